Context: an optimization exercise on an open-source flow, tuned for small area, a short achievable clock period and few clock cycles per item. The choices shown serve that exercise and are no tape-out recipe.
The RTL was checked by simulation tests, not by an equivalence proof against the original design.
Order is by start time. A run may have started before the one above it ended, and the first run may already hold edits.
Some runs may be left out. An edit can pass the tests and still lose a function that they never use.
Power and IR drop assume default switching activity.

==> design/flow/design.v <==
`default_nettype none
module pe
  ( input  var logic        i_clk
  , input  var logic        i_arst
  , input  var logic        i_doProcess
  , input  var logic [7:0]  i_a
  , input  var logic [7:0]  i_b
  , output var logic [7:0]  o_a
  , output var logic [7:0]  o_b
  , output var logic [31:0] o_y
  );
  logic [7:0]  a_q, b_q;
  logic [31:0] y_q;
  always_ff @(posedge i_clk, posedge i_arst)
    if (i_arst) begin
      a_q <= '0;
      b_q <= '0;
    end else if (i_doProcess) begin
      a_q <= i_a;
      b_q <= i_b;
    end
  always_ff @(posedge i_clk, posedge i_arst)
    if (i_arst)
      y_q <= '0;
    else if (i_doProcess)
      y_q <= y_q + (32'(i_a) * 32'(i_b));
    else
      y_q <= '0;
  always_comb begin
    o_a = a_q;
    o_b = b_q;
    o_y = y_q;
  end
endmodule
`resetall
`default_nettype none
module systolicArray
  #(parameter int unsigned N = 4)
  ( input  var logic                         i_clk
  , input  var logic                         i_arst
  , input  var logic                         i_doProcess
  , input  var logic [N-1:0][(2*N)-2:0][7:0] i_row
  , input  var logic [N-1:0][(2*N)-2:0][7:0] i_col
  , output var logic [N-1:0][N-1:0][31:0]    o_c
  );
  /*verilator lint_off UNUSED*/
  logic [N-1:0][N:0][7:0] rowInterConnect;
  logic [N:0][N-1:0][7:0] colInterConnect;
  /*verilator lint_on UNUSED*/
  for (genvar i = 0; i < N; i++) begin: PerDummyRowColInterconnect
    always_comb
      rowInterConnect[i][0] = i_row[i][0];
    always_comb
      colInterConnect[0][i] = i_col[i][0];
  end: PerDummyRowColInterconnect
  for (genvar i = 0; i < N; i++) begin: PerRow
    for (genvar j = 0; j < N; j++) begin: PerCol
      pe u_pe
      ( .i_clk
      , .i_arst
      , .i_doProcess
      , .i_a (rowInterConnect[i][j])
      , .i_b (colInterConnect[i][j])
      , .o_a (rowInterConnect[i][j+1])
      , .o_b (colInterConnect[i+1][j])
      , .o_y (o_c[i][j])
      );
    end: PerCol
  end: PerRow
endmodule
`resetall
`default_nettype none
module topSystolicArray
  #(parameter int unsigned N = 4)                              
  ( input  var logic                      i_clk
  , input  var logic                      i_arst
  , input  var logic [N-1:0][N-1:0][7:0]  i_a
  , input  var logic [N-1:0][N-1:0][7:0]  i_b
  , input  var logic                      i_validInput
  , output var logic [N-1:0][N-1:0][31:0] o_c
  , output var logic                      o_validResult
  );
    localparam bit N_VALID =
      &{ N > 2
      ,  N < 257
      };
  if (!N_VALID) begin: ParamCheck
    $error("Matrix dimension size 'N' is invalid.");
  end: ParamCheck
  localparam int unsigned MULT_CYCLES = 3*N-2;
  localparam int unsigned MULT_CYCLES_W = $clog2(MULT_CYCLES+1);
  logic [MULT_CYCLES_W-1:0] counter_d, counter_q;
  always_ff @(posedge i_clk, posedge i_arst)
    if (i_arst)
      counter_q <= 0;
    else
      counter_q <= counter_d;
  always_comb
    if (doProcess_d == '1)
      counter_d = counter_q + 1'b1;
    else
      counter_d = '0;
  logic validResult_q;
  always_ff @(posedge i_clk, posedge i_arst)
    if (i_arst)
      validResult_q <= '0;
    else if (counter_q == MULT_CYCLES_W'(MULT_CYCLES))
      validResult_q <= '1;
    else
      validResult_q <= '0;
  always_comb
    o_validResult = validResult_q;
  logic doProcess_d, doProcess_q;
  always_ff @(posedge i_clk, posedge i_arst)
    if (i_arst)
      doProcess_q <= '0;
    else
      doProcess_q <= doProcess_d;
  always_comb
    if (i_validInput)
      doProcess_d = '1;
    else if (counter_q == MULT_CYCLES_W'(MULT_CYCLES+1))
      doProcess_d = '0;
    else
      doProcess_d = doProcess_q;
  localparam int unsigned PAD = 8*(N-1);
  localparam bit [PAD-1:0] APPEND_ZERO = PAD'(0);
  logic [N-1:0][(2*N)-2:0][7:0] row_d, row_q;
  logic [N-1:0][(2*N)-2:0][7:0] col_d, col_q;
  logic [N-1:0][N-1:0][7:0] invertedRowElements;
  logic [N-1:0][N-1:0][7:0] invertedColElements;
  for (genvar i = 0; i < N; i++) begin: perRowCol
    always_ff @(posedge i_clk, posedge i_arst)
      if (i_arst)
        row_q[i] <= '0;
      else
        row_q[i] <= row_d[i];
    always_comb
      if (i_validInput)
        row_d[i] = {APPEND_ZERO, invertedRowElements[i]} << i*8;
      else if (counter_q != '0)
        row_d[i] = row_q[i] >> 8;
      else
        row_d[i] = row_q[i];
    for (genvar j = 0; j < N; j++) begin: perRowElement
      always_comb
        invertedRowElements[i][j] = i_a[i][N-j-1];
    end: perRowElement
    always_ff @(posedge i_clk, posedge i_arst)
      if (i_arst)
        col_q[i] <= '0;
      else
        col_q[i] <= col_d[i];
    always_comb
      if (i_validInput)
        col_d[i] = {APPEND_ZERO, invertedColElements[i]} << i*8;
      else if (counter_q != '0)
        col_d[i] = col_q[i] >> 8;
      else
        col_d[i] = col_q[i];
    for (genvar j = 0; j < N; j++) begin: perColElement
      always_comb
        invertedColElements[i][j] = i_b[N-j-1][i];
    end: perColElement
  end: perRowCol
  systolicArray
  #(.N (N))
  u_systolicArray
  ( .i_clk
  , .i_arst
  , .i_doProcess (doProcess_q)
  , .i_row (row_q)
  , .i_col (col_q)
  , .o_c
  );
endmodule
`resetall
==> design/flow/run.sh <==
#!/bin/bash
# synth_recipe.tcl (not shown) runs the flow's synth.tcl, then flattens the netlist and writes it again
# the make line also repeats each setting of config.mk as NAME=value (left out here)
make -C /OpenROAD-flow-scripts/flow DESIGN_CONFIG=/design/flow/config.mk WORK_HOME=/design/flow/orfs CLKGATE_MAP_FILE= SYNTH_SCRIPT=/design/flow/synth_recipe.tcl finish
==> design/flow/config.mk <==
export PLATFORM = sky130hd
export DESIGN_NAME = topSystolicArray
export DESIGN_NICKNAME = topSystolicArray
export VERILOG_FILES = /design/flow/design.v
export SDC_FILE = /design/flow/constraint.sdc
export NUM_CORES = 4
export LEC_CHECK = 0
export CAP_MARGIN = 20
export CORE_MARGIN = 2
export CORE_UTILIZATION = 40
export SLEW_MARGIN = 20
==> design/flow/constraint.sdc <==
create_clock -name core_clock -period 7.0 [get_ports {i_clk}]
set_input_delay 1.4000 -clock core_clock [delete_from_list [all_inputs] [get_ports {i_clk}]]
set_output_delay 1.4000 -clock core_clock [all_outputs]
set_load 0.01 [all_outputs]
==> results of run 1 <==
[power by group]
part	switching (W)	internal (W)
Combinational	0.00886	0.00703
Sequential	0.00194	0.00758
Clock	0.00303	0.00437
[worst max-delay path: cells and delay by family, from the launching register on]
kind                       cells  cell delay [ns]
adders and majority gates      6             2.57
xor gates and xnor gates       2             0.28
and+or+nand+nor                9             1.98
DFF                            1             0.58
buffers and inverters          3             0.31
AOI/OAI and AO/OA              3             0.65
[layout make-up]
type,count,area share [%]
Multi-Input combinational cell,6998,54.43
Sequential cell,1062,25.71
Clock buffer,187,3.751
Tap cell,2854,3.454
Antenna cell,5,0.01210
Inverter,993,3.616
Clock inverter,54,0.8000
Timing Repair Buffer,856,8.220
[state kept, by name, indices dropped and copies added (netlist names)]
| name | count |
|---|---|
| u_systolicArray.PerRow.PerCol.u_pe.y_q | 512 |
| u_systolicArray.PerRow.PerCol.u_pe.a_q | 96 |
| doProcess_q | 1 |
| validResult_q | 1 |
| u_systolicArray.PerRow.PerCol.u_pe.b_q | 96 |
| counter_q | 4 |
| col_q | 176 |
| row_q | 176 |
[layout by cell type, fill, tap and decap left out, drive strengths merged, types with 40 or more instances in the layout]
cell and instances:
nand3 109, a21o 155, nor2b 70, or3 61, o21bai 40, a21oi 466, nor2 578, nor3 159
clkdlybuf4s50 770, clkbuf 187, nand4 66, nand2b 58, mux2 192, xor2 205, xnor2 316, dfrtp 1062
o21ai 486, mux2i 209, buf 86, a211oi 46, fa 592, and3 60, o21a 66, nand2 924
and2 916, inv 999, ha 867
[path summary, 6_finish.rpt]
kind / start / end / slack, ns / cells after the start
worst min-delay path: row_q[189] / row_q[181] / 0.52 / 2
worst max-delay path: u_systolicArray.PerRow[0].PerCol[3].u_pe.b_q[2] / u_systolicArray.PerRow[1].PerCol[3].u_pe.y_q[19] / 0.45 / 23
worst min register to register: row_q[189] / row_q[181] / 0.52 / 2
max in group asynchronous: i_arst / u_systolicArray.PerRow[0].PerCol[2].u_pe.b_q[2] / 4.41 / 4
worst max register to register: u_systolicArray.PerRow[0].PerCol[3].u_pe.b_q[2] / u_systolicArray.PerRow[1].PerCol[3].u_pe.y_q[19] / 0.45 / 23
min in group asynchronous: i_arst / u_systolicArray.PerRow[0].PerCol[0].u_pe.y_q[4] / 0.98 / 2
[repair_timing]
action                                  in CTS  in global routing
gates resized for setup                      0                  5
endpoints found under the setup margin       0                 13
hold buffers                                 0                  0
[metrics by stage]
stage          setup slack [ns]  instances  total power (W)
4_1_cts                  0.3135      13000          0.03317
2_1_floorplan            -9.045       9306          0.01984
3_3_place_gp             0.3671      12760          0.02524
3_5_place_dp             0.3232      12760          0.02552
6_report                 0.4451      13010          0.03281
5_1_grt                 0.06926      13010          0.03539
[layer usage]
layer	wire, um	global-route usage (%)
met5	69	0
met4	7075	6.358
met3	12170	3.846
met2	119800	37.79
met1	109300	29.10
[cell families after synthesis]
kind of cell               count (synthesis)  synth area share (%)
AOI/OAI and AO/OA                       1505                 10.51
DFF                                     1062                 30.36
buffers and inverters                   1246                 5.370
muxes                                    401                 4.860
xor gates and xnor gates                 521                 5.213
adders and majority gates               1459                 25.93
and+or+nand+nor                         3112                 17.76
==> out/metrics.csv, run 1 <==
stage,metric,value,unit
die,rows,171,
drt,via_count,68090,
finish,num-fill-cells,20530,
placed_design,io_buffer_count,771,
timing,hold_slack,0.5150,ns
drt,antenna_left,0,
critical_path,end_kind,register,
yosys,synth.yosys.seq_area_share,30.36,%
yosys,yosys_most_used_dff,dfrtp_1,
clock_network,clkLatencyLatePin,0.82,ns
yosys,ys_warn_count,3,
timing,timing.final.crit_period,6.555,ns
critical_path,slowest_delay,0.58,ns
yosys,ys_types,96,
yosys,yosys.cell_count.top_type,dfrtp_1,
drt,routed_via_density,5.234,
clock_network,clkTransAtPathRegs,0.06,ns
critical_path,cpMostUsedCell,fa_1,
clock_network,clockBufferDepth,3,
finish,drive_above_1_share,5.350,%
critical_path,critPathMaxFanout,10,
clock_network,numClockSinks,1062,
placed_design,postPlaceCellArea,98650,sq um
critical_path,cp_cell_sequence,"and2_1, fa_1, fa_1, inv_1, fa_1, fa_1, inv_1, ha_1, nor2b_1, o21a_1, nor4_1, nor2_1, xnor2_1, ha_1, a21o_1, or3_1, nor4_1, nor3_1, o31ai_1, buf_4, nor2_1, xnor2_1, nor2_1",
global_routing,grt_antenna_before_repair,17,
die,die_x,471.8,um
clock_network,cts_tree,built,
hold_path,hp-class,register to register,
timing,worst_slew_pin_slew,1.105,ns
finish,regArea,26580,sq um
critical_path,crit_required,7.63,ns
power,p_leak,51.18,nW
timing,rsz0062_at_grt,false,
die,core,217400,sq um
clock_network,cts_root_buffer,clkbuf_16,
finish,nets,11770,
drt,drt_pass1_iterations,6,
timing,hold_viol,0,
timing,fmax,0.1526,GHz
power,p_per_area,317.4,nW/um^2
drt,wl_per_cell,19.10,um
finish,multiInputGateArea,56280,sq um
yosys,synth_top_area_share,30.36,%
power,ir_worst_vdd,0.0003843,V
placed_design,hpwl,191600,um
yosys,ys_top_cells_by_area,"dfrtp_1, fa_1, ha_1",
run_status,outcome,"complete, no violations",
global_routing,grt_max_degree,235,
finish,fin_area,103400,sq um
critical_path,crit_type,register to register,
yosys,synth_cells,9306,
yosys,yosysTopAreaCell,dfrtp_1,
global_routing,overflow,0,
die,fp.dieH,471.8,um
placed_design,globalplace.congestion,0.9038,
die,die_area,222600,sq um
yosys,async_flop_share,100.0,%
critical_path,arrival,7.19,ns
global_routing,grt_first_pass_wirelength,396500,um
die,initial_core_util,40.27,%
critical_path,critPathSlowestCell,dfrtp_1,
finish,finish.utilization,47.56,%
timing,slew_headroom,26.33,%
critical_path,startpoint_type,register,
yosys,synthTopCellsByCount,"dfrtp_1, inv_1, nand2_1",
clock_network,cts_made_buffers,138,
timing,setup_viol,0,
timing,skew,0.03742,ns
drt,wirelength,248400,um
drt,drt-initial-drc-count,3853,
clock_network,cts_max_level,4,
die,ios,772,
flow_run,cap_violations,0,
timing,finalSetupTns,0,ns
yosys,synth-seq-cells,1062,
yosys,netlist_area,87530,sq um
finish,syn_to_final_growth,18.11,%
timing,slew_violations,0,
global_routing,grt.total_usage,22.27,%
global_routing,grt_pass1_vias,70090,
drt,drc,0,
yosys,avgSynthCellArea,9.406,sq um
yosys,synth-edff-count,0,
timing,fin_crit_sh,93.64,%
clock_network,post_cts_buffers,0,
Testbench counts, summed over its fixed seeds: cycles 6,136, items 512.
==> run 2, diff against run 1 <==
==> design/flow/design.v (replaced) <==
`default_nettype none
module dotAcc
  ( input  var logic [7:0]  a0
  , input  var logic [7:0]  b0
  , input  var logic [7:0]  a1
  , input  var logic [7:0]  b1
  , input  var logic [17:0] acc
  , output var logic [17:0] s
  );
  logic pp1;
  logic pp2;
  logic pp3;
  logic pp4;
  logic pp5;
  logic pp6;
  logic pp7;
  logic pp8;
  logic pp9;
  logic pp10;
  logic pp11;
  logic pp12;
  logic pp13;
  logic pp14;
  logic pp15;
  logic pp16;
  logic pp17;
  logic pp18;
  logic pp19;
  logic pp20;
  logic pp21;
  logic pp22;
  logic pp23;
  logic pp24;
  logic pp25;
  logic pp26;
  logic pp27;
  logic pp28;
  logic pp29;
  logic pp30;
  logic pp31;
  logic pp32;
  logic pp33;
  logic pp34;
  logic pp35;
  logic pp36;
  logic pp37;
  logic pp38;
  logic pp39;
  logic pp40;
  logic pp41;
  logic pp42;
  logic pp43;
  logic pp44;
  logic pp45;
  logic pp46;
  logic pp47;
  logic pp48;
  logic pp49;
  logic pp50;
  logic pp51;
  logic pp52;
  logic pp53;
  logic pp54;
  logic pp55;
  logic pp56;
  logic pp57;
  logic pp58;
  logic pp59;
  logic pp60;
  logic pp61;
  logic pp62;
  logic pp63;
  logic pp64;
  logic pp65;
  logic pp66;
  logic pp67;
  logic pp68;
  logic pp69;
  logic pp70;
  logic pp71;
  logic pp72;
  logic pp73;
  logic pp74;
  logic pp75;
  logic pp76;
  logic pp77;
  logic pp78;
  logic pp79;
  logic pp80;
  logic pp81;
  logic pp82;
  logic pp83;
  logic pp84;
  logic pp85;
  logic pp86;
  logic pp87;
  logic pp88;
  logic pp89;
  logic pp90;
  logic pp91;
  logic pp92;
  logic pp93;
  logic pp94;
  logic pp95;
  logic pp96;
  logic pp97;
  logic pp98;
  logic pp99;
  logic pp100;
  logic pp101;
  logic pp102;
  logic pp103;
  logic pp104;
  logic pp105;
  logic pp106;
  logic pp107;
  logic pp108;
  logic pp109;
  logic pp110;
  logic pp111;
  logic pp112;
  logic pp113;
  logic pp114;
  logic pp115;
  logic pp116;
  logic pp117;
  logic pp118;
  logic pp119;
  logic pp120;
  logic pp121;
  logic pp122;
  logic pp123;
  logic pp124;
  logic pp125;
  logic pp126;
  logic pp127;
  logic pp128;
  logic s129;
  logic c130;
  logic s131;
  logic c132;
  logic s133;
  logic c134;
  logic s135;
  logic c136;
  logic s137;
  logic c138;
  logic s139;
  logic c140;
  logic s141;
  logic c142;
  logic s143;
  logic c144;
  logic s145;
  logic c146;
  logic s147;
  logic c148;
  logic s149;
  logic c150;
  logic s151;
  logic c152;
  logic s153;
  logic c154;
  logic s155;
  logic c156;
  logic s157;
  logic c158;
  logic s159;
  logic c160;
  logic s161;
  logic c162;
  logic s163;
  logic c164;
  logic s165;
  logic c166;
  logic s167;
  logic c168;
  logic s169;
  logic c170;
  logic s171;
  logic c172;
  logic s173;
  logic c174;
  logic s175;
  logic c176;
  logic s177;
  logic c178;
  logic s179;
  logic c180;
  logic s181;
  logic c182;
  logic s183;
  logic c184;
  logic s185;
  logic c186;
  logic s187;
  logic c188;
  logic s189;
  logic c190;
  logic s191;
  logic c192;
  logic s193;
  logic c194;
  logic s195;
  logic c196;
  logic s197;
  logic c198;
  logic s199;
  logic c200;
  logic s201;
  logic c202;
  logic s203;
  logic c204;
  logic s205;
  logic c206;
  logic s207;
  logic c208;
  logic s209;
  logic c210;
  logic s211;
  logic c212;
  logic s213;
  logic c214;
  logic s215;
  logic c216;
  logic s217;
  logic c218;
  logic s219;
  logic c220;
  logic s221;
  logic c222;
  logic s223;
  logic c224;
  logic s225;
  logic c226;
  logic s227;
  logic c228;
  logic s229;
  logic c230;
  logic s231;
  logic c232;
  logic s233;
  logic c234;
  logic s235;
  logic c236;
  logic s237;
  logic c238;
  logic s239;
  logic c240;
  logic s241;
  logic c242;
  logic s243;
  logic c244;
  logic s245;
  logic c246;
  logic s247;
  logic c248;
  logic s249;
  logic c250;
  logic s251;
  logic c252;
  logic s253;
  logic c254;
  logic s255;
  logic c256;
  logic s257;
  logic c258;
  logic s259;
  logic c260;
  logic s261;
  logic c262;
  logic s263;
  logic c264;
  logic s265;
  logic c266;
  logic s267;
  logic c268;
  logic s269;
  logic c270;
  logic s271;
  logic c272;
  logic s273;
  logic c274;
  logic s275;
  logic c276;
  logic s277;
  logic c278;
  logic s279;
  logic c280;
  logic s281;
  logic c282;
  logic s283;
  logic c284;
  logic s285;
  logic c286;
  logic s287;
  logic c288;
  logic s289;
  logic c290;
  logic s291;
  logic c292;
  logic s293;
  logic c294;
  logic s295;
  logic c296;
  logic s297;
  logic c298;
  logic s299;
  logic c300;
  logic s301;
  logic c302;
  logic s303;
  logic c304;
  logic s305;
  logic c306;
  logic s307;
  logic c308;
  logic s309;
  logic c310;
  logic s311;
  logic c312;
  logic s313;
  logic c314;
  logic s315;
  logic c316;
  logic s317;
  logic c318;
  logic s319;
  logic c320;
  logic s321;
  logic c322;
  logic s323;
  logic c324;
  logic s325;
  logic c326;
  logic s327;
  logic c328;
  logic s329;
  logic c330;
  logic s331;
  logic c332;
  logic s333;
  logic c334;
  logic s335;
  logic c336;
  logic s337;
  logic c338;
  logic s339;
  logic c340;
  logic s341;
  logic c342;
  logic s343;
  logic c344;
  logic s345;
  logic c346;
  logic s347;
  logic c348;
  logic s349;
  logic c350;
  logic s351;
  logic c352;
  logic s353;
  logic c354;
  logic s355;
  logic c356;
  logic s357;
  logic c358;
  logic s359;
  logic c360;
  logic s361;
  logic c362;
  logic s363;
  logic c364;
  logic s365;
  logic c366;
  logic s367;
  logic c368;
  logic s369;
  logic c370;
  logic s371;
  logic c372;
  assign pp1 = a0[0] & b0[0];
  assign pp2 = a0[0] & b0[1];
  assign pp3 = a0[0] & b0[2];
  assign pp4 = a0[0] & b0[3];
  assign pp5 = a0[0] & b0[4];
  assign pp6 = a0[0] & b0[5];
  assign pp7 = a0[0] & b0[6];
  assign pp8 = a0[0] & b0[7];
  assign pp9 = a0[1] & b0[0];
  assign pp10 = a0[1] & b0[1];
  assign pp11 = a0[1] & b0[2];
  assign pp12 = a0[1] & b0[3];
  assign pp13 = a0[1] & b0[4];
  assign pp14 = a0[1] & b0[5];
  assign pp15 = a0[1] & b0[6];
  assign pp16 = a0[1] & b0[7];
  assign pp17 = a0[2] & b0[0];
  assign pp18 = a0[2] & b0[1];
  assign pp19 = a0[2] & b0[2];
  assign pp20 = a0[2] & b0[3];
  assign pp21 = a0[2] & b0[4];
  assign pp22 = a0[2] & b0[5];
  assign pp23 = a0[2] & b0[6];
  assign pp24 = a0[2] & b0[7];
  assign pp25 = a0[3] & b0[0];
  assign pp26 = a0[3] & b0[1];
  assign pp27 = a0[3] & b0[2];
  assign pp28 = a0[3] & b0[3];
  assign pp29 = a0[3] & b0[4];
  assign pp30 = a0[3] & b0[5];
  assign pp31 = a0[3] & b0[6];
  assign pp32 = a0[3] & b0[7];
  assign pp33 = a0[4] & b0[0];
  assign pp34 = a0[4] & b0[1];
  assign pp35 = a0[4] & b0[2];
  assign pp36 = a0[4] & b0[3];
  assign pp37 = a0[4] & b0[4];
  assign pp38 = a0[4] & b0[5];
  assign pp39 = a0[4] & b0[6];
  assign pp40 = a0[4] & b0[7];
  assign pp41 = a0[5] & b0[0];
  assign pp42 = a0[5] & b0[1];
  assign pp43 = a0[5] & b0[2];
  assign pp44 = a0[5] & b0[3];
  assign pp45 = a0[5] & b0[4];
  assign pp46 = a0[5] & b0[5];
  assign pp47 = a0[5] & b0[6];
  assign pp48 = a0[5] & b0[7];
  assign pp49 = a0[6] & b0[0];
  assign pp50 = a0[6] & b0[1];
  assign pp51 = a0[6] & b0[2];
  assign pp52 = a0[6] & b0[3];
  assign pp53 = a0[6] & b0[4];
  assign pp54 = a0[6] & b0[5];
  assign pp55 = a0[6] & b0[6];
  assign pp56 = a0[6] & b0[7];
  assign pp57 = a0[7] & b0[0];
  assign pp58 = a0[7] & b0[1];
  assign pp59 = a0[7] & b0[2];
  assign pp60 = a0[7] & b0[3];
  assign pp61 = a0[7] & b0[4];
  assign pp62 = a0[7] & b0[5];
  assign pp63 = a0[7] & b0[6];
  assign pp64 = a0[7] & b0[7];
  assign pp65 = a1[0] & b1[0];
  assign pp66 = a1[0] & b1[1];
  assign pp67 = a1[0] & b1[2];
  assign pp68 = a1[0] & b1[3];
  assign pp69 = a1[0] & b1[4];
  assign pp70 = a1[0] & b1[5];
  assign pp71 = a1[0] & b1[6];
  assign pp72 = a1[0] & b1[7];
  assign pp73 = a1[1] & b1[0];
  assign pp74 = a1[1] & b1[1];
  assign pp75 = a1[1] & b1[2];
  assign pp76 = a1[1] & b1[3];
  assign pp77 = a1[1] & b1[4];
  assign pp78 = a1[1] & b1[5];
  assign pp79 = a1[1] & b1[6];
  assign pp80 = a1[1] & b1[7];
  assign pp81 = a1[2] & b1[0];
  assign pp82 = a1[2] & b1[1];
  assign pp83 = a1[2] & b1[2];
  assign pp84 = a1[2] & b1[3];
  assign pp85 = a1[2] & b1[4];
  assign pp86 = a1[2] & b1[5];
  assign pp87 = a1[2] & b1[6];
  assign pp88 = a1[2] & b1[7];
  assign pp89 = a1[3] & b1[0];
  assign pp90 = a1[3] & b1[1];
  assign pp91 = a1[3] & b1[2];
  assign pp92 = a1[3] & b1[3];
  assign pp93 = a1[3] & b1[4];
  assign pp94 = a1[3] & b1[5];
  assign pp95 = a1[3] & b1[6];
  assign pp96 = a1[3] & b1[7];
  assign pp97 = a1[4] & b1[0];
  assign pp98 = a1[4] & b1[1];
  assign pp99 = a1[4] & b1[2];
  assign pp100 = a1[4] & b1[3];
  assign pp101 = a1[4] & b1[4];
  assign pp102 = a1[4] & b1[5];
  assign pp103 = a1[4] & b1[6];
  assign pp104 = a1[4] & b1[7];
  assign pp105 = a1[5] & b1[0];
  assign pp106 = a1[5] & b1[1];
  assign pp107 = a1[5] & b1[2];
  assign pp108 = a1[5] & b1[3];
  assign pp109 = a1[5] & b1[4];
  assign pp110 = a1[5] & b1[5];
  assign pp111 = a1[5] & b1[6];
  assign pp112 = a1[5] & b1[7];
  assign pp113 = a1[6] & b1[0];
  assign pp114 = a1[6] & b1[1];
  assign pp115 = a1[6] & b1[2];
  assign pp116 = a1[6] & b1[3];
  assign pp117 = a1[6] & b1[4];
  assign pp118 = a1[6] & b1[5];
  assign pp119 = a1[6] & b1[6];
  assign pp120 = a1[6] & b1[7];
  assign pp121 = a1[7] & b1[0];
  assign pp122 = a1[7] & b1[1];
  assign pp123 = a1[7] & b1[2];
  assign pp124 = a1[7] & b1[3];
  assign pp125 = a1[7] & b1[4];
  assign pp126 = a1[7] & b1[5];
  assign pp127 = a1[7] & b1[6];
  assign pp128 = a1[7] & b1[7];
  assign s129 = acc[6] ^ pp7 ^ pp14;
  assign c130 = (acc[6] & pp7) | (acc[6] & pp14) | (pp7 & pp14);
  assign s131 = acc[7] ^ pp8 ^ pp15;
  assign c132 = (acc[7] & pp8) | (acc[7] & pp15) | (pp8 & pp15);
  assign s133 = pp22 ^ pp29 ^ pp36;
  assign c134 = (pp22 & pp29) | (pp22 & pp36) | (pp29 & pp36);
  assign s135 = pp43 ^ pp50;
  assign c136 = pp43 & pp50;
  assign s137 = acc[8] ^ pp16 ^ pp23;
  assign c138 = (acc[8] & pp16) | (acc[8] & pp23) | (pp16 & pp23);
  assign s139 = pp30 ^ pp37 ^ pp44;
  assign c140 = (pp30 & pp37) | (pp30 & pp44) | (pp37 & pp44);
  assign s141 = pp51 ^ pp58;
  assign c142 = pp51 & pp58;
  assign s143 = acc[9] ^ pp24 ^ pp31;
  assign c144 = (acc[9] & pp24) | (acc[9] & pp31) | (pp24 & pp31);
  assign s145 = pp38 ^ pp45;
  assign c146 = pp38 & pp45;
  assign s147 = acc[4] ^ pp5 ^ pp12;
  assign c148 = (acc[4] & pp5) | (acc[4] & pp12) | (pp5 & pp12);
  assign s149 = acc[5] ^ pp6 ^ pp13;
  assign c150 = (acc[5] & pp6) | (acc[5] & pp13) | (pp6 & pp13);
  assign s151 = pp20 ^ pp27 ^ pp34;
  assign c152 = (pp20 & pp27) | (pp20 & pp34) | (pp27 & pp34);
  assign s153 = pp41 ^ pp70;
  assign c154 = pp41 & pp70;
  assign s155 = pp21 ^ pp28 ^ pp35;
  assign c156 = (pp21 & pp28) | (pp21 & pp35) | (pp28 & pp35);
  assign s157 = pp42 ^ pp49 ^ pp71;
  assign c158 = (pp42 & pp49) | (pp42 & pp71) | (pp49 & pp71);
  assign s159 = pp78 ^ pp85 ^ pp92;
  assign c160 = (pp78 & pp85) | (pp78 & pp92) | (pp85 & pp92);
  assign s161 = pp99 ^ pp106;
  assign c162 = pp99 & pp106;
  assign s163 = pp57 ^ pp72 ^ pp79;
  assign c164 = (pp57 & pp72) | (pp57 & pp79) | (pp72 & pp79);
  assign s165 = pp86 ^ pp93 ^ pp100;
  assign c166 = (pp86 & pp93) | (pp86 & pp100) | (pp93 & pp100);
  assign s167 = pp107 ^ pp114 ^ pp121;
  assign c168 = (pp107 & pp114) | (pp107 & pp121) | (pp114 & pp121);
  assign s169 = s131 ^ s133 ^ s135;
  assign c170 = (s131 & s133) | (s131 & s135) | (s133 & s135);
  assign s171 = pp80 ^ pp87 ^ pp94;
  assign c172 = (pp80 & pp87) | (pp80 & pp94) | (pp87 & pp94);
  assign s173 = pp101 ^ pp108 ^ pp115;
  assign c174 = (pp101 & pp108) | (pp101 & pp115) | (pp108 & pp115);
  assign s175 = pp122 ^ s137 ^ s139;
  assign c176 = (pp122 & s137) | (pp122 & s139) | (s137 & s139);
  assign s177 = s141 ^ c132 ^ c134;
  assign c178 = (s141 & c132) | (s141 & c134) | (c132 & c134);
  assign s179 = pp52 ^ pp59 ^ pp88;
  assign c180 = (pp52 & pp59) | (pp52 & pp88) | (pp59 & pp88);
  assign s181 = pp95 ^ pp102 ^ pp109;
  assign c182 = (pp95 & pp102) | (pp95 & pp109) | (pp102 & pp109);
  assign s183 = pp116 ^ pp123 ^ s143;
  assign c184 = (pp116 & pp123) | (pp116 & s143) | (pp123 & s143);
  assign s185 = s145 ^ c138 ^ c140;
  assign c186 = (s145 & c138) | (s145 & c140) | (c138 & c140);
  assign s187 = acc[10] ^ pp32 ^ pp39;
  assign c188 = (acc[10] & pp32) | (acc[10] & pp39) | (pp32 & pp39);
  assign s189 = pp46 ^ pp53 ^ pp60;
  assign c190 = (pp46 & pp53) | (pp46 & pp60) | (pp53 & pp60);
  assign s191 = pp96 ^ pp103 ^ pp110;
  assign c192 = (pp96 & pp103) | (pp96 & pp110) | (pp103 & pp110);
  assign s193 = pp117 ^ pp124 ^ c144;
  assign c194 = (pp117 & pp124) | (pp117 & c144) | (pp124 & c144);
  assign s195 = acc[11] ^ pp40 ^ pp47;
  assign c196 = (acc[11] & pp40) | (acc[11] & pp47) | (pp40 & pp47);
  assign s197 = pp54 ^ pp61 ^ pp104;
  assign c198 = (pp54 & pp61) | (pp54 & pp104) | (pp61 & pp104);
  assign s199 = acc[2] ^ pp3;
  assign c200 = acc[2] & pp3;
  assign s201 = acc[3] ^ pp4 ^ pp11;
  assign c202 = (acc[3] & pp4) | (acc[3] & pp11) | (pp4 & pp11);
  assign s203 = pp18 ^ pp25 ^ pp68;
  assign c204 = (pp18 & pp25) | (pp18 & pp68) | (pp25 & pp68);
  assign s205 = pp19 ^ pp26 ^ pp33;
  assign c206 = (pp19 & pp26) | (pp19 & pp33) | (pp26 & pp33);
  assign s207 = pp69 ^ pp76 ^ pp83;
  assign c208 = (pp69 & pp76) | (pp69 & pp83) | (pp76 & pp83);
  assign s209 = pp90 ^ pp97;
  assign c210 = pp90 & pp97;
  assign s211 = pp77 ^ pp84 ^ pp91;
  assign c212 = (pp77 & pp84) | (pp77 & pp91) | (pp84 & pp91);
  assign s213 = pp98 ^ pp105 ^ s149;
  assign c214 = (pp98 & pp105) | (pp98 & s149) | (pp105 & s149);
  assign s215 = s151 ^ s153 ^ c148;
  assign c216 = (s151 & s153) | (s151 & c148) | (s153 & c148);
  assign s217 = pp113 ^ s129 ^ s155;
  assign c218 = (pp113 & s129) | (pp113 & s155) | (s129 & s155);
  assign s219 = s157 ^ s159 ^ s161;
  assign c220 = (s157 & s159) | (s157 & s161) | (s159 & s161);
  assign s221 = c150 ^ c152 ^ c154;
  assign c222 = (c150 & c152) | (c150 & c154) | (c152 & c154);
  assign s223 = c130 ^ s163 ^ s165;
  assign c224 = (c130 & s163) | (c130 & s165) | (s163 & s165);
  assign s225 = s167 ^ s169 ^ c156;
  assign c226 = (s167 & s169) | (s167 & c156) | (s169 & c156);
  assign s227 = c158 ^ c160 ^ c162;
  assign c228 = (c158 & c160) | (c158 & c162) | (c160 & c162);
  assign s229 = c136 ^ s171 ^ s173;
  assign c230 = (c136 & s171) | (c136 & s173) | (s171 & s173);
  assign s231 = s175 ^ s177 ^ c164;
  assign c232 = (s175 & s177) | (s175 & c164) | (s177 & c164);
  assign s233 = c166 ^ c168 ^ c170;
  assign c234 = (c166 & c168) | (c166 & c170) | (c168 & c170);
  assign s235 = c142 ^ s179 ^ s181;
  assign c236 = (c142 & s179) | (c142 & s181) | (s179 & s181);
  assign s237 = s183 ^ s185 ^ c172;
  assign c238 = (s183 & s185) | (s183 & c172) | (s185 & c172);
  assign s239 = c174 ^ c176 ^ c178;
  assign c240 = (c174 & c176) | (c174 & c178) | (c176 & c178);
  assign s241 = c146 ^ s187 ^ s189;
  assign c242 = (c146 & s187) | (c146 & s189) | (s187 & s189);
  assign s243 = s191 ^ s193 ^ c180;
  assign c244 = (s191 & s193) | (s191 & c180) | (s193 & c180);
  assign s245 = c182 ^ c184 ^ c186;
  assign c246 = (c182 & c184) | (c182 & c186) | (c184 & c186);
  assign s247 = pp111 ^ pp118 ^ pp125;
  assign c248 = (pp111 & pp118) | (pp111 & pp125) | (pp118 & pp125);
  assign s249 = s195 ^ s197 ^ c188;
  assign c250 = (s195 & s197) | (s195 & c188) | (s197 & c188);
  assign s251 = c190 ^ c192 ^ c194;
  assign c252 = (c190 & c192) | (c190 & c194) | (c192 & c194);
  assign s253 = acc[12] ^ pp48 ^ pp55;
  assign c254 = (acc[12] & pp48) | (acc[12] & pp55) | (pp48 & pp55);
  assign s255 = pp62 ^ pp112 ^ pp119;
  assign c256 = (pp62 & pp112) | (pp62 & pp119) | (pp112 & pp119);
  assign s257 = pp126 ^ c196 ^ c198;
  assign c258 = (pp126 & c196) | (pp126 & c198) | (c196 & c198);
  assign s259 = acc[13] ^ pp56 ^ pp63;
  assign c260 = (acc[13] & pp56) | (acc[13] & pp63) | (pp56 & pp63);
  assign s261 = acc[1] ^ pp2;
  assign c262 = acc[1] & pp2;
  assign s263 = pp10 ^ pp17 ^ pp67;
  assign c264 = (pp10 & pp17) | (pp10 & pp67) | (pp17 & pp67);
  assign s265 = pp74 ^ pp81;
  assign c266 = pp74 & pp81;
  assign s267 = pp75 ^ pp82 ^ pp89;
  assign c268 = (pp75 & pp82) | (pp75 & pp89) | (pp82 & pp89);
  assign s269 = s201 ^ s203 ^ c200;
  assign c270 = (s201 & s203) | (s201 & c200) | (s203 & c200);
  assign s271 = s147 ^ s205 ^ s207;
  assign c272 = (s147 & s205) | (s147 & s207) | (s205 & s207);
  assign s273 = s209 ^ c202 ^ c204;
  assign c274 = (s209 & c202) | (s209 & c204) | (c202 & c204);
  assign s275 = s211 ^ s213 ^ s215;
  assign c276 = (s211 & s213) | (s211 & s215) | (s213 & s215);
  assign s277 = c206 ^ c208 ^ c210;
  assign c278 = (c206 & c208) | (c206 & c210) | (c208 & c210);
  assign s279 = s217 ^ s219 ^ s221;
  assign c280 = (s217 & s219) | (s217 & s221) | (s219 & s221);
  assign s281 = c212 ^ c214 ^ c216;
  assign c282 = (c212 & c214) | (c212 & c216) | (c214 & c216);
  assign s283 = s223 ^ s225 ^ s227;
  assign c284 = (s223 & s225) | (s223 & s227) | (s225 & s227);
  assign s285 = c218 ^ c220 ^ c222;
  assign c286 = (c218 & c220) | (c218 & c222) | (c220 & c222);
  assign s287 = s229 ^ s231 ^ s233;
  assign c288 = (s229 & s231) | (s229 & s233) | (s231 & s233);
  assign s289 = c224 ^ c226 ^ c228;
  assign c290 = (c224 & c226) | (c224 & c228) | (c226 & c228);
  assign s291 = s235 ^ s237 ^ s239;
  assign c292 = (s235 & s237) | (s235 & s239) | (s237 & s239);
  assign s293 = c230 ^ c232 ^ c234;
  assign c294 = (c230 & c232) | (c230 & c234) | (c232 & c234);
  assign s295 = s241 ^ s243 ^ s245;
  assign c296 = (s241 & s243) | (s241 & s245) | (s243 & s245);
  assign s297 = c236 ^ c238 ^ c240;
  assign c298 = (c236 & c238) | (c236 & c240) | (c238 & c240);
  assign s299 = s247 ^ s249 ^ s251;
  assign c300 = (s247 & s249) | (s247 & s251) | (s249 & s251);
  assign s301 = c242 ^ c244 ^ c246;
  assign c302 = (c242 & c244) | (c242 & c246) | (c244 & c246);
  assign s303 = s253 ^ s255 ^ s257;
  assign c304 = (s253 & s255) | (s253 & s257) | (s255 & s257);
  assign s305 = c248 ^ c250 ^ c252;
  assign c306 = (c248 & c250) | (c248 & c252) | (c250 & c252);
  assign s307 = pp120 ^ pp127 ^ s259;
  assign c308 = (pp120 & pp127) | (pp120 & s259) | (pp127 & s259);
  assign s309 = c254 ^ c256 ^ c258;
  assign c310 = (c254 & c256) | (c254 & c258) | (c256 & c258);
  assign s311 = acc[14] ^ pp64 ^ pp128;
  assign c312 = (acc[14] & pp64) | (acc[14] & pp128) | (pp64 & pp128);
  assign s313 = pp9 ^ pp66;
  assign c314 = pp9 & pp66;
  assign s315 = s199 ^ s263 ^ s265;
  assign c316 = (s199 & s263) | (s199 & s265) | (s263 & s265);
  assign s317 = s267 ^ s269 ^ c264;
  assign c318 = (s267 & s269) | (s267 & c264) | (s269 & c264);
  assign s319 = s271 ^ s273 ^ c268;
  assign c320 = (s271 & s273) | (s271 & c268) | (s273 & c268);
  assign s321 = s275 ^ s277 ^ c272;
  assign c322 = (s275 & s277) | (s275 & c272) | (s277 & c272);
  assign s323 = s279 ^ s281 ^ c276;
  assign c324 = (s279 & s281) | (s279 & c276) | (s281 & c276);
  assign s325 = s283 ^ s285 ^ c280;
  assign c326 = (s283 & s285) | (s283 & c280) | (s285 & c280);
  assign s327 = s287 ^ s289 ^ c284;
  assign c328 = (s287 & s289) | (s287 & c284) | (s289 & c284);
  assign s329 = s291 ^ s293 ^ c288;
  assign c330 = (s291 & s293) | (s291 & c288) | (s293 & c288);
  assign s331 = s295 ^ s297 ^ c292;
  assign c332 = (s295 & s297) | (s295 & c292) | (s297 & c292);
  assign s333 = s299 ^ s301 ^ c296;
  assign c334 = (s299 & s301) | (s299 & c296) | (s301 & c296);
  assign s335 = s303 ^ s305 ^ c300;
  assign c336 = (s303 & s305) | (s303 & c300) | (s305 & c300);
  assign s337 = s307 ^ s309 ^ c304;
  assign c338 = (s307 & s309) | (s307 & c304) | (s309 & c304);
  assign s339 = c260 ^ s311 ^ c308;
  assign c340 = (c260 & s311) | (c260 & c308) | (s311 & c308);
  assign s341 = acc[0] ^ pp1;
  assign c342 = acc[0] & pp1;
  assign s343 = pp73 ^ s261 ^ s313;
  assign c344 = (pp73 & s261) | (pp73 & s313) | (s261 & s313);
  assign s345 = c262 ^ s315 ^ c314;
  assign c346 = (c262 & s315) | (c262 & c314) | (s315 & c314);
  assign s347 = c266 ^ s317 ^ c316;
  assign c348 = (c266 & s317) | (c266 & c316) | (s317 & c316);
  assign s349 = c270 ^ s319 ^ c318;
  assign c350 = (c270 & s319) | (c270 & c318) | (s319 & c318);
  assign s351 = c274 ^ s321 ^ c320;
  assign c352 = (c274 & s321) | (c274 & c320) | (s321 & c320);
  assign s353 = c278 ^ s323 ^ c322;
  assign c354 = (c278 & s323) | (c278 & c322) | (s323 & c322);
  assign s355 = c282 ^ s325 ^ c324;
  assign c356 = (c282 & s325) | (c282 & c324) | (s325 & c324);
  assign s357 = c286 ^ s327 ^ c326;
  assign c358 = (c286 & s327) | (c286 & c326) | (s327 & c326);
  assign s359 = c290 ^ s329 ^ c328;
  assign c360 = (c290 & s329) | (c290 & c328) | (s329 & c328);
  assign s361 = c294 ^ s331 ^ c330;
  assign c362 = (c294 & s331) | (c294 & c330) | (s331 & c330);
  assign s363 = c298 ^ s333 ^ c332;
  assign c364 = (c298 & s333) | (c298 & c332) | (s333 & c332);
  assign s365 = c302 ^ s335 ^ c334;
  assign c366 = (c302 & s335) | (c302 & c334) | (s335 & c334);
  assign s367 = c306 ^ s337 ^ c336;
  assign c368 = (c306 & s337) | (c306 & c336) | (s337 & c336);
  assign s369 = c310 ^ s339 ^ c338;
  assign c370 = (c310 & s339) | (c310 & c338) | (s339 & c338);
  assign s371 = acc[15] ^ c312 ^ c340;
  assign c372 = (acc[15] & c312) | (acc[15] & c340) | (c312 & c340);
  logic [17:0] ra, rb;
  assign ra = {acc[17], acc[16], s371, s369, s367, s365, s363, s361, s359, s357, s355, s353, s351, s349, s347, s345, s343, pp65};
  assign rb = {1'b0, c372, c370, c368, c366, c364, c362, c360, c358, c356, c354, c352, c350, c348, c346, c344, c342, s341};
  assign s = ra + rb;
endmodule
`resetall
`default_nettype none
module systolicArray
  ( input  var logic [3:0][1:0][7:0]  i_a
  , input  var logic [1:0][3:0][7:0]  i_b
  , input  var logic [3:0][3:0][17:0] i_acc
  , output var logic [3:0][3:0][17:0] o_c
  );
  for (genvar i = 0; i < 4; i++) begin: PerRow
    for (genvar j = 0; j < 4; j++) begin: PerCol
      dotAcc u_dotAcc
      ( .a0  (i_a[i][0])
      , .b0  (i_b[0][j])
      , .a1  (i_a[i][1])
      , .b1  (i_b[1][j])
      , .acc (i_acc[i][j])
      , .s   (o_c[i][j])
      );
    end: PerCol
  end: PerRow
endmodule
`resetall
`default_nettype none
module topSystolicArray
  ( input  var logic                  i_clk
  , input  var logic                  i_arst
  , input  var logic [3:0][3:0][7:0]  i_a
  , input  var logic [3:0][3:0][7:0]  i_b
  , input  var logic                  i_validInput
  , output var logic [3:0][3:0][31:0] o_c
  , output var logic                  o_validResult
  );
  logic validResult_q;
  always_ff @(posedge i_clk, posedge i_arst)
    if (i_arst)
      validResult_q <= 1'b0;
    else
      validResult_q <= i_validInput;
  always_comb
    o_validResult = validResult_q;
  logic [3:0][1:0][7:0] aHi_q;
  logic [1:0][3:0][7:0] bHi_q;
  for (genvar i = 0; i < 4; i++) begin: perHalf
    always_ff @(posedge i_clk) begin
      aHi_q[i] <= {i_a[i][3], i_a[i][2]};
      bHi_q[i/2][(i%2)*2 +: 2] <= {i_b[2 + i/2][(i%2)*2 + 1], i_b[2 + i/2][(i%2)*2]};
    end
  end: perHalf
  logic [3:0][1:0][7:0] xa;
  logic [1:0][3:0][7:0] xb;
  for (genvar i = 0; i < 4; i++) begin: perOperand
    for (genvar m = 0; m < 2; m++) begin: perK
      always_comb begin
        xa[i][m] = validResult_q ? aHi_q[i][m] : i_a[i][m];
        xb[m][i] = validResult_q ? bHi_q[m][i] : i_b[m][i];
      end
    end: perK
  end: perOperand
  logic [3:0][3:0][17:0] acc, sum, partial_q;
  for (genvar i = 0; i < 4; i++) begin: perRow
    for (genvar j = 0; j < 4; j++) begin: perCol
      always_comb
        acc[i][j] = validResult_q ? partial_q[i][j] : 18'd0;
      always_ff @(posedge i_clk)
        partial_q[i][j] <= sum[i][j];
      always_comb
        o_c[i][j] = {14'd0, sum[i][j]};
    end: perCol
  end: perRow
  systolicArray u_systolicArray
  ( .i_a   (xa)
  , .i_b   (xb)
  , .i_acc (acc)
  , .o_c   (sum)
  );
endmodule
`resetall
==> run 2 against run 1 <==
  * Sequential cell count down 645
  * Critical path type is now register to output pin
  * Cell count up 8.6%
  * Now fails the layout checks on setup timing
  * First-iteration DRC count up 43%
  * Area after synthesis down 8.8%
  * Worst hold slack worse by 0.029 ns
==> out/metrics.csv, run 2 <==
stage,metric,value,unit
global_routing,grt_pass1_vias,76750,
finish,finish.utilization,59.06,%
critical_path,r2r.worst_path.cells,23,
clock_network,cts_tree,built,
timing,worst_slew_pin_slew,0.7233,ns
finish,top_register,partial_q,
timing,slew_violations,0,
drt,drc,0,
clock_network,numClockSinks,417,
yosys,netlist_area,79830,sq um
yosys,synthTopCellsByCount,"fa_1, inv_1, nor2_1",
yosys,ys_types,76,
global_routing,grt.total_usage,37.70,%
timing,setup_slack,-1.760,ns
yosys,yosys_most_used_dff,dfxtp_1,
die,core,197800,sq um
critical_path,critPathMaxFanout,8,
critical_path,crit_type,register to output pin,
yosys,async_flop_share,0.2398,%
drt,antenna_left,0,
clock_network,clockBufferDepth,3,
run_status,violations,setup timing,
timing,setup_viol,255,
die,fp.dieH,450.7,um
run_status,outcome,failed layout checks,
critical_path,end_kind,output pin,
yosys,avgSynthCellArea,8.977,sq um
placed_design,io_buffer_count,547,
timing,fin_crit_sh,125.1,%
finish,syn_to_final_growth,46.35,%
yosys,synth-edff-count,0,
yosys,ys_warn_count,1,
clock_network,cts_made_buffers,60,
drt,via_count,72240,
yosys,synth-seq-cells,417,
yosys,synth_cells,8893,
yosys,synth.yosys.seq_area_share,10.46,%
die,die_area,203200,sq um
timing,skew,0.04199,ns
hold_path,whs_path_depth,2,
critical_path,crit_required,5.60,ns
die,ios,772,
finish,largest_reg_flops,288,
global_routing,grt_first_pass_wirelength,544400,um
drt,drt_pass1_iterations,6,
timing,rsz0062_at_grt,true,
clock_network,clkLatencyLatePin,0.77,ns
die,rows,163,
hold_path,hold_end,partial_q[35],
hold_path,hold_path_startpoint,partial_q[35],
drt,wirelength,387700,um
yosys,synth_top_area_share,44.94,%
drt,wl_per_cell,27.45,um
flow_run,cap_violations,0,
clock_network,cts_max_level,2,
placed_design,globalplace.congestion,1.022,
timing,fmax,0.1142,GHz
timing,hold_viol,0,
finish,reg_top3,"partial_q (288), aHi_q (64), bHi_q (64)",
yosys,yosys.cell_count.top_type,fa_1,
finish,layout_common_cells,"buf_4, fa_1, inv_1",
yosys,yosysTopAreaCell,fa_1,
critical_path,r2r-start,validResult_q,
global_routing,grt_max_degree,28,
finish,drive_above_1_share,31.22,%
die,die_x,450.7,um
finish,nets,13910,
drt,drt-initial-drc-count,5514,
critical_path,r2r_slack,0.40,ns
clock_network,clkTransAtPathRegs,0.06,ns
clock_network,cts_root_buffer,clkbuf_16,
timing,timing.final.crit_period,8.760,ns
global_routing,overflow,0,
yosys,ys_top_cells_by_area,"fa_1, dfxtp_1, inv_1",
critical_path,startpoint_type,register,
clock_network,ctsHoldBuffers,0,
finish,final_common_cell,buf_4,
die,initial_core_util,40.35,%
drt,routed_via_density,5.115,
critical_path,reg2reg_to,partial_q[233],
hold_path,hp-class,register to register,
critical_path,arrival,7.36,ns
placed_design,hpwl,325800,um
finish,num-fill-cells,17460,
global_routing,grt_antenna_before_repair,21,
timing,slew_headroom,50.54,%
-- run 2: cell types whose count changed in the layout (fill, tap and decap cells not counted), moves of 647 or more --
cell,previous run,this run
and2_1,915,181
fa_1,592,1709
dfrtp_1,1058,0
nor2_1,578,1371
inv_1,991,1638
buf_4,74,1774
-- run 2: area by class of cell --
type                       count  area [sq um]  area share (%)
inverter                    1710          6421           5.496
tap                         2640          3303           2.827
antenna                       17         42.54         0.03641
clock inverter                36         374.1          0.3202
multi-input combinational   6374         68750           58.84
clock buffer                  77          1687           1.444
timing repair buffer        2852         27900           23.88
sequential                   417          8357           7.153
-- run 2: worst max-delay path by stage --
stage / from / endpoint / depth (start not counted)
final: validResult_q / o_c[367] / 24
after global routing: validResult_q / o_c[401] / 23
after CTS: validResult_q / o_c[335] / 24
after detailed placement: i_a[34] / o_c[142] / 22
after global placement: i_a[34] / o_c[176] / 23
after floorplan: i_a[2] / o_c[112] / 21
-- run 2: per-stage QoR --
| stage | area, sq um | cells | setup TNS (ns) | hold WS, ns | setup slack (ns) |
|---|---|---|---|---|---|
| after floorplan | 84440 | 9116 | -62.84 | 0.5129 | -0.8472 |
| after global placement | 108500 | 13690 | -435.49 | 0.4767 | -2.393 |
| after detailed placement | 108500 | 13690 | -440.40 | 0.4796 | -2.396 |
| after CTS | 113300 | 13950 | -341.46 | 0.4860 | -1.779 |
| after global routing | 116800 | 14120 | -355.26 | 0.5116 | -1.915 |
| final | 116800 | 14120 | -314.30 | 0.4863 | -1.760 |
-- run 2: critical path, stage by stage, from the launching register on --
cell      delay (ns)
dfrtp_4         0.49
buf_12          0.16
buf_16          0.19
buf_16          0.18
buf_12          0.13
mux2i_4         0.21
buf_8           0.20
nor2_4          0.04
fa_1            0.53
fa_1            0.45
fa_1            0.48
fa_1            0.49
inv_1           0.05
fa_1            0.47
inv_1           0.05
fa_1            0.54
ha_4            0.22
a21o_1          0.19
or3_4           0.39
a21oi_4         0.21
o31ai_4         0.14
buf_4           0.17
o311ai_4        0.29
buf_12          0.17
buf_6           0.10
-- run 2: kinds of logic after synthesis --
group	share of synthesized area [%]
buffers and inverters	12.01
adders and majority gates	51.96
and+or+nand+nor	14.44
muxes	3.379
DFF	10.46
xor gates and xnor gates	2.457
other	0.004697
AOI/OAI and AO/OA	5.286
-- run 2: metal layers --
metal | share of wire [%] | track usage [%] | routed length [um]
met1 | 40 | 49.85 | 155800
met2 | 46 | 59.55 | 176600
met3 | 7.7 | 6.506 | 29920
met4 | 6.6 | 19.21 | 25420
met5 | 0.0088 | 0 | 34
-- run 2: what timing repair did --
item / in CTS / in global routing
buffers inserted: 141 / 163
setup endpoints to repair: 256 / 256
gates resized for setup: 646 / 805
pin swaps: 205 / 338
gates cloned: 7 / 10
hold endpoints to repair: 0 / 0
Testbench counts for the RTL of run 2, summed over its fixed seeds: cycles 1,016, items 512.
Power of run 2 is not shown: default switching activity piles up to over one toggle a cycle in this logic, so the estimate is an artifact.
==> run 3, diff against run 2 <==
==> design/flow/design.v (replaced) <==
`default_nettype none
module dotPre
  ( input  var logic [7:0]       a0
  , input  var logic [7:0]       b0
  , input  var logic [7:0]       a1
  , input  var logic [7:0]       b1
  , input  var logic [7:0]       a2
  , input  var logic [7:0]       b2
  , input  var logic [7:0]       a3
  , input  var logic [7:0]       b3
  , output var logic [37:0]      v
  );
  logic pp1;
  logic pp2;
  logic pp3;
  logic pp4;
  logic pp5;
  logic pp6;
  logic pp7;
  logic pp8;
  logic pp9;
  logic pp10;
  logic pp11;
  logic pp12;
  logic pp13;
  logic pp14;
  logic pp15;
  logic pp16;
  logic pp17;
  logic pp18;
  logic pp19;
  logic pp20;
  logic pp21;
  logic pp22;
  logic pp23;
  logic pp24;
  logic pp25;
  logic pp26;
  logic pp27;
  logic pp28;
  logic pp29;
  logic pp30;
  logic pp31;
  logic pp32;
  logic pp33;
  logic pp34;
  logic pp35;
  logic pp36;
  logic pp37;
  logic pp38;
  logic pp39;
  logic pp40;
  logic pp41;
  logic pp42;
  logic pp43;
  logic pp44;
  logic pp45;
  logic pp46;
  logic pp47;
  logic pp48;
  logic pp49;
  logic pp50;
  logic pp51;
  logic pp52;
  logic pp53;
  logic pp54;
  logic pp55;
  logic pp56;
  logic pp57;
  logic pp58;
  logic pp59;
  logic pp60;
  logic pp61;
  logic pp62;
  logic pp63;
  logic pp64;
  logic pp65;
  logic pp66;
  logic pp67;
  logic pp68;
  logic pp69;
  logic pp70;
  logic pp71;
  logic pp72;
  logic pp73;
  logic pp74;
  logic pp75;
  logic pp76;
  logic pp77;
  logic pp78;
  logic pp79;
  logic pp80;
  logic pp81;
  logic pp82;
  logic pp83;
  logic pp84;
  logic pp85;
  logic pp86;
  logic pp87;
  logic pp88;
  logic pp89;
  logic pp90;
  logic pp91;
  logic pp92;
  logic pp93;
  logic pp94;
  logic pp95;
  logic pp96;
  logic pp97;
  logic pp98;
  logic pp99;
  logic pp100;
  logic pp101;
  logic pp102;
  logic pp103;
  logic pp104;
  logic pp105;
  logic pp106;
  logic pp107;
  logic pp108;
  logic pp109;
  logic pp110;
  logic pp111;
  logic pp112;
  logic pp113;
  logic pp114;
  logic pp115;
  logic pp116;
  logic pp117;
  logic pp118;
  logic pp119;
  logic pp120;
  logic pp121;
  logic pp122;
  logic pp123;
  logic pp124;
  logic pp125;
  logic pp126;
  logic pp127;
  logic pp128;
  logic pp129;
  logic pp130;
  logic pp131;
  logic pp132;
  logic pp133;
  logic pp134;
  logic pp135;
  logic pp136;
  logic pp137;
  logic pp138;
  logic pp139;
  logic pp140;
  logic pp141;
  logic pp142;
  logic pp143;
  logic pp144;
  logic pp145;
  logic pp146;
  logic pp147;
  logic pp148;
  logic pp149;
  logic pp150;
  logic pp151;
  logic pp152;
  logic pp153;
  logic pp154;
  logic pp155;
  logic pp156;
  logic pp157;
  logic pp158;
  logic pp159;
  logic pp160;
  logic pp161;
  logic pp162;
  logic pp163;
  logic pp164;
  logic pp165;
  logic pp166;
  logic pp167;
  logic pp168;
  logic pp169;
  logic pp170;
  logic pp171;
  logic pp172;
  logic pp173;
  logic pp174;
  logic pp175;
  logic pp176;
  logic pp177;
  logic pp178;
  logic pp179;
  logic pp180;
  logic pp181;
  logic pp182;
  logic pp183;
  logic pp184;
  logic pp185;
  logic pp186;
  logic pp187;
  logic pp188;
  logic pp189;
  logic pp190;
  logic pp191;
  logic pp192;
  logic pp193;
  logic pp194;
  logic pp195;
  logic pp196;
  logic pp197;
  logic pp198;
  logic pp199;
  logic pp200;
  logic pp201;
  logic pp202;
  logic pp203;
  logic pp204;
  logic pp205;
  logic pp206;
  logic pp207;
  logic pp208;
  logic pp209;
  logic pp210;
  logic pp211;
  logic pp212;
  logic pp213;
  logic pp214;
  logic pp215;
  logic pp216;
  logic pp217;
  logic pp218;
  logic pp219;
  logic pp220;
  logic pp221;
  logic pp222;
  logic pp223;
  logic pp224;
  logic pp225;
  logic pp226;
  logic pp227;
  logic pp228;
  logic pp229;
  logic pp230;
  logic pp231;
  logic pp232;
  logic pp233;
  logic pp234;
  logic pp235;
  logic pp236;
  logic pp237;
  logic pp238;
  logic pp239;
  logic pp240;
  logic pp241;
  logic pp242;
  logic pp243;
  logic pp244;
  logic pp245;
  logic pp246;
  logic pp247;
  logic pp248;
  logic pp249;
  logic pp250;
  logic pp251;
  logic pp252;
  logic pp253;
  logic pp254;
  logic pp255;
  logic pp256;
  logic s257;
  logic c258;
  logic s259;
  logic c260;
  logic s261;
  logic c262;
  logic s263;
  logic c264;
  logic s265;
  logic c266;
  logic s267;
  logic c268;
  logic s269;
  logic c270;
  logic s271;
  logic c272;
  logic s273;
  logic c274;
  logic s275;
  logic c276;
  logic s277;
  logic c278;
  logic s279;
  logic c280;
  logic s281;
  logic c282;
  logic s283;
  logic c284;
  logic s285;
  logic c286;
  logic s287;
  logic c288;
  logic s289;
  logic c290;
  logic s291;
  logic c292;
  logic s293;
  logic c294;
  logic s295;
  logic c296;
  logic s297;
  logic c298;
  logic s299;
  logic c300;
  logic s301;
  logic c302;
  logic s303;
  logic c304;
  logic s305;
  logic c306;
  logic s307;
  logic c308;
  logic s309;
  logic c310;
  logic s311;
  logic c312;
  logic s313;
  logic c314;
  logic s315;
  logic c316;
  logic s317;
  logic c318;
  logic s319;
  logic c320;
  logic s321;
  logic c322;
  logic s323;
  logic c324;
  logic s325;
  logic c326;
  logic s327;
  logic c328;
  logic s329;
  logic c330;
  logic s331;
  logic c332;
  logic s333;
  logic c334;
  logic s335;
  logic c336;
  logic s337;
  logic c338;
  logic s339;
  logic c340;
  logic s341;
  logic c342;
  logic s343;
  logic c344;
  logic s345;
  logic c346;
  logic s347;
  logic c348;
  logic s349;
  logic c350;
  logic s351;
  logic c352;
  logic s353;
  logic c354;
  logic s355;
  logic c356;
  logic s357;
  logic c358;
  logic s359;
  logic c360;
  logic s361;
  logic c362;
  logic s363;
  logic c364;
  logic s365;
  logic c366;
  logic s367;
  logic c368;
  logic s369;
  logic c370;
  logic s371;
  logic c372;
  logic s373;
  logic c374;
  logic s375;
  logic c376;
  logic s377;
  logic c378;
  logic s379;
  logic c380;
  logic s381;
  logic c382;
  logic s383;
  logic c384;
  logic s385;
  logic c386;
  logic s387;
  logic c388;
  logic s389;
  logic c390;
  logic s391;
  logic c392;
  logic s393;
  logic c394;
  logic s395;
  logic c396;
  logic s397;
  logic c398;
  logic s399;
  logic c400;
  logic s401;
  logic c402;
  logic s403;
  logic c404;
  logic s405;
  logic c406;
  logic s407;
  logic c408;
  logic s409;
  logic c410;
  logic s411;
  logic c412;
  logic s413;
  logic c414;
  logic s415;
  logic c416;
  logic s417;
  logic c418;
  logic s419;
  logic c420;
  logic s421;
  logic c422;
  logic s423;
  logic c424;
  logic s425;
  logic c426;
  logic s427;
  logic c428;
  logic s429;
  logic c430;
  logic s431;
  logic c432;
  logic s433;
  logic c434;
  logic s435;
  logic c436;
  logic s437;
  logic c438;
  logic s439;
  logic c440;
  logic s441;
  logic c442;
  logic s443;
  logic c444;
  logic s445;
  logic c446;
  logic s447;
  logic c448;
  logic s449;
  logic c450;
  logic s451;
  logic c452;
  logic s453;
  logic c454;
  logic s455;
  logic c456;
  logic s457;
  logic c458;
  logic s459;
  logic c460;
  logic s461;
  logic c462;
  logic s463;
  logic c464;
  logic s465;
  logic c466;
  logic s467;
  logic c468;
  logic s469;
  logic c470;
  logic s471;
  logic c472;
  logic s473;
  logic c474;
  logic s475;
  logic c476;
  logic s477;
  logic c478;
  logic s479;
  logic c480;
  logic s481;
  logic c482;
  logic s483;
  logic c484;
  logic s485;
  logic c486;
  logic s487;
  logic c488;
  logic s489;
  logic c490;
  logic s491;
  logic c492;
  logic s493;
  logic c494;
  logic s495;
  logic c496;
  logic s497;
  logic c498;
  logic s499;
  logic c500;
  logic s501;
  logic c502;
  logic s503;
  logic c504;
  logic s505;
  logic c506;
  logic s507;
  logic c508;
  logic s509;
  logic c510;
  logic s511;
  logic c512;
  logic s513;
  logic c514;
  logic s515;
  logic c516;
  logic s517;
  logic c518;
  logic s519;
  logic c520;
  logic s521;
  logic c522;
  logic s523;
  logic c524;
  logic s525;
  logic c526;
  logic s527;
  logic c528;
  logic s529;
  logic c530;
  logic s531;
  logic c532;
  logic s533;
  logic c534;
  logic s535;
  logic c536;
  logic s537;
  logic c538;
  logic s539;
  logic c540;
  logic s541;
  logic c542;
  logic s543;
  logic c544;
  logic s545;
  logic c546;
  logic s547;
  logic c548;
  logic s549;
  logic c550;
  logic s551;
  logic c552;
  logic s553;
  logic c554;
  logic s555;
  logic c556;
  logic s557;
  logic c558;
  logic s559;
  logic c560;
  logic s561;
  logic c562;
  logic s563;
  logic c564;
  logic s565;
  logic c566;
  logic s567;
  logic c568;
  logic s569;
  logic c570;
  logic s571;
  logic c572;
  logic s573;
  logic c574;
  logic s575;
  logic c576;
  logic s577;
  logic c578;
  logic s579;
  logic c580;
  logic s581;
  logic c582;
  logic s583;
  logic c584;
  logic s585;
  logic c586;
  logic s587;
  logic c588;
  logic s589;
  logic c590;
  logic s591;
  logic c592;
  logic s593;
  logic c594;
  logic s595;
  logic c596;
  logic s597;
  logic c598;
  logic s599;
  logic c600;
  logic s601;
  logic c602;
  logic s603;
  logic c604;
  logic s605;
  logic c606;
  logic s607;
  logic c608;
  logic s609;
  logic c610;
  logic s611;
  logic c612;
  logic s613;
  logic c614;
  logic s615;
  logic c616;
  logic s617;
  logic c618;
  logic s619;
  logic c620;
  logic s621;
  logic c622;
  logic s623;
  logic c624;
  logic s625;
  logic c626;
  logic s627;
  logic c628;
  logic s629;
  logic c630;
  logic s631;
  logic c632;
  logic s633;
  logic c634;
  logic s635;
  logic c636;
  logic s637;
  logic c638;
  logic s639;
  logic c640;
  logic s641;
  logic c642;
  logic s643;
  logic c644;
  logic s645;
  logic c646;
  logic s647;
  logic c648;
  logic s649;
  logic c650;
  logic s651;
  logic c652;
  logic s653;
  logic c654;
  logic s655;
  logic c656;
  logic s657;
  logic c658;
  logic s659;
  logic c660;
  logic s661;
  logic c662;
  logic s663;
  logic c664;
  logic s665;
  logic c666;
  logic s667;
  logic c668;
  logic s669;
  logic c670;
  logic s671;
  logic c672;
  logic s673;
  logic c674;
  logic s675;
  logic c676;
  logic s677;
  logic c678;
  logic s679;
  logic c680;
  logic s681;
  logic c682;
  logic s683;
  logic c684;
  logic s685;
  logic c686;
  logic s687;
  logic c688;
  logic s689;
  logic c690;
  logic s691;
  logic c692;
  assign pp1 = ~(a0[0] & b0[0]);
  assign pp2 = ~(a0[0] & b0[1]);
  assign pp3 = ~(a0[0] & b0[2]);
  assign pp4 = ~(a0[0] & b0[3]);
  assign pp5 = ~(a0[0] & b0[4]);
  assign pp6 = ~(a0[0] & b0[5]);
  assign pp7 = ~(a0[0] & b0[6]);
  assign pp8 = ~(a0[0] & b0[7]);
  assign pp9 = ~(a0[1] & b0[0]);
  assign pp10 = ~(a0[1] & b0[1]);
  assign pp11 = ~(a0[1] & b0[2]);
  assign pp12 = ~(a0[1] & b0[3]);
  assign pp13 = ~(a0[1] & b0[4]);
  assign pp14 = ~(a0[1] & b0[5]);
  assign pp15 = ~(a0[1] & b0[6]);
  assign pp16 = ~(a0[1] & b0[7]);
  assign pp17 = ~(a0[2] & b0[0]);
  assign pp18 = ~(a0[2] & b0[1]);
  assign pp19 = ~(a0[2] & b0[2]);
  assign pp20 = ~(a0[2] & b0[3]);
  assign pp21 = ~(a0[2] & b0[4]);
  assign pp22 = ~(a0[2] & b0[5]);
  assign pp23 = ~(a0[2] & b0[6]);
  assign pp24 = ~(a0[2] & b0[7]);
  assign pp25 = ~(a0[3] & b0[0]);
  assign pp26 = ~(a0[3] & b0[1]);
  assign pp27 = ~(a0[3] & b0[2]);
  assign pp28 = ~(a0[3] & b0[3]);
  assign pp29 = ~(a0[3] & b0[4]);
  assign pp30 = ~(a0[3] & b0[5]);
  assign pp31 = ~(a0[3] & b0[6]);
  assign pp32 = ~(a0[3] & b0[7]);
  assign pp33 = ~(a0[4] & b0[0]);
  assign pp34 = ~(a0[4] & b0[1]);
  assign pp35 = ~(a0[4] & b0[2]);
  assign pp36 = ~(a0[4] & b0[3]);
  assign pp37 = ~(a0[4] & b0[4]);
  assign pp38 = ~(a0[4] & b0[5]);
  assign pp39 = ~(a0[4] & b0[6]);
  assign pp40 = ~(a0[4] & b0[7]);
  assign pp41 = ~(a0[5] & b0[0]);
  assign pp42 = ~(a0[5] & b0[1]);
  assign pp43 = ~(a0[5] & b0[2]);
  assign pp44 = ~(a0[5] & b0[3]);
  assign pp45 = ~(a0[5] & b0[4]);
  assign pp46 = ~(a0[5] & b0[5]);
  assign pp47 = ~(a0[5] & b0[6]);
  assign pp48 = ~(a0[5] & b0[7]);
  assign pp49 = ~(a0[6] & b0[0]);
  assign pp50 = ~(a0[6] & b0[1]);
  assign pp51 = ~(a0[6] & b0[2]);
  assign pp52 = ~(a0[6] & b0[3]);
  assign pp53 = ~(a0[6] & b0[4]);
  assign pp54 = ~(a0[6] & b0[5]);
  assign pp55 = ~(a0[6] & b0[6]);
  assign pp56 = ~(a0[6] & b0[7]);
  assign pp57 = ~(a0[7] & b0[0]);
  assign pp58 = ~(a0[7] & b0[1]);
  assign pp59 = ~(a0[7] & b0[2]);
  assign pp60 = ~(a0[7] & b0[3]);
  assign pp61 = ~(a0[7] & b0[4]);
  assign pp62 = ~(a0[7] & b0[5]);
  assign pp63 = ~(a0[7] & b0[6]);
  assign pp64 = ~(a0[7] & b0[7]);
  assign pp65 = ~(a1[0] & b1[0]);
  assign pp66 = ~(a1[0] & b1[1]);
  assign pp67 = ~(a1[0] & b1[2]);
  assign pp68 = ~(a1[0] & b1[3]);
  assign pp69 = ~(a1[0] & b1[4]);
  assign pp70 = ~(a1[0] & b1[5]);
  assign pp71 = ~(a1[0] & b1[6]);
  assign pp72 = ~(a1[0] & b1[7]);
  assign pp73 = ~(a1[1] & b1[0]);
  assign pp74 = ~(a1[1] & b1[1]);
  assign pp75 = ~(a1[1] & b1[2]);
  assign pp76 = ~(a1[1] & b1[3]);
  assign pp77 = ~(a1[1] & b1[4]);
  assign pp78 = ~(a1[1] & b1[5]);
  assign pp79 = ~(a1[1] & b1[6]);
  assign pp80 = ~(a1[1] & b1[7]);
  assign pp81 = ~(a1[2] & b1[0]);
  assign pp82 = ~(a1[2] & b1[1]);
  assign pp83 = ~(a1[2] & b1[2]);
  assign pp84 = ~(a1[2] & b1[3]);
  assign pp85 = ~(a1[2] & b1[4]);
  assign pp86 = ~(a1[2] & b1[5]);
  assign pp87 = ~(a1[2] & b1[6]);
  assign pp88 = ~(a1[2] & b1[7]);
  assign pp89 = ~(a1[3] & b1[0]);
  assign pp90 = ~(a1[3] & b1[1]);
  assign pp91 = ~(a1[3] & b1[2]);
  assign pp92 = ~(a1[3] & b1[3]);
  assign pp93 = ~(a1[3] & b1[4]);
  assign pp94 = ~(a1[3] & b1[5]);
  assign pp95 = ~(a1[3] & b1[6]);
  assign pp96 = ~(a1[3] & b1[7]);
  assign pp97 = ~(a1[4] & b1[0]);
  assign pp98 = ~(a1[4] & b1[1]);
  assign pp99 = ~(a1[4] & b1[2]);
  assign pp100 = ~(a1[4] & b1[3]);
  assign pp101 = ~(a1[4] & b1[4]);
  assign pp102 = ~(a1[4] & b1[5]);
  assign pp103 = ~(a1[4] & b1[6]);
  assign pp104 = ~(a1[4] & b1[7]);
  assign pp105 = ~(a1[5] & b1[0]);
  assign pp106 = ~(a1[5] & b1[1]);
  assign pp107 = ~(a1[5] & b1[2]);
  assign pp108 = ~(a1[5] & b1[3]);
  assign pp109 = ~(a1[5] & b1[4]);
  assign pp110 = ~(a1[5] & b1[5]);
  assign pp111 = ~(a1[5] & b1[6]);
  assign pp112 = ~(a1[5] & b1[7]);
  assign pp113 = ~(a1[6] & b1[0]);
  assign pp114 = ~(a1[6] & b1[1]);
  assign pp115 = ~(a1[6] & b1[2]);
  assign pp116 = ~(a1[6] & b1[3]);
  assign pp117 = ~(a1[6] & b1[4]);
  assign pp118 = ~(a1[6] & b1[5]);
  assign pp119 = ~(a1[6] & b1[6]);
  assign pp120 = ~(a1[6] & b1[7]);
  assign pp121 = ~(a1[7] & b1[0]);
  assign pp122 = ~(a1[7] & b1[1]);
  assign pp123 = ~(a1[7] & b1[2]);
  assign pp124 = ~(a1[7] & b1[3]);
  assign pp125 = ~(a1[7] & b1[4]);
  assign pp126 = ~(a1[7] & b1[5]);
  assign pp127 = ~(a1[7] & b1[6]);
  assign pp128 = ~(a1[7] & b1[7]);
  assign pp129 = ~(a2[0] & b2[0]);
  assign pp130 = ~(a2[0] & b2[1]);
  assign pp131 = ~(a2[0] & b2[2]);
  assign pp132 = ~(a2[0] & b2[3]);
  assign pp133 = ~(a2[0] & b2[4]);
  assign pp134 = ~(a2[0] & b2[5]);
  assign pp135 = ~(a2[0] & b2[6]);
  assign pp136 = ~(a2[0] & b2[7]);
  assign pp137 = ~(a2[1] & b2[0]);
  assign pp138 = ~(a2[1] & b2[1]);
  assign pp139 = ~(a2[1] & b2[2]);
  assign pp140 = ~(a2[1] & b2[3]);
  assign pp141 = ~(a2[1] & b2[4]);
  assign pp142 = ~(a2[1] & b2[5]);
  assign pp143 = ~(a2[1] & b2[6]);
  assign pp144 = ~(a2[1] & b2[7]);
  assign pp145 = ~(a2[2] & b2[0]);
  assign pp146 = ~(a2[2] & b2[1]);
  assign pp147 = ~(a2[2] & b2[2]);
  assign pp148 = ~(a2[2] & b2[3]);
  assign pp149 = ~(a2[2] & b2[4]);
  assign pp150 = ~(a2[2] & b2[5]);
  assign pp151 = ~(a2[2] & b2[6]);
  assign pp152 = ~(a2[2] & b2[7]);
  assign pp153 = ~(a2[3] & b2[0]);
  assign pp154 = ~(a2[3] & b2[1]);
  assign pp155 = ~(a2[3] & b2[2]);
  assign pp156 = ~(a2[3] & b2[3]);
  assign pp157 = ~(a2[3] & b2[4]);
  assign pp158 = ~(a2[3] & b2[5]);
  assign pp159 = ~(a2[3] & b2[6]);
  assign pp160 = ~(a2[3] & b2[7]);
  assign pp161 = ~(a2[4] & b2[0]);
  assign pp162 = ~(a2[4] & b2[1]);
  assign pp163 = ~(a2[4] & b2[2]);
  assign pp164 = ~(a2[4] & b2[3]);
  assign pp165 = ~(a2[4] & b2[4]);
  assign pp166 = ~(a2[4] & b2[5]);
  assign pp167 = ~(a2[4] & b2[6]);
  assign pp168 = ~(a2[4] & b2[7]);
  assign pp169 = ~(a2[5] & b2[0]);
  assign pp170 = ~(a2[5] & b2[1]);
  assign pp171 = ~(a2[5] & b2[2]);
  assign pp172 = ~(a2[5] & b2[3]);
  assign pp173 = ~(a2[5] & b2[4]);
  assign pp174 = ~(a2[5] & b2[5]);
  assign pp175 = ~(a2[5] & b2[6]);
  assign pp176 = ~(a2[5] & b2[7]);
  assign pp177 = ~(a2[6] & b2[0]);
  assign pp178 = ~(a2[6] & b2[1]);
  assign pp179 = ~(a2[6] & b2[2]);
  assign pp180 = ~(a2[6] & b2[3]);
  assign pp181 = ~(a2[6] & b2[4]);
  assign pp182 = ~(a2[6] & b2[5]);
  assign pp183 = ~(a2[6] & b2[6]);
  assign pp184 = ~(a2[6] & b2[7]);
  assign pp185 = ~(a2[7] & b2[0]);
  assign pp186 = ~(a2[7] & b2[1]);
  assign pp187 = ~(a2[7] & b2[2]);
  assign pp188 = ~(a2[7] & b2[3]);
  assign pp189 = ~(a2[7] & b2[4]);
  assign pp190 = ~(a2[7] & b2[5]);
  assign pp191 = ~(a2[7] & b2[6]);
  assign pp192 = ~(a2[7] & b2[7]);
  assign pp193 = ~(a3[0] & b3[0]);
  assign pp194 = ~(a3[0] & b3[1]);
  assign pp195 = ~(a3[0] & b3[2]);
  assign pp196 = ~(a3[0] & b3[3]);
  assign pp197 = ~(a3[0] & b3[4]);
  assign pp198 = ~(a3[0] & b3[5]);
  assign pp199 = ~(a3[0] & b3[6]);
  assign pp200 = ~(a3[0] & b3[7]);
  assign pp201 = ~(a3[1] & b3[0]);
  assign pp202 = ~(a3[1] & b3[1]);
  assign pp203 = ~(a3[1] & b3[2]);
  assign pp204 = ~(a3[1] & b3[3]);
  assign pp205 = ~(a3[1] & b3[4]);
  assign pp206 = ~(a3[1] & b3[5]);
  assign pp207 = ~(a3[1] & b3[6]);
  assign pp208 = ~(a3[1] & b3[7]);
  assign pp209 = ~(a3[2] & b3[0]);
  assign pp210 = ~(a3[2] & b3[1]);
  assign pp211 = ~(a3[2] & b3[2]);
  assign pp212 = ~(a3[2] & b3[3]);
  assign pp213 = ~(a3[2] & b3[4]);
  assign pp214 = ~(a3[2] & b3[5]);
  assign pp215 = ~(a3[2] & b3[6]);
  assign pp216 = ~(a3[2] & b3[7]);
  assign pp217 = ~(a3[3] & b3[0]);
  assign pp218 = ~(a3[3] & b3[1]);
  assign pp219 = ~(a3[3] & b3[2]);
  assign pp220 = ~(a3[3] & b3[3]);
  assign pp221 = ~(a3[3] & b3[4]);
  assign pp222 = ~(a3[3] & b3[5]);
  assign pp223 = ~(a3[3] & b3[6]);
  assign pp224 = ~(a3[3] & b3[7]);
  assign pp225 = ~(a3[4] & b3[0]);
  assign pp226 = ~(a3[4] & b3[1]);
  assign pp227 = ~(a3[4] & b3[2]);
  assign pp228 = ~(a3[4] & b3[3]);
  assign pp229 = ~(a3[4] & b3[4]);
  assign pp230 = ~(a3[4] & b3[5]);
  assign pp231 = ~(a3[4] & b3[6]);
  assign pp232 = ~(a3[4] & b3[7]);
  assign pp233 = ~(a3[5] & b3[0]);
  assign pp234 = ~(a3[5] & b3[1]);
  assign pp235 = ~(a3[5] & b3[2]);
  assign pp236 = ~(a3[5] & b3[3]);
  assign pp237 = ~(a3[5] & b3[4]);
  assign pp238 = ~(a3[5] & b3[5]);
  assign pp239 = ~(a3[5] & b3[6]);
  assign pp240 = ~(a3[5] & b3[7]);
  assign pp241 = ~(a3[6] & b3[0]);
  assign pp242 = ~(a3[6] & b3[1]);
  assign pp243 = ~(a3[6] & b3[2]);
  assign pp244 = ~(a3[6] & b3[3]);
  assign pp245 = ~(a3[6] & b3[4]);
  assign pp246 = ~(a3[6] & b3[5]);
  assign pp247 = ~(a3[6] & b3[6]);
  assign pp248 = ~(a3[6] & b3[7]);
  assign pp249 = ~(a3[7] & b3[0]);
  assign pp250 = ~(a3[7] & b3[1]);
  assign pp251 = ~(a3[7] & b3[2]);
  assign pp252 = ~(a3[7] & b3[3]);
  assign pp253 = ~(a3[7] & b3[4]);
  assign pp254 = ~(a3[7] & b3[5]);
  assign pp255 = ~(a3[7] & b3[6]);
  assign pp256 = ~(a3[7] & b3[7]);
  fullAdder u_s257 (.a(pp1), .b(pp65), .c(pp129), .s(s257), .co(c258));
  fullAdder u_s259 (.a(pp2), .b(pp9), .c(pp66), .s(s259), .co(c260));
  fullAdder u_s261 (.a(pp73), .b(pp130), .c(pp137), .s(s261), .co(c262));
  fullAdder u_s263 (.a(pp3), .b(pp10), .c(pp17), .s(s263), .co(c264));
  fullAdder u_s265 (.a(pp67), .b(pp74), .c(pp81), .s(s265), .co(c266));
  fullAdder u_s267 (.a(pp131), .b(pp138), .c(pp145), .s(s267), .co(c268));
  fullAdder u_s269 (.a(pp195), .b(pp202), .c(pp209), .s(s269), .co(c270));
  fullAdder u_s271 (.a(pp4), .b(pp11), .c(pp18), .s(s271), .co(c272));
  fullAdder u_s273 (.a(pp25), .b(pp68), .c(pp75), .s(s273), .co(c274));
  fullAdder u_s275 (.a(pp82), .b(pp89), .c(pp132), .s(s275), .co(c276));
  fullAdder u_s277 (.a(pp139), .b(pp146), .c(pp153), .s(s277), .co(c278));
  fullAdder u_s279 (.a(pp196), .b(pp203), .c(pp210), .s(s279), .co(c280));
  fullAdder u_s281 (.a(pp5), .b(pp12), .c(pp19), .s(s281), .co(c282));
  fullAdder u_s283 (.a(pp26), .b(pp33), .c(pp69), .s(s283), .co(c284));
  fullAdder u_s285 (.a(pp76), .b(pp83), .c(pp90), .s(s285), .co(c286));
  fullAdder u_s287 (.a(pp97), .b(pp133), .c(pp140), .s(s287), .co(c288));
  fullAdder u_s289 (.a(pp147), .b(pp154), .c(pp161), .s(s289), .co(c290));
  fullAdder u_s291 (.a(pp197), .b(pp204), .c(pp211), .s(s291), .co(c292));
  fullAdder u_s293 (.a(pp6), .b(pp13), .c(pp20), .s(s293), .co(c294));
  fullAdder u_s295 (.a(pp27), .b(pp34), .c(pp41), .s(s295), .co(c296));
  fullAdder u_s297 (.a(pp70), .b(pp77), .c(pp84), .s(s297), .co(c298));
  fullAdder u_s299 (.a(pp91), .b(pp98), .c(pp105), .s(s299), .co(c300));
  fullAdder u_s301 (.a(pp134), .b(pp141), .c(pp148), .s(s301), .co(c302));
  fullAdder u_s303 (.a(pp155), .b(pp162), .c(pp169), .s(s303), .co(c304));
  fullAdder u_s305 (.a(pp198), .b(pp205), .c(pp212), .s(s305), .co(c306));
  fullAdder u_s307 (.a(pp219), .b(pp226), .c(pp233), .s(s307), .co(c308));
  fullAdder u_s309 (.a(pp7), .b(pp14), .c(pp21), .s(s309), .co(c310));
  fullAdder u_s311 (.a(pp28), .b(pp35), .c(pp42), .s(s311), .co(c312));
  fullAdder u_s313 (.a(pp49), .b(pp71), .c(pp78), .s(s313), .co(c314));
  fullAdder u_s315 (.a(pp85), .b(pp92), .c(pp99), .s(s315), .co(c316));
  fullAdder u_s317 (.a(pp106), .b(pp113), .c(pp135), .s(s317), .co(c318));
  fullAdder u_s319 (.a(pp142), .b(pp149), .c(pp156), .s(s319), .co(c320));
  fullAdder u_s321 (.a(pp163), .b(pp170), .c(pp177), .s(s321), .co(c322));
  fullAdder u_s323 (.a(pp199), .b(pp206), .c(pp213), .s(s323), .co(c324));
  fullAdder u_s325 (.a(pp220), .b(pp227), .c(pp234), .s(s325), .co(c326));
  fullAdder u_s327 (.a(pp8), .b(pp15), .c(pp22), .s(s327), .co(c328));
  fullAdder u_s329 (.a(pp29), .b(pp36), .c(pp43), .s(s329), .co(c330));
  fullAdder u_s331 (.a(pp50), .b(pp57), .c(pp72), .s(s331), .co(c332));
  fullAdder u_s333 (.a(pp79), .b(pp86), .c(pp93), .s(s333), .co(c334));
  fullAdder u_s335 (.a(pp100), .b(pp107), .c(pp114), .s(s335), .co(c336));
  fullAdder u_s337 (.a(pp121), .b(pp136), .c(pp143), .s(s337), .co(c338));
  fullAdder u_s339 (.a(pp150), .b(pp157), .c(pp164), .s(s339), .co(c340));
  fullAdder u_s341 (.a(pp171), .b(pp178), .c(pp185), .s(s341), .co(c342));
  fullAdder u_s343 (.a(pp200), .b(pp207), .c(pp214), .s(s343), .co(c344));
  fullAdder u_s345 (.a(pp221), .b(pp228), .c(pp235), .s(s345), .co(c346));
  fullAdder u_s347 (.a(pp16), .b(pp23), .c(pp30), .s(s347), .co(c348));
  fullAdder u_s349 (.a(pp37), .b(pp44), .c(pp51), .s(s349), .co(c350));
  fullAdder u_s351 (.a(pp58), .b(pp80), .c(pp87), .s(s351), .co(c352));
  fullAdder u_s353 (.a(pp94), .b(pp101), .c(pp108), .s(s353), .co(c354));
  fullAdder u_s355 (.a(pp115), .b(pp122), .c(pp144), .s(s355), .co(c356));
  fullAdder u_s357 (.a(pp151), .b(pp158), .c(pp165), .s(s357), .co(c358));
  fullAdder u_s359 (.a(pp172), .b(pp179), .c(pp186), .s(s359), .co(c360));
  fullAdder u_s361 (.a(pp208), .b(pp215), .c(pp222), .s(s361), .co(c362));
  fullAdder u_s363 (.a(pp229), .b(pp236), .c(pp243), .s(s363), .co(c364));
  fullAdder u_s365 (.a(pp24), .b(pp31), .c(pp38), .s(s365), .co(c366));
  fullAdder u_s367 (.a(pp45), .b(pp52), .c(pp59), .s(s367), .co(c368));
  fullAdder u_s369 (.a(pp88), .b(pp95), .c(pp102), .s(s369), .co(c370));
  fullAdder u_s371 (.a(pp109), .b(pp116), .c(pp123), .s(s371), .co(c372));
  fullAdder u_s373 (.a(pp152), .b(pp159), .c(pp166), .s(s373), .co(c374));
  fullAdder u_s375 (.a(pp173), .b(pp180), .c(pp187), .s(s375), .co(c376));
  fullAdder u_s377 (.a(pp216), .b(pp223), .c(pp230), .s(s377), .co(c378));
  fullAdder u_s379 (.a(pp237), .b(pp244), .c(pp251), .s(s379), .co(c380));
  fullAdder u_s381 (.a(pp32), .b(pp39), .c(pp46), .s(s381), .co(c382));
  fullAdder u_s383 (.a(pp53), .b(pp60), .c(pp96), .s(s383), .co(c384));
  fullAdder u_s385 (.a(pp103), .b(pp110), .c(pp117), .s(s385), .co(c386));
  fullAdder u_s387 (.a(pp124), .b(pp160), .c(pp167), .s(s387), .co(c388));
  fullAdder u_s389 (.a(pp174), .b(pp181), .c(pp188), .s(s389), .co(c390));
  fullAdder u_s391 (.a(pp224), .b(pp231), .c(pp238), .s(s391), .co(c392));
  fullAdder u_s393 (.a(pp40), .b(pp47), .c(pp54), .s(s393), .co(c394));
  fullAdder u_s395 (.a(pp61), .b(pp104), .c(pp111), .s(s395), .co(c396));
  fullAdder u_s397 (.a(pp118), .b(pp125), .c(pp168), .s(s397), .co(c398));
  fullAdder u_s399 (.a(pp175), .b(pp182), .c(pp189), .s(s399), .co(c400));
  fullAdder u_s401 (.a(pp232), .b(pp239), .c(pp246), .s(s401), .co(c402));
  fullAdder u_s403 (.a(pp48), .b(pp55), .c(pp62), .s(s403), .co(c404));
  fullAdder u_s405 (.a(pp112), .b(pp119), .c(pp126), .s(s405), .co(c406));
  fullAdder u_s407 (.a(pp176), .b(pp183), .c(pp190), .s(s407), .co(c408));
  fullAdder u_s409 (.a(pp240), .b(pp247), .c(pp254), .s(s409), .co(c410));
  fullAdder u_s411 (.a(pp56), .b(pp63), .c(pp120), .s(s411), .co(c412));
  fullAdder u_s413 (.a(pp127), .b(pp184), .c(pp191), .s(s413), .co(c414));
  fullAdder u_s415 (.a(pp64), .b(pp128), .c(pp192), .s(s415), .co(c416));
  fullAdder u_s417 (.a(pp194), .b(pp201), .c(c258), .s(s417), .co(c418));
  fullAdder u_s419 (.a(c260), .b(c262), .c(s263), .s(s419), .co(c420));
  fullAdder u_s421 (.a(s265), .b(s267), .c(s269), .s(s421), .co(c422));
  fullAdder u_s423 (.a(pp217), .b(c264), .c(c266), .s(s423), .co(c424));
  fullAdder u_s425 (.a(c268), .b(c270), .c(s271), .s(s425), .co(c426));
  fullAdder u_s427 (.a(s273), .b(s275), .c(s277), .s(s427), .co(c428));
  fullAdder u_s429 (.a(pp218), .b(pp225), .c(c272), .s(s429), .co(c430));
  fullAdder u_s431 (.a(c274), .b(c276), .c(c278), .s(s431), .co(c432));
  fullAdder u_s433 (.a(c280), .b(s281), .c(s283), .s(s433), .co(c434));
  fullAdder u_s435 (.a(s285), .b(s287), .c(s289), .s(s435), .co(c436));
  fullAdder u_s437 (.a(c282), .b(c284), .c(c286), .s(s437), .co(c438));
  fullAdder u_s439 (.a(c288), .b(c290), .c(c292), .s(s439), .co(c440));
  fullAdder u_s441 (.a(s293), .b(s295), .c(s297), .s(s441), .co(c442));
  fullAdder u_s443 (.a(s299), .b(s301), .c(s303), .s(s443), .co(c444));
  fullAdder u_s445 (.a(pp241), .b(c294), .c(c296), .s(s445), .co(c446));
  fullAdder u_s447 (.a(c298), .b(c300), .c(c302), .s(s447), .co(c448));
  fullAdder u_s449 (.a(c304), .b(c306), .c(c308), .s(s449), .co(c450));
  fullAdder u_s451 (.a(s309), .b(s311), .c(s313), .s(s451), .co(c452));
  fullAdder u_s453 (.a(s315), .b(s317), .c(s319), .s(s453), .co(c454));
  fullAdder u_s455 (.a(s321), .b(s323), .c(s325), .s(s455), .co(c456));
  fullAdder u_s457 (.a(pp242), .b(pp249), .c(c310), .s(s457), .co(c458));
  fullAdder u_s459 (.a(c312), .b(c314), .c(c316), .s(s459), .co(c460));
  fullAdder u_s461 (.a(c318), .b(c320), .c(c322), .s(s461), .co(c462));
  fullAdder u_s463 (.a(c324), .b(c326), .c(s327), .s(s463), .co(c464));
  fullAdder u_s465 (.a(s329), .b(s331), .c(s333), .s(s465), .co(c466));
  fullAdder u_s467 (.a(s335), .b(s337), .c(s339), .s(s467), .co(c468));
  fullAdder u_s469 (.a(s341), .b(s343), .c(s345), .s(s469), .co(c470));
  fullAdder u_s471 (.a(pp250), .b(c328), .c(c330), .s(s471), .co(c472));
  fullAdder u_s473 (.a(c332), .b(c334), .c(c336), .s(s473), .co(c474));
  fullAdder u_s475 (.a(c338), .b(c340), .c(c342), .s(s475), .co(c476));
  fullAdder u_s477 (.a(c344), .b(c346), .c(s347), .s(s477), .co(c478));
  fullAdder u_s479 (.a(s349), .b(s351), .c(s353), .s(s479), .co(c480));
  fullAdder u_s481 (.a(s355), .b(s357), .c(s359), .s(s481), .co(c482));
  fullAdder u_s483 (.a(c348), .b(c350), .c(c352), .s(s483), .co(c484));
  fullAdder u_s485 (.a(c354), .b(c356), .c(c358), .s(s485), .co(c486));
  fullAdder u_s487 (.a(c360), .b(c362), .c(c364), .s(s487), .co(c488));
  fullAdder u_s489 (.a(s365), .b(s367), .c(s369), .s(s489), .co(c490));
  fullAdder u_s491 (.a(s371), .b(s373), .c(s375), .s(s491), .co(c492));
  fullAdder u_s493 (.a(pp245), .b(pp252), .c(c366), .s(s493), .co(c494));
  fullAdder u_s495 (.a(c368), .b(c370), .c(c372), .s(s495), .co(c496));
  fullAdder u_s497 (.a(c374), .b(c376), .c(c378), .s(s497), .co(c498));
  fullAdder u_s499 (.a(c380), .b(s381), .c(s383), .s(s499), .co(c500));
  fullAdder u_s501 (.a(s385), .b(s387), .c(s389), .s(s501), .co(c502));
  fullAdder u_s503 (.a(pp253), .b(c382), .c(c384), .s(s503), .co(c504));
  fullAdder u_s505 (.a(c386), .b(c388), .c(c390), .s(s505), .co(c506));
  fullAdder u_s507 (.a(c392), .b(s393), .c(s395), .s(s507), .co(c508));
  fullAdder u_s509 (.a(s397), .b(s399), .c(s401), .s(s509), .co(c510));
  fullAdder u_s511 (.a(c394), .b(c396), .c(c398), .s(s511), .co(c512));
  fullAdder u_s513 (.a(c400), .b(c402), .c(s403), .s(s513), .co(c514));
  fullAdder u_s515 (.a(s405), .b(s407), .c(s409), .s(s515), .co(c516));
  fullAdder u_s517 (.a(pp248), .b(pp255), .c(c404), .s(s517), .co(c518));
  fullAdder u_s519 (.a(c406), .b(c408), .c(c410), .s(s519), .co(c520));
  fullAdder u_s521 (.a(pp256), .b(c412), .c(c414), .s(s521), .co(c522));
  fullAdder u_s523 (.a(s259), .b(s261), .c(s417), .s(s523), .co(c524));
  fullAdder u_s525 (.a(c418), .b(s419), .c(s421), .s(s525), .co(c526));
  fullAdder u_s527 (.a(s279), .b(s423), .c(c420), .s(s527), .co(c528));
  fullAdder u_s529 (.a(c422), .b(s425), .c(s427), .s(s529), .co(c530));
  fullAdder u_s531 (.a(s291), .b(c424), .c(s429), .s(s531), .co(c532));
  fullAdder u_s533 (.a(s431), .b(c426), .c(c428), .s(s533), .co(c534));
  fullAdder u_s535 (.a(s305), .b(s307), .c(c430), .s(s535), .co(c536));
  fullAdder u_s537 (.a(c432), .b(s437), .c(s439), .s(s537), .co(c538));
  fullAdder u_s539 (.a(c434), .b(c436), .c(s441), .s(s539), .co(c540));
  fullAdder u_s541 (.a(c438), .b(c440), .c(s445), .s(s541), .co(c542));
  fullAdder u_s543 (.a(s447), .b(s449), .c(c442), .s(s543), .co(c544));
  fullAdder u_s545 (.a(c444), .b(s451), .c(s453), .s(s545), .co(c546));
  fullAdder u_s547 (.a(c446), .b(c448), .c(c450), .s(s547), .co(c548));
  fullAdder u_s549 (.a(s457), .b(s459), .c(s461), .s(s549), .co(c550));
  fullAdder u_s551 (.a(c452), .b(c454), .c(c456), .s(s551), .co(c552));
  fullAdder u_s553 (.a(s463), .b(s465), .c(s467), .s(s553), .co(c554));
  fullAdder u_s555 (.a(s361), .b(s363), .c(c458), .s(s555), .co(c556));
  fullAdder u_s557 (.a(c460), .b(c462), .c(s471), .s(s557), .co(c558));
  fullAdder u_s559 (.a(s473), .b(s475), .c(c464), .s(s559), .co(c560));
  fullAdder u_s561 (.a(c466), .b(c468), .c(c470), .s(s561), .co(c562));
  fullAdder u_s563 (.a(s477), .b(s479), .c(s481), .s(s563), .co(c564));
  fullAdder u_s565 (.a(s377), .b(s379), .c(c472), .s(s565), .co(c566));
  fullAdder u_s567 (.a(c474), .b(c476), .c(s483), .s(s567), .co(c568));
  fullAdder u_s569 (.a(s485), .b(s487), .c(c478), .s(s569), .co(c570));
  fullAdder u_s571 (.a(c480), .b(c482), .c(s489), .s(s571), .co(c572));
  fullAdder u_s573 (.a(s391), .b(c484), .c(c486), .s(s573), .co(c574));
  fullAdder u_s575 (.a(c488), .b(s493), .c(s495), .s(s575), .co(c576));
  fullAdder u_s577 (.a(s497), .b(c490), .c(c492), .s(s577), .co(c578));
  fullAdder u_s579 (.a(c494), .b(c496), .c(c498), .s(s579), .co(c580));
  fullAdder u_s581 (.a(s503), .b(s505), .c(c500), .s(s581), .co(c582));
  fullAdder u_s583 (.a(c502), .b(s507), .c(s509), .s(s583), .co(c584));
  fullAdder u_s585 (.a(c504), .b(c506), .c(s511), .s(s585), .co(c586));
  fullAdder u_s587 (.a(c508), .b(c510), .c(s513), .s(s587), .co(c588));
  fullAdder u_s589 (.a(s411), .b(s413), .c(c512), .s(s589), .co(c590));
  fullAdder u_s591 (.a(s517), .b(s519), .c(c514), .s(s591), .co(c592));
  fullAdder u_s593 (.a(s415), .b(c518), .c(c520), .s(s593), .co(c594));
  fullAdder u_s595 (.a(s527), .b(c526), .c(s529), .s(s595), .co(c596));
  fullAdder u_s597 (.a(s433), .b(s435), .c(c528), .s(s597), .co(c598));
  fullAdder u_s599 (.a(s531), .b(s533), .c(c530), .s(s599), .co(c600));
  fullAdder u_s601 (.a(s443), .b(s535), .c(c532), .s(s601), .co(c602));
  fullAdder u_s603 (.a(c534), .b(s537), .c(s539), .s(s603), .co(c604));
  fullAdder u_s605 (.a(s455), .b(c536), .c(c538), .s(s605), .co(c606));
  fullAdder u_s607 (.a(s541), .b(s543), .c(c540), .s(s607), .co(c608));
  fullAdder u_s609 (.a(s469), .b(s547), .c(c542), .s(s609), .co(c610));
  fullAdder u_s611 (.a(c544), .b(s549), .c(s551), .s(s611), .co(c612));
  fullAdder u_s613 (.a(c548), .b(s555), .c(c550), .s(s613), .co(c614));
  fullAdder u_s615 (.a(c552), .b(s557), .c(s559), .s(s615), .co(c616));
  fullAdder u_s617 (.a(s561), .b(c554), .c(s563), .s(s617), .co(c618));
  fullAdder u_s619 (.a(s491), .b(c556), .c(s565), .s(s619), .co(c620));
  fullAdder u_s621 (.a(c558), .b(c560), .c(c562), .s(s621), .co(c622));
  fullAdder u_s623 (.a(s567), .b(s569), .c(c564), .s(s623), .co(c624));
  fullAdder u_s625 (.a(s499), .b(s501), .c(c566), .s(s625), .co(c626));
  fullAdder u_s627 (.a(s573), .b(c568), .c(c570), .s(s627), .co(c628));
  fullAdder u_s629 (.a(s575), .b(s577), .c(c572), .s(s629), .co(c630));
  fullAdder u_s631 (.a(c574), .b(s579), .c(c576), .s(s631), .co(c632));
  fullAdder u_s633 (.a(c578), .b(s581), .c(s583), .s(s633), .co(c634));
  fullAdder u_s635 (.a(s515), .b(c580), .c(c582), .s(s635), .co(c636));
  fullAdder u_s637 (.a(s585), .b(c584), .c(s587), .s(s637), .co(c638));
  fullAdder u_s639 (.a(c516), .b(s589), .c(c586), .s(s639), .co(c640));
  fullAdder u_s641 (.a(s521), .b(c590), .c(s593), .s(s641), .co(c642));
  fullAdder u_s643 (.a(c416), .b(c522), .c(c594), .s(s643), .co(c644));
  fullAdder u_s645 (.a(s597), .b(s599), .c(c596), .s(s645), .co(c646));
  fullAdder u_s647 (.a(c598), .b(s601), .c(c600), .s(s647), .co(c648));
  fullAdder u_s649 (.a(s545), .b(c602), .c(s605), .s(s649), .co(c650));
  fullAdder u_s651 (.a(c546), .b(s553), .c(c606), .s(s651), .co(c652));
  fullAdder u_s653 (.a(s609), .b(c608), .c(s611), .s(s653), .co(c654));
  fullAdder u_s655 (.a(c610), .b(s613), .c(c612), .s(s655), .co(c656));
  fullAdder u_s657 (.a(s571), .b(c614), .c(s619), .s(s657), .co(c658));
  fullAdder u_s659 (.a(s621), .b(c616), .c(s623), .s(s659), .co(c660));
  fullAdder u_s661 (.a(c620), .b(c622), .c(s625), .s(s661), .co(c662));
  fullAdder u_s663 (.a(s627), .b(c624), .c(s629), .s(s663), .co(c664));
  fullAdder u_s665 (.a(c626), .b(c628), .c(s631), .s(s665), .co(c666));
  fullAdder u_s667 (.a(c632), .b(s635), .c(c634), .s(s667), .co(c668));
  fullAdder u_s669 (.a(s591), .b(c588), .c(c636), .s(s669), .co(c670));
  fullAdder u_s671 (.a(c592), .b(c640), .c(s641), .s(s671), .co(c672));
  fullAdder u_s673 (.a(s603), .b(s647), .c(c646), .s(s673), .co(c674));
  fullAdder u_s675 (.a(s607), .b(c604), .c(c648), .s(s675), .co(c676));
  fullAdder u_s677 (.a(s651), .b(c650), .c(s653), .s(s677), .co(c678));
  fullAdder u_s679 (.a(s615), .b(s617), .c(c652), .s(s679), .co(c680));
  fullAdder u_s681 (.a(c618), .b(c656), .c(s657), .s(s681), .co(c682));
  fullAdder u_s683 (.a(s661), .b(c658), .c(c660), .s(s683), .co(c684));
  fullAdder u_s685 (.a(c630), .b(s633), .c(c662), .s(s685), .co(c686));
  fullAdder u_s687 (.a(s637), .b(c666), .c(s667), .s(s687), .co(c688));
  fullAdder u_s689 (.a(s639), .b(c638), .c(s669), .s(s689), .co(c690));
  fullAdder u_s691 (.a(c642), .b(s643), .c(c672), .s(s691), .co(c692));
  assign v = {c692, c644, s691, c690, s671, c670, c688, s689, c668, c686, s687, c684, s685, c664, s665, c682, s683, s663, c680, s681, s659, c678, s679, c654, s655, c676, s677, c674, s675, s649, s673, s645, s595, s525, c524, s523, s257, pp193};
endmodule
module dotPost
  ( input  var logic [37:0]      v
  , output var logic [17:0]      s
  );
  logic s693;
  logic c694;
  logic s695;
  logic c696;
  logic s697;
  logic c698;
  logic s699;
  logic c700;
  logic s701;
  logic c702;
  logic s703;
  logic c704;
  logic s705;
  logic c706;
  logic s707;
  logic c708;
  logic s709;
  logic c710;
  logic s711;
  logic c712;
  logic s713;
  logic c714;
  logic s715;
  logic c716;
  logic s717;
  logic c718;
  fullAdder u_s693 (.a(v[8]), .b(v[9]), .c(v[10]), .s(s693), .co(c694));
  fullAdder u_s695 (.a(v[13]), .b(v[14]), .c(v[15]), .s(s695), .co(c696));
  fullAdder u_s697 (.a(v[17]), .b(v[18]), .c(v[19]), .s(s697), .co(c698));
  fullAdder u_s699 (.a(v[20]), .b(v[21]), .c(v[22]), .s(s699), .co(c700));
  fullAdder u_s701 (.a(v[23]), .b(v[24]), .c(v[25]), .s(s701), .co(c702));
  fullAdder u_s703 (.a(v[29]), .b(v[30]), .c(v[31]), .s(s703), .co(c704));
  fullAdder u_s705 (.a(v[32]), .b(v[33]), .c(v[34]), .s(s705), .co(c706));
  fullAdder u_s707 (.a(v[11]), .b(v[12]), .c(c694), .s(s707), .co(c708));
  fullAdder u_s709 (.a(v[26]), .b(c700), .c(s701), .s(s709), .co(c710));
  fullAdder u_s711 (.a(v[27]), .b(v[28]), .c(c702), .s(s711), .co(c712));
  fullAdder u_s713 (.a(v[16]), .b(s695), .c(c708), .s(s713), .co(c714));
  fullAdder u_s715 (.a(c696), .b(s697), .c(c714), .s(s715), .co(c716));
  fullAdder u_s717 (.a(c698), .b(s699), .c(c716), .s(s717), .co(c718));
  logic [17:0] raN, rbN;
  assign raN = {1'b1, v[36], v[35], c704, s703, s711, s709, s717, s715, s713, s707, s693, v[7], v[6], v[5], v[3], v[2], v[0]};
  assign rbN = {1'b1, v[37], c706, s705, c712, c710, c718, 1'b1, 1'b1, 1'b1, 1'b1, 1'b1, 1'b1, 1'b1, 1'b1, v[4], 1'b1, v[1]};
  assign s = ~(raN + rbN + 18'd1);
endmodule
module fullAdder
  ( input  var logic a
  , input  var logic b
  , input  var logic c
  , output var logic s
  , output var logic co
  );
  assign s = a ^ b ^ c;
  assign co = (a & b) | (a & c) | (b & c);
endmodule
`resetall
`default_nettype none
module preArray
  ( input  var logic [3:0][3:0][7:0]       i_a
  , input  var logic [3:0][3:0][7:0]       i_b
  , output var logic [3:0][3:0][37:0]     o_v
  );
  for (genvar i = 0; i < 4; i++) begin: PerRow
    for (genvar j = 0; j < 4; j++) begin: PerCol
      dotPre u_dotPre
      ( .a0 (i_a[i][0]), .b0 (i_b[0][j])
      , .a1 (i_a[i][1]), .b1 (i_b[1][j])
      , .a2 (i_a[i][2]), .b2 (i_b[2][j])
      , .a3 (i_a[i][3]), .b3 (i_b[3][j])
      , .v  (o_v[i][j])
      );
    end: PerCol
  end: PerRow
endmodule
module postArray
  ( input  var logic [3:0][3:0][37:0]     i_v
  , output var logic [3:0][3:0][17:0]      o_c
  );
  for (genvar i = 0; i < 4; i++) begin: PerRow
    for (genvar j = 0; j < 4; j++) begin: PerCol
      dotPost u_dotPost
      ( .v (i_v[i][j])
      , .s (o_c[i][j])
      );
    end: PerCol
  end: PerRow
endmodule
`resetall
`default_nettype none
module topSystolicArray
  ( input  var logic                  i_clk
  , input  var logic                  i_arst
  , input  var logic [3:0][3:0][7:0]  i_a
  , input  var logic [3:0][3:0][7:0]  i_b
  , input  var logic                  i_validInput
  , output var logic [3:0][3:0][31:0] o_c
  , output var logic                  o_validResult
  );
  logic validResult_q;
  always_ff @(posedge i_clk, posedge i_arst)
    if (i_arst)
      validResult_q <= 1'b0;
    else
      validResult_q <= i_validInput;
  always_comb
    o_validResult = validResult_q;
  logic [3:0][3:0][37:0] tree_d, tree_q;
  preArray u_preArray
  ( .i_a (i_a)
  , .i_b (i_b)
  , .o_v (tree_d)
  );
  always_ff @(posedge i_clk)
    tree_q <= tree_d;
  logic [3:0][3:0][17:0] c;
  postArray u_postArray
  ( .i_v (tree_q)
  , .o_c (c)
  );
  for (genvar i = 0; i < 4; i++) begin: PerRow
    for (genvar j = 0; j < 4; j++) begin: PerCol
      always_comb
        o_c[i][j] = {14'd0, c[i][j]};
    end: PerCol
  end: PerRow
endmodule
`resetall
--- a/design/flow/config.mk
+++ b/design/flow/config.mk
@@ -11 +11,3 @@
 export SLEW_MARGIN = 20
+export SYNTH_HIERARCHICAL = 1
+export SYNTH_MINIMUM_KEEP_SIZE = 0
==> run 3 against run 2 <==
  * Sequential cell count grew 192
  * Utilization shrank 19 points
  * Die area grew 61%
  * Non-clock buffer count shrank 1917
  * The run now finishes clean
  * Largest cell class unchanged
  * Wire length grew 20%
  * Setup slack gained 1.9 ns
  * Synthesized cell count grew 31%
  * Sequential share of layout area grew 2.4 points
  * Highest routed layer unchanged
==> out/metrics.csv, run 3 <==
stage,metric,value,unit
clock_network,cts_made_buffers,79,
clock_network,cts_max_level,3,
yosys,synthTopCellsByCount,"nand2_1, fa_1, buf_6",
placed_design,io_buffer_count,547,
critical_path,crit_type,register to output pin,
yosys,ys_warn_count,7,
clock_network,cts_root_buffer,clkbuf_16,
power,power_frac_seq,9.6,%
yosys,yosysTopAreaCell,fa_1,
timing,worst_slew_pin_slew,1.260,ns
finish,final_common_cell,nand2_1,
drt,routed_via_density,5.710,
finish,fin_cells,15390,
drt,drt_pass1_iterations,6,
die,die_area,328100,sq um
power,switching_power,0.03500,W
drt,wl_per_cell,30.27,um
finish,nets,15100,
power,p_per_area,550.2,nW/um^2
timing,fmax,0.1462,GHz
run_status,outcome,"complete, no violations",
placed_design,globalplace.congestion,0.9141,
finish,top_register,tree_q,
yosys,netlist_area,129400,sq um
finish,fin_area,127900,sq um
power,p_clk_share,6.2,%
global_routing,grt_antenna_before_repair,59,
placed_design,hpwl,341800,um
finish,syn_to_final_growth,-1.172,%
finish,reg_top3,"tree_q (608), validResult_q (1)",
die,ios,772,
global_routing,grt.total_usage,28.40,%
die,core,321400,sq um
finish,drive_above_1_share,7.484,%
timing,timing.final.crit_period,6.841,ns
clock_network,cts_tree,built,
die,die_x,572.8,um
timing,rsz0062_at_grt,false,
placed_design,placedCellCount,15230,
clock_network,clkTransAtPathRegs,0.07,ns
power,p_leak,44.61,nW
clock_network,ctsHoldBuffers,0,
global_routing,grt_first_pass_wirelength,674500,um
power,ir_worst_vdd,0.001255,V
yosys,yosys.cell_count.top_type,nand2_1,
drt,via_count,87900,
clock_network,clockBufferDepth,3,
power,power,0.07037,W
global_routing,overflow,0,
critical_path,critPathMaxFanout,4,
timing,fin_crit_sh,97.73,%
drt,drt-initial-drc-count,10130,
power,p_int,0.03537,W
power,p_sw_share,49.74,%
yosys,synth-seq-cells,609,
timing,slew_violations,0,
timing,finalSetupTns,0,ns
die,fp.dieH,572.8,um
yosys,async_flop_share,0.1642,%
finish,num-fill-cells,30930,
global_routing,grt_max_degree,33,
yosys,synth-edff-count,0,
yosys,synth_cells,11680,
die,initial_core_util,40.27,%
drt,antenna_left,0,
global_routing,grt_pass1_vias,97350,
yosys,avgSynthCellArea,11.08,sq um
placed_design,postPlaceCellArea,125100,sq um
yosys,ys_types,39,
yosys,synth_top_area_share,57.17,%
clock_network,numClockSinks,609,
timing,setup_viol,0,
die,rows,208,
timing,slew_headroom,15.98,%
drt,drc,0,
finish,largest_reg_flops,608,
yosys,ys_top_cells_by_area,"fa_1, nand2_1, dfxtp_1",
yosys,yosys_most_used_dff,dfxtp_1,
critical_path,arrival,5.44,ns
flow_run,cap_violations,0,
timing,hold_slack,0.7963,ns
hold_path,hp-class,input pin to async pin,
critical_path,crit_required,5.60,ns
finish,layout_common_cells,"nand2_1, fa_1, dfxtp_1",
critical_path,startpoint_type,register,
critical_path,end_kind,output pin,
timing,hold_viol,0,
yosys,synth.yosys.seq_area_share,9.424,%
drt,wirelength,465900,um
power,combPwrFrac,84.2,%
==> run 3: power groups by stage <==
stage | clock, W | sequential (W) | combinational (W)
3_3_place_gp | 0 | 0.00683 | 0.0589
2_1_floorplan | 0 | 0.00663 | 0.0445
5_1_grt | 0.00458 | 0.00699 | 0.0651
6_report | 0.00433 | 0.00677 | 0.0593
3_5_place_dp | 0 | 0.00686 | 0.0593
4_1_cts | 0.00446 | 0.00680 | 0.0597
==> run 3: cell families after synthesis <==
family	Yosys count	synth area share, %
simple gates	4656	14.20
fa+ha+maj	3840	58.56
buf+inv	2001	14.16
flops	609	9.424
compound gates	352	2.088
xor+xnor	192	1.299
mux	32	0.2630
other cells	1	0.002898
==> run 3: worst max-delay path: stages, from the launching register on <==
cell	delay, ns
dfxtp_1	0.32
fa_1	0.43
fa_1	0.39
fa_1	0.39
fa_1	0.38
fa_1	0.47
or3_1	0.46
o41a_1	0.57
o211a_1	0.30
a2111oi_4	0.37
clkdlybuf4s50_1	0.62
==> run 3: how the worst max path moves through the flow <==
stage / start / endpoint / depth (start not counted)
2_1_floorplan: tree_q[122] / o_c[112] / 9
3_3_place_gp: tree_q[122] / o_c[112] / 10
3_5_place_dp: tree_q[122] / o_c[112] / 10
4_1_cts: tree_q[122] / o_c[110] / 10
5_1_grt: tree_q[160] / o_c[144] / 10
6_report: tree_q[122] / o_c[112] / 10
==> run 3: per-module statistics from Yosys, one instance, submodules excluded, a selection <==
module            cells  flops+latches
topSystolicArray    835            609
fullAdder             1              0
dotPost              89              0
dotPre              358              0
==> run 3: final cells by class <==
| type | count | area, sq um | share of cell area (%) |
|---|---|---|---|
| multi-input cells | 9296 | 99810 | 78.03 |
| flip-flops and latches | 609 | 12200 | 9.536 |
| repair buffers | 935 | 7465 | 5.836 |
| well taps | 4305 | 5386 | 4.211 |
| clock buffers | 100 | 2180 | 1.704 |
| clock inverters | 42 | 503.0 | 0.3933 |
| inverters | 81 | 304.0 | 0.2377 |
| diodes | 24 | 60.06 | 0.04696 |
==> run 3: what timing repair did <==
item                                    CTS  global route
endpoints found under the setup margin    2             5
gates cloned                              0             0
buffers inserted                          0             0
gates resized for setup                   2             5
==> run 3: metal layers <==
metal | GRT usage [%] | up-vias | share of wire [%]
met1 | 35.65 | 46200 | 36
met2 | 43.40 | 7178 | 45
li1 | - | 32750 | -
met3 | 9.349 | 1724 | 12
met5 | 0 | - | 0.062
met4 | 15.29 | 44 | 6.5
==> run 3: through the flow <==
step,setup WS [ns],util (%)
CTS,0.005659,39.76
finish,0.1587,39.79
global route,0.0008651,39.78
floorplan,1.811,-
detailed placement,0.7601,38.92
global placement,0.7812,38.91
Testbench counts for the RTL of run 3, summed over its fixed seeds: cycles 1,016, items 512.
==> run 4, diff against run 3 <==
--- a/design/flow/design.v
+++ b/design/flow/design.v
@@ -1210,18 +1210,18 @@
   logic c718;
-  fullAdder u_s693 (.a(v[8]), .b(v[9]), .c(v[10]), .s(s693), .co(c694));
-  fullAdder u_s695 (.a(v[13]), .b(v[14]), .c(v[15]), .s(s695), .co(c696));
-  fullAdder u_s697 (.a(v[17]), .b(v[18]), .c(v[19]), .s(s697), .co(c698));
-  fullAdder u_s699 (.a(v[20]), .b(v[21]), .c(v[22]), .s(s699), .co(c700));
-  fullAdder u_s701 (.a(v[23]), .b(v[24]), .c(v[25]), .s(s701), .co(c702));
-  fullAdder u_s703 (.a(v[29]), .b(v[30]), .c(v[31]), .s(s703), .co(c704));
-  fullAdder u_s705 (.a(v[32]), .b(v[33]), .c(v[34]), .s(s705), .co(c706));
-  fullAdder u_s707 (.a(v[11]), .b(v[12]), .c(c694), .s(s707), .co(c708));
-  fullAdder u_s709 (.a(v[26]), .b(c700), .c(s701), .s(s709), .co(c710));
-  fullAdder u_s711 (.a(v[27]), .b(v[28]), .c(c702), .s(s711), .co(c712));
-  fullAdder u_s713 (.a(v[16]), .b(s695), .c(c708), .s(s713), .co(c714));
-  fullAdder u_s715 (.a(c696), .b(s697), .c(c714), .s(s715), .co(c716));
-  fullAdder u_s717 (.a(c698), .b(s699), .c(c716), .s(s717), .co(c718));
+  fullAdder u_s693 (.a(v[13]), .b(v[14]), .c(1'b1), .s(s693), .co(c694));
+  fullAdder u_s695 (.a(v[17]), .b(v[18]), .c(1'b1), .s(s695), .co(c696));
+  fullAdder u_s697 (.a(v[20]), .b(v[21]), .c(1'b1), .s(s697), .co(c698));
+  fullAdder u_s699 (.a(v[23]), .b(v[24]), .c(v[25]), .s(s699), .co(c700));
+  fullAdder u_s701 (.a(v[8]), .b(v[9]), .c(1'b1), .s(s701), .co(c702));
+  fullAdder u_s703 (.a(v[11]), .b(v[12]), .c(1'b1), .s(s703), .co(c704));
+  fullAdder u_s705 (.a(v[15]), .b(v[16]), .c(s693), .s(s705), .co(c706));
+  fullAdder u_s707 (.a(v[19]), .b(c694), .c(s695), .s(s707), .co(c708));
+  fullAdder u_s709 (.a(v[22]), .b(c696), .c(s697), .s(s709), .co(c710));
+  fullAdder u_s711 (.a(v[26]), .b(c698), .c(s699), .s(s711), .co(c712));
+  fullAdder u_s713 (.a(v[27]), .b(v[28]), .c(c700), .s(s713), .co(c714));
+  fullAdder u_s715 (.a(v[29]), .b(v[30]), .c(v[31]), .s(s715), .co(c716));
+  fullAdder u_s717 (.a(v[32]), .b(v[33]), .c(v[34]), .s(s717), .co(c718));
   logic [17:0] raN, rbN;
-  assign raN = {1'b1, v[36], v[35], c704, s703, s711, s709, s717, s715, s713, s707, s693, v[7], v[6], v[5], v[3], v[2], v[0]};
-  assign rbN = {1'b1, v[37], c706, s705, c712, c710, c718, 1'b1, 1'b1, 1'b1, 1'b1, 1'b1, 1'b1, 1'b1, 1'b1, v[4], 1'b1, v[1]};
+  assign raN = {1'b1, v[36], v[35], s717, s715, s713, s711, s709, s707, s705, s703, v[10], v[7], v[6], v[5], v[3], v[2], v[0]};
+  assign rbN = {1'b1, v[37], c718, c716, c714, c712, c710, c708, c706, c704, c702, s701, 1'b1, 1'b1, 1'b1, v[4], 1'b1, v[1]};
   assign s = ~(raN + rbN + 18'd1);
==> run 4 against run 3 <==
  * Still clean
  * Cell count increased by 0.58%
  * Synthesized cell count increased by 0.27%
  * Area after synthesis increased by 0.12%
  * First-iteration DRC count increased by 0.58%
  * Maximum frequency increased by 7.9%
  * Wire length increased by 1.7%
  * Critical endpoint is now o_c[337]
==> out/metrics.csv, run 4 <==
stage,metric,value,unit
run_status,outcome,"complete, no violations",
clock_network,postCtsResizedCells,0,
yosys,ys_warn_count,7,
drt,drt-initial-drc-count,10190,
global_routing,grt.total_usage,28.88,%
critical_path,crit_required,5.60,ns
timing,rsz0062_at_grt,false,
clock_network,ctsHoldBuffers,0,
die,core,321700,sq um
yosys,synth_top_area_share,57.10,%
drt,wl_met3,63590,um
yosys,synth_cells,11720,
finish,nets,15250,
finish,final_common_cell,nand2_1,
clock_network,post_cts_buffers,0,
placed_design,io_buffer_count,547,
flow_run,cap_violations,0,
clock_network,cts_root_buffer,clkbuf_16,
die,die_x,573.2,um
critical_path,startpoint_type,register,
finish,drive_above_1_share,5.585,%
placed_design,hpwl,333600,um
die,initial_core_util,40.28,%
timing,timing.final.crit_period,6.341,ns
yosys,synth-seq-cells,609,
timing,fin_crit_sh,90.59,%
critical_path,crit_type,register to output pin,
clock_network,numClockSinks,609,
finish,layout_common_cells,"nand2_1, fa_1, dfxtp_1",
timing,finalSetupTns,0,ns
yosys,async_flop_share,0.1642,%
drt,via_count,88010,
drt,wl_met1,165300,um
global_routing,overflow,0,
clock_network,cts_tree,built,
drt,highest_layer,met5,
timing,slew_headroom,15.60,%
die,rows,208,
yosys,synth_xor_xnor_area_share,1.514,%
timing,setup_viol,0,
yosys,synth_top_family_by_area,adder cells,
drt,routed_via_density,5.684,
yosys,muxShareOfSynthArea,0,%
die,fp.dieH,573.2,um
drt,drt_pass1_iterations,8,
drt,antenna_left,0,
yosys,synth.yosys.seq_area_share,9.413,%
critical_path,arrival,4.94,ns
timing,slew_violations,0,
yosys,synth-edff-count,0,
finish,top_register,tree_q,
critical_path,end_kind,output pin,
drt,drc,0,
yosys,netlist_area,129600,sq um
finish,syn_to_final_growth,-0.7577,%
yosys,yosys.cell_count.top_type,nand2_1,
global_routing,grt_pass1_vias,98130,
critical_path,critPathMaxFanout,5,
timing,hold_viol,0,
finish,regArea,12200,sq um
placed_design,globalplace.congestion,0.9144,
global_routing,grt_max_degree,33,
die,die_area,328500,sq um
yosys,ys_types,33,
finish,largest_reg_flops,608,
yosys,synth-simple-area-share,13.30,%
clock_network,cts_max_level,3,
yosys,yosys_most_used_dff,dfxtp_1,
timing,worst_slew_pin_slew,1.266,ns
hold_path,hp-class,input pin to async pin,
finish,num-fill-cells,30940,
yosys,synthTopCellsByCount,"nand2_1, fa_1, buf_6",
yosys,avgSynthCellArea,11.06,sq um
yosys,synth_compound_area_share,2.410,%
yosys,ys_top_cells_by_area,"fa_1, nand2_1, dfxtp_1",
timing,fmax,0.1577,GHz
drt,dr_wl_met2,210700,um
clock_network,cts_made_buffers,86,
global_routing,grt_first_pass_wirelength,684700,um
finish,reg_top3,"tree_q (608), validResult_q (1)",
global_routing,grt_antenna_before_repair,79,
yosys,synthAdderAreaFrac,59.26,%
finish,multiInputGateArea,100300,sq um
die,ios,772,
yosys,yosysTopAreaCell,fa_1,
clock_network,clockBufferDepth,4,
clock_network,clkTransAtPathRegs,0.07,ns
drt,wirelength,473600,um
drt,wl_per_cell,30.59,um
run 4: Yosys stat by module (local to each module, per instance), a selection:
| module | cell area, sq um | copies in the design | cells |
|---|---|---|---|
| dotPost | 636.9 | 16 | 91 |
| fullAdder | 20.02 | 3696 | 1 |
| topSystolicArray | 13890 | 1 | 835 |
| dotPre | 1969 | 16 | 358 |
run 4: worst max path at each step:
| stage | to | start |
|---|---|---|
| 6_report | o_c[337] | tree_q[393] |
| 3_3_place_gp | tree_q[369] | i_a[91] |
| 3_5_place_dp | tree_q[391] | i_a[91] |
| 5_1_grt | o_c[463] | tree_q[545] |
| 2_1_floorplan | tree_q[11] | i_b[6] |
| 4_1_cts | o_c[463] | tree_q[545] |
run 4: area by class of cell:
type                            count  area share [%]
Multi-Input combinational cell   9424           77.96
Antenna cell                       41         0.07978
Clock inverter                     43          0.4359
Timing Repair Buffer              840           5.667
Tap cell                         4305           4.189
Inverter                          113          0.3298
Sequential cell                   609           9.485
Clock buffer                      107           1.852
run 4: cell families after synthesis:
logic type / Yosys count
compound gates: 496
fa+ha+maj: 3920
buf+inv: 1969
xor+xnor: 224
other cells: 17
flops: 609
simple gates: 4480
run 4: metrics by stage:
| step | utilization [%] | hold WS [ns] | cells | instance area, sq um | setup slack (ns) |
|---|---|---|---|---|---|
| after floorplan | - | 1.129 | 12000 | 130700 | 2.369 |
| after global placement | 39.02 | 1.543 | 15290 | 125500 | 1.178 |
| after detailed placement | 39.02 | 1.542 | 15290 | 125500 | 1.153 |
| after CTS | 39.93 | 0.6620 | 15440 | 128400 | 0.7059 |
| after global routing | 39.96 | 0.7138 | 15470 | 128600 | 0.5382 |
| final | 39.98 | 0.7120 | 15480 | 128600 | 0.6585 |
run 4: worst max-delay path, stage by stage, from the launching register on:
cell	delay, ns
dfxtp_1	0.32
fa_1	0.55
fa_1	0.41
ha_1	0.37
a21oi_1	0.23
o22ai_1	0.11
a31o_1	0.25
a21oi_1	0.26
o21ai_0	0.11
a21oi_1	0.80
clkdlybuf4s50_1	0.69
run 4: per-layer routing:
metal / vias up / GRT usage, %
li1: 32780 / -
met1: 45960 / 34.86
met2: 7323 / 44.22
met3: 1882 / 10.70
met4: 66 / 16.96
met5: - / 0.05807
Testbench counts for the RTL of run 4, summed over its fixed seeds: cycles 1,016, items 512.
Power of run 4 is not shown: the default activity estimate is doubtful for this run.
==> run 5, diff against run 4 <==
--- a/design/flow/design.v
+++ b/design/flow/design.v
@@ -10,3 +10,3 @@
   , input  var logic [7:0]       b3
-  , output var logic [37:0]      v
+  , output var logic [30:0]      v
   );
@@ -704,2 +704,16 @@
   logic c692;
+  logic s693;
+  logic c694;
+  logic s695;
+  logic c696;
+  logic s697;
+  logic c698;
+  logic s699;
+  logic c700;
+  logic s701;
+  logic c702;
+  logic s703;
+  logic c704;
+  logic s705;
+  logic c706;
   assign pp1 = ~(a0[0] & b0[0]);
@@ -1178,22 +1192,15 @@
   fullAdder u_s691 (.a(c642), .b(s643), .c(c672), .s(s691), .co(c692));
-  assign v = {c692, c644, s691, c690, s671, c670, c688, s689, c668, c686, s687, c684, s685, c664, s665, c682, s683, s663, c680, s681, s659, c678, s679, c654, s655, c676, s677, c674, s675, s649, s673, s645, s595, s525, c524, s523, s257, pp193};
+  fullAdder u_s693 (.a(s649), .b(s675), .c(c674), .s(s693), .co(c694));
+  fullAdder u_s695 (.a(s655), .b(c654), .c(s679), .s(s695), .co(c696));
+  fullAdder u_s697 (.a(s659), .b(c680), .c(s681), .s(s697), .co(c698));
+  fullAdder u_s699 (.a(s663), .b(c682), .c(s683), .s(s699), .co(c700));
+  fullAdder u_s701 (.a(s665), .b(c664), .c(s685), .s(s701), .co(c702));
+  fullAdder u_s703 (.a(c668), .b(s689), .c(c688), .s(s703), .co(c704));
+  fullAdder u_s705 (.a(c670), .b(s671), .c(c690), .s(s705), .co(c706));
+  assign v = {c692, c644, c706, s691, c704, s705, s703, c702, s687, c686, c700, s701, c684, c698, s699, c696, s697, s695, c678, c694, s677, c676, s693, s673, s645, s595, s525, c524, s523, s257, pp193};
 endmodule
 module dotPost
-  ( input  var logic [37:0]      v
+  ( input  var logic [30:0]      v
   , output var logic [17:0]      s
   );
-  logic s693;
-  logic c694;
-  logic s695;
-  logic c696;
-  logic s697;
-  logic c698;
-  logic s699;
-  logic c700;
-  logic s701;
-  logic c702;
-  logic s703;
-  logic c704;
-  logic s705;
-  logic c706;
   logic s707;
@@ -1210,18 +1217,11 @@
   logic c718;
-  fullAdder u_s693 (.a(v[13]), .b(v[14]), .c(1'b1), .s(s693), .co(c694));
-  fullAdder u_s695 (.a(v[17]), .b(v[18]), .c(1'b1), .s(s695), .co(c696));
-  fullAdder u_s697 (.a(v[20]), .b(v[21]), .c(1'b1), .s(s697), .co(c698));
-  fullAdder u_s699 (.a(v[23]), .b(v[24]), .c(v[25]), .s(s699), .co(c700));
-  fullAdder u_s701 (.a(v[8]), .b(v[9]), .c(1'b1), .s(s701), .co(c702));
-  fullAdder u_s703 (.a(v[11]), .b(v[12]), .c(1'b1), .s(s703), .co(c704));
-  fullAdder u_s705 (.a(v[15]), .b(v[16]), .c(s693), .s(s705), .co(c706));
-  fullAdder u_s707 (.a(v[19]), .b(c694), .c(s695), .s(s707), .co(c708));
-  fullAdder u_s709 (.a(v[22]), .b(c696), .c(s697), .s(s709), .co(c710));
-  fullAdder u_s711 (.a(v[26]), .b(c698), .c(s699), .s(s711), .co(c712));
-  fullAdder u_s713 (.a(v[27]), .b(v[28]), .c(c700), .s(s713), .co(c714));
-  fullAdder u_s715 (.a(v[29]), .b(v[30]), .c(v[31]), .s(s715), .co(c716));
-  fullAdder u_s717 (.a(v[32]), .b(v[33]), .c(v[34]), .s(s717), .co(c718));
+  fullAdder u_s707 (.a(v[9]), .b(v[10]), .c(1'b1), .s(s707), .co(c708));
+  fullAdder u_s709 (.a(v[12]), .b(v[13]), .c(1'b1), .s(s709), .co(c710));
+  fullAdder u_s711 (.a(v[14]), .b(v[15]), .c(1'b1), .s(s711), .co(c712));
+  fullAdder u_s713 (.a(v[16]), .b(v[17]), .c(1'b1), .s(s713), .co(c714));
+  fullAdder u_s715 (.a(v[18]), .b(v[19]), .c(v[20]), .s(s715), .co(c716));
+  fullAdder u_s717 (.a(v[21]), .b(v[22]), .c(v[23]), .s(s717), .co(c718));
   logic [17:0] raN, rbN;
-  assign raN = {1'b1, v[36], v[35], s717, s715, s713, s711, s709, s707, s705, s703, v[10], v[7], v[6], v[5], v[3], v[2], v[0]};
-  assign rbN = {1'b1, v[37], c718, c716, c714, c712, c710, c708, c706, c704, c702, s701, 1'b1, 1'b1, 1'b1, v[4], 1'b1, v[1]};
+  assign raN = {1'b1, v[29], v[27], v[25], v[24], s717, s715, s713, s711, s709, v[11], v[8], v[7], v[6], v[5], v[3], v[2], v[0]};
+  assign rbN = {1'b1, v[30], v[28], v[26], c718, c716, c714, c712, c710, c708, s707, 1'b1, 1'b1, 1'b1, 1'b1, v[4], 1'b1, v[1]};
   assign s = ~(raN + rbN + 18'd1);
@@ -1243,3 +1243,3 @@
   , input  var logic [3:0][3:0][7:0]       i_b
-  , output var logic [3:0][3:0][37:0]     o_v
+  , output var logic [3:0][3:0][30:0]     o_v
   );
@@ -1258,3 +1258,3 @@
 module postArray
-  ( input  var logic [3:0][3:0][37:0]     i_v
+  ( input  var logic [3:0][3:0][30:0]     i_v
   , output var logic [3:0][3:0][17:0]      o_c
@@ -1289,3 +1289,3 @@
     o_validResult = validResult_q;
-  logic [3:0][3:0][37:0] tree_d, tree_q;
+  logic [3:0][3:0][30:0] tree_d, tree_q;
   preArray u_preArray
--- a/design/flow/config.mk
+++ b/design/flow/config.mk
@@ -10,2 +10,3 @@
 export CORE_UTILIZATION = 40
+export SETUP_SLACK_MARGIN = 1.5
 export SLEW_MARGIN = 20
==> run 5 against run 4 <==
  * Area after synthesis is 1.8% lower
  * Still clean on timing, DRC and antenna
  * Utilization is 0.41 points higher
  * Die area is 1.8% lower
  * Worst hold slack better by 0.10 ns
==> out/metrics.csv, run 5 <==
stage,metric,value,unit
global_routing,grt_antenna_before_repair,64,
yosys,synth-seq-cells,497,
run_status,outcome,"complete, no violations",
power,p_leak,44.73,nW
critical_path,critPathMaxFanout,6,
drt,antenna_left,0,
timing,finalSetupTns,0,ns
finish,nets,15150,
timing,fin_crit_sh,77.90,%
yosys,yosys.cell_count.top_type,nand2_1,
timing,fmax,0.1834,GHz
clock_network,cts_root_buffer,clkbuf_16,
yosys,avgSynthCellArea,11.11,sq um
clock_network,cts_tree,built,
timing,hold_viol,0,
drt,wl_per_cell,30.82,um
clock_network,cts_max_level,3,
finish,layout_common_cells,"nand2_1, fa_1, dfxtp_1",
finish,drive_above_1_share,8.172,%
die,rows,207,
yosys,yosys_most_used_dff,dfxtp_1,
drt,via_count,87370,
placed_design,hpwl,348000,um
die,die_area,322700,sq um
drt,routed_via_density,5.734,
finish,syn_to_final_growth,0.6784,%
finish,largest_reg_flops,496,
global_routing,grt_first_pass_wirelength,675200,um
placed_design,globalplace.congestion,0.9547,
die,die_x,568.1,um
critical_path,crit_required,5.60,ns
yosys,synthTopCellsByCount,"nand2_1, fa_1, buf_6",
drt,wirelength,469600,um
power,power,0.06361,W
power,p_clk_share,6.0,%
yosys,synth-edff-count,0,
critical_path,crit_type,register to output pin,
clock_network,cts_made_buffers,72,
clock_network,ctsHoldBuffers,0,
yosys,synth_cells,11460,
die,fp.dieH,568.1,um
die,core,317300,sq um
timing,slew_violations,0,
timing,worst_slew_pin_slew,1.127,ns
timing,timing.final.crit_period,5.453,ns
critical_path,end_kind,output pin,
drt,drc,0,
yosys,yosysTopAreaCell,fa_1,
critical_path,startpoint_type,register,
die,initial_core_util,40.12,%
clock_network,numClockSinks,497,
timing,rsz0062_at_grt,true,
clock_network,post_cts_buffers,0,
power,switching_power,0.03220,W
clock_network,clockBufferDepth,3,
finish,top_register,tree_q,
flow_run,cap_violations,0,
global_routing,grt_max_degree,33,
yosys,netlist_area,127300,sq um
power,combPwrFrac,84.6,%
drt,drt_pass1_iterations,8,
critical_path,arrival,4.05,ns
timing,slew_headroom,24.86,%
power,ir_worst_vdd,0.0006729,V
drt,drt-initial-drc-count,9766,
yosys,synth_top_area_share,58.13,%
hold_path,hp-class,input pin to async pin,
yosys,async_flop_share,0.2012,%
die,ios,772,
finish,num-fill-cells,30570,
yosys,ys_types,42,
power,p_int,0.03140,W
timing,setup_viol,0,
power,power_frac_seq,9.4,%
power,p_per_area,496.4,nW/um^2
critical_path,startpoint,tree_q[76],
yosys,ys_top_cells_by_area,"fa_1, nand2_1, buf_6",
finish,final_common_cell,nand2_1,
global_routing,grt.total_usage,29.22,%
critical_path,endpoint,o_c[79],
finish,reg_top3,"tree_q (496), validResult_q (1)",
yosys,ys_warn_count,7,
global_routing,grt_pass1_vias,96970,
global_routing,overflow,0,
yosys,synth.yosys.seq_area_share,7.821,%
placed_design,io_buffer_count,547,
power,p_sw_share,50.63,%
finish,finish.utilization,40.39,%
clock_network,clkTransAtPathRegs,0.07,ns
==> run 5: cell type report <==
type | instances | area (sq um) | share of cell area (%)
antenna | 20 | 50.05 | 0.03906
clock buffer | 88 | 1973 | 1.540
timing repair buffer | 925 | 8859 | 6.913
inverter | 65 | 244.0 | 0.1904
tap | 4180 | 5230 | 4.082
multi-input combinational | 9424 | 101400 | 79.12
sequential | 497 | 9955 | 7.769
clock inverter | 39 | 439.2 | 0.3427
==> run 5: worst min-delay path by stage <==
stage / from / endpoint / cells after the start
2_1_floorplan: i_arst / validResult_q / 1
3_3_place_gp: i_arst / validResult_q / 2
3_5_place_dp: i_arst / validResult_q / 2
4_1_cts: i_arst / validResult_q / 2
5_1_grt: i_arst / validResult_q / 2
6_report: i_arst / validResult_q / 2
==> run 5: kinds of logic (layout without fill, tap and decap cells) <==
group	after synthesis	after routing	synth area share (%)
simple gates	4512	4512	13.90
fa+ha+maj	3904	3904	60.18
buf+inv	1809	1117	13.50
flops	497	497	7.821
compound gates	496	496	3.004
xor+xnor	224	224	1.541
other cells	17	308	0.05014
==> run 5: power by group through the flow <==
stage	logic [W]	registers (W)	clock network, W
floorplan	0.0449	0.00582	0
global placement	0.0529	0.00600	0
detailed placement	0.0535	0.00600	0
CTS	0.0540	0.00597	0.00394
global route	0.0596	0.00613	0.00405
finish	0.0538	0.00596	0.00384
==> run 5: timing repair <==
item / CTS / global route
resized for setup: 15 / 25
endpoints found under the setup margin: 13 / 22
pin swaps: 2 / 4
==> run 5: worst max-delay path, stage by stage (launching register included) <==
cell and delay [ns]:
dfxtp_1 0.32, fa_1 0.50, ha_1 0.42, and4_1 0.22, a211oi_1 0.06, a211oi_2 0.55
o2111ai_1 0.21, o211ai_1 0.38, clkdlybuf4s50_1 0.67
==> run 5: modules after synthesis, one instance, submodules excluded, excerpt <==
module	copies in the design	flops+latches	cells	cell area [sq um]
dotPost	16	0	89	685.7
dotPre	16	0	351	1917
topSystolicArray	1	497	723	11640
fullAdder	3696	0	1	20.02
==> run 5: per-layer routing <==
metal / wire, um / up-vias / part of all wire (%) / track usage, %
li1: - / 32650 / - / -
met4: 31100 / 62 / 6.6 / 15.66
met3: 61920 / 1579 / 13 / 10.40
met5: 391 / - / 0.083 / 0
met1: 172000 / 46120 / 37 / 37.11
met2: 204200 / 6963 / 43 / 43.63
==> run 5: stage by stage <==
stage	cells	setup slack, ns	hold slack (ns)	cell area (sq um)
2_1_floorplan	11730	1.929	1.129	128300
3_3_place_gp	15090	0.9025	1.550	125400
3_5_place_dp	15090	0.8847	1.542	125400
4_1_cts	15220	1.358	0.7568	127900
5_1_grt	15220	1.345	0.7832	128100
6_report	15240	1.547	0.8121	128100
Testbench counts for the RTL of run 5, summed over its fixed seeds: cycles 1,016, items 512.
==> run 6, diff against run 5 <==
--- a/design/flow/config.mk
+++ b/design/flow/config.mk
@@ -10,3 +10,3 @@
 export CORE_UTILIZATION = 40
-export SETUP_SLACK_MARGIN = 1.5
+export SETUP_SLACK_MARGIN = 2.0
 export SLEW_MARGIN = 20
==> run 6 against run 5 <==
  * Still clean
  * Synthesized cell count stayed put
  * Sequential share of layout area decreased by 0.26 points
  * Maximum frequency is 4.9% higher
  * Cell count rose by 0.65%
  * First-iteration DRC count up 23%
  * Sequential cell count did not move
  * Count of clock-buffer cells in the layout up 7
  * Sequential power about the same
  * Wire length rose by 11%
  * Area after synthesis stayed put
  * Critical endpoint is now o_c[144]
==> out/metrics.csv, run 6 <==
stage,metric,value,unit
global_routing,grt_first_pass_wirelength,709900,um
global_routing,grt_max_degree,33,
drt,antenna_left,0,
clock_network,clockBufferDepth,3,
timing,hold_slack,0.7908,ns
finish,fin_cells,15340,
hold_path,hp-class,input pin to async pin,
power,p_per_area,515.5,nW/um^2
finish,drive_above_1_share,10.88,%
timing,hold_viol,0,
flow_run,cap_violations,0,
clock_network,clkTransAtPathRegs,0.06,ns
finish,reg_top3,"tree_q (496), validResult_q (1)",
yosys,ys_warn_count,7,
timing,worst_slew_pin_slew,1.228,ns
timing,setup_viol,0,
yosys,netlist_area,127300,sq um
timing,fin_crit_sh,74.26,%
power,p_leak,46.95,nW
die,die_x,568.1,um
yosys,synth-simple-area-share,13.90,%
timing,finalSetupTns,0,ns
finish,finish.utilization,41.79,%
critical_path,endpoint,o_c[144],
yosys,synth-seq-cells,497,
finish,final_common_cell,nand2_1,
critical_path,startpoint,tree_q[142],
power,power,0.06835,W
global_routing,grt.total_usage,31.14,%
placed_design,hpwl,358100,um
global_routing,grt_antenna_before_repair,54,
drt,via_count,91160,
drt,wirelength,522700,um
yosys,synth_cells,11460,
finish,regArea,9956,sq um
timing,fmax,0.1924,GHz
die,ios,772,
timing,slew_headroom,17.87,%
clock_network,cts_max_level,3,
critical_path,critPathSlowestCell,fa_1,
critical_path,crit_required,5.60,ns
finish,multiInputGateArea,102800,sq um
drt,drt-initial-drc-count,12050,
run_status,outcome,"complete, no violations",
finish,layout_common_cells,"nand2_1, fa_1, dfxtp_1",
drt,drt_pass1_iterations,9,
yosys,ys_top_cells_by_area,"fa_1, nand2_1, buf_6",
yosys,synthTopCellsByCount,"nand2_1, fa_1, buf_6",
yosys,async_flop_share,0.2012,%
clock_network,numClockSinks,497,
drt,routed_via_density,5.944,
critical_path,critPathMaxFanout,4,
yosys,yosys_most_used_dff,dfxtp_1,
die,core,317300,sq um
yosys,yosysTopAreaCell,fa_1,
yosys,yosys.cell_count.top_type,nand2_1,
critical_path,startpoint_type,register,
yosys,avgSynthCellArea,11.11,sq um
die,initial_core_util,40.12,%
finish,nets,15240,
yosys,synth_compound_area_share,3.004,%
critical_path,end_kind,output pin,
drt,wl_per_cell,34.08,um
finish,top_register,tree_q,
yosys,synthAdderAreaFrac,60.18,%
clock_network,cts_made_buffers,73,
finish,syn_to_final_growth,4.170,%
yosys,synth_top_area_share,58.13,%
yosys,synth-edff-count,0,
yosys,ys_types,42,
yosys,synth_xor_xnor_area_share,1.541,%
global_routing,overflow,0,
placed_design,placedCellCount,15090,
global_routing,grt_pass1_vias,99010,
critical_path,slowest_delay,0.51,ns
timing,timing.final.crit_period,5.198,ns
yosys,muxShareOfSynthArea,0,%
timing,slew_violations,0,
die,die_area,322700,sq um
die,fp.dieH,568.1,um
clock_network,cts_tree,built,
critical_path,crit_type,register to output pin,
placed_design,globalplace.congestion,0.9504,
die,rows,207,
finish,num-fill-cells,30010,
yosys,synth.yosys.seq_area_share,7.821,%
drt,drc,0,
power,ir_worst_vdd,0.0007114,V
placed_design,io_buffer_count,547,
timing,rsz0062_at_grt,true,
finish,largest_reg_flops,496,
critical_path,cp_cell_sequence,"fa_1, ha_1, and2_1, a221oi_1, a21boi_4, o21ai_1, xnor2_4, dlygate4sd2_1",
critical_path,arrival,3.80,ns
clock_network,cts_root_buffer,clkbuf_16,
yosys,synth_top_family_by_area,adder cells,
[run 6: power by group]
part           internal [W]  total (W)  leakage, nW  switching, W
sequential          0.00507    0.00598         4.19      0.000908
clock               0.00249    0.00417         1.25       0.00168
combinational        0.0251     0.0582         41.5        0.0331
[run 6: per-module statistics from Yosys, one instance, submodules excluded, a selection]
module,cell area (sq um),flops+latches,cells inside,copies in the design
dotPost,685.7,0,89,16
dotPre,1917,0,351,16
fullAdder,20.02,0,1,3696
topSystolicArray,11640,497,723,1
[run 6: how the worst min path moves through the flow]
stage	cells past startpoint	slack [ns]	start	to
after floorplan	1	1.13	i_arst	validResult_q
after global placement	2	1.54	i_arst	validResult_q
after detailed placement	2	1.55	i_arst	validResult_q
after CTS	2	0.74	i_arst	validResult_q
after global routing	2	0.79	i_arst	validResult_q
final	2	0.79	i_arst	validResult_q
[run 6: logic make-up after synthesis]
group                      count (synthesis)
adders and majority gates               3904
and+or+nand+nor                         4512
DFF                                      497
buffers and inverters                   1809
xor gates and xnor gates                 224
AOI/OAI and AO/OA                        496
other                                     17
[run 6: layout make-up]
cell class,instances,area share [%]
antenna,25,0.04719
timing repair buffer,1012,8.827
inverter,65,0.1840
clock buffer,95,1.549
tap,4180,3.945
sequential,497,7.509
multi-input combinational,9424,77.53
clock inverter,39,0.4133
[run 6: routing by layer]
metal  vias up  share of wire [%]  GRT usage (%)
met1     47310                 33          37.43
met3      2148                 17          15.05
met4        42                8.1          19.19
met2      8822                 41          44.77
li1      32840                  -              -
met5         -              0.094         0.1785
[run 6: worst max-delay path, delay by kind of cell, from the launching register on]
family          cells  cell delay (ns)
buf+inv             1             0.34
fa+ha+maj           2             0.89
xor+xnor            1             0.47
flops               1             0.31
compound gates      3             0.83
simple gates        1             0.24
[run 6: timing repair]
item,CTS,global route
gates cloned,27,40
hold buffers,0,0
buffers inserted,11,14
resized for setup,538,265
hold endpoints to repair,0,0
pin swaps,44,28
endpoints found under the setup margin,292,213
[run 6: metrics by stage]
step	setup WS, ns	area [sq um]
after floorplan	2.004	128500
after global placement	0.9895	125600
after detailed placement	0.9324	125600
after CTS	1.744	130900
after global routing	1.657	132500
final	1.802	132600
==> run 7, diff against run 6 <==
==> design/flow/flow/run.sh (new file) <==
#!/bin/bash
# The standard layout, with every port buffered by a buf_4 instead of the
# cell buffer_ports picks by default (a slow delay cell).
set -e
cp standard.sh standard.sh.copy.log
echo 'export BUFFER_PORTS_ARGS = -buffer_cell sky130_fd_sc_hd__buf_4' >> config.mk
bash standard.sh > standard.log 2>&1
==> design/flow/standard.sh (new file) <==
#!/bin/bash
# synth_recipe.tcl (not shown) runs the flow's synth.tcl, then flattens the netlist and writes it again
# the make line also repeats each setting of config.mk as NAME=value (left out here)
make -C /OpenROAD-flow-scripts/flow DESIGN_CONFIG=/design/flow/config.mk WORK_HOME=/design/flow/orfs CLKGATE_MAP_FILE= SYNTH_SCRIPT=/design/flow/synth_recipe.tcl "${@:-finish}"
--- a/design/flow/config.mk
+++ b/design/flow/config.mk
@@ -10,3 +10,3 @@
 export CORE_UTILIZATION = 40
-export SETUP_SLACK_MARGIN = 2.0
+export SETUP_SLACK_MARGIN = 1.5
 export SLEW_MARGIN = 20
@@ -14 +14,2 @@
 export SYNTH_MINIMUM_KEEP_SIZE = 0
+export BUFFER_PORTS_ARGS = -buffer_cell sky130_fd_sc_hd__buf_4
removed: design/flow/run.sh
==> run 7 against run 6 <==
  * First-iteration DRC count down 8.3%
  * Via count down 4.1%
  * Clock power down 5.0%
  * Area after synthesis unchanged
  * Cell count down 3.0%
  * Global-route usage down 1.5 points
  * Sequential power about the same
  * Largest power group unchanged
==> out/metrics.csv, run 7 <==
stage,metric,value,unit
timing,setup_slack,1.546,ns
finish,fin_area,123300,sq um
global_routing,grt_first_pass_wirelength,682100,um
clock_network,cts_root_buffer,clkbuf_16,
critical_path,crit_buf_inv,1,
timing,setup_viol,0,
critical_path,slowest_delay,0.65,ns
placed_design,hpwl,313700,um
die,fp.dieH,568.1,um
yosys,synth.yosys.seq_area_share,7.821,%
power,p_per_area,507.8,nW/um^2
hold_path,hp-class,input pin to async pin,
timing,timing.final.crit_period,5.454,ns
yosys,ys_types,42,
power,p_leak,42.77,nW
placed_design,io_buffer_count,547,
clock_network,cts_made_buffers,73,
critical_path,endpoint,o_c[432],
drt,dr_wl_met2,213600,um
die,die_x,568.1,um
placed_design,globalplace.congestion,0.8867,
critical_path,arrival,4.05,ns
drt,antenna_left,0,
critical_path,crit_type,register to output pin,
critical_path,startpoint,tree_q[421],
clock_network,clockBufferDepth,3,
drt,routed_via_density,5.879,
finish,reg_top3,"tree_q (496), validResult_q (1)",
clock_network,post_cts_buffers,0,
clock_network,clkTransAtPathRegs,0.06,ns
timing,slew_violations,0,
drt,drt-initial-drc-count,11060,
die,ios,772,
finish,fin_cells,14870,
placed_design,place_ws,1.270,ns
critical_path,critPathSlowestCell,fa_1,
timing,finalSetupTns,0,ns
critical_path,end_kind,output pin,
global_routing,overflow,0,
flow_run,cap_violations,0,
drt,wl_met1,167200,um
drt,drc,0,
yosys,netlist_area,127300,sq um
drt,via_count,87430,
yosys,yosys_most_used_dff,dfxtp_1,
finish,finish.utilization,38.88,%
clock_network,numClockSinks,497,
yosys,ys_top_cells_by_area,"fa_1, nand2_1, buf_6",
die,rows,207,
critical_path,startpoint_type,register,
yosys,yosys.cell_count.top_type,nand2_1,
global_routing,grt_max_degree,33,
critical_path,crit_required,5.60,ns
yosys,avgSynthCellArea,11.11,sq um
yosys,synth-seq-cells,497,
critical_path,cp_num_cells,8,
timing,worst_slew_pin_slew,1.167,ns
timing,slew_headroom,21.67,%
global_routing,grt.total_usage,29.60,%
placed_design,postPlaceCellArea,120800,sq um
finish,largest_reg_flops,496,
drt,highest_layer,met5,
yosys,synth-edff-count,0,
yosys,synthTopCellsByCount,"nand2_1, fa_1, buf_6",
critical_path,critPathMaxFanout,4,
run_status,outcome,"complete, no violations",
finish,layout_common_cells,"nand2_1, fa_1, buf_4",
finish,syn_to_final_growth,-3.087,%
die,die_area,322700,sq um
clock_network,cts_max_level,3,
drt,drt_pass1_iterations,9,
global_routing,grt_antenna_before_repair,41,
yosys,ys_warn_count,7,
timing,fin_crit_sh,77.92,%
finish,top_register,tree_q,
placed_design,placedCellCount,14720,
timing,rsz0062_at_grt,true,
yosys,synth_cells,11460,
global_routing,grt_pass1_vias,96150,
timing,fmax,0.1833,GHz
finish,num-fill-cells,30920,
finish,drive_above_1_share,7.728,%
drt,wirelength,476400,um
critical_path,cp_cell_sequence,"fa_1, ha_1, and2_1, a221oi_1, a21boi_1, o21ai_1, xnor2_4, buf_4",
power,ir_worst_vdd,0.0007190,V
critical_path,crit_family,compound AO/OA/AOI/OAI gates,
finish,nets,14780,
timing,hold_viol,0,
drt,wl_met3,65640,um
yosys,synth_top_area_share,58.13,%
drt,wl_per_cell,32.03,um
yosys,async_flop_share,0.2012,%
clock_network,ctsHoldBuffers,0,
clock_network,cts_tree,built,
yosys,yosysTopAreaCell,fa_1,
die,core,317300,sq um
die,initial_core_util,40.12,%
finish,final_common_cell,nand2_1,
## run 7: changes by cell type in the layout (fill, tap and decap cells not counted), sizes merged, moves of 11 or more
cell           previous run  this run
dlygate4sd2              64         0
dlymetal6s2s             40         0
clkbuf                  222        97
bufbuf                   26         0
clkdlybuf4s50           193         0
clkdlybuf4s15            11         0
## run 7: worst min-delay path by stage
stage,cells past startpoint,to,startpoint
after CTS,2,validResult_q,i_arst
final,2,validResult_q,i_arst
after global routing,2,validResult_q,i_arst
after global placement,2,validResult_q,i_arst
after floorplan,1,validResult_q,i_arst
after detailed placement,2,validResult_q,i_arst
## run 7: layer usage
metal	vias up	GRT usage (%)
met1	46330	36.59
li1	31910	-
met4	10	15.45
met5	-	0
met3	1752	10.45
met2	7425	45.59
## run 7: final cells by class
class	count	area, sq um	area share, %
multi-input cells	9424	101200	82.05
flip-flops and latches	497	9955	8.070
well taps	4180	5230	4.240
repair buffers	556	4174	3.384
clock buffers	97	2017	1.635
clock inverters	37	476.7	0.3865
inverters	65	244.0	0.1978
diodes	17	42.54	0.03449
## run 7: report_power, final
group	internal, W	switching [W]
sequential	0.00507	0.000880
combinational	0.0222	0.0305
clock	0.00232	0.00165
## run 7: cells by family after synthesis
group | after synthesis | synth area share (%)
fa+ha+maj | 3904 | 60.18
compound gates | 496 | 3.004
simple gates | 4512 | 13.90
flops | 497 | 7.821
xor+xnor | 224 | 1.541
buf+inv | 1809 | 13.50
other cells | 17 | 0.05014
## run 7: repair_timing
action                                 CTS  global route
resized for setup                        3             2
endpoints found under the hold margin    0             0
setup endpoints to repair                3             3
pin swaps                                0             0
## run 7: stage by stage
stage	power, W	hold slack (ns)
6_report	0.06264	0.5084
5_1_grt	0.06885	0.4699
4_1_cts	0.06325	0.4420
3_5_place_dp	0.05883	1.246
3_3_place_gp	0.05821	1.245
2_1_floorplan	0.05077	1.129
## run 7: modules after synthesis (local to each module, per instance), a selection
module	flops+latches	cells inside	copies in the design
topSystolicArray	497	723	1
dotPre	0	351	16
dotPost	0	89	16
fullAdder	0	1	3696
==> run 8, diff against run 7 <==
--- a/design/flow/config.mk
+++ b/design/flow/config.mk
@@ -10,3 +10,3 @@
 export CORE_UTILIZATION = 40
-export SETUP_SLACK_MARGIN = 1.5
+export SETUP_SLACK_MARGIN = 2.0
 export SLEW_MARGIN = 20
==> run 8 against run 7 <==
  * Area after synthesis unchanged
  * Synthesized cell count is the same
  * Sequential cell count unchanged
  * Worst hold slack got worse by 0.023 ns
  * Sequential share of layout area about the same
  * Largest cell class unchanged
==> out/metrics.csv, run 8 <==
stage,metric,value,unit
timing,hold_viol,0,
critical_path,endpoint,o_c[144],
yosys,synth-edff-count,0,
critical_path,slowest_delay,0.52,ns
critical_path,crit_family,compound AO/OA/AOI/OAI gates,
finish,regArea,9955,sq um
drt,via_count,88670,
drt,routed_via_density,5.965,
yosys,yosysTopAreaCell,fa_1,
hold_path,hp-class,input pin to async pin,
die,fp.dieH,568.1,um
timing,slew_violations,0,
finish,drive_above_1_share,8.907,%
critical_path,end_kind,output pin,
global_routing,grt.total_usage,30.01,%
drt,antenna_left,0,
run_status,outcome,"complete, no violations",
power,p_leak,42.94,nW
timing,timing.final.crit_period,5.117,ns
die,ios,772,
power,ir_worst_vdd,0.0006390,V
critical_path,critPathMaxFanout,4,
clock_network,clkTransAtPathRegs,0.06,ns
clock_network,numClockSinks,497,
drt,wirelength,484700,um
clock_network,cts_made_buffers,70,
clock_network,clockBufferDepth,3,
finish,syn_to_final_growth,-2.492,%
clock_network,cts_root_buffer,clkbuf_16,
drt,drt_pass1_iterations,9,
placed_design,io_buffer_count,547,
yosys,yosys_most_used_dff,dfxtp_1,
finish,reg_top3,"tree_q (496), validResult_q (1)",
yosys,synth_cells,11460,
timing,rsz0062_at_grt,true,
yosys,synth-seq-cells,497,
yosys,netlist_area,127300,sq um
critical_path,cp_cell_sequence,"fa_1, ha_1, and2_1, a221oi_2, a21boi_2, o21ai_1, xnor2_2, buf_4",
yosys,synth_top_family_by_area,adder cells,
die,core,317300,sq um
critical_path,cp_num_cells,8,
power,p_per_area,507.0,nW/um^2
critical_path,critPathSlowestCell,fa_1,
timing,fmax,0.1954,GHz
clock_network,cts_max_level,3,
yosys,ys_types,42,
yosys,synth_xor_xnor_area_share,1.541,%
yosys,synth_compound_area_share,3.004,%
yosys,synth-simple-area-share,13.90,%
yosys,ys_top_cells_by_area,"fa_1, nand2_1, buf_6",
die,die_area,322700,sq um
drt,drt-initial-drc-count,11020,
global_routing,overflow,0,
global_routing,grt_first_pass_wirelength,689100,um
critical_path,crit_type,register to output pin,
clock_network,ctsHoldBuffers,0,
yosys,synth.yosys.seq_area_share,7.821,%
critical_path,arrival,3.72,ns
die,rows,207,
critical_path,startpoint,tree_q[142],
global_routing,grt_antenna_before_repair,44,
placed_design,globalplace.congestion,0.9124,
placed_design,placedCellCount,14720,
critical_path,startpoint_type,register,
global_routing,grt_pass1_vias,97090,
yosys,muxShareOfSynthArea,0,%
yosys,synth_top_area_share,58.13,%
yosys,synthAdderAreaFrac,60.18,%
clock_network,cts_tree,built,
yosys,yosys.cell_count.top_type,nand2_1,
yosys,synthTopCellsByCount,"nand2_1, fa_1, buf_6",
finish,top_register,tree_q,
finish,largest_reg_flops,496,
timing,finalSetupTns,0,ns
yosys,async_flop_share,0.2012,%
placed_design,hpwl,314100,um
finish,multiInputGateArea,101700,sq um
timing,worst_slew_pin_slew,1.017,ns
drt,wl_per_cell,32.61,um
finish,layout_common_cells,"nand2_1, fa_1, dfxtp_1",
timing,setup_viol,0,
yosys,avgSynthCellArea,11.11,sq um
flow_run,cap_violations,0,
global_routing,grt_max_degree,33,
timing,fin_crit_sh,73.10,%
critical_path,crit_required,5.60,ns
yosys,ys_warn_count,7,
finish,final_common_cell,nand2_1,
finish,num-fill-cells,30720,
timing,slew_headroom,31.75,%
drt,drc,0,
critical_path,crit_buf_inv,1,
finish,fin_cells,14860,
finish,nets,14780,
die,initial_core_util,40.12,%
die,die_x,568.1,um
run 8: cell counts after synthesis:
Identical to the previous run, type by type.
run 8: cell type report:
cell class	instances	share of cell area, %
Antenna cell	18	0.03630
Timing Repair Buffer	554	3.572
Clock inverter	32	0.3781
Inverter	65	0.1966
Tap cell	4180	4.214
Sequential cell	497	8.021
Multi-Input combinational cell	9424	81.98
Clock buffer	94	1.598
run 8: repair_timing:
| action | in CTS | in global routing |
|---|---|---|
| setup endpoints to repair | 27 | 82 |
| pin swaps | 5 | 7 |
| resized for setup | 37 | 99 |
| buffers inserted | 0 | 3 |
run 8: kinds of logic (layout without fill, tap and decap cells):
group	Yosys count	after routing
compound gates	496	496
xor+xnor	224	224
fa+ha+maj	3904	3904
buf+inv	1809	745
flops	497	497
other cells	17	306
simple gates	4512	4512
run 8: per-module statistics from Yosys (local to each module, per instance), a selection:
| module | cells | area (sq um) | flip-flops and latches | times used |
|---|---|---|---|---|
| topSystolicArray | 723 | 11640 | 497 | 1 |
| fullAdder | 1 | 20.02 | 0 | 3696 |
| dotPost | 89 | 685.7 | 0 | 16 |
| dotPre | 351 | 1917 | 0 | 16 |
run 8: per-layer routing:
metal  GRT usage (%)  part of all wire, %  wire length, um
met1           36.22                   34           164600
met2           45.25                   44           212800
met3           11.69                   15            71250
met4           18.16                  7.4            35850
met5               0                0.048              234
run 8: worst min path at each step:
stage / endpoint / slack [ns] / startpoint / cells past startpoint
detailed placement: validResult_q / 1.25 / i_arst / 2
global placement: validResult_q / 1.24 / i_arst / 2
floorplan: validResult_q / 1.13 / i_arst / 1
global route: validResult_q / 0.46 / i_arst / 2
finish: validResult_q / 0.49 / i_arst / 2
CTS: validResult_q / 0.42 / i_arst / 2
run 8: stage by stage:
step                      hold slack (ns)  utilization, %  total power [W]  worst slack (ns)  cell area (sq um)
after floorplan                     1.129               -          0.05080             2.004             128500
after global placement              1.244           38.11          0.05765             1.308             120900
after detailed placement            1.245           38.11          0.05835             1.255             120900
after CTS                          0.4205           38.96          0.06295             1.882             123600
after global routing               0.4559           39.10          0.06878             1.856             124100
final                              0.4857           39.12          0.06292             1.883             124100
run 8: report_power, final:
part	switching (W)	internal (W)	leakage (nW)
combinational	0.0304	0.0226	37.6
sequential	0.000889	0.00507	4.19
clock	0.00167	0.00231	1.19
==> run 9, diff against run 8 <==
--- a/design/flow/config.mk
+++ b/design/flow/config.mk
@@ -10,2 +10,3 @@
 export CORE_UTILIZATION = 40
+export PLACE_DENSITY = 0.7
 export SETUP_SLACK_MARGIN = 2.0
==> run 9 against run 8 <==
  * Synthesized cell count is the same
  * Sequential power is essentially flat
  * Area after synthesis is the same
  * Non-clock buffer count grew 19
  * Cell area grew 0.27%
  * Utilization grew 0.11 points
  * Global-route usage shrank 1.1 points
  * Die area is the same
  * Highest routed layer unchanged
==> out/metrics.csv, run 9 <==
stage,metric,value,unit
placed_design,hpwl,306300,um
die,core,317300,sq um
finish,syn_to_final_growth,-2.229,%
critical_path,critPathMaxFanout,4,
global_routing,grt.total_usage,28.94,%
die,die_area,322700,sq um
global_routing,grt_first_pass_wirelength,671700,um
finish,regArea,9957,sq um
finish,final_common_cell,nand2_1,
timing,slew_headroom,25.01,%
timing,hold_slack,0.4896,ns
timing,rsz0062_at_grt,true,
clock_network,clkTransAtPathRegs,0.07,ns
timing,finalSetupTns,0,ns
finish,largest_reg_flops,496,
drt,via_count,90140,
timing,setup_viol,0,
timing,worst_slew_pin_slew,1.120,ns
yosys,yosysTopAreaCell,fa_1,
finish,layout_common_cells,"nand2_1, fa_1, buf_4",
clock_network,cts_tree,built,
timing,hold_viol,0,
drt,drt_pass1_iterations,10,
critical_path,crit_type,register to output pin,
yosys,synth-edff-count,0,
yosys,synth.yosys.seq_area_share,7.821,%
clock_network,cts_max_level,2,
finish,multiInputGateArea,102200,sq um
timing,timing.final.crit_period,5.124,ns
clock_network,clockBufferDepth,3,
die,fp.dieH,568.1,um
finish,top_register,tree_q,
placed_design,globalplace.congestion,0.9330,
global_routing,grt_antenna_before_repair,52,
finish,drive_above_1_share,9.345,%
drt,antenna_left,0,
timing,slew_violations,0,
critical_path,end_kind,output pin,
finish,num-fill-cells,30230,
global_routing,overflow,0,
yosys,synth_cells,11460,
placed_design,io_buffer_count,547,
finish,finish.utilization,39.22,%
yosys,yosys.cell_count.top_type,nand2_1,
timing,fmax,0.1952,GHz
finish,fin_cells,14890,
clock_network,numClockSinks,497,
clock_network,cts_root_buffer,clkbuf_16,
yosys,yosys_most_used_dff,dfxtp_1,
yosys,ys_warn_count,7,
timing,fin_crit_sh,73.19,%
yosys,synth-seq-cells,497,
placed_design,placedCellCount,14720,
die,rows,207,
drt,routed_via_density,6.053,
die,die_x,568.1,um
finish,nets,14790,
global_routing,grt_pass1_vias,97260,
power,p_leak,42.93,nW
yosys,async_flop_share,0.2012,%
drt,drt-initial-drc-count,12480,
yosys,netlist_area,127300,sq um
clock_network,ctsHoldBuffers,0,
power,p_per_area,517.5,nW/um^2
die,ios,772,
yosys,ys_types,42,
yosys,ys_top_cells_by_area,"fa_1, nand2_1, buf_6",
flow_run,cap_violations,0,
drt,wl_per_cell,31.52,um
drt,drc,0,
global_routing,grt_max_degree,33,
critical_path,startpoint_type,register,
yosys,synthTopCellsByCount,"nand2_1, fa_1, buf_6",
power,ir_worst_vdd,0.0007608,V
die,initial_core_util,40.12,%
run_status,outcome,"complete, no violations",
critical_path,crit_required,5.60,ns
hold_path,hp-class,input pin to async pin,
yosys,synth_top_area_share,58.13,%
yosys,avgSynthCellArea,11.11,sq um
finish,reg_top3,"tree_q (496), validResult_q (1)",
critical_path,arrival,3.72,ns
drt,wirelength,469400,um
power,power,0.06440,W
clock_network,cts_made_buffers,61,
[run 9: cell counts after synthesis]
No cell type changed its count.
[run 9: cell type report]
class	count	share of cell area (%)
Clock buffer	69	1.292
Timing Repair Buffer	573	3.657
Sequential cell	497	8.002
Tap cell	4180	4.203
Multi-Input combinational cell	9424	82.15
Clock inverter	41	0.4143
Inverter	65	0.1961
Antenna cell	43	0.08647
[run 9: cell families (layout without fill, tap and decap cells)]
| group | Yosys count | in the layout | share of synthesized area (%) |
|---|---|---|---|
| adder cells (fa/ha/maj) | 3904 | 3904 | 60.18 |
| AO/OA/AOI/OAI | 496 | 496 | 3.004 |
| flip-flops | 497 | 497 | 7.821 |
| buffers and inverters | 1809 | 748 | 13.50 |
| XOR/XNOR | 224 | 224 | 1.541 |
| AND/OR/NAND/NOR | 4512 | 4512 | 13.90 |
| other | 17 | 331 | 0.05014 |
[run 9: where the power goes]
part / switching (W) / total [W] / internal, W / leakage [nW]
sequential: 0.000924 / 0.00599 / 0.00507 / 4.19
clock: 0.00155 / 0.00353 / 0.00198 / 1.02
combinational: 0.0315 / 0.0549 / 0.0234 / 37.7
total: 0.0339 / 0.0644 / 0.0305 / 42.9
[run 9: critical path, cell delays in order (launching register included)]
cell and delay [ns]:
dfxtp_1 0.32, fa_1 0.58, ha_2 0.35, and2_2 0.29
a221oi_4 0.34, a21boi_4 0.29, o21ai_1 0.18, xnor2_4 0.41
buf_4 0.20
[run 9: routing by layer]
metal / wire length [um] / global-route usage (%)
met1: 152500 / 34.01
met5: 423 / 0.1487
met4: 39350 / 20.01
met2: 198000 / 41.70
met3: 79070 / 13.75
[run 9: what timing repair did]
action | 4_1_cts | 5_1_grt
setup buffers | 7 | 9
resized for setup | 78 | 123
pin swaps | 16 | 25
setup endpoints to repair | 37 | 76
hold endpoints to repair | 0 | 0
[run 9: Yosys stat by module (local to each module, per instance), a selection]
| module | cells | copies in the design | flip-flops and latches | area [sq um] |
|---|---|---|---|---|
| dotPre | 351 | 16 | 0 | 1917 |
| dotPost | 89 | 16 | 0 | 685.7 |
| fullAdder | 1 | 3696 | 0 | 20.02 |
| topSystolicArray | 723 | 1 | 497 | 11640 |
[run 9: per-stage QoR]
stage | worst slack [ns] | instance area, sq um
6_report | 1.876 | 124400
5_1_grt | 1.821 | 124300
4_1_cts | 1.726 | 123700
3_5_place_dp | 1.251 | 121000
3_3_place_gp | 1.327 | 121000
2_1_floorplan | 2.004 | 128500
[run 9: path summary, 6_finish.rpt]
check                        startpoint       endpoint  slack (ns)
hold / removal                   i_arst  validResult_q        0.49
max in group asynchronous        i_arst  validResult_q        6.40
setup / recovery            tree_q[421]       o_c[432]        1.88
min in group core_clock    i_validInput  validResult_q        0.76
==> run 10, diff against run 9 <==
--- a/design/flow/config.mk
+++ b/design/flow/config.mk
@@ -10,4 +10,3 @@
 export CORE_UTILIZATION = 40
-export PLACE_DENSITY = 0.7
-export SETUP_SLACK_MARGIN = 2.0
+export SETUP_SLACK_MARGIN = 2.3
 export SLEW_MARGIN = 20
==> run 10 against run 9 <==
  * Still clean on timing, DRC and antenna
  * Utilization rose by 1.9 points
  * Worst hold slack got worse by 0.011 ns
  * Setup slack improved by 0.29 ns
  * Combinational power rose by 6.7%
  * Via count fell by 4.3%
  * Critical path depth fell by 1
  * Non-clock buffer count rose by 19
  * Count of clock-buffer cells in the layout rose by 6
  * Critical endpoint is now o_c[431]
==> out/metrics.csv, run 10 <==
stage,metric,value,unit
run_status,outcome,"complete, no violations",
power,p_clk_share,5.0,%
drt,wl_per_cell,30.49,um
global_routing,grt_pass1_vias,94840,
placed_design,hpwl,304800,um
power,p_leak,43.45,nW
critical_path,critPathMaxFanout,4,
yosys,ys_top_cells_by_area,"fa_1, nand2_1, buf_6",
finish,regArea,9965,sq um
clock_network,cts_tree,built,
global_routing,grt_first_pass_wirelength,650600,um
yosys,async_flop_share,0.2012,%
drt,drt-initial-drc-count,10710,
die,die_x,568.1,um
power,power_frac_seq,8.7,%
clock_network,clkTransAtPathRegs,0.06,ns
yosys,synth_top_area_share,58.13,%
critical_path,crit_required,5.60,ns
yosys,synth-seq-cells,497,
yosys,ys_types,42,
timing,worst_slew_pin_slew,1.078,ns
flow_run,cap_violations,0,
global_routing,grt_max_degree,33,
finish,nets,14800,
finish,drive_above_1_share,23.29,%
yosys,yosys.cell_count.top_type,nand2_1,
clock_network,cts_root_buffer,clkbuf_16,
critical_path,cpMostUsedCell,a211oi_4,
timing,timing.final.crit_period,4.837,ns
finish,largest_reg_flops,496,
yosys,avgSynthCellArea,11.11,sq um
power,p_sw_share,50.55,%
finish,finish.utilization,41.07,%
yosys,synth_cells,11460,
drt,via_count,86260,
critical_path,critPathSlowestCell,o211ai_1,
yosys,yosysTopAreaCell,fa_1,
power,p_per_area,521.3,nW/um^2
timing,setup_viol,0,
timing,hold_viol,0,
finish,syn_to_final_growth,2.387,%
finish,fin_area,130300,sq um
clock_network,clockBufferDepth,3,
power,combPwrFrac,86.3,%
critical_path,crit_buf_inv,1,
finish,layout_common_cells,"nand2_1, fa_1, fa_2",
yosys,ys_warn_count,7,
finish,multiInputGateArea,107300,sq um
drt,drc,0,
power,p_int,0.03360,W
drt,antenna_left,0,
clock_network,cts_max_level,2,
power,ir_worst_vdd,0.0007927,V
hold_path,hp-class,input pin to async pin,
die,initial_core_util,40.12,%
clock_network,cts_made_buffers,60,
placed_design,globalplace.congestion,0.8825,
drt,wirelength,453700,um
global_routing,grt.total_usage,28.00,%
critical_path,cp_num_cells,7,
critical_path,crit_type,register to output pin,
critical_path,crit_family,compound AO/OA/AOI/OAI gates,
placed_design,placedCellCount,14720,
power,switching_power,0.03434,W
timing,slew_violations,0,
critical_path,startpoint_type,register,
timing,finalSetupTns,0,ns
timing,rsz0062_at_grt,true,
critical_path,slowest_delay,0.61,ns
yosys,synth.yosys.seq_area_share,7.821,%
clock_network,ctsHoldBuffers,0,
die,ios,772,
placed_design,postPlaceCellArea,124500,sq um
drt,drt_pass1_iterations,7,
yosys,netlist_area,127300,sq um
die,die_area,322700,sq um
global_routing,grt_antenna_before_repair,41,
global_routing,overflow,0,
finish,top_register,tree_q,
finish,reg_top3,"tree_q (496), validResult_q (1)",
timing,slew_headroom,27.65,%
timing,fin_crit_sh,69.11,%
die,rows,207,
yosys,yosys_most_used_dff,dfxtp_1,
yosys,synthTopCellsByCount,"nand2_1, fa_1, buf_6",
placed_design,io_buffer_count,547,
finish,num-fill-cells,30130,
clock_network,numClockSinks,497,
timing,fmax,0.2067,GHz
die,core,317300,sq um
drt,routed_via_density,5.796,
yosys,synth-edff-count,0,
critical_path,arrival,3.44,ns
finish,final_common_cell,nand2_1,
critical_path,cp_cell_sequence,"fa_1, ha_4, a211o_4, a211oi_4, a211oi_4, o211ai_1, buf_4",
finish,fin_cells,14880,
critical_path,end_kind,output pin,
die,fp.dieH,568.1,um
run 10: layer usage:
layer,part of all wire [%],global-route usage (%),up-vias
li1,-,-,31900
met1,34,34.39,45800
met2,46,43.98,7019
met4,6.5,14.70,6
met5,0.043,0.3867,-
met3,14,8.981,1525
run 10: through the flow:
step,hold slack (ns),total power (W),setup slack (ns)
floorplan,1.129,0.05313,2.069
global placement,1.245,0.05847,1.453
detailed placement,1.247,0.05939,1.389
CTS,0.4283,0.06672,2.120
global route,0.4643,0.07452,2.051
finish,0.4790,0.06793,2.163
run 10: path summary, 6_finish.rpt:
kind                                 end         start
setup / recovery                o_c[431]   tree_q[416]
hold / removal             validResult_q        i_arst
max in group asynchronous  validResult_q        i_arst
min in group core_clock    validResult_q  i_validInput
run 10: power groups by stage:
stage | registers [W] | clock network (W) | logic (W)
floorplan | 0.00582 | 0 | 0.0473
global placement | 0.00596 | 0 | 0.0525
detailed placement | 0.00597 | 0 | 0.0534
CTS | 0.00592 | 0.00351 | 0.0573
global route | 0.00607 | 0.00362 | 0.0648
finish | 0.00590 | 0.00340 | 0.0586
run 10: cell type report:
type                    count  area share [%]
diodes                     12         0.02304
clock buffers              75           1.258
clock inverters            38          0.3140
inverters                  65          0.1872
multi-input cells        9424           82.37
flip-flops and latches    497           7.647
well taps                4180           4.013
repair buffers            592           4.191
run 10: logic make-up (layout without fill, tap and decap cells):
group,after synthesis,in the layout,share of synthesized area [%]
compound gates,496,496,3.004
xor+xnor,224,224,1.541
fa+ha+maj,3904,3904,60.18
buf+inv,1809,770,13.50
flops,497,497,7.821
other cells,17,300,0.05014
simple gates,4512,4512,13.90
run 10: timing repair:
action	in CTS	in global routing
buffers inserted	24	18
resized for setup	322	313
pin swaps	87	96
endpoints found under the setup margin	97	150
run 10: Yosys stat by module, one instance, submodules excluded, excerpt:
| module | flip-flops and latches | cells |
|---|---|---|
| dotPre | 0 | 351 |
| dotPost | 0 | 89 |
| fullAdder | 0 | 1 |
| topSystolicArray | 497 | 723 |

static timing again, ports no longer ideal:
How much do the figures lean on ideal ports? The routed layouts below were timed once more, with nothing changed but the port constraints. Step 1 (the two cells are an assumption about what drives the block):
set clk [get_ports {i_clk}]
set_driving_cell -lib_cell sky130_fd_sc_hd__clkbuf_16 $clk
set_driving_cell -lib_cell sky130_fd_sc_hd__buf_2 [delete_from_list [all_inputs] $clk]
Step 2 moves the port delays by t, midway between the first and last clock arrival at a register: inputs arrive t later, outputs are due t later. That takes back most of the time a late clock gives input paths. a / b / c = ideal ports / drivers / drivers and shift; a / b = the first two.
run	t, ns	slack for setup (ns)	hold WS [ns]	worst register clock-pin slew, ns	cell pins on the clock port's net
run 1	0.897	0.445 / 0.445 / 0.445	0.515 / 0.515 / 0.515	0.06 / 0.06	1
run 2	0.837	-1.760 / -1.848 / -1.771	0.486 / 0.486 / 0.486	0.08 / 0.08	1
run 3	0.841	0.159 / 0.052 / 0.893	0.796 / 0.715 / 1.556	0.07 / 0.07	1
run 4	0.915	0.659 / 0.564 / 1.007	0.712 / 0.642 / 1.558	0.07 / 0.07	1
run 5	0.809	1.547 / 1.449 / 0.855	0.812 / 0.740 / 1.549	0.07 / 0.07	1
run 6	0.806	1.802 / 1.699 / 1.207	0.791 / 0.712 / 1.518	0.08 / 0.08	1
run 7	0.814	1.546 / 1.440 / 1.068	0.508 / 0.424 / 1.238	0.07 / 0.07	1
run 8	0.832	1.883 / 1.778 / 1.160	0.486 / 0.405 / 1.237	0.09 / 0.09	1
run 9	0.843	1.876 / 1.784 / 1.103	0.490 / 0.419 / 1.261	0.08 / 0.08	1
run 10	0.851	2.163 / 2.058 / 1.435	0.479 / 0.401 / 1.252	0.08 / 0.08	1
The setup slack of run 9, which loses most, moves by -0.092 ns with the drivers and by -0.773 ns with both steps.
